From an optimization exercise on the open Yosys and OpenROAD flow, aimed at small area, a short achievable clock period and few clock cycles; shortcuts taken in it are not production practice. RTL that was checked went through simulation tests only; none was proved equivalent to the original. Runs are listed by start time; runs that overlapped did not see each other's results, and the first one shown may already differ from the original design. The series may have gaps, and a smaller design here may also do less where the tests do not look. No functional check of the RTL was part of runs 1 to 7, 11, 13 and 14. Power is estimated from default activity; no workload was simulated.

File: config.mk
export PLATFORM = sky130hd
export DESIGN_NAME = cpu
export DESIGN_NICKNAME = cpu
export VERILOG_FILES = /design/flow/design.v
export SDC_FILE = /design/flow/constraint.sdc
export NUM_CORES = 4
export LEC_CHECK = 0
export CAP_MARGIN = 20
export CORE_MARGIN = 2
export CORE_UTILIZATION = 30
export PLACE_DENSITY = 0.5
export SLEW_MARGIN = 20
File: constraint.sdc
create_clock -name core_clock -period 10.0 [get_ports {clk_in}]
set_input_delay 2.0000 -clock core_clock [delete_from_list [all_inputs] [get_ports {clk_in}]]
set_output_delay 2.0000 -clock core_clock [all_outputs]
set_load 0.01 [all_outputs]
File: design.v
module cpu(
    input  wire                 clk_in,
    input  wire                 rst_in,
    input  wire                 rdy_in,
    input  wire [ 7:0]          mem_din,
    output reg  [ 7:0]          mem_dout,
    output wire [31:0]          mem_a,
    output reg                  mem_wr
);
    reg [31:0] rf [1:31];
    reg [31:0] A, B, IR;
    reg [14:0] pc;         
    reg [14:0] fpc;        
    reg [1:0]  fstep;      
    reg [17:0] ma;
    assign mem_a = {14'b0, ma};
    reg        iss_f, iss_l, iss_last;
    reg [1:0]  iss_lane;
    reg        cap_f, cap_l, cap_last;
    reg [1:0]  cap_lane;
    reg [1:0]  mrem;       
    reg        dec;        
    reg        ldwb;       
    reg        ex_alu, ex_rdnz, ex_sub, ex_arith;
    reg [4:0]  ex_rd;
    reg [2:0]  ex_f3;
    wire rdA = cap_f & (cap_lane == 2'd3);
    wire rdB = cap_f & (cap_lane == 2'd0);
    wire [2:0] f3 = IR[14:12];
    wire is_jb    = IR[6];                          
    wire is_br    = IR[6] & ~IR[2];
    wire is_jalr  = IR[6] & IR[2] & ~IR[3];
    wire is_jal   = IR[6] & IR[3];
    wire is_u     = ~IR[6] & IR[2];                 
    wire is_lui   = is_u & IR[5];
    wire is_mem   = ~IR[6] & ~IR[4];                
    wire is_st    = is_mem & IR[5];
    wire is_ld    = is_mem & ~IR[5];
    wire is_alu   = ~IR[6] & IR[4] & ~IR[2];        
    wire is_op    = is_alu & IR[5];
    wire eq  = (A == B);
    wire ltu = (A < B);
    wire lt  = (A[31] ^ B[31]) ? A[31] : ltu;
    wire cond = (f3[2] ? (f3[1] ? ltu : lt) : eq) ^ f3[0];
    wire taken = is_jal | is_jalr | (is_br & cond);
    wire [11:0] imm12 = is_st ? {IR[31:25], IR[11:7]} : IR[31:20];
    wire [17:0] addr  = A[17:0] + {{6{imm12[11]}}, imm12};
    wire [14:0] poff  = is_jal ? {IR[16:12], IR[20], IR[30:22]}
                               : {{4{IR[31]}}, IR[31], IR[7], IR[30:25], IR[11:9]};
    wire [14:0] ptgt  = pc + poff;
    wire [14:0] target = is_jalr ? addr[16:2] : ptgt;
    wire [4:0]  ra = rdA ? IR[19:15] : IR[24:20];
    reg  [31:0] ldext;
    always @(*) begin
        case (ex_f3)
            3'b000: ldext = {{24{B[31]}}, B[31:24]};
            3'b100: ldext = {24'b0, B[31:24]};
            3'b001: ldext = {{16{B[31]}}, B[31:16]};
            3'b101: ldext = {16'b0, B[31:16]};
            default: ldext = B;
        endcase
    end
    wire        fwd = ldwb & ex_rdnz & (ex_rd == ra);
    wire [31:0] rdata = fwd ? ldext : (ra == 5'd0) ? 32'b0 : rf[ra];
    wire [31:0] alu_c;
    alu alu(.f3(ex_f3), .sub(ex_sub), .arith(ex_arith), .a(A), .b(B), .c(alu_c));
    wire        we = (ex_alu | ldwb) & ex_rdnz;
    wire [31:0] wd = ldwb ? ldext : alu_c;
    always @(posedge clk_in)
        if (we) rf[ex_rd] <= wd;
    always @(posedge clk_in) begin
        if (cap_f) IR[8*cap_lane +: 8] <= mem_din;
        if (rdA) A <= rdata;
        else if (dec & is_u) A <= is_lui ? 32'b0 : {15'b0, pc, 2'b00};
        else if (dec & is_jb) A <= {15'b0, fpc, 2'b00};
        if (rdB) B <= rdata;
        else if (dec & is_u) B <= {IR[31:12], 12'b0};
        else if (dec & is_jb) B <= 32'b0;
        else if (dec & is_alu & ~IR[5]) B <= {{20{IR[31]}}, IR[31:20]};
        else if (cap_l | (dec & is_st) | (mrem != 2'd0 & mem_wr)) B <= {mem_din, B[31:8]};
        if (dec) begin
            ex_rd    <= IR[11:7];
            ex_f3    <= (is_alu | is_ld) ? f3 : 3'b000;
            ex_sub   <= is_alu & ((is_op & IR[30] & f3 == 3'b000) | f3[2:1] == 2'b01);
            ex_arith <= IR[30];
        end
        if (dec & is_st) mem_dout <= B[7:0];
        else if (mrem != 2'd0 & mem_wr) mem_dout <= B[7:0];
    end
    always @(posedge clk_in) begin
        if (rst_in) begin
            ma <= 18'd1;
            mem_wr <= 1'b0;
            iss_f <= 1'b1; iss_lane <= 2'd1; iss_l <= 1'b0; iss_last <= 1'b0;
            cap_f <= 1'b0; cap_l <= 1'b0; cap_last <= 1'b0; cap_lane <= 2'd0;
            fpc <= 15'd0; fstep <= 2'd1; pc <= 15'd0;
            mrem <= 2'd0;
            dec <= 1'b0; ldwb <= 1'b0;
            ex_alu <= 1'b0; ex_rdnz <= 1'b0;
        end else begin
            cap_f <= iss_f; cap_lane <= iss_lane; cap_l <= iss_l; cap_last <= iss_last;
            dec <= rdB;
            ldwb <= cap_l & cap_last;
            ex_alu <= dec & ~is_mem & ~is_br;
            if (dec) ex_rdnz <= (IR[11:7] != 5'd0);
            if (dec & taken) begin
                ma <= {1'b0, target, 2'b01};
                mem_wr <= 1'b0;
                iss_f <= 1'b1; iss_lane <= 2'd1; iss_l <= 1'b0;
                fpc <= target; fstep <= 2'd1;
            end else if (dec & is_mem) begin
                ma <= addr;
                mem_wr <= is_st;
                iss_f <= 1'b0; iss_l <= is_ld;
                iss_last <= (f3[1:0] == 2'b00);
                mrem <= {f3[1], f3[1] | f3[0]};
            end else if (mrem != 2'd0) begin
                ma[1:0] <= ma[1:0] + 2'd1;
                mrem <= mrem - 2'd1;
                iss_last <= (mrem == 2'd1);
            end else begin
                ma <= {1'b0, fpc, fstep + 2'd1};
                mem_wr <= 1'b0;
                iss_f <= 1'b1; iss_lane <= fstep + 2'd1; iss_l <= 1'b0;
                fstep <= fstep + 2'd1;
                if (fstep == 2'd3) begin
                    pc <= fpc;
                    fpc <= fpc + 15'd1;
                end
            end
        end
    end
endmodule
module alu(
    input  wire [2:0]  f3,      
    input  wire        sub,     
    input  wire        arith,   
    input  wire [31:0] a,
    input  wire [31:0] b,
    output reg  [31:0] c
);
    wire [32:0] sum = {1'b0, a} + {1'b0, sub ? ~b : b} + {32'b0, sub};
    wire ltu = ~sum[32];
    wire lt  = (a[31] ^ b[31]) ? a[31] : sum[31];
    function [31:0] rev(input [31:0] x);
        integer i;
        for (i = 0; i < 32; i = i + 1) rev[i] = x[31 - i];
    endfunction
    wire        left = (f3 == 3'b001);
    wire [31:0] shin = left ? rev(a) : a;
    wire [31:0] shr  = $signed({arith & shin[31], shin}) >>> b[4:0];
    always @(*) begin
        case (f3)
            3'b000: c = sum[31:0];
            3'b001: c = rev(shr);
            3'b010: c = {31'b0, lt};
            3'b011: c = {31'b0, ltu};
            3'b100: c = a ^ b;
            3'b101: c = shr;
            3'b110: c = a | b;
            default: c = a & b;
        endcase
    end
endmodule
File: run.sh
#!/bin/bash
# synth_recipe.tcl (not shown) runs the flow's synth.tcl, then flattens the netlist and writes it again
# the make line also repeats each setting of config.mk as NAME=value (left out here)
make -C /OpenROAD-flow-scripts/flow DESIGN_CONFIG=/design/flow/config.mk WORK_HOME=/design/flow/orfs CLKGATE_MAP_FILE= SYNTH_SCRIPT=/design/flow/synth_recipe.tcl finish
==> impl_metrics.json, run 1 <==
{
  "outcome": "complete, no violations",
  "place_inst": 6743,
  "p_sw_uw": 5870,
  "layout_min_cycle_time_ns": 5.67,
  "seq_power_share_pct": 38.7,
  "drt_iter0_markers": 4458,
  "post-synth-top-count-cell": "edfxtp_1",
  "pre_cts_ws_ns": 4.39,
  "async_flop_share_pct": 0,
  "clockBufferDepth": 3,
  "fp.dieArea_mm2": 0.191,
  "hp-start": "iss_l",
  "postCtsResizedCells": 0,
  "synth_common_cells": "edfxtp_1, nand2_1, a21oi_1",
  "wl_per_cell_um": 27.9,
  "final_area_mm2": 0.0645,
  "post_cts_buffers": 0,
  "fp.coreArea_mm2": 0.186,
  "n_fill_cell": 18050,
  "seq_area_frac_synth_pct": 61.3,
  "max_slew.worst_pin.slew_ns": 1.23,
  "clk_latency_ns": 0.79,
  "period_share_pct": 56.7,
  "synthToLayoutAreaGrowth_pct": 14.7,
  "reg2reg_from": "B[0]",
  "p_sw_share_pct": 35.7,
  "routed_wl_um": 194000,
  "fin_setup_tns_ns": 0,
  "worstSetupStartpoint": "B[0]",
  "vias_per_cell": 5.47,
  "cp-start-kind": "flip-flop",
  "clkTransAtPathRegs_ns": 0.06,
  "end_kind": "flip-flop",
  "final_nets": 4567,
  "avgSynthCellArea_um2": 12.9,
  "grt_max_degree": 121,
  "p_leak_uw": 0.0222,
  "min_path_type": "reg -> reg",
  "worst-r2r-cell-count": 13,
  "grt_usage_pct": 19.8,
  "drc": 0,
  "yosysTopAreaCell": "edfxtp_1",
  "path_cells": "buf_4, mux2_2, fa_1, a211oi_1, nor3_1, o21ai_0, o31ai_1, a211oi_1, o21bai_1, xor2_1, a221oi_1, a211oi_4, buf_4",
  "p_per_area_mw_per_mm2": 255,
  "initial_core_util_pct": 30.3,
  "intPower_uw": 10600,
  "required_ns": 10.47,
  "final-setup-viol-count": 0,
  "synth_area_mm2": 0.0562,
  "stdcell_count": 6974,
  "htreeDepth": 3,
  "max_freq_mhz": 176,
  "drive_gt1_share_pct": 13.9,
  "hold_viol": 0,
  "synth.distinct_cells": 77,
  "placed_area_mm2": 0.0603,
  "r2r_slack_ns": 4.33,
  "cts_root_buffer": "clkbuf_16",
  "vias": 38156,
  "grt_pass1_wl_um": 275000,
  "synth_top_area_share_pct": 59.0,
  "whs_endpoint": "cap_l",
  "cts_inserted_buffers": 120,
  "path_class": "reg -> reg",
  "maxSlewViolCount": 0,
  "io_pins": 52,
  "r2r_end": "rf[28][24]",
  "critPathMaxFanout": 31,
  "gp_congestion": 0.956,
  "fin_skew_ns": 0.0834,
  "pwr-share-comb_pct": 32.1,
  "synthFlopType": "edfxtp_1",
  "setup_ws_ns": 4.33,
  "dp_hpwl_um": 114000,
  "antenna_found_initial": 5,
  "antenna_left": 0,
  "ys_warn_count": 2,
  "max_stage_delay_ns": 0.78,
  "die_width_um": 437,
  "cts_sinks": 1169,
  "fp-row-count": 158,
  "clkPwrFrac_pct": 29.2,
  "die_h_um": 437,
  "grt_pass1_vias": 36031,
  "drt_pass1_iterations": 6,
  "relSlewSlack_pct": 17.3,
  "cts_tree": "done",
  "synthCells": 4365,
  "maxCapViolCount": 0,
  "ir_drop_mv": 0.161,
  "slowest_stage": "a211oi_1",
  "cts_hold_buf": 0,
  "holdPathStages": 1,
  "grt-ovfl-total": 0,
  "synthTopCellsByArea": "edfxtp_1, mux4_2, nand2_1",
  "io_buffers": 36,
  "critPathArrivalTime_ns": 6.14,
  "grt_setup_unrepaired": "no",
  "fin_util_pct": 34.7,
  "synth-edff-count": 1104,
  "ys_ff_latch": 1169
}
[per-stage QoR]
stage	power (µW)	hold slack (ns)
detailed placement	11700	0.461
global route	17100	0.493
floorplan	9540	0.432
global placement	11600	0.457
finish	16400	0.473
CTS	16400	0.477
[routing by layer]
metal | share of wire (%) | global-route usage [%]
met2 | 46 | 31.0
met5 | 0.0067 | 0
met4 | 3.3 | 6.21
met1 | 44 | 28.4
met3 | 6.4 | 2.79
[flip-flops by register name, indices dropped and copies added (netlist names), 2 cells and up]
name,count
mem_dout,8
cap_lane,2
IR,30
ex_f3,3
fpc,15
mrem,2
pc,15
rf,992
iss_lane,2
B,32
A,32
ma,18
ex_rd,5
[cell families (layout without fill, tap and decap cells)]
kind of cell,count (synthesis),in the layout,synth area share [%]
and+or+nand+nor,1333,1333,10.1
adders and majority gates,170,170,3.82
other,1,16,0.00667
muxes,288,288,9.53
AOI/OAI and AO/OA,891,891,10.6
DFF,1169,1169,61.3
buffers and inverters,404,518,2.91
xor gates and xnor gates,109,109,1.70
[worst max-delay path: cells and delay by family (launching register included)]
kind	cells	cell delay [ns]
XOR/XNOR	1	0.19
multiplexers	1	0.45
buffers and inverters	2	0.74
flip-flops	1	0.32
adder cells (fa/ha/maj)	1	0.45
AND/OR/NAND/NOR	1	0.14
AO/OA/AOI/OAI	7	3.06
[power groups by stage]
| stage | Sequential [µW] | Clock [µW] | Combinational, µW |
|---|---|---|---|
| 2_1_floorplan | 6340 | 0 | 3200 |
| 3_3_place_gp | 6460 | 0 | 5170 |
| 3_5_place_dp | 6460 | 0 | 5190 |
| 4_1_cts | 6360 | 4880 | 5210 |
| 5_1_grt | 6370 | 5070 | 5650 |
| 6_report | 6370 | 4790 | 5290 |
[cell usage in the layout (no fill, tap or decap), types with 24 or more instances in the layout]
cell type / instances
ha_1: 167
buf_4: 124
clkdlybuf4s50_1: 35
a221oi_1: 24
a21o_1: 49
a31oi_1: 46
a21oi_1: 239
edfxtp_1: 1104
clkbuf_16: 120
nor2_1: 186
xnor2_1: 47
nand3_1: 147
and3_1: 64
dfxtp_1: 64
o21ai_0: 134
nand2_1: 759
a311oi_1: 83
o221ai_1: 26
mux4_2: 197
a211oi_1: 56
xor2_1: 62
nor2_4: 32
inv_1: 119
clkinv_1: 30
mux2i_1: 81
nor3_1: 40
[final cells by class]
class / instances / area, µm² / share of cell area, %
Inverter: 120 / 450 / 0.698
Timing Repair Buffer: 170 / 1480 / 2.29
Multi-Input combinational cell: 2805 / 20800 / 32.2
Sequential cell: 1169 / 34500 / 53.4
Antenna cell: 2 / 5.00 / 0.00776
Tap cell: 2480 / 3100 / 4.81
Clock inverter: 85 / 1130 / 1.76
Clock buffer: 143 / 3090 / 4.79
[how the worst max path moves through the flow]
stage	slack [ns]	endpoint
CTS	4.44	ma[0]
global route	4.20	B[23]
finish	4.33	rf[28][24]
floorplan	4.72	rf[10][24]
global placement	4.41	rf[11][26]
detailed placement	4.39	ma[0]
==> inputs of run 2 (changes only) <==
--- a/design.v
+++ b/design.v
@@ -9,6 +9,7 @@
 );
     reg [31:0] rf [1:31];
     reg [31:0] A, B, IR;
+    reg [31:0] W;          
     reg [14:0] pc;         
     reg [14:0] fpc;        
     reg [1:0]  fstep;      
@@ -21,7 +22,9 @@
     reg [1:0]  mrem;       
     reg        dec;        
     reg        ldwb;       
-    reg        ex_alu, ex_rdnz, ex_sub, ex_arith;
+    reg [4:0]  ra;         
+    reg        rz;         
+    reg        ex_alu, wb_alu, ex_rdnz, ex_sub, ex_arith;
     reg [4:0]  ex_rd;
     reg [2:0]  ex_f3;
     wire rdA = cap_f & (cap_lane == 2'd3);
@@ -49,7 +52,6 @@
                                : {{4{IR[31]}}, IR[31], IR[7], IR[30:25], IR[11:9]};
     wire [14:0] ptgt  = pc + poff;
     wire [14:0] target = is_jalr ? addr[16:2] : ptgt;
-    wire [4:0]  ra = rdA ? IR[19:15] : IR[24:20];
     reg  [31:0] ldext;
     always @(*) begin
         case (ex_f3)
@@ -60,16 +62,25 @@
             default: ldext = B;
         endcase
     end
-    wire        fwd = ldwb & ex_rdnz & (ex_rd == ra);
-    wire [31:0] rdata = fwd ? ldext : (ra == 5'd0) ? 32'b0 : rf[ra];
+    wire        we = (wb_alu | ldwb) & ex_rdnz;
+    wire [31:0] wd = ldwb ? ldext : W;
+    wire        fwd = we & (ex_rd == ra);
+    wire [31:0] rdata = fwd ? wd : rz ? 32'b0 : rf[ra];
+    always @(posedge clk_in)
+        if (we) rf[ex_rd] <= wd;
     wire [31:0] alu_c;
     alu alu(.f3(ex_f3), .sub(ex_sub), .arith(ex_arith), .a(A), .b(B), .c(alu_c));
-    wire        we = (ex_alu | ldwb) & ex_rdnz;
-    wire [31:0] wd = ldwb ? ldext : alu_c;
     always @(posedge clk_in)
-        if (we) rf[ex_rd] <= wd;
+        W <= alu_c;
     always @(posedge clk_in) begin
         if (cap_f) IR[8*cap_lane +: 8] <= mem_din;
+        if (cap_f & cap_lane == 2'd2) begin
+            ra <= {mem_din[3:0], IR[15]};
+            rz <= {mem_din[3:0], IR[15]} == 5'd0;
+        end else if (rdA) begin
+            ra <= {mem_din[0], IR[23:20]};
+            rz <= {mem_din[0], IR[23:20]} == 5'd0;
+        end
         if (rdA) A <= rdata;
         else if (dec & is_u) A <= is_lui ? 32'b0 : {15'b0, pc, 2'b00};
         else if (dec & is_jb) A <= {15'b0, fpc, 2'b00};
@@ -84,8 +95,7 @@
             ex_sub   <= is_alu & ((is_op & IR[30] & f3 == 3'b000) | f3[2:1] == 2'b01);
             ex_arith <= IR[30];
         end
-        if (dec & is_st) mem_dout <= B[7:0];
-        else if (mrem != 2'd0 & mem_wr) mem_dout <= B[7:0];
+        if ((dec & is_st) | (mrem != 2'd0 & mem_wr)) mem_dout <= B[7:0];
     end
     always @(posedge clk_in) begin
         if (rst_in) begin
@@ -96,24 +106,34 @@
             fpc <= 15'd0; fstep <= 2'd1; pc <= 15'd0;
             mrem <= 2'd0;
             dec <= 1'b0; ldwb <= 1'b0;
-            ex_alu <= 1'b0; ex_rdnz <= 1'b0;
+            ex_alu <= 1'b0; wb_alu <= 1'b0; ex_rdnz <= 1'b0;
         end else begin
             cap_f <= iss_f; cap_lane <= iss_lane; cap_l <= iss_l; cap_last <= iss_last;
             dec <= rdB;
             ldwb <= cap_l & cap_last;
             ex_alu <= dec & ~is_mem & ~is_br;
+            wb_alu <= ex_alu;
             if (dec) ex_rdnz <= (IR[11:7] != 5'd0);
-            if (dec & taken) begin
-                ma <= {1'b0, target, 2'b01};
-                mem_wr <= 1'b0;
-                iss_f <= 1'b1; iss_lane <= 2'd1; iss_l <= 1'b0;
-                fpc <= target; fstep <= 2'd1;
-            end else if (dec & is_mem) begin
-                ma <= addr;
-                mem_wr <= is_st;
-                iss_f <= 1'b0; iss_l <= is_ld;
-                iss_last <= (f3[1:0] == 2'b00);
-                mrem <= {f3[1], f3[1] | f3[0]};
+            if (fstep == 2'd3 & mrem == 2'd0) begin
+                pc <= fpc;
+                fpc <= fpc + 15'd1;
+            end
+            if (dec) begin
+                if (taken) begin
+                    ma <= {1'b0, target, 2'b01};
+                    iss_f <= 1'b1; iss_lane <= 2'd1; iss_l <= 1'b0;
+                    fpc <= target; fstep <= 2'd1;
+                end else if (is_mem) begin
+                    ma <= addr;
+                    mem_wr <= is_st;
+                    iss_f <= 1'b0; iss_l <= is_ld;
+                    iss_last <= (f3[1:0] == 2'b00);
+                    mrem <= {f3[1], f3[1] | f3[0]};
+                end else begin
+                    ma[1:0] <= 2'd3;
+                    iss_lane <= 2'd3;
+                    fstep <= 2'd3;
+                end
             end else if (mrem != 2'd0) begin
                 ma[1:0] <= ma[1:0] + 2'd1;
                 mrem <= mrem - 2'd1;
@@ -123,10 +143,6 @@
                 mem_wr <= 1'b0;
                 iss_f <= 1'b1; iss_lane <= fstep + 2'd1; iss_l <= 1'b0;
                 fstep <= fstep + 2'd1;
-                if (fstep == 2'd3) begin
-                    pc <= fpc;
-                    fpc <= fpc + 15'd1;
-                end
             end
         end
     end
--- a/config.mk
+++ b/config.mk
@@ -5,8 +5,10 @@
 export SDC_FILE = /design/flow/constraint.sdc
 export NUM_CORES = 4
 export LEC_CHECK = 0
+export ABC_CLOCK_PERIOD_IN_PS = 3000
 export CAP_MARGIN = 20
 export CORE_MARGIN = 2
 export CORE_UTILIZATION = 30
 export PLACE_DENSITY = 0.5
+export SETUP_SLACK_MARGIN = 5
 export SLEW_MARGIN = 20
==> impl_metrics.json, run 2 <==
{
  "max_stage_delay_ns": 0.71,
  "drive_gt1_share_pct": 17.1,
  "initial_core_util_pct": 30.2,
  "die_h_um": 439,
  "num_antenna_cells": 0,
  "clkTransAtPathRegs_ns": 0.06,
  "slowest_stage": "a2111oi_1",
  "setup_ws_ns": 5.19,
  "max_freq_mhz": 208,
  "max_slew.worst_pin.slew_ns": 1.03,
  "final_common_cell": "edfxtp_1",
  "critPathMaxFanout": 28,
  "path_class": "reg -> reg",
  "grt_pass1_wl_um": 253000,
  "synthFlopType": "edfxtp_1",
  "async_flop_share_pct": 0,
  "antenna_found_initial": 4,
  "pre_cts_ws_ns": 5.05,
  "worstSetupStartpoint": "B[3]",
  "relSlewSlack_pct": 29.5,
  "holdPathStages": 2,
  "cts_hold_buf": 0,
  "grt_usage_pct": 18.1,
  "fin_setup_tns_ns": 0,
  "grt-ovfl-total": 0,
  "cts_inserted_buffers": 134,
  "synth.distinct_cells": 76,
  "final_cell_mix": "edfxtp_1, mux4_2, nand2_1",
  "final-setup-viol-count": 0,
  "io_pins": 52,
  "drt_iter0_markers": 3773,
  "min_path_type": "reg -> reg",
  "synth_top_area_share_pct": 58.6,
  "whs_endpoint": "ldwb",
  "cts_tree": "done",
  "yosysTopAreaCell": "edfxtp_1",
  "fp.dieArea_mm2": 0.193,
  "hold_viol": 0,
  "period_share_pct": 48.1,
  "dp_hpwl_um": 105000,
  "grt_setup_unrepaired": "no",
  "ys_ff_latch": 1213,
  "ir_drop_mv": 0.157,
  "maxSlewViolCount": 0,
  "cts_root_buffer": "clkbuf_16",
  "antenna_left": 0,
  "p_per_area_mw_per_mm2": 250,
  "maxCapViolCount": 0,
  "clockBufferDepth": 3,
  "vias": 35008,
  "ys_warn_count": 2,
  "fp-row-count": 159,
  "worst-r2r-cell-count": 14,
  "reg2reg_from": "B[3]",
  "synthTopCellsByArea": "edfxtp_1, mux4_2, ha_1",
  "vias_per_cell": 5.34,
  "avgSynthCellArea_um2": 14.5,
  "final_nets": 4150,
  "post-synth-top-count-cell": "edfxtp_1",
  "drc": 0,
  "r2r_end": "ma[10]",
  "synthCells": 3915,
  "gp_congestion": 0.922,
  "seq_area_frac_synth_pct": 62.2,
  "power_uw": 16200,
  "largest_register_ffs": 992,
  "grt_max_degree": 107,
  "clk_latency_ns": 0.79,
  "routed_wl_um": 177000,
  "cts_sinks": 1213,
  "end_kind": "flip-flop",
  "synth_common_cells": "edfxtp_1, mux4_2, nor2_1",
  "die_width_um": 439,
  "required_ns": 10.65,
  "htreeDepth": 4,
  "synth_area_mm2": 0.0569,
  "synthToLayoutAreaGrowth_pct": 13.9,
  "fp.coreArea_mm2": 0.188,
  "hold_ws_ns": 0.411,
  "outcome": "complete, no violations",
  "cp-start-kind": "flip-flop",
  "io_buffers": 36,
  "path_cells": "buf_4, inv_1, ha_1, inv_1, a21oi_1, a21oi_1, a2111oi_1, o21ai_1, mux2i_1, or3_1, buf_4, nand2_1, nor2_1, a2111oi_0",
  "layout_min_cycle_time_ns": 4.81,
  "r2r_slack_ns": 5.19,
  "wl_per_cell_um": 26.9,
  "p_leak_uw": 0.0217,
  "grt_pass1_vias": 33938,
  "fin_skew_ns": 0.0453,
  "hp-start": "cap_last",
  "critPathArrivalTime_ns": 5.46,
  "drt_pass1_iterations": 6,
  "fin_util_pct": 34.5,
  "synth-edff-count": 1110,
  "max_flop_register": "rf"
}
==> run 2: changes by cell type after synthesis, moves of 43 or more <==
cell,delta
nand3_1,-98
nor2_1,+76
a311oi_1,-80
o21ai_0,+53
clkbuf_1,-43
mux4_2,+113
nand2_1,-469
mux2i_1,+64
==> run 2: cell type report <==
| class | instances | area (µm²) |
|---|---|---|
| Fill cell | 18052 | 123000 |
| Sequential cell | 1213 | 35400 |
| Multi-Input combinational cell | 2335 | 20300 |
| Clock buffer | 168 | 3530 |
| Tap cell | 2495 | 3120 |
| Timing Repair Buffer | 146 | 1230 |
| Clock inverter | 64 | 627 |
| Inverter | 138 | 518 |
==> run 2: what timing repair did <==
item                       4_1_cts  5_1_grt
buffers inserted                 0        0
cloned                           0        0
setup endpoints to repair        1       15
gates resized for setup          1        3
==> run 2: worst max path at each step <==
stage / endpoint / slack, ns / depth (start not counted)
after global routing: ma[10] / 5.01 / 14
after global placement: ma[3] / 4.98 / 14
after detailed placement: ma[3] / 5.05 / 14
after floorplan: W[31] / 6.21 / 16
final: ma[10] / 5.19 / 14
after CTS: ma[14] / 5.01 / 15
==> run 2: power breakdown <==
part	total [µW]	internal, µW	switching (µW)
sequential	6710	6340	372
combinational	4770	1660	3110
clock	4740	2640	2110
total	16200	10600	5590
==> run 2: kinds of logic after synthesis <==
family	Yosys count	share of synthesized area [%]
DFF	1213	62.2
and+or+nand+nor	813	6.23
AOI/OAI and AO/OA	763	8.28
muxes	474	15.2
buffers and inverters	380	2.70
adders and majority gates	171	3.80
xor gates and xnor gates	100	1.54
other	1	0.00659
==> run 2: layer usage <==
layer  vias to the layer above  track usage [%]  routed length [µm]
li1                      15293                -                   -
met1                     18201             25.7               79000
met2                      1276             28.6               82900
met3                       238             2.57               10100
met4                         0             5.35                4690
met5                         -                0                   0
==> run 2: stage by stage <==
stage / instances / area [µm²]
after detailed placement: 6327 / 60600
final: 6559 / 64800
after CTS: 6559 / 64800
after global routing: 6559 / 64800
after global placement: 6327 / 60600
after floorplan: 3928 / 56900
==> run 2: worst max-delay path: cells and delay by family, from the launching register on <==
| kind | cells | cell delay [ns] |
|---|---|---|
| compound gates | 5 | 1.65 |
| buf+inv | 4 | 1.04 |
| simple gates | 3 | 0.89 |
| fa+ha+maj | 1 | 0.45 |
| flops | 1 | 0.33 |
| mux | 1 | 0.27 |
==> inputs of run 3 (changes only) <==
--- a/config.mk
+++ b/config.mk
@@ -8,7 +8,7 @@
 export ABC_CLOCK_PERIOD_IN_PS = 3000
 export CAP_MARGIN = 20
 export CORE_MARGIN = 2
-export CORE_UTILIZATION = 30
-export PLACE_DENSITY = 0.5
+export CORE_UTILIZATION = 55
+export PLACE_DENSITY = 0.65
 export SETUP_SLACK_MARGIN = 5
 export SLEW_MARGIN = 20
==> impl_metrics.json, run 3 <==
{
  "outcome": "complete, no violations",
  "die_h_um": 326,
  "seq_area_frac_synth_pct": 62.2,
  "io_buffers": 36,
  "path_class": "reg -> reg",
  "ys_ff_latch": 1213,
  "critPathMaxFanout": 58,
  "required_ns": 10.44,
  "wl_per_cell_um": 29.9,
  "n_fill_cell": 7641,
  "grt-ovfl-total": 0,
  "critPathArrivalTime_ns": 5.25,
  "place_inst": 5197,
  "max_slew.worst_pin.slew_ns": 1.08,
  "synth-edff-count": 1110,
  "grt_setup_unrepaired": "no",
  "max_freq_mhz": 208,
  "synth_top_area_share_pct": 58.6,
  "ir_drop_mv": 0.157,
  "htreeDepth": 3,
  "final-setup-viol-count": 0,
  "final_common_cell": "edfxtp_1",
  "synth_area_mm2": 0.0569,
  "async_flop_share_pct": 0,
  "clockBufferDepth": 3,
  "final_cell_mix": "edfxtp_1, mux4_2, nand2_1",
  "yosysTopAreaCell": "edfxtp_1",
  "routed_wl_um": 162000,
  "synthToLayoutAreaGrowth_pct": 10.9,
  "synth.distinct_cells": 76,
  "max_flop_register": "rf",
  "p_leak_uw": 0.0216,
  "clk_latency_ns": 0.72,
  "grt_usage_pct": 30.5,
  "grt_pass1_wl_um": 235000,
  "relSlewSlack_pct": 27.0,
  "cts_tree": "done",
  "grt_max_degree": 89,
  "ys_warn_count": 2,
  "fin_setup_tns_ns": 0,
  "vias_per_cell": 6.47,
  "avgSynthCellArea_um2": 14.5,
  "io_pins": 52,
  "initial_core_util_pct": 55.7,
  "fp-row-count": 117,
  "antenna_left": 0,
  "synthFlopType": "edfxtp_1",
  "largest_register_ffs": 992,
  "maxSlewViolCount": 0,
  "seqCellArea_mm2": 0.0354,
  "cts_inserted_buffers": 119,
  "synthCells": 3915,
  "cp-start-kind": "flip-flop",
  "die_width_um": 326,
  "power_uw": 15800,
  "setup_ws_ns": 5.18,
  "end_kind": "flip-flop",
  "maxCapViolCount": 0,
  "clkTransAtPathRegs_ns": 0.06,
  "synth_common_cells": "edfxtp_1, mux4_2, nor2_1",
  "multi_input_area_mm2": 0.0203,
  "cts_hold_buf": 0,
  "hold_viol": 0,
  "grt_pass1_vias": 33633,
  "fp.coreArea_mm2": 0.102,
  "fin_skew_ns": 0.0279,
  "antenna_found_initial": 1,
  "p_per_area_mw_per_mm2": 250,
  "hp-start": "cap_last",
  "post-synth-top-count-cell": "edfxtp_1",
  "stdcell_count": 5426,
  "gp_congestion": 0.981,
  "min_path_type": "reg -> reg",
  "dp_hpwl_um": 96700,
  "synthTopCellsByArea": "edfxtp_1, mux4_2, ha_1",
  "pre_cts_ws_ns": 5.18,
  "drive_gt1_share_pct": 16.9,
  "fp.dieArea_mm2": 0.106,
  "drt_iter0_markers": 4451,
  "period_share_pct": 48.2,
  "layout_min_cycle_time_ns": 4.82,
  "drc": 0,
  "cts_root_buffer": "clkbuf_16",
  "vias": 35109,
  "final_nets": 4132,
  "cts_sinks": 1213,
  "drt_pass1_iterations": 6
}
## run 3: cell counts after synthesis
No cell type changed its count.
## run 3: metrics by stage
step | area, µm² | utilization (%) | hold slack, ns
5_1_grt | 63100 | 61.7 | 0.461
6_report | 63100 | 61.7 | 0.415
4_1_cts | 63000 | 61.7 | 0.417
3_5_place_dp | 59100 | 57.9 | 0.409
3_3_place_gp | 59100 | 57.9 | 0.401
2_1_floorplan | 56900 | - | 0.402
## run 3: power by group
group	switching [µW]	internal [µW]	total (µW)
combinational	2980	1650	4620
clock	1920	2550	4470
sequential	360	6340	6700
## run 3: critical path: stages, from the launching register on
cell     delay (ns)
dfxtp_4        0.89
buf_4          0.68
buf_4          0.79
mux4_2         0.42
mux4_2         0.49
mux2i_1        0.54
o22ai_1        0.39
nor2_1         0.18
a21oi_1        0.05
## run 3: cell families after synthesis
group,after synthesis,synth area share (%)
other,1,0.00659
multiplexers,474,15.2
flip-flops,1213,62.2
AND/OR/NAND/NOR,813,6.23
AO/OA/AOI/OAI,763,8.28
XOR/XNOR,100,1.54
adder cells (fa/ha/maj),171,3.80
buffers and inverters,380,2.70
## run 3: worst paths after layout
path           end  slack [ns]  cells after the start
min           ldwb        0.42                      2
max reg2reg  A[10]        5.18                      8
max          A[10]        5.18                      8
min reg2reg   ldwb        0.42                      2
## run 3: metal layers
metal / up-vias / share of wire (%) / GRT usage [%]
met5: - / 0.0043 / 0
met4: 2 / 4.4 / 12.8
met3: 307 / 7.5 / 4.45
met2: 1617 / 48 / 48.7
met1: 17953 / 40 / 42.4
li1: 15230 / - / -
## run 3: layout make-up
| cell class | instances | share of cell area, % |
|---|---|---|
| Sequential cell | 1213 | 56.2 |
| Multi-Input combinational cell | 2335 | 32.2 |
| Clock buffer | 154 | 5.01 |
| Tap cell | 1368 | 2.71 |
| Timing Repair Buffer | 143 | 1.86 |
| Clock inverter | 74 | 1.20 |
| Inverter | 138 | 0.821 |
| Antenna cell | 1 | 0.00397 |
## run 3: repair_timing
item / CTS / global route
setup endpoints to repair: 0 / 11
buffers inserted: 0 / 0
resized for setup: 0 / 4
==> inputs of run 4 (changes only) <==
--- a/design.v
+++ b/design.v
@@ -25,32 +25,45 @@
     reg [4:0]  ra;         
     reg        rz;         
     reg        ex_alu, wb_alu, ex_rdnz, ex_sub, ex_arith;
+    reg        mis;        
     reg [4:0]  ex_rd;
     reg [2:0]  ex_f3;
     wire rdA = cap_f & (cap_lane == 2'd3);
     wire rdB = cap_f & (cap_lane == 2'd0);
     wire [2:0] f3 = IR[14:12];
-    wire is_jb    = IR[6];                          
-    wire is_br    = IR[6] & ~IR[2];
-    wire is_jalr  = IR[6] & IR[2] & ~IR[3];
-    wire is_jal   = IR[6] & IR[3];
-    wire is_u     = ~IR[6] & IR[2];                 
-    wire is_lui   = is_u & IR[5];
-    wire is_mem   = ~IR[6] & ~IR[4];                
-    wire is_st    = is_mem & IR[5];
-    wire is_ld    = is_mem & ~IR[5];
-    wire is_alu   = ~IR[6] & IR[4] & ~IR[2];        
-    wire is_op    = is_alu & IR[5];
+    wire [6:0] opc = mem_din[6:0];
+    reg is_jb, is_br, is_jalr, is_jal, is_u, is_lui, is_mem, is_st, is_ld, is_alu, is_op, alu_sub;
+    always @(posedge clk_in) begin
+        if (rst_in) begin
+            is_jb <= 1'b0; is_br <= 1'b0; is_jalr <= 1'b0; is_jal <= 1'b0;
+            is_u <= 1'b0; is_lui <= 1'b0; is_mem <= 1'b0; is_st <= 1'b0;
+            is_ld <= 1'b0; is_alu <= 1'b0; is_op <= 1'b0; alu_sub <= 1'b0;
+        end else begin
+            is_jb   <= rdB & opc[6];                           
+            is_br   <= rdB & opc[6] & ~opc[2];
+            is_jalr <= rdB & opc[6] & opc[2] & ~opc[3];
+            is_jal  <= rdB & opc[6] & opc[3];
+            is_u    <= rdB & ~opc[6] & opc[2];                 
+            is_lui  <= rdB & ~opc[6] & opc[2] & opc[5];
+            is_mem  <= rdB & ~opc[6] & ~opc[4];                
+            is_st   <= rdB & ~opc[6] & ~opc[4] & opc[5];
+            is_ld   <= rdB & ~opc[6] & ~opc[4] & ~opc[5];
+            is_alu  <= rdB & ~opc[6] & opc[4] & ~opc[2];       
+            is_op   <= rdB & ~opc[6] & opc[4] & ~opc[2] & opc[5];
+            alu_sub <= rdB & ~opc[6] & opc[4] & ~opc[2] &
+                       ((opc[5] & IR[30] & IR[14:12] == 3'b000) | IR[14:13] == 2'b01);
+        end
+    end
     wire eq  = (A == B);
     wire ltu = (A < B);
     wire lt  = (A[31] ^ B[31]) ? A[31] : ltu;
     wire cond = (f3[2] ? (f3[1] ? ltu : lt) : eq) ^ f3[0];
-    wire taken = is_jal | is_jalr | (is_br & cond);
     wire [11:0] imm12 = is_st ? {IR[31:25], IR[11:7]} : IR[31:20];
     wire [17:0] addr  = A[17:0] + {{6{imm12[11]}}, imm12};
     wire [14:0] poff  = is_jal ? {IR[16:12], IR[20], IR[30:22]}
                                : {{4{IR[31]}}, IR[31], IR[7], IR[30:25], IR[11:9]};
     wire [14:0] ptgt  = pc + poff;
+    wire [14:0] pnext = pc + 15'd1;
     wire [14:0] target = is_jalr ? addr[16:2] : ptgt;
     reg  [31:0] ldext;
     always @(*) begin
@@ -82,20 +95,20 @@
             rz <= {mem_din[0], IR[23:20]} == 5'd0;
         end
         if (rdA) A <= rdata;
-        else if (dec & is_u) A <= is_lui ? 32'b0 : {15'b0, pc, 2'b00};
-        else if (dec & is_jb) A <= {15'b0, fpc, 2'b00};
+        else if (is_u) A <= is_lui ? 32'b0 : {15'b0, pc, 2'b00};
+        else if (is_jb) A <= {15'b0, fpc, 2'b00};
         if (rdB) B <= rdata;
-        else if (dec & is_u) B <= {IR[31:12], 12'b0};
-        else if (dec & is_jb) B <= 32'b0;
-        else if (dec & is_alu & ~IR[5]) B <= {{20{IR[31]}}, IR[31:20]};
-        else if (cap_l | (dec & is_st) | (mrem != 2'd0 & mem_wr)) B <= {mem_din, B[31:8]};
+        else if (is_u) B <= {IR[31:12], 12'b0};
+        else if (is_jb) B <= 32'b0;
+        else if (is_alu) B <= (IR[5] ? B : {{20{IR[31]}}, IR[31:20]}) ^ {32{alu_sub}};
+        else if (cap_l | (is_st) | (mrem != 2'd0 & mem_wr)) B <= {mem_din, B[31:8]};
         if (dec) begin
             ex_rd    <= IR[11:7];
             ex_f3    <= (is_alu | is_ld) ? f3 : 3'b000;
-            ex_sub   <= is_alu & ((is_op & IR[30] & f3 == 3'b000) | f3[2:1] == 2'b01);
+            ex_sub   <= alu_sub;
             ex_arith <= IR[30];
         end
-        if ((dec & is_st) | (mrem != 2'd0 & mem_wr)) mem_dout <= B[7:0];
+        if ((is_st) | (mrem != 2'd0 & mem_wr)) mem_dout <= B[7:0];
     end
     always @(posedge clk_in) begin
         if (rst_in) begin
@@ -106,9 +119,10 @@
             fpc <= 15'd0; fstep <= 2'd1; pc <= 15'd0;
             mrem <= 2'd0;
             dec <= 1'b0; ldwb <= 1'b0;
-            ex_alu <= 1'b0; wb_alu <= 1'b0; ex_rdnz <= 1'b0;
+            ex_alu <= 1'b0; wb_alu <= 1'b0; ex_rdnz <= 1'b0; mis <= 1'b0;
         end else begin
-            cap_f <= iss_f; cap_lane <= iss_lane; cap_l <= iss_l; cap_last <= iss_last;
+            mis <= is_br & ~cond;
+            cap_f <= iss_f & ~mis; cap_lane <= iss_lane; cap_l <= iss_l; cap_last <= iss_last;
             dec <= rdB;
             ldwb <= cap_l & cap_last;
             ex_alu <= dec & ~is_mem & ~is_br;
@@ -119,7 +133,7 @@
                 fpc <= fpc + 15'd1;
             end
             if (dec) begin
-                if (taken) begin
+                if (is_jb) begin
                     ma <= {1'b0, target, 2'b01};
                     iss_f <= 1'b1; iss_lane <= 2'd1; iss_l <= 1'b0;
                     fpc <= target; fstep <= 2'd1;
@@ -134,6 +148,10 @@
                     iss_lane <= 2'd3;
                     fstep <= 2'd3;
                 end
+            end else if (mis) begin
+                ma <= {1'b0, pnext, 2'b11};
+                iss_lane <= 2'd3;
+                fpc <= pnext; fstep <= 2'd3;
             end else if (mrem != 2'd0) begin
                 ma[1:0] <= ma[1:0] + 2'd1;
                 mrem <= mrem - 2'd1;
@@ -155,9 +173,10 @@
     input  wire [31:0] b,
     output reg  [31:0] c
 );
-    wire [32:0] sum = {1'b0, a} + {1'b0, sub ? ~b : b} + {32'b0, sub};
+    wire [33:0] s2  = {1'b0, a, 1'b1} + {1'b0, b, sub};
+    wire [32:0] sum = s2[33:1];
     wire ltu = ~sum[32];
-    wire lt  = (a[31] ^ b[31]) ? a[31] : sum[31];
+    wire lt  = (a[31] == b[31]) ? a[31] : sum[31];
     function [31:0] rev(input [31:0] x);
         integer i;
         for (i = 0; i < 32; i = i + 1) rev[i] = x[31 - i];
--- a/config.mk
+++ b/config.mk
@@ -8,7 +8,7 @@
 export ABC_CLOCK_PERIOD_IN_PS = 3000
 export CAP_MARGIN = 20
 export CORE_MARGIN = 2
-export CORE_UTILIZATION = 55
-export PLACE_DENSITY = 0.65
+export CORE_UTILIZATION = 30
+export PLACE_DENSITY = 0.5
 export SETUP_SLACK_MARGIN = 5
 export SLEW_MARGIN = 20
==> impl_metrics.json, run 4 <==
{
  "clk_latency_ns": 0.80,
  "whs_endpoint": "wb_alu",
  "synth-edff-count": 1106,
  "io_pins": 52,
  "placed_area_mm2": 0.0614,
  "p_per_area_mw_per_mm2": 252,
  "path_cells": "buf_4, buf_4, mux4_2, mux4_2, mux2i_1, nor2_1, a21oi_1, o22ai_1",
  "path_class": "reg -> reg",
  "holdPathStages": 1,
  "cts_hold_buf": 0,
  "grt_max_degree": 124,
  "async_flop_share_pct": 0,
  "drc": 0,
  "final_common_cell": "edfxtp_1",
  "grt_pass1_wl_um": 265000,
  "max_flop_register": "rf",
  "pwr-share-comb_pct": 29.9,
  "cts_sinks": 1221,
  "cp-start-kind": "flip-flop",
  "r2r_end": "B[10]",
  "path_buf_inv": 2,
  "outcome": "complete, no violations",
  "worst-r2r-cell-count": 8,
  "intPower_uw": 10800,
  "max_freq_mhz": 217,
  "synth.distinct_cells": 80,
  "drt_iter0_markers": 3981,
  "clockBufferDepth": 3,
  "critPathMaxFanout": 37,
  "synth_top_area_share_pct": 57.5,
  "relSlewSlack_pct": 22.7,
  "antenna_left": 0,
  "io_buffers": 36,
  "r2r_slack_ns": 5.38,
  "fin_skew_ns": 0.0434,
  "final_cell_mix": "edfxtp_1, nand2_1, mux4_2",
  "final_nets": 4207,
  "slowest_stage": "a21oi_1",
  "grt_usage_pct": 18.6,
  "seq_area_frac_synth_pct": 61.5,
  "p_leak_uw": 0.0216,
  "yosysTopAreaCell": "edfxtp_1",
  "dp_hpwl_um": 113000,
  "cts_inserted_buffers": 134,
  "max_slew.worst_pin.slew_ns": 1.16,
  "wl_per_cell_um": 27.9,
  "layout_min_cycle_time_ns": 4.62,
  "fp-row-count": 161,
  "cts_tree": "done",
  "vias": 36348,
  "htreeDepth": 4,
  "synth_area_mm2": 0.0577,
  "final-setup-viol-count": 0,
  "fp.coreArea_mm2": 0.192,
  "initial_core_util_pct": 30.1,
  "synthCells": 4035,
  "synth_common_cells": "edfxtp_1, nand2_1, mux4_2",
  "p_sw_uw": 5770,
  "fin_util_pct": 34.3,
  "post_cts_buffers": 0,
  "hold_ws_ns": 0.447,
  "ys_warn_count": 2,
  "postCtsResizedCells": 0,
  "setup_ws_ns": 5.38,
  "routed_wl_um": 187000,
  "clkPwrFrac_pct": 29.5,
  "synthToLayoutAreaGrowth_pct": 13.9,
  "maxSlewViolCount": 0,
  "ir_drop_mv": 0.170,
  "cts_root_buffer": "clkbuf_16",
  "vias_per_cell": 5.44,
  "grt-ovfl-total": 0,
  "drive_gt1_share_pct": 17.3,
  "pre_cts_ws_ns": 5.45,
  "synthTopCellsByArea": "edfxtp_1, mux4_2, dfxtp_1",
  "final_area_mm2": 0.0657,
  "gp_congestion": 0.941,
  "period_share_pct": 46.2,
  "p_sw_share_pct": 34.9,
  "grt_pass1_vias": 34944,
  "die_width_um": 443,
  "post-synth-top-count-cell": "edfxtp_1",
  "required_ns": 10.48,
  "die_h_um": 443,
  "end_kind": "flip-flop",
  "ys_ff_latch": 1221,
  "fin_setup_tns_ns": 0,
  "critPathArrivalTime_ns": 5.10,
  "grt_setup_unrepaired": "no",
  "avgSynthCellArea_um2": 14.3,
  "largest_register_ffs": 992,
  "maxCapViolCount": 0,
  "max_stage_delay_ns": 0.74,
  "clkTransAtPathRegs_ns": 0.06,
  "synthFlopType": "edfxtp_1",
  "hp-start": "ex_alu",
  "drt_pass1_iterations": 5,
  "crit_family": "multiplexers",
  "fp.dieArea_mm2": 0.196,
  "min_path_type": "reg -> reg",
  "hold_viol": 0,
  "seq_power_share_pct": 40.6,
  "antenna_found_initial": 3
}
[run 4: cell count changes after synthesis, moves of 16 or more]
cell	before	now
clkbuf_1	148	196
xnor2_1	42	84
xor2_1	58	22
a221oi_1	8	40
ha_1	168	138
a21oi_1	245	269
o21ai_0	189	165
mux2i_1	146	168
nand2_1	290	309
a31oi_1	35	17
and3_1	39	22
buf_2	32	15
mux2_2	18	34
[run 4: worst max path at each step]
| stage | end | startpoint | slack (ns) | cells past startpoint |
|---|---|---|---|---|
| 2_1_floorplan | W[22] | B[0] | 6.32 | 13 |
| 5_1_grt | B[10] | flip-flop | 5.29 | 8 |
| 4_1_cts | B[10] | flip-flop | 5.42 | 8 |
| 3_5_place_dp | B[10] | flip-flop | 5.45 | 8 |
| 3_3_place_gp | B[10] | flip-flop | 5.45 | 8 |
| 6_report | B[10] | flip-flop | 5.38 | 8 |
[run 4: routing by layer]
metal  share of wire (%)  global-route usage (%)  wire (µm)
met1                  44                    26.3      82800
met5               0.011                       0         20
met4                 3.3                    6.37       6170
met2                  46                    29.2      86000
met3                 6.3                    2.83      11800
[run 4: area by class of cell]
cell class	count	area, µm²
Multi-Input combinational cell	2407	20900
Sequential cell	1221	35500
Inverter	147	552
Timing Repair Buffer	144	1240
Fill cell	18595	126000
Clock buffer	174	3610
Clock inverter	65	694
Tap cell	2526	3160
Antenna cell	1	2.50
[run 4: power by group through the flow]
stage	sequential, µW	combinational (µW)	clock, µW
6_report	6720	4950	4880
2_1_floorplan	6590	3180	0
4_1_cts	6720	4880	4990
5_1_grt	6740	5300	5190
3_5_place_dp	6820	4860	0
3_3_place_gp	6820	4840	0
[run 4: cell families after synthesis]
logic type / after synthesis / synth area share [%]
other: 1 / 0.00650
flip-flops: 1221 / 61.5
AO/OA/AOI/OAI: 827 / 9.15
XOR/XNOR: 106 / 1.61
adder cells (fa/ha/maj): 141 / 3.10
AND/OR/NAND/NOR: 808 / 6.10
buffers and inverters: 420 / 2.90
multiplexers: 511 / 15.6
[run 4: metrics by stage]
stage	cells	total power, µW
floorplan	4048	9770
global placement	6443	11700
detailed placement	6443	11700
CTS	6682	16600
global route	6684	17200
finish	6685	16600
==> inputs of run 5 (changes only) <==
==> flow/run.sh (new file) <==
#!/bin/bash
# The standard layout, with faster port buffers and a repair that aims
# further below the clock period. Make's output goes to flow.log.
set -euo pipefail
bash standard.sh "BUFFER_PORTS_ARGS=-buffer_cell sky130_fd_sc_hd__buf_4" \
    SETUP_SLACK_MARGIN=7 finish > flow.log 2>&1
==> standard.sh (new file) <==
#!/bin/bash
# synth_recipe.tcl (not shown) runs the flow's synth.tcl, then flattens the netlist and writes it again
# the make line also repeats each setting of config.mk as NAME=value (left out here)
make -C /OpenROAD-flow-scripts/flow DESIGN_CONFIG=/design/flow/config.mk WORK_HOME=/design/flow/orfs CLKGATE_MAP_FILE= SYNTH_SCRIPT=/design/flow/synth_recipe.tcl "${@:-finish}"
--- a/config.mk
+++ b/config.mk
@@ -8,7 +8,8 @@
 export ABC_CLOCK_PERIOD_IN_PS = 3000
 export CAP_MARGIN = 20
 export CORE_MARGIN = 2
-export CORE_UTILIZATION = 30
-export PLACE_DENSITY = 0.5
+export CORE_UTILIZATION = 40
+export PLACE_DENSITY = 0.55
 export SETUP_SLACK_MARGIN = 5
 export SLEW_MARGIN = 20
+export TNS_END_PERCENT = 0
removed: run.sh
==> impl_metrics.json, run 5 <==
{
  "maxCapViolCount": 0,
  "synth_top_area_share_pct": 57.5,
  "crit_family": "compound AO/OA/AOI/OAI gates",
  "final_nets": 4281,
  "grt_usage_pct": 24.9,
  "p_leak_uw": 0.0222,
  "r2r_slack_ns": 6.38,
  "end_kind": "flip-flop",
  "cts_inserted_buffers": 134,
  "synthFlopType": "edfxtp_1",
  "antenna_left": 0,
  "ys_ff_latch": 1221,
  "clk_latency_ns": 0.77,
  "synth-edff-count": 1106,
  "fin_util_pct": 46.1,
  "grt_pass1_wl_um": 263000,
  "fp.coreArea_mm2": 0.143,
  "synth_area_mm2": 0.0577,
  "cts_sinks": 1221,
  "final_common_cell": "edfxtp_1",
  "avgSynthCellArea_um2": 14.3,
  "synthCells": 4035,
  "clockBufferDepth": 3,
  "yosysTopAreaCell": "edfxtp_1",
  "critPathArrivalTime_ns": 4.27,
  "maxSlewViolCount": 0,
  "drive_gt1_share_pct": 21.0,
  "htreeDepth": 4,
  "drt_pass1_iterations": 6,
  "period_share_pct": 36.2,
  "cp-start-kind": "flip-flop",
  "relSlewSlack_pct": 25.4,
  "post-synth-top-count-cell": "edfxtp_1",
  "final-setup-viol-count": 0,
  "grt-ovfl-total": 0,
  "synth_common_cells": "edfxtp_1, nand2_1, mux4_2",
  "outcome": "complete, no violations",
  "fin_skew_ns": 0.0576,
  "path_buf_inv": 4,
  "grt_max_degree": 65,
  "fp.dieArea_mm2": 0.147,
  "seq_area_frac_synth_pct": 61.5,
  "max_stage_delay_ns": 0.53,
  "cts_tree": "done",
  "required_ns": 10.64,
  "path_cells": "buf_12, buf_12, or3b_4, buf_4, bufbuf_16, a21oi_1, o21ai_0, a32oi_1, o221ai_1, nor2_1, nand2_1, a31oi_1",
  "routed_wl_um": 185000,
  "final_cell_mix": "edfxtp_1, mux4_2, nand2_1",
  "wl_per_cell_um": 30.2,
  "synth.distinct_cells": 80,
  "p_per_area_mw_per_mm2": 253,
  "synthToLayoutAreaGrowth_pct": 14.5,
  "ys_warn_count": 2,
  "largest_register_ffs": 992,
  "io_pins": 52,
  "fin_setup_tns_ns": 0,
  "drt_iter0_markers": 4276,
  "die_width_um": 384,
  "antenna_found_initial": 4,
  "dp_hpwl_um": 108000,
  "cts_root_buffer": "clkbuf_16",
  "async_flop_share_pct": 0,
  "hold_viol": 0,
  "path_class": "reg -> reg",
  "crit_top_cell": "buf_12",
  "max_freq_mhz": 276,
  "drc": 0,
  "gp_congestion": 0.978,
  "initial_core_util_pct": 40.2,
  "max_flop_register": "rf",
  "clkTransAtPathRegs_ns": 0.07,
  "max_slew.worst_pin.slew_ns": 1.12,
  "grt_setup_unrepaired": "yes",
  "io_buffers": 36,
  "die_h_um": 384,
  "min_path_type": "reg -> reg",
  "ir_drop_mv": 0.143,
  "vias": 37121,
  "grt_pass1_vias": 35744,
  "fp-row-count": 139,
  "vias_per_cell": 6.06,
  "critPathMaxFanout": 16,
  "layout_min_cycle_time_ns": 3.62,
  "synthTopCellsByArea": "edfxtp_1, mux4_2, dfxtp_1",
  "slowest_stage": "nor2_1"
}
run 5: path summary, 6_finish.rpt:
kind / cells after the start / to / from
worst max-delay path: 12 / W[3] / ex_f3[2]
worst min-delay path: 2 / ldwb / cap_last
worst max register to register: 12 / W[3] / ex_f3[2]
worst min register to register: 2 / ldwb / cap_last
run 5: cell families after synthesis:
family,Yosys count,synth area share [%]
xor gates and xnor gates,106,1.61
AOI/OAI and AO/OA,827,9.15
adders and majority gates,141,3.10
buffers and inverters,420,2.90
other,1,0.00650
muxes,511,15.6
and+or+nand+nor,808,6.10
DFF,1221,61.5
run 5: layout make-up:
class	count	area (µm²)
Antenna cell	1	2.50
Fill cell	12635	77400
Clock inverter	55	617
Clock buffer	178	3600
Timing Repair Buffer	215	2100
Inverter	147	574
Timing Repair inverter	3	15.0
Tap cell	1903	2380
Multi-Input combinational cell	2407	21300
Sequential cell	1221	35500
run 5: timing repair:
action                     4_1_cts  5_1_grt
setup endpoints to repair     1033      981
resized for setup              114       23
hold buffers                     0        0
setup buffers                   52       12
pin swaps                       13        3
cloned                           9        1
run 5: metrics by stage:
| stage | setup slack, ns | hold slack [ns] | total power [µW] | std cells | cell area [µm²] |
|---|---|---|---|---|---|
| after floorplan | 6.80 | 0.402 | 9780 | 4048 | 57800 |
| after global placement | 5.23 | 0.443 | 11500 | 5821 | 60500 |
| after detailed placement | 5.22 | 0.441 | 11600 | 5821 | 60500 |
| after CTS | 6.51 | 0.449 | 16700 | 6115 | 65900 |
| after global routing | 6.43 | 0.470 | 17300 | 6129 | 66100 |
| final | 6.38 | 0.435 | 16700 | 6130 | 66100 |
run 5: metal layers:
layer,routed length [µm],global-route usage [%],vias to the layer above,share of wire [%]
li1,-,-,15885,-
met2,86800,39.4,1599,47
met3,12600,4.13,393,6.8
met1,77400,34.1,19242,42
met5,13,0,-,0.0070
met4,8020,10.2,2,4.3
run 5: tightest hold or removal path, cell delays in order (launching register included):
cell and delay (ns):
dfxtp_1 0.31, nand2_1 0.06, nor2_1 0.03
run 5: where the power goes:
group	total, µW	switching [µW]	internal [µW]
logic	5210	3330	1880
registers	6680	358	6320
clock network	4830	2070	2760
total	16700	5760	11000
==> inputs of run 6 (changes only) <==
--- a/design.v
+++ b/design.v
@@ -25,6 +25,8 @@
     reg [4:0]  ra;         
     reg        rz;         
     reg        ex_alu, wb_alu, ex_rdnz, ex_sub, ex_arith;
+    reg        op_add, op_sll, op_slt, op_sltu, op_xor, op_srx, op_or, op_and;
+    reg [4:0]  sh;         
     reg        mis;        
     reg [4:0]  ex_rd;
     reg [2:0]  ex_f3;
@@ -32,12 +34,12 @@
     wire rdB = cap_f & (cap_lane == 2'd0);
     wire [2:0] f3 = IR[14:12];
     wire [6:0] opc = mem_din[6:0];
-    reg is_jb, is_br, is_jalr, is_jal, is_u, is_lui, is_mem, is_st, is_ld, is_alu, is_op, alu_sub;
+    reg is_jb, is_br, is_jalr, is_jal, is_u, is_lui, is_mem, is_st, is_ld, is_alu, is_op, alu_sub, is_sll;
     always @(posedge clk_in) begin
         if (rst_in) begin
             is_jb <= 1'b0; is_br <= 1'b0; is_jalr <= 1'b0; is_jal <= 1'b0;
             is_u <= 1'b0; is_lui <= 1'b0; is_mem <= 1'b0; is_st <= 1'b0;
-            is_ld <= 1'b0; is_alu <= 1'b0; is_op <= 1'b0; alu_sub <= 1'b0;
+            is_ld <= 1'b0; is_alu <= 1'b0; is_op <= 1'b0; alu_sub <= 1'b0; is_sll <= 1'b0;
         end else begin
             is_jb   <= rdB & opc[6];                           
             is_br   <= rdB & opc[6] & ~opc[2];
@@ -50,6 +52,7 @@
             is_ld   <= rdB & ~opc[6] & ~opc[4] & ~opc[5];
             is_alu  <= rdB & ~opc[6] & opc[4] & ~opc[2];       
             is_op   <= rdB & ~opc[6] & opc[4] & ~opc[2] & opc[5];
+            is_sll  <= rdB & ~opc[6] & opc[4] & ~opc[2] & IR[14:12] == 3'b001;
             alu_sub <= rdB & ~opc[6] & opc[4] & ~opc[2] &
                        ((opc[5] & IR[30] & IR[14:12] == 3'b000) | IR[14:13] == 2'b01);
         end
@@ -82,9 +85,15 @@
     always @(posedge clk_in)
         if (we) rf[ex_rd] <= wd;
     wire [31:0] alu_c;
-    alu alu(.f3(ex_f3), .sub(ex_sub), .arith(ex_arith), .a(A), .b(B), .c(alu_c));
+    alu alu(.op_add(op_add), .op_sll(op_sll), .op_slt(op_slt), .op_sltu(op_sltu),
+            .op_xor(op_xor), .op_srx(op_srx), .op_or(op_or), .op_and(op_and),
+            .sub(ex_sub), .arith(ex_arith), .sh(sh), .a(A), .b(B), .c(alu_c));
     always @(posedge clk_in)
         W <= alu_c;
+    function [31:0] rev(input [31:0] x);
+        integer i;
+        for (i = 0; i < 32; i = i + 1) rev[i] = x[31 - i];
+    endfunction
     always @(posedge clk_in) begin
         if (cap_f) IR[8*cap_lane +: 8] <= mem_din;
         if (cap_f & cap_lane == 2'd2) begin
@@ -97,6 +106,9 @@
         if (rdA) A <= rdata;
         else if (is_u) A <= is_lui ? 32'b0 : {15'b0, pc, 2'b00};
         else if (is_jb) A <= {15'b0, fpc, 2'b00};
+        else if (is_sll) A <= rev(A);
+        if (rdB) sh <= rdata[4:0];
+        else if (is_alu & ~IR[5]) sh <= IR[24:20];
         if (rdB) B <= rdata;
         else if (is_u) B <= {IR[31:12], 12'b0};
         else if (is_jb) B <= 32'b0;
@@ -104,9 +116,17 @@
         else if (cap_l | (is_st) | (mrem != 2'd0 & mem_wr)) B <= {mem_din, B[31:8]};
         if (dec) begin
             ex_rd    <= IR[11:7];
-            ex_f3    <= (is_alu | is_ld) ? f3 : 3'b000;
+            ex_f3    <= f3;
             ex_sub   <= alu_sub;
-            ex_arith <= IR[30];
+            ex_arith <= IR[30] & f3 == 3'b101;
+            op_add   <= ~is_alu | f3 == 3'b000;
+            op_sll   <= is_alu & f3 == 3'b001;
+            op_slt   <= is_alu & f3 == 3'b010;
+            op_sltu  <= is_alu & f3 == 3'b011;
+            op_xor   <= is_alu & f3 == 3'b100;
+            op_srx   <= is_alu & f3 == 3'b101;
+            op_or    <= is_alu & f3 == 3'b110;
+            op_and   <= is_alu & f3 == 3'b111;
         end
         if ((is_st) | (mrem != 2'd0 & mem_wr)) mem_dout <= B[7:0];
     end
@@ -166,12 +186,13 @@
     end
 endmodule
 module alu(
-    input  wire [2:0]  f3,      
+    input  wire        op_add, op_sll, op_slt, op_sltu, op_xor, op_srx, op_or, op_and,
     input  wire        sub,     
     input  wire        arith,   
+    input  wire [4:0]  sh,      
     input  wire [31:0] a,
     input  wire [31:0] b,
-    output reg  [31:0] c
+    output wire [31:0] c
 );
     wire [33:0] s2  = {1'b0, a, 1'b1} + {1'b0, b, sub};
     wire [32:0] sum = s2[33:1];
@@ -181,19 +202,12 @@
         integer i;
         for (i = 0; i < 32; i = i + 1) rev[i] = x[31 - i];
     endfunction
-    wire        left = (f3 == 3'b001);
-    wire [31:0] shin = left ? rev(a) : a;
-    wire [31:0] shr  = $signed({arith & shin[31], shin}) >>> b[4:0];
-    always @(*) begin
-        case (f3)
-            3'b000: c = sum[31:0];
-            3'b001: c = rev(shr);
-            3'b010: c = {31'b0, lt};
-            3'b011: c = {31'b0, ltu};
-            3'b100: c = a ^ b;
-            3'b101: c = shr;
-            3'b110: c = a | b;
-            default: c = a & b;
-        endcase
-    end
+    wire [31:0] shr = $signed({arith & a[31], a}) >>> sh;
+    assign c = ({32{op_add}} & sum[31:0]) |
+               ({32{op_sll}} & rev(shr)) |
+               ({32{op_srx}} & shr) |
+               {31'b0, (op_slt & lt) | (op_sltu & ltu)} |
+               ({32{op_xor}} & (a ^ b)) |
+               ({32{op_or}}  & (a | b)) |
+               ({32{op_and}} & (a & b));
 endmodule
==> impl_metrics.json, run 6 <==
{
  "outcome": "complete, no violations",
  "placed_area_mm2": 0.0603,
  "synth_area_mm2": 0.0575,
  "drt_iter0_markers": 4015,
  "drc": 0,
  "synth_common_cells": "edfxtp_1, nand2_1, mux4_2",
  "setup_ws_ns": 6.45,
  "end_kind": "flip-flop",
  "grt-ovfl-total": 0,
  "seq_area_frac_synth_pct": 62.5,
  "grt_pass1_vias": 34662,
  "avgSynthCellArea_um2": 14.4,
  "cts_inserted_buffers": 134,
  "htreeDepth": 4,
  "critPathMaxFanout": 9,
  "cp-start-kind": "flip-flop",
  "clk_latency_ns": 0.79,
  "post-synth-top-count-cell": "edfxtp_1",
  "max_freq_mhz": 282,
  "io_buffers": 36,
  "async_flop_share_pct": 0,
  "fp-row-count": 139,
  "clockBufferDepth": 3,
  "stdcell_count": 6085,
  "vias": 36212,
  "pre_cts_ws_ns": 5.01,
  "grt_max_degree": 55,
  "synthTopCellsByArea": "edfxtp_1, mux4_2, dfxtp_1",
  "layout_min_cycle_time_ns": 3.55,
  "final_common_cell": "edfxtp_1",
  "ys_ff_latch": 1235,
  "path_class": "reg -> reg",
  "synthCells": 3983,
  "grt_setup_unrepaired": "yes",
  "p_per_area_mw_per_mm2": 252,
  "synth-edff-count": 1119,
  "cts_sinks": 1235,
  "min_path_type": "reg -> reg",
  "final_cell_mix": "edfxtp_1, nand2_1, mux4_2",
  "p_leak_uw": 0.0219,
  "synth.distinct_cells": 77,
  "period_share_pct": 35.5,
  "cts_tree": "done",
  "synth_top_area_share_pct": 58.5,
  "die_h_um": 383,
  "final-setup-viol-count": 0,
  "largest_register_ffs": 992,
  "power_uw": 16500,
  "slowest_stage": "o31ai_1",
  "critPathArrivalTime_ns": 4.20,
  "maxCapViolCount": 0,
  "initial_core_util_pct": 40.2,
  "final_area_mm2": 0.0655,
  "cts_hold_buf": 0,
  "antenna_found_initial": 9,
  "wl_per_cell_um": 29.9,
  "path_cells": "buf_4, inv_1, ha_1, o21bai_1, a21oi_1, o311ai_0, a221oi_1, o31ai_1, a41oi_2, mux2i_1",
  "max_slew.worst_pin.slew_ns": 1.24,
  "fp.coreArea_mm2": 0.143,
  "fin_skew_ns": 0.0576,
  "place_inst": 5786,
  "ir_drop_mv": 0.144,
  "vias_per_cell": 5.95,
  "max_stage_delay_ns": 0.60,
  "synthFlopType": "edfxtp_1",
  "hold_viol": 0,
  "r2r_slack_ns": 6.45,
  "num_antenna_cells": 0,
  "fin_setup_tns_ns": 0,
  "ys_warn_count": 2,
  "drive_gt1_share_pct": 20.2,
  "drt_pass1_iterations": 6,
  "max_flop_register": "rf",
  "relSlewSlack_pct": 17.0,
  "clkTransAtPathRegs_ns": 0.06,
  "dp_hpwl_um": 107000,
  "required_ns": 10.65,
  "fp.dieArea_mm2": 0.147,
  "gp_congestion": 0.965,
  "antenna_left": 0,
  "io_pins": 52,
  "grt_usage_pct": 24.6,
  "die_width_um": 383,
  "grt_pass1_wl_um": 258000,
  "maxSlewViolCount": 0,
  "synthToLayoutAreaGrowth_pct": 13.9,
  "final_nets": 4240,
  "yosysTopAreaCell": "edfxtp_1",
  "cts_root_buffer": "clkbuf_16",
  "routed_wl_um": 182000
}
## run 6: changes by cell type in the layout (fill, tap and decap cells not counted), moves of 18 or more
cell / before / now
buf_4: 176 / 199
nand3_1: 59 / 34
mux2i_1: 159 / 141
o21ai_0: 154 / 211
nor2_1: 248 / 172
clkinv_1: 18 / 36
nand2_1: 306 / 366
## run 6: report_power, final
part	internal (µW)	switching, µW	total, µW
clock network	2680	2090	4770
registers	6410	367	6780
logic	1760	3170	4930
## run 6: metrics by stage
stage	utilization, %	hold slack (ns)
final	45.7	0.457
after global routing	45.7	0.470
after CTS	45.6	0.457
after detailed placement	42.1	0.453
after global placement	42.1	0.447
after floorplan	-	0.406
## run 6: critical path: cells and delay by family, from the launching register on
kind | cells | cell delay, ns
AO/OA/AOI/OAI | 6 | 1.96
adder cells (fa/ha/maj) | 1 | 0.49
buffers and inverters | 2 | 0.43
flip-flops | 1 | 0.32
multiplexers | 1 | 0.19
## run 6: final cells by class
cell class | count | area [µm²]
fillers | 12613 | 77700
flip-flops and latches | 1235 | 36000
multi-input cells | 2346 | 20400
clock buffers | 164 | 3520
well taps | 1903 | 2380
repair buffers | 224 | 1970
clock inverters | 66 | 662
inverters | 147 | 552
## run 6: timing repair
action | 4_1_cts | 5_1_grt
gates resized for setup | 69 | 12
setup endpoints to repair | 348 | 783
gates cloned | 1 | 0
pin swaps | 1 | 4
buffers inserted | 46 | 22
## run 6: logic make-up (layout without fill, tap and decap cells)
family / Yosys count / count (layout) / synth area share (%)
multiplexers: 481 / 481 / 14.9
XOR/XNOR: 108 / 108 / 1.65
adder cells (fa/ha/maj): 141 / 141 / 3.11
AO/OA/AOI/OAI: 843 / 843 / 9.17
other: 1 / 14 / 0.00653
AND/OR/NAND/NOR: 759 / 759 / 5.72
flip-flops: 1235 / 1235 / 62.5
buffers and inverters: 415 / 601 / 2.97
## run 6: layer usage
layer,up-vias,GRT usage [%],wire [µm]
li1,15635,-,-
met4,2,9.41,7370
met3,329,3.53,12300
met5,-,0,11
met1,18732,33.5,75100
met2,1514,39.8,87000
## run 6: path summary, 6_finish.rpt
kind,from,end,depth (start not counted)
max,A[10],mis,10
min,is_ld,iss_l,2
max reg2reg,A[10],mis,10
min reg2reg,is_ld,iss_l,2
==> inputs of run 7 (changes only) <==
--- a/design.v
+++ b/design.v
@@ -63,9 +63,10 @@
     wire cond = (f3[2] ? (f3[1] ? ltu : lt) : eq) ^ f3[0];
     wire [11:0] imm12 = is_st ? {IR[31:25], IR[11:7]} : IR[31:20];
     wire [17:0] addr  = A[17:0] + {{6{imm12[11]}}, imm12};
-    wire [14:0] poff  = is_jal ? {IR[16:12], IR[20], IR[30:22]}
-                               : {{4{IR[31]}}, IR[31], IR[7], IR[30:25], IR[11:9]};
-    wire [14:0] ptgt  = pc + poff;
+    wire [14:0] ptgt  = pc + {IR[16:12], IR[20], IR[30:22]};
+    wire [14:0] btgt0 = pc + {{4{IR[31]}}, IR[31], 1'b0, IR[30:25], IR[11:9]};
+    wire [14:0] btgt  = mem_din[7] ? {btgt0[14:9] + 6'd1, btgt0[8:0]} : btgt0;
+    wire        early = rdB & mem_din[6] & ~mem_din[2];
     wire [14:0] pnext = pc + 15'd1;
     wire [14:0] target = is_jalr ? addr[16:2] : ptgt;
     reg  [31:0] ldext;
@@ -95,7 +96,7 @@
         for (i = 0; i < 32; i = i + 1) rev[i] = x[31 - i];
     endfunction
     always @(posedge clk_in) begin
-        if (cap_f) IR[8*cap_lane +: 8] <= mem_din;
+        if (cap_f & ~mis) IR[8*cap_lane +: 8] <= mem_din;
         if (cap_f & cap_lane == 2'd2) begin
             ra <= {mem_din[3:0], IR[15]};
             rz <= {mem_din[3:0], IR[15]} == 5'd0;
@@ -152,7 +153,7 @@
                 pc <= fpc;
                 fpc <= fpc + 15'd1;
             end
-            if (dec) begin
+            if (dec & ~is_br) begin
                 if (is_jb) begin
                     ma <= {1'b0, target, 2'b01};
                     iss_f <= 1'b1; iss_lane <= 2'd1; iss_l <= 1'b0;
@@ -169,9 +170,9 @@
                     fstep <= 2'd3;
                 end
             end else if (mis) begin
-                ma <= {1'b0, pnext, 2'b11};
-                iss_lane <= 2'd3;
-                fpc <= pnext; fstep <= 2'd3;
+                ma <= {1'b0, pnext, 2'b10};
+                iss_lane <= 2'd2;
+                fpc <= pnext; fstep <= 2'd2;
             end else if (mrem != 2'd0) begin
                 ma[1:0] <= ma[1:0] + 2'd1;
                 mrem <= mrem - 2'd1;
@@ -181,6 +182,11 @@
                 mem_wr <= 1'b0;
                 iss_f <= 1'b1; iss_lane <= fstep + 2'd1; iss_l <= 1'b0;
                 fstep <= fstep + 2'd1;
+            end
+            if (early) begin
+                ma[16:0] <= {btgt, 2'b01};
+                iss_lane <= 2'd1;
+                fpc <= btgt; fstep <= 2'd1;
             end
         end
     end
==> impl_metrics.json, run 7 <==
{
  "outcome": "complete, no violations",
  "maxUsedRoutingLayer": "met5",
  "placed_area_mm2": 0.0609,
  "routed_wl_um": 187000,
  "reg2reg_from": "B[12]",
  "hp-start": "ex_alu",
  "dp_hpwl_um": 113000,
  "end_kind": "flip-flop",
  "holdPathStages": 1,
  "seq_area_frac_synth_pct": 61.7,
  "synthCells": 4040,
  "synth_area_mm2": 0.0582,
  "avgSynthCellArea_um2": 14.4,
  "post-synth-top-count-cell": "edfxtp_1",
  "path_cells": "inv_1, ha_1, nor2_1, nand4_1, nor3_2, a31oi_1, o21ai_1, a221oi_1, a21oi_2, mux2i_1",
  "final_common_cell": "edfxtp_1",
  "synth_common_cells": "edfxtp_1, nand2_1, mux4_2",
  "drt_iter0_markers": 4167,
  "pwr-share-comb_pct": 27.0,
  "grt_usage_pct": 24.9,
  "pre_cts_ws_ns": 5.31,
  "cts_root_buffer": "clkbuf_16",
  "cts_tree": "done",
  "fp-row-count": 139,
  "initial_core_util_pct": 40.4,
  "io_pins": 52,
  "maxCapViolCount": 0,
  "min_path_type": "reg -> reg",
  "layout_min_cycle_time_ns": 3.55,
  "drive_gt1_share_pct": 20.7,
  "route.met2.wl_um": 88100,
  "largest_register_ffs": 992,
  "period_share_pct": 35.5,
  "yosysTopAreaCell": "edfxtp_1",
  "setup_ws_ns": 6.45,
  "final_nets": 4302,
  "synthToLayoutAreaGrowth_pct": 13.8,
  "vias": 37068,
  "wl_met1_um": 78000,
  "synthTopCellsByArea": "edfxtp_1, mux4_2, dfxtp_1",
  "r2r_end": "mis",
  "final-setup-viol-count": 0,
  "fin_skew_ns": 0.0292,
  "cts_inserted_buffers": 134,
  "hold_ws_ns": 0.454,
  "synth.distinct_cells": 87,
  "grt_max_degree": 75,
  "gp_congestion": 0.945,
  "die_h_um": 385,
  "async_flop_share_pct": 0,
  "critPathArrivalTime_ns": 4.26,
  "htreeDepth": 4,
  "drc": 0,
  "intPower_uw": 10600,
  "worst-r2r-cell-count": 10,
  "clkPwrFrac_pct": 30.5,
  "max_slew.worst_pin.slew_ns": 1.13,
  "grt_pass1_wl_um": 264000,
  "grt_setup_unrepaired": "yes",
  "hold_viol": 0,
  "slowest_stage": "edfxtp_1",
  "wl_per_cell_um": 30.4,
  "vias_per_cell": 6.03,
  "cts_hold_buf": 0,
  "grt_pass1_vias": 35557,
  "max_freq_mhz": 281,
  "path_class": "reg -> reg",
  "maxSlewViolCount": 0,
  "fp.dieArea_mm2": 0.149,
  "grt-ovfl-total": 0,
  "die_width_um": 385,
  "whs_endpoint": "wb_alu",
  "ys_warn_count": 2,
  "relSlewSlack_pct": 24.7,
  "max_flop_register": "rf",
  "met3_length_um": 13200,
  "ys_ff_latch": 1234,
  "critPathMaxFanout": 9,
  "seq_power_share_pct": 42.5,
  "final_area_mm2": 0.0662,
  "cts_sinks": 1234,
  "clockBufferDepth": 3,
  "p_sw_share_pct": 32.8,
  "required_ns": 10.70,
  "p_leak_uw": 0.0221,
  "fin_setup_tns_ns": 0,
  "p_sw_uw": 5140,
  "synth_top_area_share_pct": 57.8,
  "drt_pass1_iterations": 6,
  "antenna_found_initial": 8,
  "synth-edff-count": 1119,
  "max_stage_delay_ns": 0.57,
  "final_cell_mix": "edfxtp_1, nand2_1, mux4_2",
  "cp-start-kind": "flip-flop",
  "clkTransAtPathRegs_ns": 0.06,
  "synthFlopType": "edfxtp_1",
  "clk_latency_ns": 0.77,
  "io_buffers": 36,
  "r2r_slack_ns": 6.45,
  "ir_drop_mv": 0.155,
  "fp.coreArea_mm2": 0.144,
  "p_per_area_mw_per_mm2": 237,
  "antenna_left": 0
}
-- run 7: worst max-delay path, delay by kind of cell (launching register included) --
family                     cells  cell delay [ns]
AOI/OAI and AO/OA              4             1.21
and+or+nand+nor                3             0.93
DFF                            1             0.57
adders and majority gates      1             0.42
muxes                          1             0.22
buffers and inverters          1             0.11
-- run 7: repair_timing --
action                     4_1_cts  5_1_grt
gates resized for setup         68       26
pin swaps                        7        5
gates cloned                     1        2
setup endpoints to repair      412      413
setup buffers                   35       31
-- run 7: routing by layer --
metal	vias to the layer above	global-route usage [%]
met5	-	0
met3	348	3.86
met1	19199	34.6
met4	6	9.27
li1	15882	-
met2	1633	39.8
-- run 7: worst max path at each step --
stage | from | to | slack, ns | depth (start not counted)
after global routing | IR[20] | ma[8] | 6.53 | 13
after CTS | mem_dout[5] | mem_dout[5] | 6.56 | 1
after floorplan | mem_din[7] | ma[16] | 6.86 | 5
after detailed placement | flip-flop | B[25] | 5.31 | 8
after global placement | flip-flop | A[24] | 5.28 | 7
final | B[12] | mis | 6.45 | 10
-- run 7: layout make-up --
type                            count  area [µm²]
Antenna cell                        1        2.50
Clock buffer                      167        3600
Clock inverter                     72         606
Fill cell                       12639       77800
Inverter                          144         541
Multi-Input combinational cell   2412       21200
Sequential cell                  1234       35900
Tap cell                         1903        2380
Timing Repair Buffer              215        1920
-- run 7: logic make-up (layout without fill, tap and decap cells) --
group                    count (synthesis)  count (layout)  synth area share, %
AO/OA/AOI/OAI                          861             861                 9.47
XOR/XNOR                               120             120                 1.82
adder cells (fa/ha/maj)                150             150                 3.28
buffers and inverters                  407             598                 3.11
flip-flops                            1234            1234                 61.7
multiplexers                           480             480                 14.7
other                                    1              15              0.00645
AND/OR/NAND/NOR                        787             787                 5.86
-- run 7: power by group through the flow --
| stage | registers (µW) | logic, µW | clock network, µW |
|---|---|---|---|
| after floorplan | 6590 | 2620 | 0 |
| after global routing | 6670 | 4520 | 5070 |
| after detailed placement | 6850 | 3840 | 0 |
| after global placement | 6850 | 3820 | 0 |
| after CTS | 6680 | 4070 | 4870 |
| final | 6670 | 4240 | 4790 |
-- run 7: stage by stage --
stage          total power, µW  cells  utilization, %
2_1_floorplan             9210   4053               -
3_3_place_gp             10700   5838            42.3
3_5_place_dp             10700   5838            42.3
4_1_cts                  15600   6113            45.6
5_1_grt                  16300   6147            46.0
6_report                 15700   6148            46.0
==> inputs of run 8 (changes only) <==
--- a/design.v
+++ b/design.v
@@ -66,9 +66,10 @@
     wire [14:0] ptgt  = pc + {IR[16:12], IR[20], IR[30:22]};
     wire [14:0] btgt0 = pc + {{4{IR[31]}}, IR[31], 1'b0, IR[30:25], IR[11:9]};
     wire [14:0] btgt  = mem_din[7] ? {btgt0[14:9] + 6'd1, btgt0[8:0]} : btgt0;
-    wire        early = rdB & mem_din[6] & ~mem_din[2];
+    wire        early = rdB & mem_din[6] & (~mem_din[2] | mem_din[3]);
+    wire [14:0] etgt  = mem_din[3] ? ptgt : btgt;
     wire [14:0] pnext = pc + 15'd1;
-    wire [14:0] target = is_jalr ? addr[16:2] : ptgt;
+    wire [14:0] target = addr[16:2];    
     reg  [31:0] ldext;
     always @(*) begin
         case (ex_f3)
@@ -106,7 +107,7 @@
         end
         if (rdA) A <= rdata;
         else if (is_u) A <= is_lui ? 32'b0 : {15'b0, pc, 2'b00};
-        else if (is_jb) A <= {15'b0, fpc, 2'b00};
+        else if (is_jb) A <= {15'b0, pnext, 2'b00};
         else if (is_sll) A <= rev(A);
         if (rdB) sh <= rdata[4:0];
         else if (is_alu & ~IR[5]) sh <= IR[24:20];
@@ -129,7 +130,7 @@
             op_or    <= is_alu & f3 == 3'b110;
             op_and   <= is_alu & f3 == 3'b111;
         end
-        if ((is_st) | (mrem != 2'd0 & mem_wr)) mem_dout <= B[7:0];
+        mem_dout <= B[7:0];
     end
     always @(posedge clk_in) begin
         if (rst_in) begin
@@ -153,7 +154,7 @@
                 pc <= fpc;
                 fpc <= fpc + 15'd1;
             end
-            if (dec & ~is_br) begin
+            if (dec & ~is_br & ~is_jal) begin
                 if (is_jb) begin
                     ma <= {1'b0, target, 2'b01};
                     iss_f <= 1'b1; iss_lane <= 2'd1; iss_l <= 1'b0;
@@ -184,9 +185,9 @@
                 fstep <= fstep + 2'd1;
             end
             if (early) begin
-                ma[16:0] <= {btgt, 2'b01};
+                ma[16:0] <= {etgt, 2'b01};
                 iss_lane <= 2'd1;
-                fpc <= btgt; fstep <= 2'd1;
+                fpc <= etgt; fstep <= 2'd1;
             end
         end
     end
@@ -208,7 +209,12 @@
         integer i;
         for (i = 0; i < 32; i = i + 1) rev[i] = x[31 - i];
     endfunction
-    wire [31:0] shr = $signed({arith & a[31], a}) >>> sh;
+    wire        fill = arith & a[31];
+    wire [31:0] h0  = sh[0] ? {fill, a[31:1]} : a;
+    wire [31:0] h1  = sh[1] ? {{2{fill}}, h0[31:2]} : h0;
+    wire [31:0] h2  = sh[2] ? {{4{fill}}, h1[31:4]} : h1;
+    wire [31:0] h3  = sh[3] ? {{8{fill}}, h2[31:8]} : h2;
+    wire [31:0] shr = sh[4] ? {{16{fill}}, h3[31:16]} : h3;
     assign c = ({32{op_add}} & sum[31:0]) |
                ({32{op_sll}} & rev(shr)) |
                ({32{op_srx}} & shr) |
--- a/config.mk
+++ b/config.mk
@@ -9,6 +9,8 @@
 export CAP_MARGIN = 20
 export CORE_MARGIN = 2
 export CORE_UTILIZATION = 40
+export CTS_CLUSTER_DIAMETER = 60
+export CTS_CLUSTER_SIZE = 20
 export PLACE_DENSITY = 0.55
 export SETUP_SLACK_MARGIN = 5
 export SLEW_MARGIN = 20
==> impl_metrics.json, run 8 <==
{
  "cp-start-kind": "flip-flop",
  "n_fill_cell": 12609,
  "ys_warn_count": 2,
  "post-synth-top-count-cell": "edfxtp_1",
  "dp_hpwl_um": 107000,
  "maxCapViolCount": 0,
  "critPathArrivalTime_ns": 4.09,
  "final_common_cell": "edfxtp_1",
  "initial_core_util_pct": 40.2,
  "clk_latency_ns": 0.76,
  "cts_tree": "done",
  "synth_area_mm2": 0.0577,
  "htreeDepth": 3,
  "multi_input_area_mm2": 0.0209,
  "largest_register_ffs": 992,
  "outcome": "complete, no violations",
  "min_path_type": "reg -> reg",
  "cts_sinks": 1234,
  "synthToLayoutAreaGrowth_pct": 12.8,
  "critPathMaxFanout": 8,
  "vias": 36552,
  "synthCells": 4042,
  "final-setup-viol-count": 0,
  "p_per_area_mw_per_mm2": 233,
  "antenna_found_initial": 1,
  "grt_pass1_vias": 35048,
  "fin_skew_ns": 0.0849,
  "grt_usage_pct": 24.5,
  "final_nets": 4265,
  "grt_pass1_wl_um": 260000,
  "drt_pass1_iterations": 6,
  "drc": 0,
  "synth.distinct_cells": 89,
  "maxSlewViolCount": 0,
  "end_kind": "flip-flop",
  "cts_root_buffer": "clkbuf_16",
  "ys_ff_latch": 1234,
  "routed_wl_um": 182000,
  "clkTransAtPathRegs_ns": 0.07,
  "gp_congestion": 0.942,
  "layout_min_cycle_time_ns": 3.47,
  "synth_common_cells": "edfxtp_1, nand2_1, mux4_2",
  "io_pins": 52,
  "fin_setup_tns_ns": 0,
  "fp-row-count": 139,
  "hold_viol": 0,
  "grt_max_degree": 58,
  "avgSynthCellArea_um2": 14.3,
  "cts_hold_buf": 0,
  "path_class": "reg -> reg",
  "synthFlopType": "edfxtp_1",
  "place_inst": 5821,
  "drive_gt1_share_pct": 20.1,
  "async_flop_share_pct": 0,
  "antenna_left": 0,
  "die_width_um": 384,
  "max_flop_register": "rf",
  "fp.dieArea_mm2": 0.147,
  "period_share_pct": 34.7,
  "fp.coreArea_mm2": 0.143,
  "wl_per_cell_um": 29.8,
  "seq_area_frac_synth_pct": 62.0,
  "synth_top_area_share_pct": 57.8,
  "grt-ovfl-total": 0,
  "yosysTopAreaCell": "edfxtp_1",
  "vias_per_cell": 5.99,
  "drt_iter0_markers": 4292,
  "io_buffers": 36,
  "max_slew.worst_pin.slew_ns": 1.10,
  "power_uw": 15100,
  "required_ns": 10.61,
  "synthTopCellsByArea": "edfxtp_1, mux4_2, dfxtp_1",
  "stdcell_count": 6099,
  "final_cell_mix": "edfxtp_1, nand2_1, mux4_2",
  "ir_drop_mv": 0.163,
  "die_h_um": 384,
  "seqCellArea_mm2": 0.0358,
  "synth-edff-count": 1111,
  "cts_inserted_buffers": 105,
  "relSlewSlack_pct": 26.4,
  "clockBufferDepth": 3,
  "max_freq_mhz": 288,
  "grt_setup_unrepaired": "yes",
  "p_leak_uw": 0.0215
}
## run 8: worst max-delay path, stage by stage, from the launching register on
cell and delay [ns]:
edfxtp_1 0.63, inv_1 0.11, ha_1 0.43, a21o_1 0.19
a21o_1 0.16, a21oi_1 0.25, o41ai_4 0.21, a2111oi_4 0.54
o22ai_4 0.16, a31oi_4 0.21, mux2_4 0.32, o21ai_2 0.11
## run 8: cell families after synthesis
group,synth area share [%]
simple gates,5.81
flops,62.0
other cells,0.00649
compound gates,9.88
buf+inv,2.96
fa+ha+maj,3.30
xor+xnor,1.88
mux,14.1
## run 8: worst paths after layout
kind	from	endpoint	cells after the start	slack (ns)
setup reg to reg	A[7]	W[30]	11	6.53
hold / removal	iss_l	iss_l	2	0.46
setup / recovery	A[7]	W[30]	11	6.53
hold reg to reg	iss_l	iss_l	2	0.46
## run 8: what timing repair did
action,4_1_cts,5_1_grt
gates cloned,5,0
setup endpoints to repair,274,456
pin swaps,4,7
resized for setup,48,24
setup buffers,43,30
## run 8: metrics by stage
step / cell area (µm²) / setup slack (ns) / utilization, % / hold WS (ns)
floorplan: 57800 / 6.75 / - / 0.406
CTS: 64700 / 6.57 / 45.1 / 0.458
finish: 65100 / 6.53 / 45.4 / 0.462
detailed placement: 60500 / 5.24 / 42.2 / 0.448
global placement: 60500 / 5.26 / 42.2 / 0.436
global route: 65100 / 6.48 / 45.4 / 0.488
## run 8: cell type report
type / count / share of cell area, %
multi-input combinational: 2402 / 32.0
antenna: 2 / 0.00769
timing repair buffer: 216 / 2.95
sequential: 1234 / 55.1
clock inverter: 86 / 1.37
inverter: 145 / 0.842
tap: 1903 / 3.66
clock buffer: 111 / 4.07
## run 8: layer usage
layer	up-vias	track usage, %	wire, µm
met3	308	4.22	13300
met4	2	8.10	6710
met2	1501	39.2	85300
met1	18977	34.1	76500
met5	-	0	10
li1	15764	-	-
## run 8: power by group
part / leakage, µW / total, µW / internal [µW] / switching, µW
combinational: 0.00896 / 4200 / 1540 / 2670
clock: 0.00172 / 4240 / 2140 / 2100
sequential: 0.0109 / 6700 / 6340 / 354
Testbench counts for the RTL of run 8, summed over its fixed seeds: cycles 818,495.
==> inputs of run 9 (changes only) <==
--- a/design.v
+++ b/design.v
@@ -110,11 +110,11 @@
         else if (is_jb) A <= {15'b0, pnext, 2'b00};
         else if (is_sll) A <= rev(A);
         if (rdB) sh <= rdata[4:0];
-        else if (is_alu & ~IR[5]) sh <= IR[24:20];
+        else if (is_alu & ~is_op) sh <= IR[24:20];
         if (rdB) B <= rdata;
         else if (is_u) B <= {IR[31:12], 12'b0};
         else if (is_jb) B <= 32'b0;
-        else if (is_alu) B <= (IR[5] ? B : {{20{IR[31]}}, IR[31:20]}) ^ {32{alu_sub}};
+        else if (is_alu) B <= (is_op ? B : {{20{IR[31]}}, IR[31:20]}) ^ {32{alu_sub}};
         else if (cap_l | (is_st) | (mrem != 2'd0 & mem_wr)) B <= {mem_din, B[31:8]};
         if (dec) begin
             ex_rd    <= IR[11:7];
--- a/config.mk
+++ b/config.mk
@@ -9,8 +9,8 @@
 export CAP_MARGIN = 20
 export CORE_MARGIN = 2
 export CORE_UTILIZATION = 40
-export CTS_CLUSTER_DIAMETER = 60
-export CTS_CLUSTER_SIZE = 20
+export CTS_CLUSTER_DIAMETER = 70
+export CTS_CLUSTER_SIZE = 30
 export PLACE_DENSITY = 0.55
 export SETUP_SLACK_MARGIN = 5
 export SLEW_MARGIN = 20
==> impl_metrics.json, run 9 <==
{
  "dp_hpwl_um": 106000,
  "maxSlewViolCount": 0,
  "clockBufferDepth": 3,
  "num_antenna_cells": 0,
  "synthFlopType": "edfxtp_1",
  "relSlewSlack_pct": 25.3,
  "max_stage_delay_ns": 0.67,
  "n_fill_cell": 12734,
  "power_uw": 15100,
  "synthCells": 4026,
  "path_class": "reg -> reg",
  "synth-edff-count": 1110,
  "drc": 0,
  "synth.distinct_cells": 83,
  "ys_ff_latch": 1234,
  "critPathMaxFanout": 8,
  "htreeDepth": 3,
  "p_per_area_mw_per_mm2": 231,
  "p_leak_uw": 0.0217,
  "grt_max_degree": 66,
  "max_flop_register": "rf",
  "path_cells": "inv_1, ha_1, o211ai_1, nand2_1, o2111ai_2, a21oi_2, a211o_2, nand2_1, a211oi_2, mux2i_1, a221o_1",
  "outcome": "complete, no violations",
  "cts_root_buffer": "clkbuf_16",
  "die_h_um": 384,
  "cts_inserted_buffers": 91,
  "fp.coreArea_mm2": 0.144,
  "post-synth-top-count-cell": "edfxtp_1",
  "die_width_um": 384,
  "final_cell_mix": "edfxtp_1, nand2_1, mux4_2",
  "grt-ovfl-total": 0,
  "async_flop_share_pct": 0,
  "final-setup-viol-count": 0,
  "fin_skew_ns": 0.0638,
  "initial_core_util_pct": 40.3,
  "antenna_found_initial": 5,
  "drive_gt1_share_pct": 20.7,
  "synth_top_area_share_pct": 57.6,
  "gp_congestion": 0.945,
  "drt_pass1_iterations": 17,
  "min_path_type": "reg -> reg",
  "fp.dieArea_mm2": 0.148,
  "required_ns": 10.56,
  "end_kind": "flip-flop",
  "final_common_cell": "edfxtp_1",
  "hold_viol": 0,
  "layout_min_cycle_time_ns": 3.38,
  "wl_per_cell_um": 29.7,
  "cts_hold_buf": 0,
  "ir_drop_mv": 0.159,
  "grt_pass1_wl_um": 257000,
  "largest_register_ffs": 992,
  "io_pins": 52,
  "final_nets": 4264,
  "cts_sinks": 1234,
  "vias": 36153,
  "critPathArrivalTime_ns": 3.94,
  "antenna_left": 0,
  "max_freq_mhz": 296,
  "vias_per_cell": 5.94,
  "crit_family": "compound AO/OA/AOI/OAI gates",
  "avgSynthCellArea_um2": 14.4,
  "cp-start-kind": "flip-flop",
  "yosysTopAreaCell": "edfxtp_1",
  "slowest_stage": "edfxtp_1",
  "period_share_pct": 33.8,
  "grt_usage_pct": 24.2,
  "seq_area_frac_synth_pct": 61.8,
  "synthToLayoutAreaGrowth_pct": 12.9,
  "cts_tree": "done",
  "clkTransAtPathRegs_ns": 0.10,
  "synth_common_cells": "edfxtp_1, nand2_1, mux4_2",
  "clk_latency_ns": 0.74,
  "path_buf_inv": 1,
  "io_buffers": 36,
  "grt_setup_unrepaired": "yes",
  "synth_area_mm2": 0.0579,
  "routed_wl_um": 181000,
  "synthTopCellsByArea": "edfxtp_1, mux4_2, dfxtp_1",
  "max_slew.worst_pin.slew_ns": 1.12,
  "drt_iter0_markers": 3911,
  "ys_warn_count": 2,
  "grt_pass1_vias": 34505,
  "crit_top_cell": "nand2_1",
  "fp-row-count": 139,
  "maxCapViolCount": 0,
  "fin_setup_tns_ns": 0
}
==> run 9: cell families (layout without fill, tap and decap cells) <==
group | Yosys count | count (layout) | share of synthesized area, %
compound gates | 868 | 868 | 9.49
xor+xnor | 120 | 120 | 1.84
fa+ha+maj | 150 | 150 | 3.29
buf+inv | 409 | 549 | 3.14
flops | 1234 | 1234 | 61.8
mux | 468 | 468 | 14.5
other cells | 1 | 14 | 0.00648
simple gates | 776 | 776 | 5.87
==> run 9: power breakdown <==
| part | internal (µW) | switching (µW) | leakage (µW) | total, µW |
|---|---|---|---|---|
| registers | 6340 | 355 | 0.0109 | 6700 |
| logic | 1540 | 2650 | 0.00911 | 4190 |
| clock network | 1950 | 2280 | 0.00167 | 4230 |
| total | 9830 | 5290 | 0.0217 | 15100 |
==> run 9: cell type report <==
| type | count | area (µm²) | area share [%] |
|---|---|---|---|
| Sequential cell | 1234 | 35800 | 54.8 |
| Clock buffer | 95 | 2310 | 3.54 |
| Tap cell | 1903 | 2380 | 3.64 |
| Multi-Input combinational cell | 2396 | 21000 | 32.2 |
| Clock inverter | 74 | 1200 | 1.84 |
| Timing Repair Buffer | 239 | 2080 | 3.18 |
| Inverter | 141 | 536 | 0.819 |
==> run 9: worst paths after layout <==
path,startpoint,endpoint,slack (ns),cells past startpoint
worst max-delay path,B[4],W[27],6.62,11
worst min-delay path,iss_last,cap_last,0.48,1
worst max register to register,B[4],W[27],6.62,11
worst min register to register,iss_last,cap_last,0.48,1
==> run 9: what timing repair did <==
item / 4_1_cts / 5_1_grt
endpoints found under the setup margin: 272 / 352
gates cloned: 2 / 1
pin swaps: 2 / 11
resized for setup: 37 / 53
hold endpoints to repair: 0 / 0
setup buffers: 23 / 70
==> run 9: metal layers <==
metal	vias to the layer above	global-route usage [%]	wire, µm
met3	302	3.24	11800
met5	-	0	0
met2	1444	39.0	85500
met4	0	8.18	7430
li1	15743	-	-
met1	18664	33.7	76100
==> run 9: stage by stage <==
| stage | std cells | hold WS, ns | cell area (µm²) | utilization [%] | worst slack [ns] |
|---|---|---|---|---|---|
| floorplan | 4039 | 0.406 | 58000 | - | 6.82 |
| global placement | 5817 | 0.458 | 60600 | 42.2 | 5.41 |
| detailed placement | 5817 | 0.453 | 60600 | 42.2 | 5.39 |
| CTS | 6011 | 0.475 | 64600 | 44.9 | 6.49 |
| global route | 6082 | 0.490 | 65400 | 45.5 | 6.57 |
| finish | 6082 | 0.481 | 65400 | 45.5 | 6.62 |
Testbench counts for the RTL of run 9, summed over its fixed seeds: cycles 818,495.
==> inputs of run 10 (changes only) <==
--- a/config.mk
+++ b/config.mk
@@ -8,10 +8,10 @@
 export ABC_CLOCK_PERIOD_IN_PS = 3000
 export CAP_MARGIN = 20
 export CORE_MARGIN = 2
-export CORE_UTILIZATION = 40
+export CORE_UTILIZATION = 55
 export CTS_CLUSTER_DIAMETER = 70
 export CTS_CLUSTER_SIZE = 30
-export PLACE_DENSITY = 0.55
+export PLACE_DENSITY = 0.65
 export SETUP_SLACK_MARGIN = 5
 export SLEW_MARGIN = 20
 export TNS_END_PERCENT = 0
==> impl_metrics.json, run 10 <==
{
  "holdPathStages": 1,
  "cp-start-kind": "flip-flop",
  "dp_hpwl_um": 101000,
  "initial_core_util_pct": 55.2,
  "path_class": "reg -> reg",
  "end_kind": "flip-flop",
  "slowest_stage": "edfxtp_1",
  "final_cell_mix": "edfxtp_1, nand2_1, mux4_2",
  "grt_setup_unrepaired": "yes",
  "antenna_found_initial": 4,
  "drive_gt1_share_pct": 19.9,
  "grt_pass1_wl_um": 239000,
  "fin_setup_tns_ns": 0,
  "crit_family": "simple AND/OR/NAND/NOR gates",
  "path_buf_inv": 1,
  "fp.coreArea_mm2": 0.105,
  "fp.dieArea_mm2": 0.108,
  "post-synth-top-count-cell": "edfxtp_1",
  "die_width_um": 328,
  "antenna_left": 0,
  "io_pins": 52,
  "cts_inserted_buffers": 74,
  "reg2reg_from": "A[26]",
  "max_freq_mhz": 291,
  "maxSlewViolCount": 0,
  "cts_tree": "done",
  "placed_area_mm2": 0.0599,
  "largest_register_ffs": 992,
  "grt_usage_pct": 30.7,
  "routed_wl_um": 167000,
  "io_buffers": 36,
  "final-setup-viol-count": 0,
  "max_stage_delay_ns": 0.67,
  "period_share_pct": 34.4,
  "final_area_mm2": 0.0639,
  "htreeDepth": 3,
  "r2r_end": "mis",
  "p_per_area_mw_per_mm2": 225,
  "max_slew.worst_pin.slew_ns": 1.11,
  "required_ns": 10.59,
  "clkTransAtPathRegs_ns": 0.09,
  "layout_min_cycle_time_ns": 3.44,
  "fp-row-count": 119,
  "cts_root_buffer": "clkbuf_16",
  "r2r_slack_ns": 6.56,
  "seq_area_frac_synth_pct": 61.8,
  "synthCells": 4026,
  "vias_per_cell": 6.55,
  "synthToLayoutAreaGrowth_pct": 10.4,
  "whs_endpoint": "wb_alu",
  "avgSynthCellArea_um2": 14.4,
  "wl_per_cell_um": 30.2,
  "critPathMaxFanout": 9,
  "ys_ff_latch": 1234,
  "gp_congestion": 0.958,
  "hold_ws_ns": 0.459,
  "max_flop_register": "rf",
  "drt_pass1_iterations": 6,
  "critPathArrivalTime_ns": 4.03,
  "relSlewSlack_pct": 25.9,
  "maxCapViolCount": 0,
  "synth_area_mm2": 0.0579,
  "outcome": "complete, no violations",
  "ir_drop_mv": 0.214,
  "die_h_um": 328,
  "final_nets": 4237,
  "drt_iter0_markers": 4322,
  "synthTopCellsByArea": "edfxtp_1, mux4_2, dfxtp_1",
  "async_flop_share_pct": 0,
  "clockBufferDepth": 3,
  "cts_sinks": 1234,
  "path_cells": "inv_1, ha_1, or4_1, nor2_1, and3_1, o31ai_1, a31oi_2, xnor2_1, nor3b_1",
  "grt_max_degree": 63,
  "synthFlopType": "edfxtp_1",
  "synth_top_area_share_pct": 57.6,
  "clk_latency_ns": 0.69,
  "yosysTopAreaCell": "edfxtp_1",
  "hold_viol": 0,
  "p_leak_uw": 0.0213,
  "grt_pass1_vias": 34105,
  "fin_skew_ns": 0.0437,
  "synth_common_cells": "edfxtp_1, nand2_1, mux4_2",
  "cts_hold_buf": 0,
  "synth.distinct_cells": 83,
  "hp-start": "ex_alu",
  "drc": 0,
  "vias": 36215,
  "fin_util_pct": 61.0,
  "min_path_type": "reg -> reg",
  "final_common_cell": "edfxtp_1",
  "power_uw": 14400,
  "synth-edff-count": 1110,
  "ys_warn_count": 2,
  "worst-r2r-cell-count": 9,
  "grt-ovfl-total": 0
}
-- run 10: timing repair --
item                                    4_1_cts  5_1_grt
cloned                                        3        2
buffers inserted                             26       59
hold endpoints to repair                      0        0
endpoints found under the setup margin      313      319
pin swaps                                     4        6
gates resized for setup                      52       27
-- run 10: worst max path at each step --
stage	start	endpoint	slack, ns	depth (start not counted)
after CTS	flip-flop	A[18]	6.61	7
final	A[26]	mis	6.56	9
after detailed placement	flip-flop	B[17]	5.23	8
after floorplan	mem_din[3]	fpc[7]	6.82	9
after global placement	flip-flop	A[18]	5.23	7
after global routing	flip-flop	B[22]	6.54	8
-- run 10: layout make-up --
| class | count | area [µm²] |
|---|---|---|
| fillers | 7904 | 40900 |
| flip-flops and latches | 1234 | 35800 |
| multi-input cells | 2396 | 21000 |
| repair buffers | 229 | 2010 |
| clock buffers | 79 | 1920 |
| well taps | 1391 | 1740 |
| clock inverters | 55 | 872 |
| inverters | 141 | 532 |
| diodes | 1 | 2.50 |
-- run 10: through the flow --
stage / setup slack (ns) / cells
detailed placement: 5.23 / 5301
CTS: 6.61 / 5464
global route: 6.54 / 5525
finish: 6.56 / 5526
global placement: 5.23 / 5301
floorplan: 6.82 / 4039
-- run 10: per-layer routing --
layer  GRT usage [%]  part of all wire, %  vias up
met1            41.5                   39    18413
met4            14.4                  5.3        8
met3            4.38                  7.4      372
met2            49.6                   48     1743
li1                -                    -    15679
met5               0                0.032        -
-- run 10: cells by family (layout without fill, tap and decap cells) --
| kind of cell | Yosys count | after routing | synth area share, % |
|---|---|---|---|
| AND/OR/NAND/NOR | 776 | 776 | 5.87 |
| other | 1 | 15 | 0.00648 |
| XOR/XNOR | 120 | 120 | 1.84 |
| AO/OA/AOI/OAI | 868 | 868 | 9.49 |
| multiplexers | 468 | 468 | 14.5 |
| buffers and inverters | 409 | 504 | 3.14 |
| adder cells (fa/ha/maj) | 150 | 150 | 3.29 |
| flip-flops | 1234 | 1234 | 61.8 |
-- run 10: report_power, final --
group	switching [µW]	internal [µW]	leakage, µW
combinational	2580	1530	0.00907
sequential	331	6340	0.0109
clock	1990	1620	0.00134
total	4900	9490	0.0213
==> inputs of run 11 (changes only) <==
--- a/design.v
+++ b/design.v
@@ -7,8 +7,8 @@
     output wire [31:0]          mem_a,
     output reg                  mem_wr
 );
-    reg [31:0] rf [1:31];
     reg [31:0] A, B, IR;
+    reg [31:0] R;          
     reg [31:0] W;          
     reg [14:0] pc;         
     reg [14:0] fpc;        
@@ -23,27 +23,28 @@
     reg        dec;        
     reg        ldwb;       
     reg [4:0]  ra;         
-    reg        rz;         
-    reg        ex_alu, wb_alu, ex_rdnz, ex_sub, ex_arith;
+    reg        ex_alu, wb_alu, ex_rdnz, ex_arith, ex_br;
     reg        op_add, op_sll, op_slt, op_sltu, op_xor, op_srx, op_or, op_and;
     reg [4:0]  sh;         
-    reg        mis;        
+    reg [15:0] slo;        
+    reg        c16;        
     reg [4:0]  ex_rd;
+    reg [31:1] wsel;       
     reg [2:0]  ex_f3;
+    reg        c_eqh, c_eql, c_ltuh, c_ltul, c_lth;   
     wire rdA = cap_f & (cap_lane == 2'd3);
     wire rdB = cap_f & (cap_lane == 2'd0);
     wire [2:0] f3 = IR[14:12];
     wire [6:0] opc = mem_din[6:0];
-    reg is_jb, is_br, is_jalr, is_jal, is_u, is_lui, is_mem, is_st, is_ld, is_alu, is_op, alu_sub, is_sll;
+    reg is_jb, is_br, is_jal, is_u, is_lui, is_mem, is_st, is_ld, is_alu, is_op, alu_sub, is_sll;
     always @(posedge clk_in) begin
         if (rst_in) begin
-            is_jb <= 1'b0; is_br <= 1'b0; is_jalr <= 1'b0; is_jal <= 1'b0;
+            is_jb <= 1'b0; is_br <= 1'b0; is_jal <= 1'b0;
             is_u <= 1'b0; is_lui <= 1'b0; is_mem <= 1'b0; is_st <= 1'b0;
             is_ld <= 1'b0; is_alu <= 1'b0; is_op <= 1'b0; alu_sub <= 1'b0; is_sll <= 1'b0;
         end else begin
             is_jb   <= rdB & opc[6];                           
             is_br   <= rdB & opc[6] & ~opc[2];
-            is_jalr <= rdB & opc[6] & opc[2] & ~opc[3];
             is_jal  <= rdB & opc[6] & opc[3];
             is_u    <= rdB & ~opc[6] & opc[2];                 
             is_lui  <= rdB & ~opc[6] & opc[2] & opc[5];
@@ -57,10 +58,11 @@
                        ((opc[5] & IR[30] & IR[14:12] == 3'b000) | IR[14:13] == 2'b01);
         end
     end
-    wire eq  = (A == B);
-    wire ltu = (A < B);
-    wire lt  = (A[31] ^ B[31]) ? A[31] : ltu;
-    wire cond = (f3[2] ? (f3[1] ? ltu : lt) : eq) ^ f3[0];
+    wire eq   = c_eqh & c_eql;
+    wire ltu  = c_ltuh | (c_eqh & c_ltul);
+    wire lt   = c_lth  | (c_eqh & c_ltul);
+    wire cond = (ex_f3[2] ? (ex_f3[1] ? ltu : lt) : eq) ^ ex_f3[0];
+    wire mis  = ex_br & ~cond;     
     wire [11:0] imm12 = is_st ? {IR[31:25], IR[11:7]} : IR[31:20];
     wire [17:0] addr  = A[17:0] + {{6{imm12[11]}}, imm12};
     wire [14:0] ptgt  = pc + {IR[16:12], IR[20], IR[30:22]};
@@ -70,6 +72,17 @@
     wire [14:0] etgt  = mem_din[3] ? ptgt : btgt;
     wire [14:0] pnext = pc + 15'd1;
     wire [14:0] target = addr[16:2];    
+    function [31:0] rev(input [31:0] x);
+        integer i;
+        for (i = 0; i < 32; i = i + 1) rev[i] = x[31 - i];
+    endfunction
+    wire [31:0] A_n = is_u  ? (is_lui ? 32'b0 : {15'b0, pc, 2'b00}) :
+                      is_jb ? {15'b0, pnext, 2'b00} :
+                      is_sll ? rev(A) : A;
+    wire [31:0] B_n = is_u   ? {IR[31:12], 12'b0} :
+                      is_jb  ? 32'b0 :
+                      is_alu ? (is_op ? R : {{20{IR[31]}}, IR[31:20]}) ^ {32{alu_sub}} : R;
+    wire [16:0] s_lo = {1'b0, A_n[15:0]} + {1'b0, B_n[15:0]} + {16'b0, alu_sub};
     reg  [31:0] ldext;
     always @(*) begin
         case (ex_f3)
@@ -80,46 +93,42 @@
             default: ldext = B;
         endcase
     end
-    wire        we = (wb_alu | ldwb) & ex_rdnz;
-    wire [31:0] wd = ldwb ? ldext : W;
-    wire        fwd = we & (ex_rd == ra);
-    wire [31:0] rdata = fwd ? wd : rz ? 32'b0 : rf[ra];
-    always @(posedge clk_in)
-        if (we) rf[ex_rd] <= wd;
+    wire        wact = wb_alu | ldwb;
+    wire [31:0] wd   = ldwb ? ldext : W;
+    wire        fwd  = wact & ex_rdnz & (ex_rd == ra);
+    wire [31:0] rv [0:31];
+    assign rv[0] = 32'b0;
+    genvar g;
+    generate
+        for (g = 1; g < 32; g = g + 1) begin : x
+            reg [31:0] r;
+            always @(posedge clk_in)
+                if (wact & wsel[g]) r <= wd;
+            assign rv[g] = r;
+        end
+    endgenerate
+    wire [31:0] rdata = fwd ? wd : rv[ra];
     wire [31:0] alu_c;
     alu alu(.op_add(op_add), .op_sll(op_sll), .op_slt(op_slt), .op_sltu(op_sltu),
             .op_xor(op_xor), .op_srx(op_srx), .op_or(op_or), .op_and(op_and),
-            .sub(ex_sub), .arith(ex_arith), .sh(sh), .a(A), .b(B), .c(alu_c));
+            .arith(ex_arith), .sh(sh), .slo(slo), .c16(c16), .a(A), .b(B), .c(alu_c));
     always @(posedge clk_in)
         W <= alu_c;
-    function [31:0] rev(input [31:0] x);
-        integer i;
-        for (i = 0; i < 32; i = i + 1) rev[i] = x[31 - i];
-    endfunction
     always @(posedge clk_in) begin
         if (cap_f & ~mis) IR[8*cap_lane +: 8] <= mem_din;
-        if (cap_f & cap_lane == 2'd2) begin
-            ra <= {mem_din[3:0], IR[15]};
-            rz <= {mem_din[3:0], IR[15]} == 5'd0;
-        end else if (rdA) begin
-            ra <= {mem_din[0], IR[23:20]};
-            rz <= {mem_din[0], IR[23:20]} == 5'd0;
-        end
-        if (rdA) A <= rdata;
-        else if (is_u) A <= is_lui ? 32'b0 : {15'b0, pc, 2'b00};
-        else if (is_jb) A <= {15'b0, pnext, 2'b00};
-        else if (is_sll) A <= rev(A);
-        if (rdB) sh <= rdata[4:0];
-        else if (is_alu & ~is_op) sh <= IR[24:20];
-        if (rdB) B <= rdata;
-        else if (is_u) B <= {IR[31:12], 12'b0};
-        else if (is_jb) B <= 32'b0;
-        else if (is_alu) B <= (is_op ? B : {{20{IR[31]}}, IR[31:20]}) ^ {32{alu_sub}};
-        else if (cap_l | (is_st) | (mrem != 2'd0 & mem_wr)) B <= {mem_din, B[31:8]};
+        if (cap_f & cap_lane == 2'd2) ra <= {mem_din[3:0], IR[15]};
+        else if (rdA) ra <= {mem_din[0], IR[23:20]};
+        R <= rdata;
+        if (rdB) A <= R;           
+        else if (dec) A <= A_n;
+        if (dec) sh <= is_op ? R[4:0] : IR[24:20];
+        if (dec & ~is_mem) B <= B_n;
+        else if (dec) B <= {mem_din, R[31:8]};    
+        else if (cap_l | (mrem != 2'd0 & mem_wr)) B <= {mem_din, B[31:8]};
         if (dec) begin
             ex_rd    <= IR[11:7];
+            wsel     <= {31'b0, 1'b1} << IR[11:7] >> 1;
             ex_f3    <= f3;
-            ex_sub   <= alu_sub;
             ex_arith <= IR[30] & f3 == 3'b101;
             op_add   <= ~is_alu | f3 == 3'b000;
             op_sll   <= is_alu & f3 == 3'b001;
@@ -129,8 +138,15 @@
             op_srx   <= is_alu & f3 == 3'b101;
             op_or    <= is_alu & f3 == 3'b110;
             op_and   <= is_alu & f3 == 3'b111;
-        end
-        mem_dout <= B[7:0];
+            slo      <= s_lo[15:0];
+            c16      <= s_lo[16];
+            c_eqh    <= A[31:16] == R[31:16];
+            c_eql    <= A[15:0] == R[15:0];
+            c_ltuh   <= A[31:16] < R[31:16];
+            c_ltul   <= A[15:0] < R[15:0];
+            c_lth    <= (A[31] ^ R[31]) ? A[31] : (A[30:16] < R[30:16]);
+        end
+        mem_dout <= dec ? R[7:0] : B[7:0];
     end
     always @(posedge clk_in) begin
         if (rst_in) begin
@@ -141,13 +157,13 @@
             fpc <= 15'd0; fstep <= 2'd1; pc <= 15'd0;
             mrem <= 2'd0;
             dec <= 1'b0; ldwb <= 1'b0;
-            ex_alu <= 1'b0; wb_alu <= 1'b0; ex_rdnz <= 1'b0; mis <= 1'b0;
+            ex_alu <= 1'b0; wb_alu <= 1'b0; ex_rdnz <= 1'b0; ex_br <= 1'b0;
         end else begin
-            mis <= is_br & ~cond;
             cap_f <= iss_f & ~mis; cap_lane <= iss_lane; cap_l <= iss_l; cap_last <= iss_last;
             dec <= rdB;
             ldwb <= cap_l & cap_last;
             ex_alu <= dec & ~is_mem & ~is_br;
+            ex_br <= is_br;
             wb_alu <= ex_alu;
             if (dec) ex_rdnz <= (IR[11:7] != 5'd0);
             if (fstep == 2'd3 & mrem == 2'd0) begin
@@ -194,16 +210,17 @@
 endmodule
 module alu(
     input  wire        op_add, op_sll, op_slt, op_sltu, op_xor, op_srx, op_or, op_and,
-    input  wire        sub,     
     input  wire        arith,   
     input  wire [4:0]  sh,      
+    input  wire [15:0] slo,     
+    input  wire        c16,     
     input  wire [31:0] a,
     input  wire [31:0] b,
     output wire [31:0] c
 );
-    wire [33:0] s2  = {1'b0, a, 1'b1} + {1'b0, b, sub};
-    wire [32:0] sum = s2[33:1];
-    wire ltu = ~sum[32];
+    wire [16:0] shi = {1'b0, a[31:16]} + {1'b0, b[31:16]} + {16'b0, c16};
+    wire [31:0] sum = {shi[15:0], slo};
+    wire ltu = ~shi[16];
     wire lt  = (a[31] == b[31]) ? a[31] : sum[31];
     function [31:0] rev(input [31:0] x);
         integer i;
@@ -215,7 +232,7 @@
     wire [31:0] h2  = sh[2] ? {{4{fill}}, h1[31:4]} : h1;
     wire [31:0] h3  = sh[3] ? {{8{fill}}, h2[31:8]} : h2;
     wire [31:0] shr = sh[4] ? {{16{fill}}, h3[31:16]} : h3;
-    assign c = ({32{op_add}} & sum[31:0]) |
+    assign c = ({32{op_add}} & sum) |
                ({32{op_sll}} & rev(shr)) |
                ({32{op_srx}} & shr) |
                {31'b0, (op_slt & lt) | (op_sltu & ltu)} |
--- a/config.mk
+++ b/config.mk
@@ -8,10 +8,10 @@
 export ABC_CLOCK_PERIOD_IN_PS = 3000
 export CAP_MARGIN = 20
 export CORE_MARGIN = 2
-export CORE_UTILIZATION = 55
+export CORE_UTILIZATION = 40
 export CTS_CLUSTER_DIAMETER = 70
 export CTS_CLUSTER_SIZE = 30
-export PLACE_DENSITY = 0.65
+export PLACE_DENSITY = 0.55
 export SETUP_SLACK_MARGIN = 5
 export SLEW_MARGIN = 20
 export TNS_END_PERCENT = 0
==> impl_metrics.json, run 11 <==
{
  "layout_min_cycle_time_ns": 3.49,
  "async_flop_share_pct": 0,
  "fp.coreArea_mm2": 0.144,
  "cts_tree": "done",
  "drc": 0,
  "clk_latency_ns": 0.74,
  "cts_root_buffer": "clkbuf_16",
  "vias": 41465,
  "clockBufferDepth": 3,
  "synthAdderAreaFrac_pct": 3.71,
  "die_h_um": 385,
  "final_common_cell": "edfxtp_1",
  "dp_hpwl_um": 124000,
  "p_leak_uw": 0.0216,
  "fp-row-count": 139,
  "io_buffers": 36,
  "min_path_type": "reg -> reg",
  "htreeDepth": 3,
  "n_fill_cell": 12857,
  "wl_per_cell_um": 33.1,
  "synthMuxAreaShare_pct": 2.25,
  "max_slew.worst_pin.slew_ns": 1.11,
  "cts_inserted_buffers": 73,
  "ys_ff_latch": 1312,
  "outcome": "complete, no violations",
  "crit_top_cell": "a31oi_4",
  "drt_pass1_iterations": 6,
  "antenna_found_initial": 5,
  "fin_setup_tns_ns": 0,
  "routed_wl_um": 215000,
  "final_cell_mix": "edfxtp_1, nand2_1, a22oi_1",
  "initial_core_util_pct": 40.4,
  "gp_congestion": 0.919,
  "grt_max_degree": 88,
  "synth_xor_area_share_pct": 1.40,
  "yosysTopAreaCell": "edfxtp_1",
  "synthFlopType": "edfxtp_1",
  "worstSetupStartpoint": "A[4]",
  "synth_top_family_by_area": "compound AO/OA/AOI/OAI gates",
  "critPathMaxFanout": 8,
  "synthCells": 4523,
  "synthSimpleGateAreaFrac_pct": 8.23,
  "end_kind": "flip-flop",
  "synth_compound_area_share_pct": 16.0,
  "antenna_left": 0,
  "drt_iter0_markers": 6935,
  "relSlewSlack_pct": 25.9,
  "reg2reg_from": "A[4]",
  "synth_common_cells": "edfxtp_1, nand2_1, o21ai_0",
  "ys_warn_count": 2,
  "placed_area_mm2": 0.0610,
  "fin_skew_ns": 0.0633,
  "maxUsedRoutingLayer": "met5",
  "synth_area_mm2": 0.0580,
  "required_ns": 10.43,
  "maxCapViolCount": 0,
  "ir_drop_mv": 0.133,
  "met3_length_um": 21200,
  "synth-edff-count": 1161,
  "p_per_area_mw_per_mm2": 211,
  "path_class": "reg -> reg",
  "vias_per_cell": 6.38,
  "avgSynthCellArea_um2": 12.8,
  "largest_register_ffs": 992,
  "cts_sinks": 1312,
  "hold_viol": 0,
  "die_width_um": 385,
  "cp-start-kind": "flip-flop",
  "slowest_stage": "edfxtp_1",
  "grt_setup_unrepaired": "yes",
  "period_share_pct": 34.9,
  "grt_pass1_wl_um": 296000,
  "max_stage_delay_ns": 0.50,
  "grt_pass1_vias": 38045,
  "grt-ovfl-total": 0,
  "final_nets": 4720,
  "synthToLayoutAreaGrowth_pct": 11.4,
  "synth.distinct_cells": 82,
  "critPathArrivalTime_ns": 3.93,
  "maxSlewViolCount": 0,
  "fp.dieArea_mm2": 0.148,
  "drive_gt1_share_pct": 12.3,
  "post-synth-top-count-cell": "edfxtp_1",
  "route.met2.wl_um": 97400,
  "io_pins": 52,
  "synth_top_area_share_pct": 60.1,
  "clkTransAtPathRegs_ns": 0.10,
  "seq_area_frac_synth_pct": 65.3,
  "final_area_mm2": 0.0647,
  "synthTopCellsByArea": "edfxtp_1, dfxtp_1, ha_1",
  "grt_usage_pct": 28.4,
  "wl_met1_um": 90100,
  "hp-start": "ex_alu",
  "max_flop_register": "x.r",
  "path_cells": "buf_4, mux2i_1, o22a_1, o21ai_1, ha_1, a21boi_2, o21a_1, a211o_1, nand4_1, a31oi_4, a31oi_4, xnor2_1",
  "final-setup-viol-count": 0,
  "max_freq_mhz": 286
}
==> run 11: cell types whose count changed in the layout (fill, tap and decap cells not counted), moves of 51 or more <==
cell      change
a221oi_1     +91
a22o_1      +100
a22oi_1     +242
edfxtp_1     +51
mux2i_1      -65
mux4_2      -284
nand3_1     +104
o21ai_0      +85
==> run 11: final timing paths <==
kind	endpoint	slack [ns]	cells after the start
hold reg to reg	wb_alu	0.47	1
hold / removal	wb_alu	0.47	1
setup reg to reg	slo[14]	6.51	12
setup / recovery	slo[14]	6.51	12
==> run 11: worst max-delay path: cells and delay by family (launching register included) <==
| kind | cells | cell delay (ns) |
|---|---|---|
| compound gates | 7 | 1.67 |
| xor+xnor | 1 | 0.13 |
| fa+ha+maj | 1 | 0.38 |
| buf+inv | 1 | 0.27 |
| flops | 1 | 0.50 |
| mux | 1 | 0.12 |
| simple gates | 1 | 0.16 |
==> run 11: timing repair <==
action | 4_1_cts | 5_1_grt
resized for setup | 103 | 34
endpoints found under the setup margin | 139 | 137
hold buffers | 0 | 0
setup buffers | 42 | 15
gates cloned | 3 | 1
pin swaps | 13 | 14
==> run 11: power breakdown <==
group	internal [µW]	total [µW]	switching, µW	leakage, µW
logic	1020	3030	2020	0.00879
registers	6550	6960	405	0.0115
clock network	1570	3630	2060	0.00126
total	9140	13600	4490	0.0216
==> run 11: cell type report <==
class / count / area (µm²) / share of cell area, %
Antenna cell: 2 / 5.00 / 0.00774
Clock buffer: 75 / 1860 / 2.87
Multi-Input combinational cell: 2763 / 19400 / 29.9
Clock inverter: 52 / 778 / 1.20
Inverter: 184 / 707 / 1.09
Tap cell: 1903 / 2380 / 3.68
Timing Repair Buffer: 207 / 1660 / 2.56
Sequential cell: 1312 / 37900 / 58.6
==> run 11: metal layers <==
metal,global-route usage [%],vias up
li1,-,17524
met1,41.3,21293
met2,44.1,2351
met3,4.11,293
met4,8.17,4
met5,0,-
==> run 11: per-stage QoR <==
step / hold slack (ns) / setup WS, ns / power [µW] / utilization [%] / instances
4_1_cts: 0.467 / 6.58 / 13500 / 44.8 / 6480
2_1_floorplan: 0.414 / 6.52 / 8650 / - / 4536
3_3_place_gp: 0.429 / 5.36 / 9840 / 42.4 / 6308
5_1_grt: 0.469 / 6.45 / 14100 / 44.9 / 6496
3_5_place_dp: 0.429 / 5.29 / 9880 / 42.4 / 6308
6_report: 0.466 / 6.51 / 13600 / 45.0 / 6498
==> run 11: kinds of logic (layout without fill, tap and decap cells) <==
kind of cell | count (synthesis) | after routing
simple gates | 1042 | 1043
fa+ha+maj | 168 | 168
xor+xnor | 92 | 92
flops | 1312 | 1312
buf+inv | 463 | 518
mux | 113 | 113
other cells | 1 | 16
compound gates | 1332 | 1333
==> inputs of run 12 (changes only) <==
==> design.v: back to that of run 9 <==
--- a/config.mk
+++ b/config.mk
@@ -8,10 +8,10 @@
 export ABC_CLOCK_PERIOD_IN_PS = 3000
 export CAP_MARGIN = 20
 export CORE_MARGIN = 2
-export CORE_UTILIZATION = 40
-export CTS_CLUSTER_DIAMETER = 70
-export CTS_CLUSTER_SIZE = 30
-export PLACE_DENSITY = 0.55
+export CORE_UTILIZATION = 65
+export CTS_CLUSTER_DIAMETER = 60
+export CTS_CLUSTER_SIZE = 25
+export PLACE_DENSITY = 0.75
 export SETUP_SLACK_MARGIN = 5
 export SLEW_MARGIN = 20
 export TNS_END_PERCENT = 0
==> impl_metrics.json, run 12 <==
{
  "grt_pass1_vias": 36447,
  "path_buf_inv": 3,
  "maxCapViolCount": 0,
  "path_class": "reg -> reg",
  "fin_skew_ns": 0.0436,
  "outcome": "complete, no violations",
  "p_sw_uw": 5080,
  "die_width_um": 302,
  "clk_latency_ns": 0.72,
  "critPathMaxFanout": 26,
  "max_stage_delay_ns": 0.53,
  "cts_root_buffer": "clkbuf_16",
  "required_ns": 10.42,
  "gp_congestion": 1.01,
  "synth_top_area_share_pct": 57.6,
  "seq_power_share_pct": 45.2,
  "fp.dieArea_mm2": 0.0915,
  "routed_wl_um": 180000,
  "synthCells": 4026,
  "max_freq_mhz": 302,
  "clkPwrFrac_pct": 25.7,
  "synth.distinct_cells": 83,
  "dp_hpwl_um": 104000,
  "antenna_left": 0,
  "path_cells": "buf_12, buf_4, bufbuf_16, mux4_2, a211oi_1, a211oi_1, a21oi_2, nor2_1, a21oi_1, a21oi_1",
  "hold_viol": 0,
  "drt_iter0_markers": 5795,
  "synthTopCellsByArea": "edfxtp_1, mux4_2, dfxtp_1",
  "fp.coreArea_mm2": 0.0884,
  "vias_per_cell": 7.21,
  "crit_family": "compound AO/OA/AOI/OAI gates",
  "cts_sinks": 1234,
  "post-synth-top-count-cell": "edfxtp_1",
  "drt_pass1_iterations": 6,
  "die_h_um": 302,
  "ys_warn_count": 2,
  "yosysTopAreaCell": "edfxtp_1",
  "cts_tree": "done",
  "p_sw_share_pct": 34.5,
  "max_flop_register": "rf",
  "final-setup-viol-count": 0,
  "initial_core_util_pct": 65.5,
  "clockBufferDepth": 3,
  "drive_gt1_share_pct": 20.3,
  "period_share_pct": 33.1,
  "cts_inserted_buffers": 84,
  "final_common_cell": "edfxtp_1",
  "fp-row-count": 109,
  "cp-start-kind": "flip-flop",
  "n_fill_cell": 5545,
  "grt_usage_pct": 39.6,
  "grt_pass1_wl_um": 256000,
  "synthToLayoutAreaGrowth_pct": 10.2,
  "htreeDepth": 3,
  "wl_per_cell_um": 34.0,
  "fin_setup_tns_ns": 0,
  "pwr-share-comb_pct": 29.1,
  "ys_ff_latch": 1234,
  "end_kind": "flip-flop",
  "p_per_area_mw_per_mm2": 230,
  "ir_drop_mv": 0.181,
  "io_buffers": 36,
  "seq_area_frac_synth_pct": 61.8,
  "slowest_stage": "mux4_2",
  "grt-ovfl-total": 0,
  "synthFlopType": "edfxtp_1",
  "maxSlewViolCount": 0,
  "seqCellArea_mm2": 0.0359,
  "hold_ws_ns": 0.437,
  "io_pins": 52,
  "critPathArrivalTime_ns": 3.73,
  "vias": 38184,
  "placed_area_mm2": 0.0596,
  "max_slew.worst_pin.slew_ns": 1.16,
  "synth-edff-count": 1110,
  "relSlewSlack_pct": 22.4,
  "synth_common_cells": "edfxtp_1, nand2_1, mux4_2",
  "final_area_mm2": 0.0638,
  "async_flop_share_pct": 0,
  "multi_input_area_mm2": 0.0211,
  "largest_register_ffs": 992,
  "clkTransAtPathRegs_ns": 0.09,
  "grt_max_degree": 78,
  "intPower_uw": 9630,
  "grt_setup_unrepaired": "yes",
  "avgSynthCellArea_um2": 14.4,
  "final_nets": 4227,
  "drc": 0,
  "antenna_found_initial": 4,
  "layout_min_cycle_time_ns": 3.31,
  "final_cell_mix": "edfxtp_1, nand2_1, mux4_2",
  "synth_area_mm2": 0.0579,
  "min_path_type": "reg -> reg",
  "p_leak_uw": 0.0213
}
-- run 12: through the flow --
| step | power (µW) | utilization (%) | cells | setup WS [ns] |
|---|---|---|---|---|
| 2_1_floorplan | 9230 | - | 4039 | 6.82 |
| 3_5_place_dp | 10600 | 67.5 | 5073 | 5.79 |
| 4_1_cts | 14500 | 71.9 | 5280 | 6.82 |
| 6_report | 14700 | 72.2 | 5297 | 6.69 |
| 5_1_grt | 15100 | 72.2 | 5296 | 6.65 |
| 3_3_place_gp | 10500 | 67.5 | 5073 | 5.84 |
-- run 12: layer usage --
| metal | global-route usage, % | share of wire (%) |
|---|---|---|
| met5 | 0 | 0.0072 |
| met1 | 52.3 | 35 |
| met4 | 22.4 | 6.6 |
| met3 | 7.51 | 11 |
| met2 | 62.6 | 47 |
-- run 12: kinds of logic after synthesis --
group | Yosys count | synth area share, %
flops | 1234 | 61.8
mux | 468 | 14.5
compound gates | 868 | 9.49
other cells | 1 | 0.00648
simple gates | 776 | 5.87
fa+ha+maj | 150 | 3.29
buf+inv | 409 | 3.14
xor+xnor | 120 | 1.84
-- run 12: area by class of cell --
class	count	share of cell area [%]
Timing Repair Buffer	209	3.03
Clock inverter	64	1.25
Tap cell	1165	2.28
Antenna cell	1	0.00392
Sequential cell	1234	56.2
Clock buffer	87	3.36
Inverter	141	0.833
Multi-Input combinational cell	2396	33.1
-- run 12: worst paths after layout --
kind | slack [ns] | endpoint | cells after the start | start
worst max register to register | 6.69 | B[28] | 10 | flip-flop
worst min-delay path | 0.44 | wb_alu | 1 | ex_alu
worst min register to register | 0.44 | wb_alu | 1 | ex_alu
worst max-delay path | 6.69 | B[28] | 10 | flip-flop
-- run 12: power groups by stage --
stage | clock, µW | combinational (µW) | sequential, µW
6_report | 3770 | 4280 | 6650
3_5_place_dp | 0 | 3750 | 6820
5_1_grt | 3930 | 4520 | 6660
2_1_floorplan | 0 | 2610 | 6620
4_1_cts | 3750 | 4080 | 6640
3_3_place_gp | 0 | 3690 | 6820
-- run 12: repair_timing --
| action | CTS | global route |
|---|---|---|
| setup endpoints to repair | 810 | 405 |
| resized for setup | 88 | 29 |
| setup buffers | 49 | 16 |
| pin swaps | 6 | 7 |
| hold buffers | 0 | 0 |
| gates cloned | 7 | 0 |
Testbench counts for the RTL of run 12, summed over its fixed seeds: cycles 818,495.
==> inputs of run 13 (changes only) <==
==> design.v: back to that of run 11 <==
==> impl_metrics.json, run 13 <==
{
  "fp.dieArea_mm2": 0.0917,
  "yosysTopAreaCell": "edfxtp_1",
  "initial_core_util_pct": 65.6,
  "grt_pass1_vias": 39022,
  "largest_register_ffs": 992,
  "antenna_left": 0,
  "period_share_pct": 35.2,
  "gp_congestion": 1.01,
  "grt_usage_pct": 42.8,
  "ys_ff_latch": 1312,
  "vias_per_cell": 7.37,
  "p_per_area_mw_per_mm2": 216,
  "seq_area_frac_synth_pct": 65.3,
  "crit_family": "compound AO/OA/AOI/OAI gates",
  "synth_common_cells": "edfxtp_1, nand2_1, o21ai_0",
  "max_flop_register": "x.r",
  "grt-ovfl-total": 0,
  "path_buf_inv": 1,
  "async_flop_share_pct": 0,
  "io_pins": 52,
  "stdcell_count": 5787,
  "io_buffers": 36,
  "synthCells": 4523,
  "path_cells": "inv_1, ha_1, a21o_1, a21o_1, a21oi_1, o21ai_0, a2111o_1, and2_1, a41oi_2, nand4_1, o311ai_1",
  "r2r_slack_ns": 6.48,
  "synth-edff-count": 1161,
  "pre_cts_ws_ns": 5.41,
  "cts_root_buffer": "clkbuf_16",
  "fin_skew_ns": 0.0868,
  "synthTopCellsByArea": "edfxtp_1, dfxtp_1, ha_1",
  "synth_top_area_share_pct": 60.1,
  "maxSlewViolCount": 0,
  "multi_input_area_mm2": 0.0193,
  "setup_ws_ns": 6.48,
  "max_freq_mhz": 284,
  "drt_iter0_markers": 8967,
  "wl_per_cell_um": 34.2,
  "slowest_stage": "edfxtp_1",
  "cp-endpoint": "W[31]",
  "critPathArrivalTime_ns": 4.04,
  "cp.depth": 11,
  "crit_top_cell": "a21o_1",
  "die_width_um": 303,
  "seqCellArea_mm2": 0.0379,
  "antenna_found_initial": 3,
  "final_nets": 4732,
  "cts_inserted_buffers": 87,
  "clk_latency_ns": 0.71,
  "drc": 0,
  "layout_min_cycle_time_ns": 3.52,
  "synthToLayoutAreaGrowth_pct": 10.3,
  "relSlewSlack_pct": 23.2,
  "cts_hold_buf": 0,
  "end_kind": "flip-flop",
  "clkTransAtPathRegs_ns": 0.10,
  "drt_pass1_iterations": 9,
  "cts_sinks": 1312,
  "synth.distinct_cells": 82,
  "die_h_um": 303,
  "required_ns": 10.52,
  "critPathMaxFanout": 5,
  "worst-r2r-cell-count": 11,
  "path_class": "reg -> reg",
  "final_cell_mix": "edfxtp_1, nand2_1, a22oi_1",
  "worstSetupStartpoint": "B[17]",
  "clockBufferDepth": 3,
  "fin_setup_tns_ns": 0,
  "cts_tree": "done",
  "ys_warn_count": 2,
  "p_leak_uw": 0.0217,
  "place_inst": 5564,
  "outcome": "complete, no violations",
  "synth_area_mm2": 0.0580,
  "final-setup-viol-count": 0,
  "vias": 42669,
  "dp_hpwl_um": 114000,
  "r2r_end": "W[31]",
  "ir_drop_mv": 0.187,
  "hold_viol": 0,
  "htreeDepth": 3,
  "routed_wl_um": 198000,
  "grt_max_degree": 76,
  "reg2reg_from": "B[17]",
  "final_common_cell": "edfxtp_1",
  "max_stage_delay_ns": 0.57,
  "max_slew.worst_pin.slew_ns": 1.15,
  "fp.coreArea_mm2": 0.0885,
  "cp-start-kind": "flip-flop",
  "min_path_type": "reg -> reg",
  "n_fill_cell": 5851,
  "grt_setup_unrepaired": "yes",
  "grt_pass1_wl_um": 277000,
  "maxCapViolCount": 0,
  "synthFlopType": "edfxtp_1",
  "fp-row-count": 109,
  "post-synth-top-count-cell": "edfxtp_1",
  "drive_gt1_share_pct": 12.5,
  "avgSynthCellArea_um2": 12.8
}
==> run 13: power breakdown <==
part,internal [µW],switching [µW]
logic,1020,1990
clock network,1800,2080
registers,6560,386
==> run 13: worst min-delay path by stage <==
stage / startpoint / end / slack, ns / depth (start not counted)
floorplan: ex_alu / wb_alu / 0.41 / 1
finish: iss_l / cap_l / 0.46 / 1
global route: ex_alu / wb_alu / 0.46 / 1
CTS: ex_alu / wb_alu / 0.45 / 1
detailed placement: ex_alu / wb_alu / 0.43 / 1
global placement: ex_alu / wb_alu / 0.42 / 1
==> run 13: cells by family (layout without fill, tap and decap cells) <==
| kind of cell | count (synthesis) | after routing | synth area share (%) |
|---|---|---|---|
| AOI/OAI and AO/OA | 1332 | 1332 | 16.0 |
| xor gates and xnor gates | 92 | 92 | 1.40 |
| adders and majority gates | 168 | 168 | 3.71 |
| buffers and inverters | 463 | 544 | 3.15 |
| DFF | 1312 | 1312 | 65.3 |
| muxes | 113 | 113 | 2.25 |
| other | 1 | 18 | 0.00646 |
| and+or+nand+nor | 1042 | 1043 | 8.23 |
==> run 13: through the flow <==
stage	hold WS, ns	total power (µW)	util [%]	area (µm²)
2_1_floorplan	0.414	8650	-	58100
3_3_place_gp	0.420	9700	67.9	60100
3_5_place_dp	0.435	9760	67.9	60100
4_1_cts	0.454	13600	71.9	63700
5_1_grt	0.462	14200	72.3	64000
6_report	0.459	13800	72.3	64000
==> run 13: worst reg2reg max path, stage by stage, from the launching register on <==
cell and delay [ns]:
edfxtp_1 0.57, inv_1 0.14, ha_1 0.31, a21o_1 0.19
a21o_1 0.20, a21oi_1 0.25, o21ai_0 0.22, a2111o_1 0.45
and2_1 0.21, a41oi_2 0.35, nand4_1 0.17, o311ai_1 0.27
==> run 13: layer usage <==
layer | track usage, % | part of all wire (%)
met4 | 17.9 | 5.2
met5 | 0 | 0.074
met2 | 61.9 | 43
met3 | 12.5 | 17
met1 | 61.2 | 35
==> run 13: what timing repair did <==
action / CTS / global route
pin swaps: 13 / 18
setup endpoints to repair: 194 / 259
cloned: 2 / 0
gates resized for setup: 80 / 46
setup buffers: 43 / 20
hold endpoints to repair: 0 / 0
==> run 13: final cells by class <==
type	instances	share of cell area (%)
Tap cell	1165	2.28
Inverter	184	1.10
Sequential cell	1312	59.2
Timing Repair Buffer	206	2.50
Multi-Input combinational cell	2762	30.1
Clock inverter	60	1.27
Antenna cell	4	0.0156
Clock buffer	94	3.44
==> inputs of run 14 (changes only) <==
--- a/design.v
+++ b/design.v
@@ -7,8 +7,8 @@
     output wire [31:0]          mem_a,
     output reg                  mem_wr
 );
+    reg [31:0] rf [1:31];
     reg [31:0] A, B, IR;
-    reg [31:0] R;          
     reg [31:0] W;          
     reg [14:0] pc;         
     reg [14:0] fpc;        
@@ -23,28 +23,27 @@
     reg        dec;        
     reg        ldwb;       
     reg [4:0]  ra;         
-    reg        ex_alu, wb_alu, ex_rdnz, ex_arith, ex_br;
+    reg [31:1] rsel;       
+    reg        ex_alu, wb_alu, ex_rdnz, ex_sub, ex_arith;
     reg        op_add, op_sll, op_slt, op_sltu, op_xor, op_srx, op_or, op_and;
     reg [4:0]  sh;         
-    reg [15:0] slo;        
-    reg        c16;        
+    reg        mis;        
     reg [4:0]  ex_rd;
-    reg [31:1] wsel;       
     reg [2:0]  ex_f3;
-    reg        c_eqh, c_eql, c_ltuh, c_ltul, c_lth;   
     wire rdA = cap_f & (cap_lane == 2'd3);
     wire rdB = cap_f & (cap_lane == 2'd0);
     wire [2:0] f3 = IR[14:12];
     wire [6:0] opc = mem_din[6:0];
-    reg is_jb, is_br, is_jal, is_u, is_lui, is_mem, is_st, is_ld, is_alu, is_op, alu_sub, is_sll;
+    reg is_jb, is_br, is_jalr, is_jal, is_u, is_lui, is_mem, is_st, is_ld, is_alu, is_op, alu_sub, is_sll;
     always @(posedge clk_in) begin
         if (rst_in) begin
-            is_jb <= 1'b0; is_br <= 1'b0; is_jal <= 1'b0;
+            is_jb <= 1'b0; is_br <= 1'b0; is_jalr <= 1'b0; is_jal <= 1'b0;
             is_u <= 1'b0; is_lui <= 1'b0; is_mem <= 1'b0; is_st <= 1'b0;
             is_ld <= 1'b0; is_alu <= 1'b0; is_op <= 1'b0; alu_sub <= 1'b0; is_sll <= 1'b0;
         end else begin
             is_jb   <= rdB & opc[6];                           
             is_br   <= rdB & opc[6] & ~opc[2];
+            is_jalr <= rdB & opc[6] & opc[2] & ~opc[3];
             is_jal  <= rdB & opc[6] & opc[3];
             is_u    <= rdB & ~opc[6] & opc[2];                 
             is_lui  <= rdB & ~opc[6] & opc[2] & opc[5];
@@ -58,11 +57,10 @@
                        ((opc[5] & IR[30] & IR[14:12] == 3'b000) | IR[14:13] == 2'b01);
         end
     end
-    wire eq   = c_eqh & c_eql;
-    wire ltu  = c_ltuh | (c_eqh & c_ltul);
-    wire lt   = c_lth  | (c_eqh & c_ltul);
-    wire cond = (ex_f3[2] ? (ex_f3[1] ? ltu : lt) : eq) ^ ex_f3[0];
-    wire mis  = ex_br & ~cond;     
+    wire eq  = (A == B);
+    wire ltu = (A < B);
+    wire lt  = (A[31] ^ B[31]) ? A[31] : ltu;
+    wire cond = (f3[2] ? (f3[1] ? ltu : lt) : eq) ^ f3[0];
     wire [11:0] imm12 = is_st ? {IR[31:25], IR[11:7]} : IR[31:20];
     wire [17:0] addr  = A[17:0] + {{6{imm12[11]}}, imm12};
     wire [14:0] ptgt  = pc + {IR[16:12], IR[20], IR[30:22]};
@@ -72,17 +70,6 @@
     wire [14:0] etgt  = mem_din[3] ? ptgt : btgt;
     wire [14:0] pnext = pc + 15'd1;
     wire [14:0] target = addr[16:2];    
-    function [31:0] rev(input [31:0] x);
-        integer i;
-        for (i = 0; i < 32; i = i + 1) rev[i] = x[31 - i];
-    endfunction
-    wire [31:0] A_n = is_u  ? (is_lui ? 32'b0 : {15'b0, pc, 2'b00}) :
-                      is_jb ? {15'b0, pnext, 2'b00} :
-                      is_sll ? rev(A) : A;
-    wire [31:0] B_n = is_u   ? {IR[31:12], 12'b0} :
-                      is_jb  ? 32'b0 :
-                      is_alu ? (is_op ? R : {{20{IR[31]}}, IR[31:20]}) ^ {32{alu_sub}} : R;
-    wire [16:0] s_lo = {1'b0, A_n[15:0]} + {1'b0, B_n[15:0]} + {16'b0, alu_sub};
     reg  [31:0] ldext;
     always @(*) begin
         case (ex_f3)
@@ -93,42 +80,53 @@
             default: ldext = B;
         endcase
     end
-    wire        wact = wb_alu | ldwb;
-    wire [31:0] wd   = ldwb ? ldext : W;
-    wire        fwd  = wact & ex_rdnz & (ex_rd == ra);
-    wire [31:0] rv [0:31];
-    assign rv[0] = 32'b0;
-    genvar g;
-    generate
-        for (g = 1; g < 32; g = g + 1) begin : x
-            reg [31:0] r;
-            always @(posedge clk_in)
-                if (wact & wsel[g]) r <= wd;
-            assign rv[g] = r;
-        end
-    endgenerate
-    wire [31:0] rdata = fwd ? wd : rv[ra];
+    wire        we = (wb_alu | ldwb) & ex_rdnz;
+    wire [31:0] wd = ldwb ? ldext : W;
+    wire        fwd = we & (ex_rd == ra);
+    reg  [31:0] rfo;
+    integer k;
+    always @(*) begin
+        rfo = 32'b0;
+        for (k = 1; k < 32; k = k + 1)
+            rfo = rfo | ({32{rsel[k]}} & rf[k]);
+    end
+    wire [31:0] rdata = fwd ? wd : rfo;
+    always @(posedge clk_in)
+        if (we) rf[ex_rd] <= wd;
     wire [31:0] alu_c;
     alu alu(.op_add(op_add), .op_sll(op_sll), .op_slt(op_slt), .op_sltu(op_sltu),
             .op_xor(op_xor), .op_srx(op_srx), .op_or(op_or), .op_and(op_and),
-            .arith(ex_arith), .sh(sh), .slo(slo), .c16(c16), .a(A), .b(B), .c(alu_c));
+            .sub(ex_sub), .arith(ex_arith), .sh(sh), .a(A), .b(B), .c(alu_c));
     always @(posedge clk_in)
         W <= alu_c;
+    function [31:0] rev(input [31:0] x);
+        integer i;
+        for (i = 0; i < 32; i = i + 1) rev[i] = x[31 - i];
+    endfunction
     always @(posedge clk_in) begin
         if (cap_f & ~mis) IR[8*cap_lane +: 8] <= mem_din;
-        if (cap_f & cap_lane == 2'd2) ra <= {mem_din[3:0], IR[15]};
-        else if (rdA) ra <= {mem_din[0], IR[23:20]};
-        R <= rdata;
-        if (rdB) A <= R;           
-        else if (dec) A <= A_n;
-        if (dec) sh <= is_op ? R[4:0] : IR[24:20];
-        if (dec & ~is_mem) B <= B_n;
-        else if (dec) B <= {mem_din, R[31:8]};    
-        else if (cap_l | (mrem != 2'd0 & mem_wr)) B <= {mem_din, B[31:8]};
+        if (cap_f & cap_lane == 2'd2) begin
+            ra <= {mem_din[3:0], IR[15]};
+            rsel <= {31'b0, 1'b1} << {mem_din[3:0], IR[15]} >> 1;
+        end else if (rdA) begin
+            ra <= {mem_din[0], IR[23:20]};
+            rsel <= {31'b0, 1'b1} << {mem_din[0], IR[23:20]} >> 1;
+        end
+        if (rdA) A <= rdata;
+        else if (is_u) A <= is_lui ? 32'b0 : {15'b0, pc, 2'b00};
+        else if (is_jb) A <= {15'b0, pnext, 2'b00};
+        else if (is_sll) A <= rev(A);
+        if (rdB) sh <= rdata[4:0];
+        else if (is_alu & ~is_op) sh <= IR[24:20];
+        if (rdB) B <= rdata;
+        else if (is_u) B <= {IR[31:12], 12'b0};
+        else if (is_jb) B <= 32'b0;
+        else if (is_alu) B <= (is_op ? B : {{20{IR[31]}}, IR[31:20]}) ^ {32{alu_sub}};
+        else if (cap_l | (is_st) | (mrem != 2'd0 & mem_wr)) B <= {mem_din, B[31:8]};
         if (dec) begin
             ex_rd    <= IR[11:7];
-            wsel     <= {31'b0, 1'b1} << IR[11:7] >> 1;
             ex_f3    <= f3;
+            ex_sub   <= alu_sub;
             ex_arith <= IR[30] & f3 == 3'b101;
             op_add   <= ~is_alu | f3 == 3'b000;
             op_sll   <= is_alu & f3 == 3'b001;
@@ -138,15 +136,8 @@
             op_srx   <= is_alu & f3 == 3'b101;
             op_or    <= is_alu & f3 == 3'b110;
             op_and   <= is_alu & f3 == 3'b111;
-            slo      <= s_lo[15:0];
-            c16      <= s_lo[16];
-            c_eqh    <= A[31:16] == R[31:16];
-            c_eql    <= A[15:0] == R[15:0];
-            c_ltuh   <= A[31:16] < R[31:16];
-            c_ltul   <= A[15:0] < R[15:0];
-            c_lth    <= (A[31] ^ R[31]) ? A[31] : (A[30:16] < R[30:16]);
-        end
-        mem_dout <= dec ? R[7:0] : B[7:0];
+        end
+        mem_dout <= B[7:0];
     end
     always @(posedge clk_in) begin
         if (rst_in) begin
@@ -157,13 +148,13 @@
             fpc <= 15'd0; fstep <= 2'd1; pc <= 15'd0;
             mrem <= 2'd0;
             dec <= 1'b0; ldwb <= 1'b0;
-            ex_alu <= 1'b0; wb_alu <= 1'b0; ex_rdnz <= 1'b0; ex_br <= 1'b0;
+            ex_alu <= 1'b0; wb_alu <= 1'b0; ex_rdnz <= 1'b0; mis <= 1'b0;
         end else begin
+            mis <= is_br & ~cond;
             cap_f <= iss_f & ~mis; cap_lane <= iss_lane; cap_l <= iss_l; cap_last <= iss_last;
             dec <= rdB;
             ldwb <= cap_l & cap_last;
             ex_alu <= dec & ~is_mem & ~is_br;
-            ex_br <= is_br;
             wb_alu <= ex_alu;
             if (dec) ex_rdnz <= (IR[11:7] != 5'd0);
             if (fstep == 2'd3 & mrem == 2'd0) begin
@@ -210,17 +201,16 @@
 endmodule
 module alu(
     input  wire        op_add, op_sll, op_slt, op_sltu, op_xor, op_srx, op_or, op_and,
+    input  wire        sub,     
     input  wire        arith,   
     input  wire [4:0]  sh,      
-    input  wire [15:0] slo,     
-    input  wire        c16,     
     input  wire [31:0] a,
     input  wire [31:0] b,
     output wire [31:0] c
 );
-    wire [16:0] shi = {1'b0, a[31:16]} + {1'b0, b[31:16]} + {16'b0, c16};
-    wire [31:0] sum = {shi[15:0], slo};
-    wire ltu = ~shi[16];
+    wire [33:0] s2  = {1'b0, a, 1'b1} + {1'b0, b, sub};
+    wire [32:0] sum = s2[33:1];
+    wire ltu = ~sum[32];
     wire lt  = (a[31] == b[31]) ? a[31] : sum[31];
     function [31:0] rev(input [31:0] x);
         integer i;
@@ -232,7 +222,7 @@
     wire [31:0] h2  = sh[2] ? {{4{fill}}, h1[31:4]} : h1;
     wire [31:0] h3  = sh[3] ? {{8{fill}}, h2[31:8]} : h2;
     wire [31:0] shr = sh[4] ? {{16{fill}}, h3[31:16]} : h3;
-    assign c = ({32{op_add}} & sum) |
+    assign c = ({32{op_add}} & sum[31:0]) |
                ({32{op_sll}} & rev(shr)) |
                ({32{op_srx}} & shr) |
                {31'b0, (op_slt & lt) | (op_sltu & ltu)} |
--- a/config.mk
+++ b/config.mk
@@ -8,10 +8,10 @@
 export ABC_CLOCK_PERIOD_IN_PS = 3000
 export CAP_MARGIN = 20
 export CORE_MARGIN = 2
-export CORE_UTILIZATION = 65
+export CORE_UTILIZATION = 70
 export CTS_CLUSTER_DIAMETER = 60
 export CTS_CLUSTER_SIZE = 25
-export PLACE_DENSITY = 0.75
+export PLACE_DENSITY = 0.8
 export SETUP_SLACK_MARGIN = 5
 export SLEW_MARGIN = 20
 export TNS_END_PERCENT = 0
==> impl_metrics.json, run 14 <==
{
  "maxSlewViolCount": 0,
  "crit_top_cell": "a21oi_1",
  "dp_hpwl_um": 113000,
  "fp.coreArea_mm2": 0.0791,
  "vias_per_cell": 7.78,
  "synthFlopType": "edfxtp_1",
  "path_buf_inv": 1,
  "final-setup-viol-count": 0,
  "met2_usage_pct": 66.1,
  "fp.dieArea_mm2": 0.0823,
  "clkPwrFrac_pct": 26.0,
  "htreeDepth": 3,
  "drc": 0,
  "synth_area_mm2": 0.0560,
  "stdcell_count": 5323,
  "fin_skew_ns": 0.0831,
  "place_inst": 5161,
  "max_freq_mhz": 275,
  "ys_ff_latch": 1259,
  "grt_max_degree": 65,
  "synth_common_cells": "edfxtp_1, nand2_1, a21oi_1",
  "slowest_stage": "edfxtp_1",
  "grt_usage_pct": 46.7,
  "grt_setup_unrepaired": "yes",
  "hold_viol": 0,
  "fin_setup_tns_ns": 0,
  "multi_input_area_mm2": 0.0183,
  "io_pins": 52,
  "n_fill_cell": 4710,
  "clockBufferDepth": 3,
  "crit_family": "compound AO/OA/AOI/OAI gates",
  "seq_area_frac_synth_pct": 65.4,
  "critPathMaxFanout": 9,
  "cp-start-kind": "flip-flop",
  "grtUsageMet1_pct": 63.3,
  "p_sw_uw": 4280,
  "outcome": "complete, no violations",
  "grt_pass1_vias": 38310,
  "grt-ovfl-total": 0,
  "antenna_left": 0,
  "hold_ws_ns": 0.464,
  "required_ns": 10.57,
  "drt_iter0_markers": 8904,
  "cts_root_buffer": "clkbuf_16",
  "intPower_uw": 8960,
  "synth_top_area_share_pct": 61.1,
  "die_h_um": 287,
  "routed_wl_um": 194000,
  "gp_congestion": 1.02,
  "cts_inserted_buffers": 76,
  "fp-row-count": 103,
  "vias": 41391,
  "grt_pass1_wl_um": 271000,
  "yosysTopAreaCell": "edfxtp_1",
  "synth.distinct_cells": 89,
  "synthTopCellsByArea": "edfxtp_1, dfxtp_1, ha_1",
  "antenna_found_initial": 8,
  "grt-busiest-layer": "met2",
  "layout_min_cycle_time_ns": 3.63,
  "synth-edff-count": 1140,
  "wl_per_cell_um": 36.5,
  "end_kind": "flip-flop",
  "max_slew.worst_pin.slew_ns": 1.18,
  "drt_pass1_iterations": 9,
  "clkTransAtPathRegs_ns": 0.09,
  "final_common_cell": "edfxtp_1",
  "initial_core_util_pct": 70.8,
  "die_width_um": 287,
  "cts_sinks": 1259,
  "seq_power_share_pct": 50.7,
  "critPathArrivalTime_ns": 4.20,
  "p_sw_share_pct": 32.3,
  "fin_util_pct": 76.9,
  "drive_gt1_share_pct": 11.2,
  "path_cells": "inv_1, ha_1, nand2b_1, a21oi_1, o21ai_0, a311oi_1, nor3b_1, a21boi_2, a21oi_1, a31o_2",
  "pwr-share-comb_pct": 23.3,
  "avgSynthCellArea_um2": 13.3,
  "min_path_type": "reg -> reg",
  "ys_warn_count": 2,
  "synthCells": 4216,
  "largest_register_ffs": 992,
  "maxCapViolCount": 0,
  "final_cell_mix": "edfxtp_1, nand2_1, a21oi_1",
  "synthToLayoutAreaGrowth_pct": 8.63,
  "ir_drop_mv": 0.220,
  "clk_latency_ns": 0.69,
  "io_buffers": 36,
  "final_nets": 4381,
  "max_flop_register": "rf",
  "path_class": "reg -> reg",
  "global_route.usage.met3_pct": 17.4,
  "cts_tree": "done",
  "async_flop_share_pct": 0,
  "seqCellArea_mm2": 0.0366,
  "post-synth-top-count-cell": "edfxtp_1",
  "p_leak_uw": 0.0203,
  "max_stage_delay_ns": 0.73,
  "period_share_pct": 36.3,
  "p_per_area_mw_per_mm2": 218,
  "relSlewSlack_pct": 21.0
}
==> run 14: cell count changes after synthesis, sizes merged, moves of 29 or more <==
cell	delta
o21ai	-111
a22o	+49
nand2	-75
inv	-32
dfxtp	-32
nor2	-29
a221oi	+48
a22oi	-76
nand3	-68
==> run 14: area by class of cell <==
cell class / count / area share [%]
diodes: 4 / 0.0164
clock buffers: 81 / 3.23
clock inverters: 46 / 1.01
inverters: 152 / 0.938
multi-input cells: 2542 / 30.1
flip-flops and latches: 1259 / 60.2
well taps: 1050 / 2.16
repair buffers: 189 / 2.37
==> run 14: metal layers <==
metal / vias to the layer above / part of all wire, %
met1: 19690 / 33
met5: - / 0.080
met4: 12 / 6.7
li1: 16506 / -
met2: 4288 / 42
met3: 895 / 18
==> run 14: repair_timing <==
item	in CTS	in global routing
hold buffers	0	0
pin swaps	1	1
buffers inserted	29	2
resized for setup	30	1
setup endpoints to repair	407	805
==> run 14: logic make-up after synthesis <==
group / share of synthesized area (%)
fa+ha+maj: 3.40
compound gates: 16.0
simple gates: 7.37
other cells: 0.00669
xor+xnor: 1.92
buf+inv: 3.03
mux: 2.87
flops: 65.4
==> run 14: worst register-to-register path, delay by kind of cell, from the launching register on <==
family                     cells  cell delay (ns)
adders and majority gates      1             0.51
AOI/OAI and AO/OA              6             1.52
buffers and inverters          1             0.38
and+or+nand+nor                2             0.37
DFF                            1             0.73
==> run 14: power by group through the flow <==
stage,clock (µW),combinational [µW],sequential (µW)
6_report,3440,3080,6710
5_1_grt,3590,3230,6710
4_1_cts,3410,2920,6680
3_5_place_dp,0,2830,6830
3_3_place_gp,0,2780,6830
2_1_floorplan,0,1850,6670
==> run 14: through the flow <==
step / cell area (µm²) / setup slack, ns / total power (µW)
6_report: 60900 / 6.37 / 13200
4_1_cts: 60800 / 6.69 / 13000
3_3_place_gp: 57800 / 5.91 / 9610
5_1_grt: 60800 / 6.42 / 13500
3_5_place_dp: 57900 / 5.85 / 9660
2_1_floorplan: 56100 / 6.79 / 8520
==> run 14: worst paths after layout <==
kind | startpoint | to | slack, ns | depth (start not counted)
setup / recovery | B[25] | mis | 6.37 | 10
hold / removal | iss_l | cap_l | 0.46 | 1
setup reg to reg | B[25] | mis | 6.37 | 10
hold reg to reg | iss_l | cap_l | 0.46 | 1
==> inputs of run 15 (changes only) <==
--- a/design.v
+++ b/design.v
@@ -91,6 +91,8 @@
             rfo = rfo | ({32{rsel[k]}} & rf[k]);
     end
     wire [31:0] rdata = fwd ? wd : rfo;
+    wire [4:0]  rs1n  = {(cap_f & cap_lane == 2'd2) ? mem_din[3:0] : IR[19:16], IR[15]};
+    wire [4:0]  rnext = (iss_f & iss_lane == 2'd3) ? rs1n : {mem_din[0], IR[23:20]};
     always @(posedge clk_in)
         if (we) rf[ex_rd] <= wd;
     wire [31:0] alu_c;
@@ -105,13 +107,8 @@
     endfunction
     always @(posedge clk_in) begin
         if (cap_f & ~mis) IR[8*cap_lane +: 8] <= mem_din;
-        if (cap_f & cap_lane == 2'd2) begin
-            ra <= {mem_din[3:0], IR[15]};
-            rsel <= {31'b0, 1'b1} << {mem_din[3:0], IR[15]} >> 1;
-        end else if (rdA) begin
-            ra <= {mem_din[0], IR[23:20]};
-            rsel <= {31'b0, 1'b1} << {mem_din[0], IR[23:20]} >> 1;
-        end
+        ra <= rnext;
+        rsel <= {31'b0, 1'b1} << rnext >> 1;
         if (rdA) A <= rdata;
         else if (is_u) A <= is_lui ? 32'b0 : {15'b0, pc, 2'b00};
         else if (is_jb) A <= {15'b0, pnext, 2'b00};
--- a/config.mk
+++ b/config.mk
@@ -8,10 +8,10 @@
 export ABC_CLOCK_PERIOD_IN_PS = 3000
 export CAP_MARGIN = 20
 export CORE_MARGIN = 2
-export CORE_UTILIZATION = 70
+export CORE_UTILIZATION = 65
 export CTS_CLUSTER_DIAMETER = 60
 export CTS_CLUSTER_SIZE = 25
-export PLACE_DENSITY = 0.8
+export PLACE_DENSITY = 0.75
 export SETUP_SLACK_MARGIN = 5
 export SLEW_MARGIN = 20
 export TNS_END_PERCENT = 0
==> impl_metrics.json, run 15 <==
{
  "ir_drop_mv": 0.247,
  "antenna_found_initial": 3,
  "intPower_uw": 9560,
  "cp-start-kind": "flip-flop",
  "synth.distinct_cells": 81,
  "drc": 0,
  "vias": 40471,
  "drt_pass1_iterations": 10,
  "hold_viol": 0,
  "drt_iter0_markers": 9122,
  "fp.dieArea_mm2": 0.0877,
  "synthTopCellsByArea": "edfxtp_1, dfxtp_1, ha_1",
  "maxCapViolCount": 0,
  "die_h_um": 296,
  "io_buffers": 36,
  "p_sw_uw": 5670,
  "grt_pass1_vias": 36930,
  "grt_usage_pct": 43.5,
  "critPathMaxFanout": 32,
  "post-synth-top-count-cell": "edfxtp_1",
  "min_path_type": "reg -> reg",
  "wl_per_cell_um": 35.2,
  "gp_congestion": 1.01,
  "power_uw": 15200,
  "final_area_mm2": 0.0606,
  "max_slew.worst_pin.slew_ns": 1.19,
  "initial_core_util_pct": 65.4,
  "async_flop_share_pct": 0,
  "yosysTopAreaCell": "edfxtp_1",
  "largest_register_ffs": 992,
  "outcome": "complete, no violations",
  "max_flop_register": "rf",
  "seq_area_frac_synth_pct": 65.3,
  "avgSynthCellArea_um2": 13.1,
  "grt_max_degree": 65,
  "cts_inserted_buffers": 77,
  "dp_hpwl_um": 112000,
  "grtUsageMet1_pct": 62.0,
  "setup_ws_ns": 6.44,
  "synthCells": 4222,
  "final_cell_mix": "edfxtp_1, nand2_1, a21oi_1",
  "final_common_cell": "edfxtp_1",
  "io_pins": 52,
  "fin_setup_tns_ns": 0,
  "final-setup-viol-count": 0,
  "max_freq_mhz": 281,
  "fp-row-count": 107,
  "vias_per_cell": 7.43,
  "clockBufferDepth": 3,
  "cts_tree": "done",
  "cts_hold_buf": 0,
  "cts_sinks": 1259,
  "cts_root_buffer": "clkbuf_16",
  "fin_skew_ns": 0.0452,
  "final_nets": 4409,
  "p_sw_share_pct": 37.2,
  "grt_pass1_wl_um": 267000,
  "seq_power_share_pct": 45.4,
  "synth-edff-count": 1104,
  "synth_common_cells": "edfxtp_1, nand2_1, nor2_1",
  "ys_ff_latch": 1259,
  "p_per_area_mw_per_mm2": 251,
  "clkTransAtPathRegs_ns": 0.09,
  "maxSlewViolCount": 0,
  "end_kind": "flip-flop",
  "period_share_pct": 35.6,
  "clk_latency_ns": 0.69,
  "num_antenna_cells": 0,
  "relSlewSlack_pct": 20.6,
  "met2_usage_pct": 62.7,
  "pwr-share-comb_pct": 31.5,
  "grt_setup_unrepaired": "yes",
  "grt-ovfl-total": 0,
  "n_fill_cell": 5807,
  "grt-busiest-layer": "met2",
  "drive_gt1_share_pct": 11.5,
  "synthFlopType": "edfxtp_1",
  "ys_warn_count": 2,
  "synthToLayoutAreaGrowth_pct": 9.16,
  "critPathArrivalTime_ns": 3.95,
  "htreeDepth": 3,
  "antenna_left": 0,
  "placed_area_mm2": 0.0574,
  "synth_area_mm2": 0.0555,
  "routed_wl_um": 192000,
  "p_leak_uw": 0.0204,
  "global_route.usage.met3_pct": 12.2,
  "r2r_slack_ns": 6.44,
  "required_ns": 10.39,
  "layout_min_cycle_time_ns": 3.56,
  "pre_cts_ws_ns": 5.64,
  "clkPwrFrac_pct": 23.1,
  "path_class": "reg -> reg",
  "die_width_um": 296,
  "synth_top_area_share_pct": 59.8,
  "fp.coreArea_mm2": 0.0849
}
==> run 15: cell types whose count changed in the layout (fill, tap and decap cells not counted), sizes merged, moves of 10 or more <==
cell	before	now
a211oi	42	24
a222oi	33	64
inv	167	200
buf	189	209
edfxtp	1140	1104
dfxtp	119	155
mux4	22	12
a21o	22	35
nor2	233	256
a21oi	238	248
nand2	282	265
==> run 15: logic make-up after synthesis <==
| group | after synthesis | share of synthesized area (%) |
|---|---|---|
| buffers and inverters | 448 | 3.18 |
| AND/OR/NAND/NOR | 858 | 7.14 |
| multiplexers | 127 | 2.62 |
| other | 1 | 0.00676 |
| XOR/XNOR | 124 | 2.00 |
| flip-flops | 1259 | 65.3 |
| AO/OA/AOI/OAI | 1255 | 16.3 |
| adder cells (fa/ha/maj) | 150 | 3.44 |
==> run 15: final cells by class <==
class,instances,area [µm²],share of cell area [%]
clock inverter,44,579,0.957
sequential,1259,36300,59.9
inverter,173,649,1.07
timing repair buffer,209,1580,2.61
multi-input combinational,2528,18000,29.7
clock buffer,89,2050,3.38
tap,1144,1430,2.36
==> run 15: power groups by stage <==
stage                     logic (µW)  clock network (µW)  registers (µW)
final                           4800                3510            6920
after CTS                       4520                3490            6900
after global routing            4990                3650            6910
after global placement          4380                   0            7040
after detailed placement        4440                   0            7040
after floorplan                 2710                   0            6800
==> run 15: worst max-delay path: stages (launching register included) <==
cell and delay (ns):
edfxtp_1 0.55, inv_1 0.21, nor2_1 0.11, o31ai_2 0.82, o22ai_2 0.32, buf_4 0.33
o22ai_1 0.72, a21oi_1 0.19
==> run 15: stage by stage <==
stage / cells / utilization (%) / hold WS (ns)
6_report: 5446 / 71.4 / 0.456
5_1_grt: 5446 / 71.4 / 0.481
4_1_cts: 5408 / 70.9 / 0.457
3_5_place_dp: 5256 / 67.6 / 0.446
3_3_place_gp: 5256 / 67.6 / 0.443
2_1_floorplan: 4235 / - / 0.406
==> run 15: worst paths after layout <==
kind,start,to,depth (start not counted)
setup / recovery,B[31],A[14],7
hold / removal,ex_alu,wb_alu,1
setup reg to reg,B[31],A[14],7
hold reg to reg,ex_alu,wb_alu,1
==> run 15: layer usage <==
layer,vias to the layer above,wire [µm],part of all wire [%]
li1,16475,-,-
met1,19618,66600,35
met2,3765,82300,43
met3,607,32700,17
met4,6,10200,5.3
met5,-,35,0.018
==> run 15: timing repair <==
action	4_1_cts	5_1_grt
pin swaps	1	3
setup endpoints to repair	439	702
hold endpoints to repair	0	0
resized for setup	9	11
setup buffers	19	38
Testbench counts for the RTL of run 15, summed over its fixed seeds: cycles 818,495.
==> inputs of run 16 (changes only) <==
--- a/design.v
+++ b/design.v
@@ -23,7 +23,7 @@
     reg        dec;        
     reg        ldwb;       
     reg [4:0]  ra;         
-    reg [31:1] rsel;       
+    reg        rz;         
     reg        ex_alu, wb_alu, ex_rdnz, ex_sub, ex_arith;
     reg        op_add, op_sll, op_slt, op_sltu, op_xor, op_srx, op_or, op_and;
     reg [4:0]  sh;         
@@ -83,16 +83,7 @@
     wire        we = (wb_alu | ldwb) & ex_rdnz;
     wire [31:0] wd = ldwb ? ldext : W;
     wire        fwd = we & (ex_rd == ra);
-    reg  [31:0] rfo;
-    integer k;
-    always @(*) begin
-        rfo = 32'b0;
-        for (k = 1; k < 32; k = k + 1)
-            rfo = rfo | ({32{rsel[k]}} & rf[k]);
-    end
-    wire [31:0] rdata = fwd ? wd : rfo;
-    wire [4:0]  rs1n  = {(cap_f & cap_lane == 2'd2) ? mem_din[3:0] : IR[19:16], IR[15]};
-    wire [4:0]  rnext = (iss_f & iss_lane == 2'd3) ? rs1n : {mem_din[0], IR[23:20]};
+    wire [31:0] rdata = fwd ? wd : rz ? 32'b0 : rf[ra];
     always @(posedge clk_in)
         if (we) rf[ex_rd] <= wd;
     wire [31:0] alu_c;
@@ -107,8 +98,13 @@
     endfunction
     always @(posedge clk_in) begin
         if (cap_f & ~mis) IR[8*cap_lane +: 8] <= mem_din;
-        ra <= rnext;
-        rsel <= {31'b0, 1'b1} << rnext >> 1;
+        if (cap_f & cap_lane == 2'd2) begin
+            ra <= {mem_din[3:0], IR[15]};
+            rz <= {mem_din[3:0], IR[15]} == 5'd0;
+        end else if (rdA) begin
+            ra <= {mem_din[0], IR[23:20]};
+            rz <= {mem_din[0], IR[23:20]} == 5'd0;
+        end
         if (rdA) A <= rdata;
         else if (is_u) A <= is_lui ? 32'b0 : {15'b0, pc, 2'b00};
         else if (is_jb) A <= {15'b0, pnext, 2'b00};
--- a/config.mk
+++ b/config.mk
@@ -9,8 +9,8 @@
 export CAP_MARGIN = 20
 export CORE_MARGIN = 2
 export CORE_UTILIZATION = 65
-export CTS_CLUSTER_DIAMETER = 60
-export CTS_CLUSTER_SIZE = 25
+export CTS_CLUSTER_DIAMETER = 70
+export CTS_CLUSTER_SIZE = 30
 export PLACE_DENSITY = 0.75
 export SETUP_SLACK_MARGIN = 5
 export SLEW_MARGIN = 20
==> impl_metrics.json, run 16 <==
{
  "cts_root_buffer": "clkbuf_16",
  "fin_skew_ns": 0.0437,
  "cts_hold_buf": 0,
  "p_leak_uw": 0.0210,
  "antenna_left": 0,
  "die_h_um": 302,
  "drc": 0,
  "drt_pass1_iterations": 7,
  "post-synth-top-count-cell": "edfxtp_1",
  "fp.coreArea_mm2": 0.0884,
  "grt-busiest-layer": "met2",
  "final_common_cell": "edfxtp_1",
  "stdcell_count": 5269,
  "final_nets": 4232,
  "whs_endpoint": "wb_alu",
  "holdPathStages": 1,
  "synthToLayoutAreaGrowth_pct": 9.16,
  "layout_min_cycle_time_ns": 3.24,
  "place_inst": 5073,
  "p_per_area_mw_per_mm2": 218,
  "synth_top_area_share_pct": 57.6,
  "synthFlopType": "edfxtp_1",
  "grt-ovfl-total": 0,
  "ir_drop_mv": 0.219,
  "grt_setup_unrepaired": "yes",
  "synth_area_mm2": 0.0579,
  "min_path_type": "reg -> reg",
  "ys_warn_count": 2,
  "met2_usage_pct": 60.0,
  "placed_area_mm2": 0.0596,
  "worst-r2r-cell-count": 9,
  "synth-edff-count": 1110,
  "die_width_um": 302,
  "fin_setup_tns_ns": 0,
  "max_freq_mhz": 308,
  "drt_iter0_markers": 5828,
  "gp_congestion": 1.01,
  "htreeDepth": 2,
  "async_flop_share_pct": 0,
  "vias_per_cell": 7.17,
  "clk_latency_ns": 0.71,
  "final-setup-viol-count": 0,
  "maxSlewViolCount": 0,
  "critPathArrivalTime_ns": 3.84,
  "cts_tree": "done",
  "hp-start": "ex_alu",
  "required_ns": 10.60,
  "seq_area_frac_synth_pct": 61.8,
  "fp-row-count": 109,
  "r2r_end": "mis",
  "critPathMaxFanout": 8,
  "end_kind": "flip-flop",
  "synthTopCellsByArea": "edfxtp_1, mux4_2, dfxtp_1",
  "dp_hpwl_um": 104000,
  "drive_gt1_share_pct": 20.8,
  "max_flop_register": "rf",
  "grt_pass1_vias": 35345,
  "outcome": "complete, no violations",
  "synth_common_cells": "edfxtp_1, nand2_1, mux4_2",
  "final_area_mm2": 0.0632,
  "cts_sinks": 1234,
  "grtUsageMet1_pct": 50.6,
  "avgSynthCellArea_um2": 14.4,
  "yosysTopAreaCell": "edfxtp_1",
  "vias": 37770,
  "max_slew.worst_pin.slew_ns": 1.17,
  "clockBufferDepth": 3,
  "fp.dieArea_mm2": 0.0915,
  "maxCapViolCount": 0,
  "synth.distinct_cells": 83,
  "final_cell_mix": "edfxtp_1, nand2_1, mux4_2",
  "ys_ff_latch": 1234,
  "grt_pass1_wl_um": 245000,
  "hold_ws_ns": 0.450,
  "synthCells": 4026,
  "period_share_pct": 32.4,
  "relSlewSlack_pct": 21.9,
  "grt_usage_pct": 37.6,
  "grt_max_degree": 78,
  "hold_viol": 0,
  "antenna_found_initial": 5,
  "wl_per_cell_um": 33.3,
  "io_buffers": 36,
  "global_route.usage.met3_pct": 6.87,
  "largest_register_ffs": 992,
  "reg2reg_from": "B[31]",
  "io_pins": 52,
  "initial_core_util_pct": 65.5,
  "cts_inserted_buffers": 56,
  "cp-start-kind": "flip-flop",
  "path_class": "reg -> reg",
  "r2r_slack_ns": 6.76,
  "routed_wl_um": 175000,
  "clkTransAtPathRegs_ns": 0.10
}
## run 16: cell types whose count changed after synthesis, sizes merged, moves of 57 or more
cell	previous run	this run
a221oi	176	36
a222oi	64	2
a22o	162	12
a22oi	176	17
clkbuf	222	165
mux4	12	295
nand2	265	330
## run 16: kinds of logic (layout without fill, tap and decap cells)
kind of cell    after synthesis  count (layout)  share of synthesized area (%)
mux                         468             468                           14.5
other cells                   1              16                        0.00648
buf+inv                     409             471                           3.14
fa+ha+maj                   150             150                           3.29
flops                      1234            1234                           61.8
simple gates                776             776                           5.87
xor+xnor                    120             120                           1.84
compound gates              868             869                           9.49
## run 16: through the flow
step / total power [µW] / util, % / setup slack, ns
after floorplan: 9230 / - / 6.82
after global placement: 10500 / 67.5 / 5.84
after detailed placement: 10600 / 67.5 / 5.79
after CTS: 13500 / 70.6 / 6.81
after global routing: 14200 / 71.5 / 6.75
final: 13800 / 71.5 / 6.76
## run 16: layer usage
layer / up-vias / part of all wire (%) / wire length [µm]
li1: 15620 / - / -
met1: 18775 / 35 / 62200
met2: 2762 / 47 / 82200
met3: 607 / 11 / 19200
met4: 6 / 6.7 / 11800
met5: - / 0.023 / 41
## run 16: timing repair
action / in CTS / in global routing
gates resized for setup: 94 / 82
gates cloned: 5 / 4
setup endpoints to repair: 767 / 367
pin swaps: 6 / 21
setup buffers: 48 / 48
## run 16: cell type report
class | instances | area [µm²]
clock inverters | 28 | 380
flip-flops and latches | 1234 | 35900
clock buffers | 61 | 1430
multi-input cells | 2397 | 21300
fillers | 5657 | 25200
repair buffers | 241 | 2230
well taps | 1165 | 1460
diodes | 2 | 5.00
inverters | 141 | 536
## run 16: critical path, cell delays in order (launching register included)
cell,delay (ns)
edfxtp_1,0.60
inv_1,0.22
ha_1,0.44
or4_1,0.53
nor2_1,0.23
and3_1,0.26
o31ai_1,0.13
a31oi_2,0.44
xnor2_1,0.12
nor3b_1,0.19
## run 16: how the worst max path moves through the flow
stage                           from   endpoint  slack [ns]  cells after the start
after CTS                      ma[0]   mem_a[0]        6.81                      1
after detailed placement   flip-flop       B[4]        5.79                      7
final                          B[31]        mis        6.76                      9
after global routing            ldwb  rf[16][9]        6.75                      4
after global placement     flip-flop       B[4]        5.84                      7
after floorplan           mem_din[3]     fpc[7]        6.82                      9
## run 16: power breakdown
part,leakage [µW],internal [µW],switching [µW],total (µW)
Sequential,0.0109,6340,293,6640
Clock,0.000880,1140,1650,2800
Combinational,0.00923,1610,2770,4380
Testbench counts for the RTL of run 16, summed over its fixed seeds: cycles 818,495.
==> inputs of run 17 (changes only) <==
--- a/design.v
+++ b/design.v
@@ -23,7 +23,7 @@
     reg        dec;        
     reg        ldwb;       
     reg [4:0]  ra;         
-    reg        rz;         
+    reg [31:1] rsel;       
     reg        ex_alu, wb_alu, ex_rdnz, ex_sub, ex_arith;
     reg        op_add, op_sll, op_slt, op_sltu, op_xor, op_srx, op_or, op_and;
     reg [4:0]  sh;         
@@ -83,7 +83,16 @@
     wire        we = (wb_alu | ldwb) & ex_rdnz;
     wire [31:0] wd = ldwb ? ldext : W;
     wire        fwd = we & (ex_rd == ra);
-    wire [31:0] rdata = fwd ? wd : rz ? 32'b0 : rf[ra];
+    reg  [31:0] rfo;
+    integer k;
+    always @(*) begin
+        rfo = 32'b0;
+        for (k = 1; k < 32; k = k + 1)
+            rfo = rfo | ({32{rsel[k]}} & rf[k]);
+    end
+    wire [31:0] rdata = fwd ? wd : rfo;
+    wire [4:0]  rs1n  = {(cap_f & cap_lane == 2'd2) ? mem_din[3:0] : IR[19:16], IR[15]};
+    wire [4:0]  rnext = (iss_f & iss_lane == 2'd3) ? rs1n : {mem_din[0], IR[23:20]};
     always @(posedge clk_in)
         if (we) rf[ex_rd] <= wd;
     wire [31:0] alu_c;
@@ -98,13 +107,8 @@
     endfunction
     always @(posedge clk_in) begin
         if (cap_f & ~mis) IR[8*cap_lane +: 8] <= mem_din;
-        if (cap_f & cap_lane == 2'd2) begin
-            ra <= {mem_din[3:0], IR[15]};
-            rz <= {mem_din[3:0], IR[15]} == 5'd0;
-        end else if (rdA) begin
-            ra <= {mem_din[0], IR[23:20]};
-            rz <= {mem_din[0], IR[23:20]} == 5'd0;
-        end
+        ra <= rnext;
+        rsel <= {31'b0, 1'b1} << rnext >> 1;
         if (rdA) A <= rdata;
         else if (is_u) A <= is_lui ? 32'b0 : {15'b0, pc, 2'b00};
         else if (is_jb) A <= {15'b0, pnext, 2'b00};
==> flow/run.sh (replaced) <==
#!/bin/bash
# The standard layout, with faster port buffers and a repair that aims
# further below the clock period. Make's output goes to flow.log.
set -euo pipefail
bash standard.sh "BUFFER_PORTS_ARGS=-buffer_cell sky130_fd_sc_hd__buf_4" \
    SETUP_SLACK_MARGIN=8 finish > flow.log 2>&1
--- a/config.mk
+++ b/config.mk
@@ -9,8 +9,8 @@
 export CAP_MARGIN = 20
 export CORE_MARGIN = 2
 export CORE_UTILIZATION = 65
-export CTS_CLUSTER_DIAMETER = 70
-export CTS_CLUSTER_SIZE = 30
+export CTS_CLUSTER_DIAMETER = 60
+export CTS_CLUSTER_SIZE = 25
 export PLACE_DENSITY = 0.75
 export SETUP_SLACK_MARGIN = 5
 export SLEW_MARGIN = 20
==> impl_metrics.json, run 17 <==
{
  "outcome": "complete, no violations",
  "intPower_uw": 9720,
  "antenna_found_initial": 6,
  "grt_usage_pct": 44.4,
  "p_per_area_mw_per_mm2": 251,
  "ys_ff_latch": 1259,
  "routed_wl_um": 197000,
  "layout_min_cycle_time_ns": 3.20,
  "fp.coreArea_mm2": 0.0849,
  "clkPwrFrac_pct": 22.6,
  "synthCells": 4222,
  "worst-r2r-cell-count": 7,
  "maxCapViolCount": 0,
  "num_antenna_cells": 0,
  "fin_setup_tns_ns": 0,
  "stdcell_count": 5535,
  "max_flop_register": "rf",
  "cp-start-kind": "flip-flop",
  "holdPathStages": 1,
  "required_ns": 10.43,
  "place_inst": 5256,
  "cts_hold_buf": 0,
  "final-setup-viol-count": 0,
  "hold_viol": 0,
  "end_kind": "flip-flop",
  "avgSynthCellArea_um2": 13.1,
  "fin_skew_ns": 0.0414,
  "max_freq_mhz": 312,
  "max_slew.worst_pin.slew_ns": 1.15,
  "wl_per_cell_um": 35.6,
  "antenna_left": 0,
  "seq_power_share_pct": 44.1,
  "p_leak_uw": 0.0209,
  "grt_pass1_vias": 37313,
  "die_h_um": 296,
  "die_width_um": 296,
  "synth_area_mm2": 0.0555,
  "synth_top_area_share_pct": 59.8,
  "synthAdderAreaFrac_pct": 3.44,
  "grt_setup_unrepaired": "yes",
  "n_fill_cell": 5626,
  "synth_compound_area_share_pct": 16.3,
  "drc": 0,
  "critPathArrivalTime_ns": 3.63,
  "cts_inserted_buffers": 77,
  "pre_cts_ws_ns": 5.64,
  "pwr-share-comb_pct": 33.3,
  "period_share_pct": 32.0,
  "ir_drop_mv": 0.244,
  "grt_pass1_wl_um": 272000,
  "gp_congestion": 1.01,
  "clkTransAtPathRegs_ns": 0.09,
  "io_pins": 52,
  "p_sw_uw": 5800,
  "fp-row-count": 107,
  "io_buffers": 36,
  "synthSimpleGateAreaFrac_pct": 7.14,
  "largest_register_ffs": 992,
  "synth_xor_area_share_pct": 2.00,
  "yosysTopAreaCell": "edfxtp_1",
  "clockBufferDepth": 3,
  "setup_ws_ns": 6.80,
  "synthToLayoutAreaGrowth_pct": 11.3,
  "synth_common_cells": "edfxtp_1, nand2_1, nor2_1",
  "drive_gt1_share_pct": 15.5,
  "synth_top_family_by_area": "compound AO/OA/AOI/OAI gates",
  "power_uw": 15500,
  "cts_tree": "done",
  "relSlewSlack_pct": 23.5,
  "cts_root_buffer": "clkbuf_16",
  "p_sw_share_pct": 37.4,
  "fp.dieArea_mm2": 0.0877,
  "final_common_cell": "edfxtp_1",
  "vias_per_cell": 7.42,
  "async_flop_share_pct": 0,
  "dp_hpwl_um": 112000,
  "synthFlopType": "edfxtp_1",
  "multi_input_area_mm2": 0.0184,
  "critPathMaxFanout": 21,
  "grt_max_degree": 65,
  "initial_core_util_pct": 65.4,
  "synthMuxAreaShare_pct": 2.62,
  "synthTopCellsByArea": "edfxtp_1, dfxtp_1, ha_1",
  "min_path_type": "reg -> reg",
  "final_nets": 4498,
  "grt-ovfl-total": 0,
  "final_cell_mix": "edfxtp_1, buf_4, nand2_1",
  "cts_sinks": 1259,
  "htreeDepth": 3,
  "synth-edff-count": 1104,
  "ys_warn_count": 2,
  "drt_pass1_iterations": 8,
  "synth.distinct_cells": 81,
  "post-synth-top-count-cell": "edfxtp_1",
  "vias": 41049,
  "seq_area_frac_synth_pct": 65.3,
  "seqCellArea_mm2": 0.0363,
  "path_class": "reg -> reg",
  "drt_iter0_markers": 8535,
  "clk_latency_ns": 0.69,
  "maxSlewViolCount": 0
}
[run 17: cell count changes in the layout (fill, tap and decap cells not counted), moves of 28 or more]
cell and delta:
nand3_1 +33, a221oi_1 +140, nand4_1 +53, a222oi_1 +62, a22o_1 +150, mux4_2 -283, a22oi_1 +159, nand2_1 -65
buf_4 +72, mux2i_1 -42, inv_1 +36, dfxtp_2 +36, o21ai_1 -28, a211oi_1 -40
[run 17: layout make-up]
class | count | area share, %
clock buffer | 89 | 3.31
clock inverter | 44 | 0.938
inverter | 173 | 1.07
multi-input combinational | 2529 | 29.8
sequential | 1259 | 58.8
tap | 1144 | 2.32
timing repair buffer | 296 | 3.74
timing repair inverter | 1 | 0.00810
[run 17: cell families (layout without fill, tap and decap cells)]
logic type	Yosys count	in the layout
muxes	127	127
DFF	1259	1259
buffers and inverters	448	603
other	1	14
adders and majority gates	150	150
and+or+nand+nor	858	858
AOI/OAI and AO/OA	1255	1256
xor gates and xnor gates	124	124
[run 17: power by group through the flow]
stage	combinational (µW)	sequential, µW	clock [µW]
3_3_place_gp	4380	7040	0
2_1_floorplan	2710	6800	0
3_5_place_dp	4440	7040	0
5_1_grt	5340	6840	3650
4_1_cts	4720	6850	3490
6_report	5170	6840	3510
[run 17: path summary, 6_finish.rpt]
kind	slack (ns)	to	startpoint
worst max-delay path	6.80	A[30]	rsel[6]
worst min-delay path	0.46	wb_alu	ex_alu
worst max register to register	6.80	A[30]	rsel[6]
worst min register to register	0.46	wb_alu	ex_alu
[run 17: metrics by stage]
step           hold WS, ns  utilization [%]  instance area [µm²]
2_1_floorplan        0.406                -                55500
3_3_place_gp         0.443             67.6                57400
3_5_place_dp         0.446             67.6                57400
4_1_cts              0.457             71.7                60900
5_1_grt              0.484             72.8                61800
6_report             0.459             72.8                61800
[run 17: worst max-delay path, stage by stage (launching register included)]
cell	delay, ns
dfxtp_2	0.50
buf_4	0.39
a22o_1	0.31
a221oi_1	0.26
nand4_1	0.16
nor3_1	0.68
a21oi_1	0.36
a22o_1	0.28
[run 17: repair_timing]
action	in CTS	in global routing
pin swaps	17	31
cloned	0	2
gates resized for setup	70	91
buffers inserted	80	64
endpoints found under the setup margin	1760	2319
[run 17: per-layer routing]
metal	vias up	part of all wire [%]	GRT usage, %
met1	19848	34	62.6
met5	-	0.035	0
li1	16637	-	-
met3	704	18	13.9
met4	10	5.8	20.2
met2	3850	42	63.6
Testbench counts for the RTL of run 17, summed over its fixed seeds: cycles 818,495.
==> inputs of run 18 (changes only) <==
==> flow/run.sh (replaced) <==
#!/bin/bash
# The standard layout, with faster port buffers and a repair that aims
# further below the clock period. Make's output goes to flow.log.
set -euo pipefail
bash standard.sh "BUFFER_PORTS_ARGS=-buffer_cell sky130_fd_sc_hd__buf_4" \
    SETUP_SLACK_MARGIN=9 finish > flow.log 2>&1
==> impl_metrics.json, run 18 <==
{
  "relSlewSlack_pct": 23.5,
  "p_per_area_mw_per_mm2": 251,
  "drt_pass1_iterations": 8,
  "largest_register_ffs": 992,
  "post-synth-top-count-cell": "edfxtp_1",
  "ir_drop_mv": 0.244,
  "dp_hpwl_um": 112000,
  "drt_iter0_markers": 8535,
  "gp_congestion": 1.01,
  "final-setup-viol-count": 0,
  "maxSlewViolCount": 0,
  "crit_top_cell": "a22o_1",
  "io_pins": 52,
  "clkTransAtPathRegs_ns": 0.09,
  "clockBufferDepth": 3,
  "synthTopCellsByArea": "edfxtp_1, dfxtp_1, ha_1",
  "cts_inserted_buffers": 77,
  "path_buf_inv": 1,
  "synthCells": 4222,
  "fp.dieArea_mm2": 0.0877,
  "drive_gt1_share_pct": 15.5,
  "htreeDepth": 3,
  "synth_top_area_share_pct": 59.8,
  "synth_area_mm2": 0.0555,
  "crit_family": "compound AO/OA/AOI/OAI gates",
  "path_class": "reg -> reg",
  "outcome": "complete, no violations",
  "fin_util_pct": 72.8,
  "grt_max_degree": 65,
  "slowest_stage": "nor3_1",
  "end_kind": "flip-flop",
  "clk_latency_ns": 0.69,
  "fin_skew_ns": 0.0414,
  "grt_pass1_wl_um": 272000,
  "cts_tree": "done",
  "cts_sinks": 1259,
  "placed_area_mm2": 0.0574,
  "ys_ff_latch": 1259,
  "maxCapViolCount": 0,
  "grt_pass1_vias": 37313,
  "synth.distinct_cells": 81,
  "ys_warn_count": 2,
  "num_antenna_cells": 0,
  "layout_min_cycle_time_ns": 3.20,
  "stdcell_count": 5535,
  "grt_setup_unrepaired": "yes",
  "p_leak_uw": 0.0209,
  "final_area_mm2": 0.0618,
  "drc": 0,
  "place_inst": 5256,
  "critPathArrivalTime_ns": 3.63,
  "fin_setup_tns_ns": 0,
  "fp.coreArea_mm2": 0.0849,
  "final_nets": 4498,
  "synthToLayoutAreaGrowth_pct": 11.3,
  "final_common_cell": "edfxtp_1",
  "global_route.usage.met3_pct": 13.9,
  "max_freq_mhz": 312,
  "fp-row-count": 107,
  "max_slew.worst_pin.slew_ns": 1.15,
  "critPathMaxFanout": 21,
  "io_buffers": 36,
  "vias_per_cell": 7.42,
  "required_ns": 10.43,
  "grt_usage_pct": 44.4,
  "min_path_type": "reg -> reg",
  "max_stage_delay_ns": 0.68,
  "async_flop_share_pct": 0,
  "max_flop_register": "rf",
  "hold_viol": 0,
  "period_share_pct": 32.0,
  "n_fill_cell": 5626,
  "hold_ws_ns": 0.459,
  "routed_wl_um": 197000,
  "avgSynthCellArea_um2": 13.1,
  "yosysTopAreaCell": "edfxtp_1",
  "seq_area_frac_synth_pct": 65.3,
  "synthFlopType": "edfxtp_1",
  "cp-start-kind": "flip-flop",
  "met2_usage_pct": 63.6,
  "antenna_found_initial": 6,
  "grt-ovfl-total": 0,
  "wl_per_cell_um": 35.6,
  "cts_root_buffer": "clkbuf_16",
  "final_cell_mix": "edfxtp_1, buf_4, nand2_1",
  "synth-edff-count": 1104,
  "initial_core_util_pct": 65.4,
  "die_width_um": 296,
  "die_h_um": 296,
  "synth_common_cells": "edfxtp_1, nand2_1, nor2_1",
  "grtUsageMet1_pct": 62.6,
  "path_cells": "buf_4, a22o_1, a221oi_1, nand4_1, nor3_1, a21oi_1, a22o_1",
  "vias": 41049,
  "grt-busiest-layer": "met2",
  "antenna_left": 0
}
run 18: final timing paths:
path	startpoint	to	slack (ns)	cells past startpoint
setup / recovery	rsel[6]	A[30]	6.80	7
hold reg to reg	ex_alu	wb_alu	0.46	1
hold / removal	ex_alu	wb_alu	0.46	1
setup reg to reg	rsel[6]	A[30]	6.80	7
run 18: cell families after synthesis:
| family | Yosys count | share of synthesized area, % |
|---|---|---|
| buffers and inverters | 448 | 3.18 |
| multiplexers | 127 | 2.62 |
| AO/OA/AOI/OAI | 1255 | 16.3 |
| other | 1 | 0.00676 |
| flip-flops | 1259 | 65.3 |
| XOR/XNOR | 124 | 2.00 |
| AND/OR/NAND/NOR | 858 | 7.14 |
| adder cells (fa/ha/maj) | 150 | 3.44 |
run 18: report_power, final:
part           switching, µW  total (µW)  internal [µW]
sequential               339        6840           6500
combinational           3570        5170           1600
clock                   1890        3510           1620
run 18: what timing repair did:
action,4_1_cts,5_1_grt
setup buffers,80,64
setup endpoints to repair,2376,2377
pin swaps,17,31
gates cloned,0,2
resized for setup,70,91
hold buffers,0,0
run 18: layout make-up:
| type | count | area, µm² | area share, % |
|---|---|---|---|
| Timing Repair inverter | 1 | 5.00 | 0.00810 |
| Tap cell | 1144 | 1430 | 2.32 |
| Clock buffer | 89 | 2050 | 3.31 |
| Sequential cell | 1259 | 36300 | 58.8 |
| Multi-Input combinational cell | 2529 | 18400 | 29.8 |
| Clock inverter | 44 | 579 | 0.938 |
| Timing Repair Buffer | 296 | 2310 | 3.74 |
| Inverter | 173 | 659 | 1.07 |
run 18: metrics by stage:
step                power, µW  worst slack [ns]
global placement        11400              5.66
detailed placement      11500              5.64
finish                  15500              6.80
CTS                     15100              6.85
global route            15800              6.80
floorplan                9510              6.57
run 18: routing by layer:
metal,part of all wire (%),routed length (µm)
met5,0.035,69
met4,5.8,11400
met3,18,35200
met2,42,83300
met1,34,66900
run 18: worst register-to-register path, delay by kind of cell, from the launching register on:
kind | cells | cell delay [ns]
buffers and inverters | 1 | 0.40
AOI/OAI and AO/OA | 4 | 1.21
and+or+nand+nor | 2 | 0.84
DFF | 1 | 0.50
==> inputs of run 19 (changes only) <==
==> flow/run.sh (replaced) <==
#!/bin/bash
# The standard layout, with faster port buffers and a repair that aims
# further below the clock period. Make's output goes to flow.log.
set -euo pipefail
bash standard.sh "BUFFER_PORTS_ARGS=-buffer_cell sky130_fd_sc_hd__buf_4" \
    SETUP_SLACK_MARGIN=8 finish > flow.log 2>&1
--- a/config.mk
+++ b/config.mk
@@ -8,10 +8,10 @@
 export ABC_CLOCK_PERIOD_IN_PS = 3000
 export CAP_MARGIN = 20
 export CORE_MARGIN = 2
-export CORE_UTILIZATION = 65
+export CORE_UTILIZATION = 60
 export CTS_CLUSTER_DIAMETER = 60
 export CTS_CLUSTER_SIZE = 25
-export PLACE_DENSITY = 0.75
+export PLACE_DENSITY = 0.7
 export SETUP_SLACK_MARGIN = 5
 export SLEW_MARGIN = 20
 export TNS_END_PERCENT = 0
==> impl_metrics.json, run 19 <==
{
  "wl_per_cell_um": 35.9,
  "min_path_type": "reg -> reg",
  "maxSlewViolCount": 0,
  "cts_tree": "done",
  "maxCapViolCount": 0,
  "final_cell_mix": "edfxtp_1, nand2_1, buf_4",
  "layout_min_cycle_time_ns": 3.40,
  "clockBufferDepth": 3,
  "relSlewSlack_pct": 4.30,
  "cts_inserted_buffers": 85,
  "cp-start-kind": "flip-flop",
  "fp.coreArea_mm2": 0.0917,
  "p_per_area_mw_per_mm2": 256,
  "vias": 41127,
  "synthToLayoutAreaGrowth_pct": 11.6,
  "synth_top_area_share_pct": 59.8,
  "grt_max_degree": 65,
  "grt_usage_pct": 40.9,
  "critPathArrivalTime_ns": 3.83,
  "drc": 0,
  "antenna_left": 0,
  "max_flop_register": "rf",
  "outcome": "complete, no violations",
  "drt_iter0_markers": 8229,
  "synth-edff-count": 1104,
  "cts_root_buffer": "clkbuf_16",
  "yosysTopAreaCell": "edfxtp_1",
  "grt_setup_unrepaired": "yes",
  "grt_pass1_wl_um": 272000,
  "routed_wl_um": 200000,
  "critPathMaxFanout": 24,
  "path_class": "reg -> reg",
  "final_nets": 4472,
  "seq_area_frac_synth_pct": 65.3,
  "antenna_found_initial": 7,
  "grt-ovfl-total": 0,
  "fp-row-count": 111,
  "synthTopCellsByArea": "edfxtp_1, dfxtp_1, ha_1",
  "ir_drop_mv": 0.211,
  "power_uw": 15800,
  "gp_congestion": 0.995,
  "post-synth-top-count-cell": "edfxtp_1",
  "final_common_cell": "edfxtp_1",
  "required_ns": 10.43,
  "fp.dieArea_mm2": 0.0949,
  "ys_ff_latch": 1259,
  "cts_sinks": 1259,
  "final-setup-viol-count": 0,
  "vias_per_cell": 7.38,
  "dp_hpwl_um": 114000,
  "synth_area_mm2": 0.0555,
  "drive_gt1_share_pct": 15.2,
  "fin_util_pct": 67.5,
  "async_flop_share_pct": 0,
  "multi_input_area_mm2": 0.0184,
  "drt_pass1_iterations": 8,
  "io_buffers": 36,
  "period_share_pct": 34.0,
  "htreeDepth": 3,
  "io_pins": 52,
  "initial_core_util_pct": 60.5,
  "fin_skew_ns": 0.0783,
  "fin_setup_tns_ns": 0,
  "die_width_um": 308,
  "n_fill_cell": 6662,
  "end_kind": "flip-flop",
  "ys_warn_count": 2,
  "synth_common_cells": "edfxtp_1, nand2_1, nor2_1",
  "largest_register_ffs": 992,
  "p_leak_uw": 0.0209,
  "clkTransAtPathRegs_ns": 0.09,
  "max_slew.worst_pin.slew_ns": 1.43,
  "die_h_um": 308,
  "cts_hold_buf": 0,
  "synthCells": 4222,
  "synth.distinct_cells": 81,
  "avgSynthCellArea_um2": 13.1,
  "max_freq_mhz": 294,
  "grt_pass1_vias": 37134,
  "hold_viol": 0,
  "seqCellArea_mm2": 0.0363,
  "clk_latency_ns": 0.74,
  "synthFlopType": "edfxtp_1"
}
-- run 19: cell counts after synthesis --
Identical to the previous run, type by type.
-- run 19: cell type report --
class                   instances  share of cell area [%]
multi-input cells            2533                    29.7
repair buffers                259                    3.26
clock buffers                  96                    3.59
diodes                          6                  0.0243
inverters                     173                    1.06
well taps                    1186                    2.40
flip-flops and latches       1259                    58.7
clock inverters                62                    1.29
-- run 19: what timing repair did --
| item | in CTS | in global routing |
|---|---|---|
| cloned | 0 | 5 |
| endpoints found under the setup margin | 2160 | 2319 |
| pin swaps | 15 | 31 |
| resized for setup | 60 | 76 |
| setup buffers | 53 | 51 |
-- run 19: kinds of logic after synthesis --
logic type      count (synthesis)  synth area share (%)
simple gates                  858                  7.14
xor+xnor                      124                  2.00
buf+inv                       448                  3.18
other cells                     1               0.00676
compound gates               1255                  16.3
flops                        1259                  65.3
fa+ha+maj                     150                  3.44
mux                           127                  2.62
-- run 19: metal layers --
metal / track usage [%] / up-vias / routed length (µm)
met5: 0 / - / 27
met4: 18.5 / 4 / 10800
met3: 11.2 / 610 / 33900
met2: 58.8 / 3634 / 84600
met1: 58.3 / 20223 / 70700
li1: - / 16656 / -
-- run 19: power breakdown --
group	switching [µW]	total (µW)	internal [µW]
clock network	2040	3830	1790
registers	360	6860	6500
logic	3590	5150	1560
total	5990	15800	9850
-- run 19: critical path: stages (launching register included) --
cell and delay, ns:
dfxtp_2 0.49, buf_4 0.38, a22o_1 0.29, a221oi_1 0.28, nand3_1 0.12, nor3_1 0.86
a21oi_1 0.40, a22o_1 0.28
-- run 19: metrics by stage --
step / hold WS (ns) / setup slack [ns] / cells / instance area (µm²)
global placement: 0.451 / 5.69 / 5301 / 57500
detailed placement: 0.454 / 5.68 / 5301 / 57500
CTS: 0.465 / 6.82 / 5512 / 61100
global route: 0.475 / 6.73 / 5568 / 61900
floorplan: 0.406 / 6.57 / 4235 / 55500
finish: 0.462 / 6.60 / 5574 / 61900
-- run 19: final timing paths --
check / startpoint / endpoint / slack (ns) / cells after the start
worst max register to register: rsel[19] / A[28] / 6.60 / 7
worst min register to register: is_ld / iss_l / 0.46 / 2
worst max-delay path: rsel[19] / A[28] / 6.60 / 7
worst min-delay path: is_ld / iss_l / 0.46 / 2
==> inputs of run 20 (changes only) <==
==> config.mk (replaced) <==
export PLATFORM = sky130hd
export DESIGN_NAME = cpu
export DESIGN_NICKNAME = cpu
export VERILOG_FILES = /design/flow/design.v
export SDC_FILE = /design/flow/constraint.sdc
export NUM_CORES = 4
export LEC_CHECK = 0
export ABC_CLOCK_PERIOD_IN_PS = 2500
export CAP_MARGIN = 20
export CORE_MARGIN = 2
export CORE_UTILIZATION = 65
export CTS_CLUSTER_DIAMETER = 60
export CTS_CLUSTER_SIZE = 25
export PLACE_DENSITY = 0.75
export SETUP_SLACK_MARGIN = 5
export SLEW_MARGIN = 20
export TNS_END_PERCENT = 0
==> impl_metrics.json, run 20 <==
{
  "routed_wl_um": 197000,
  "required_ns": 10.43,
  "htreeDepth": 3,
  "vias": 41049,
  "wl_per_cell_um": 35.6,
  "r2r_slack_ns": 6.80,
  "slowest_stage": "nor3_1",
  "clockBufferDepth": 3,
  "drt_pass1_iterations": 8,
  "synth_common_cells": "edfxtp_1, nand2_1, nor2_1",
  "cts_hold_buf": 0,
  "min_path_type": "reg -> reg",
  "seqCellArea_mm2": 0.0363,
  "cts_tree": "done",
  "cts_inserted_buffers": 77,
  "relSlewSlack_pct": 23.5,
  "grt_usage_pct": 44.4,
  "drc": 0,
  "cts_sinks": 1259,
  "hp-start": "ex_alu",
  "crit_family": "compound AO/OA/AOI/OAI gates",
  "grt_max_degree": 65,
  "cp-start-kind": "flip-flop",
  "path_class": "reg -> reg",
  "grt_pass1_vias": 37313,
  "die_h_um": 296,
  "initial_core_util_pct": 65.4,
  "die_width_um": 296,
  "multi_input_area_mm2": 0.0184,
  "fin_skew_ns": 0.0414,
  "max_freq_mhz": 312,
  "synth_top_area_share_pct": 59.8,
  "hold_viol": 0,
  "path_buf_inv": 1,
  "async_flop_share_pct": 0,
  "clkTransAtPathRegs_ns": 0.09,
  "largest_register_ffs": 992,
  "maxCapViolCount": 0,
  "avgSynthCellArea_um2": 13.1,
  "critPathArrivalTime_ns": 3.63,
  "whs_endpoint": "wb_alu",
  "outcome": "complete, no violations",
  "clk_latency_ns": 0.69,
  "end_kind": "flip-flop",
  "final-setup-viol-count": 0,
  "period_share_pct": 32.0,
  "io_pins": 52,
  "crit_top_cell": "a22o_1",
  "holdPathStages": 1,
  "placed_area_mm2": 0.0574,
  "synthCells": 4222,
  "layout_min_cycle_time_ns": 3.20,
  "pre_cts_ws_ns": 5.64,
  "grt_setup_unrepaired": "yes",
  "path_cells": "buf_4, a22o_1, a221oi_1, nand4_1, nor3_1, a21oi_1, a22o_1",
  "r2r_end": "A[30]",
  "p_leak_uw": 0.0209,
  "yosysTopAreaCell": "edfxtp_1",
  "final_common_cell": "edfxtp_1",
  "grt_pass1_wl_um": 272000,
  "fp.dieArea_mm2": 0.0877,
  "max_slew.worst_pin.slew_ns": 1.15,
  "final_nets": 4498,
  "setup_ws_ns": 6.80,
  "io_buffers": 36,
  "synth-edff-count": 1104,
  "ir_drop_mv": 0.244,
  "max_stage_delay_ns": 0.68,
  "n_fill_cell": 5626,
  "seq_area_frac_synth_pct": 65.3,
  "fin_setup_tns_ns": 0,
  "final_cell_mix": "edfxtp_1, buf_4, nand2_1",
  "gp_congestion": 1.01,
  "antenna_left": 0,
  "synthToLayoutAreaGrowth_pct": 11.3,
  "fp.coreArea_mm2": 0.0849,
  "synthFlopType": "edfxtp_1",
  "max_flop_register": "rf",
  "power_uw": 15500,
  "worst-r2r-cell-count": 7,
  "vias_per_cell": 7.42,
  "reg2reg_from": "rsel[6]",
  "fp-row-count": 107,
  "drive_gt1_share_pct": 15.5,
  "grt-ovfl-total": 0,
  "num_antenna_cells": 0,
  "p_per_area_mw_per_mm2": 251,
  "critPathMaxFanout": 21,
  "post-synth-top-count-cell": "edfxtp_1",
  "cts_root_buffer": "clkbuf_16",
  "final_area_mm2": 0.0618,
  "ys_ff_latch": 1259,
  "synthTopCellsByArea": "edfxtp_1, dfxtp_1, ha_1",
  "synth_area_mm2": 0.0555,
  "synth.distinct_cells": 81,
  "drt_iter0_markers": 8535,
  "antenna_found_initial": 6,
  "dp_hpwl_um": 112000,
  "maxSlewViolCount": 0,
  "ys_warn_count": 2
}
==> run 20: worst max path at each step <==
| stage | from | endpoint | depth (start not counted) |
|---|---|---|---|
| 2_1_floorplan | mem_din[3] | fpc[7] | 10 |
| 3_5_place_dp | mem_din[3] | ma[14] | 7 |
| 6_report | rsel[6] | A[30] | 7 |
| 3_3_place_gp | mem_din[3] | ma[14] | 7 |
| 5_1_grt | IR[23] | fpc[9] | 12 |
| 4_1_cts | ma[11] | mem_a[11] | 1 |
==> run 20: routing by layer <==
| layer | global-route usage [%] | vias to the layer above | part of all wire, % |
|---|---|---|---|
| met2 | 63.6 | 3850 | 42 |
| met5 | 0 | - | 0.035 |
| met1 | 62.6 | 19848 | 34 |
| met4 | 20.2 | 10 | 5.8 |
| met3 | 13.9 | 704 | 18 |
| li1 | - | 16637 | - |
==> run 20: through the flow <==
step	cells	hold slack (ns)	utilization [%]
global route	5535	0.484	72.8
detailed placement	5256	0.446	67.6
global placement	5256	0.443	67.6
floorplan	4235	0.406	-
CTS	5469	0.457	71.7
finish	5535	0.459	72.8
==> run 20: worst reg2reg max path, delay by kind of cell, from the launching register on <==
| kind | cells | cell delay (ns) |
|---|---|---|
| simple gates | 2 | 0.84 |
| buf+inv | 1 | 0.40 |
| flops | 1 | 0.50 |
| compound gates | 4 | 1.21 |
==> run 20: kinds of logic after synthesis <==
family	synth area share, %
xor gates and xnor gates	2.00
DFF	65.3
muxes	2.62
other	0.00676
and+or+nand+nor	7.14
adders and majority gates	3.44
AOI/OAI and AO/OA	16.3
buffers and inverters	3.18
==> run 20: repair_timing <==
item	in CTS	in global routing
setup endpoints to repair	1760	2319
pin swaps	17	31
gates cloned	0	2
gates resized for setup	70	91
buffers inserted	80	64
==> run 20: area by class of cell <==
type,instances,share of cell area (%)
Sequential cell,1259,58.8
Multi-Input combinational cell,2529,29.8
Timing Repair Buffer,296,3.74
Clock buffer,89,3.31
Tap cell,1144,2.32
Inverter,173,1.07
Clock inverter,44,0.938
Timing Repair inverter,1,0.00810
==> run 20: power by group <==
group          switching, µW  internal [µW]  total, µW
registers                339           6500       6840
clock network           1890           1620       3510
logic                   3570           1600       5170

-- re-timing with driven ports --
How much do the figures lean on ideal ports? The routed layouts below were timed once more, with nothing changed but the port constraints. Step 1, drivers: a clkbuf_16 drives clk_in and a buf_2 each remaining input, both assumed. Step 2 times the ports against the registers' clock, not the clock port: input delays grow and output delays shrink by t, the midpoint of the rising clock arrivals with the driver on. a / b / c = ideal / step 1 / step 2; a / b = the first two.
| run | shift t [ns] | setup WS [ns] | clock arrival spread, ns |
|---|---|---|---|
| run 1 | 0.821 | 4.332 / 4.332 / 4.332 | 0.087 / 0.087 |
| run 2 | 0.850 | 5.192 / 5.192 / 5.192 | 0.047 / 0.046 |
| run 3 | 0.788 | 5.185 / 5.185 / 5.185 | 0.030 / 0.031 |
| run 4 | 0.853 | 5.382 / 5.382 / 5.382 | 0.047 / 0.047 |
| run 5 | 0.820 | 6.375 / 6.375 / 6.375 | 0.059 / 0.059 |
| run 6 | 0.823 | 6.448 / 6.448 / 6.430 | 0.057 / 0.058 |
| run 7 | 0.839 | 6.447 / 6.447 / 6.279 | 0.030 / 0.029 |
| run 8 | 0.801 | 6.526 / 6.526 / 6.249 | 0.085 / 0.085 |
| run 9 | 0.791 | 6.619 / 6.605 / 6.082 | 0.068 / 0.068 |
| run 10 | 0.754 | 6.562 / 6.562 / 6.098 | 0.053 / 0.052 |
| run 11 | 0.788 | 6.509 / 6.509 / 5.882 | 0.073 / 0.073 |
| run 12 | 0.762 | 6.692 / 6.692 / 6.158 | 0.052 / 0.052 |
| run 13 | 0.742 | 6.481 / 6.481 / 5.987 | 0.087 / 0.087 |
| run 14 | 0.721 | 6.368 / 6.368 / 5.962 | 0.090 / 0.090 |
| run 15 | 0.744 | 6.443 / 6.443 / 5.930 | 0.048 / 0.049 |
| run 16 | 0.758 | 6.757 / 6.757 / 6.209 | 0.051 / 0.051 |
| run 17 | 0.740 | 6.796 / 6.784 / 6.206 | 0.049 / 0.049 |
| run 18 | 0.740 | 6.796 / 6.784 / 6.206 | 0.049 / 0.049 |
| run 19 | 0.765 | 6.604 / 6.604 / 6.155 | 0.084 / 0.084 |
| run 20 | 0.740 | 6.796 / 6.784 / 6.206 | 0.049 / 0.049 |
After both steps setup and hold are still met in every run listed. The setup slack of run 11, which loses most, moves by 0.000 ns with the drivers and by -0.627 ns with both steps.
